This design comes from an exercise in tuning for small area, a short achievable clock period and few clock cycles on the open sky130 flow, not from production work.
In this exercise RTL edits were held to simulation tests only and were not proved equivalent to the original.
Runs are listed by start time; runs that overlapped did not see each other's results, and the first one shown may already differ from the original design.
The series may have gaps, and a smaller design here may also do less where the tests do not look.
Power and IR drop assume default switching activity.

==> run.sh <==
#!/bin/bash
# synth_recipe.tcl (not shown) runs the flow's synth.tcl, then flattens the netlist and writes it again
# the make line also repeats each setting of config.mk as NAME=value (left out here)
make -C /OpenROAD-flow-scripts/flow DESIGN_CONFIG=/design/flow/config.mk WORK_HOME=/design/flow/orfs CLKGATE_MAP_FILE= SYNTH_SCRIPT=/design/flow/synth_recipe.tcl finish
==> config.mk <==
export PLATFORM = sky130hd
export DESIGN_NAME = mips_core
export DESIGN_NICKNAME = mips_core
export VERILOG_FILES = /design/flow/design.v
export SDC_FILE = /design/flow/constraint.sdc
export NUM_CORES = 4
export LEC_CHECK = 0
export CAP_MARGIN = 20
export CORE_MARGIN = 2
export CORE_UTILIZATION = 35
export PLACE_DENSITY = 0.55
export SLEW_MARGIN = 20
==> constraint.sdc <==
create_clock -name core_clock -period 22.0 [get_ports {clk}]
set_input_delay 4.4000 -clock core_clock [delete_from_list [all_inputs] [get_ports {clk}]]
set_output_delay 4.4000 -clock core_clock [all_outputs]
set_load 0.01 [all_outputs]
==> design.v <==
module Adder32 (
    input wire [31:0]   A_in,
    input wire [31:0]   B_in,
    output wire [31:0]   C_out
);
    assign C_out = A_in + B_in;
endmodule
module MUX2x1 
    #(parameter WIDTH = 32)
(
    input wire [WIDTH-1:0] In1,
    input wire [WIDTH-1:0] In2,
    output wire [WIDTH-1:0] MUX_out,
    input wire Select
);
reg [WIDTH-1:0] MUX_reg;
assign MUX_out = MUX_reg;
    always @(*) begin
        if (Select)
            MUX_reg = In2;
        else
            MUX_reg = In1;
    end
endmodule
module shift_left_twice 
#(parameter WIDTH = 4 )
( input wire [WIDTH-1:0]in,
  output wire [WIDTH-1:0]out
);
assign out = in << 2 ;
endmodule
module sign_extend 
( input wire [15:0]Inst,
  output reg  [31:0]Signlmm
);
wire [15:0] ones = 16'b 1111_1111_1111_1111 ;
wire [15:0] zeros = 16'b 0000_0000_0000_0000 ;
always @(*) begin
    if(Inst[15]==1)
        begin
        Signlmm = { ones , Inst[15:0]};
        end
        else
        begin
        Signlmm = {zeros , Inst[15:0]};
        end 
end
endmodule 
module P_Count (
    input wire [31:0]   PC_bar,
    input wire clk,
    input wire rst,
    output wire [31:0]   PC
);
    reg [31:0] PC_internal;
    assign PC = PC_internal;
    always @(posedge clk or negedge rst) begin
        if(~rst) begin
            PC_internal <= 32'b0;
        end
        else begin
            PC_internal <= PC_bar;
        end
    end
endmodule
module register_file 
#(parameter  WIDTH =32,
  parameter  DEPTH = 32 
)
(
    input wire [$clog2(WIDTH)-1:0] A1,A2,A3,
    input wire [WIDTH-1:0] WD3,
    input wire WE3,
    input wire clk,
    output wire [WIDTH-1:0]RD1,
    output wire [WIDTH-1:0]RD2,
    input wire rst
);   
 integer  i;
 reg[WIDTH-1:0]register_Bank[DEPTH-1:0];
       assign RD1 = register_Bank[A1];
       assign RD2 = register_Bank[A2];
    always @(posedge clk, negedge rst) begin
      if(rst == 0)
      begin 
            for(i=0;i<32;i=i+1)
            begin
            register_Bank[i] <= 0 ; 
             end 
      end 
      else if(WE3 == 1)
      begin
        register_Bank[A3] <= WD3;
      end 
    end
endmodule
module ALU 
(
input wire [2:0]ALU_Control,
input wire [31:0] SrcA,
input wire [31:0] SrcB,
output wire [31:0] ALUResult,
output wire zero 
);
reg [31:0] Res ;
reg zero_temp ;
always @(*) begin
case(ALU_Control)
3'b000:
    begin
        Res = SrcA & SrcB ;
        zero_temp = ~|Res;
    end 
3'b001:
    begin 
        Res = SrcA | SrcB ;
        zero_temp = ~|Res;
    end 
3'b010:
    begin 
        Res = SrcA + SrcB ; 
        zero_temp = ~|Res;
    end 
3'b100:
    begin 
        Res = SrcA - SrcB ;
        zero_temp = ~|Res;
    end 
3'b101:
    begin 
        Res = SrcA * SrcB;
        zero_temp = ~|Res;
    end
3'b110:
    begin 
        Res = (SrcA < SrcB ? 1 : 0);  
        zero_temp = ~|Res;
    end 
default:
     begin 
        Res = 0;
        zero_temp = 1; 
    end 
endcase
end 
    assign ALUResult = Res;
    assign zero = zero_temp;
endmodule
module control_unit
#( parameter WIDTH = 32, 
   loadWord = 6'b10_0011,
   storeWord = 6'b10_1011,
   rType = 6'b00_0000,
   addImmediate = 6'b00_1000,
   branchIfEqual = 6'b00_0100,
   jump_inst = 6'b00_0010
)
( input wire [WIDTH-1:0]Instr,
  output wire MemtoReg,
  output wire Branch,
  output wire ALUSrc,
  output wire RegDst,
  output wire RegWrite,
  output wire Jump,
  output wire [2:0]ALUControl,
  output wire MemWrite
);
       wire [5:0]Opcode;
       wire [5:0]Funct;
assign Opcode = Instr[31:26];
assign Funct =  Instr[5:0];
   reg MemtoReg_temp;
   reg Branch_temp; 
   reg ALUSrc_temp;
   reg RegDst_temp;
   reg RegWrite_temp;
   reg Jump_temp; 
   reg [1:0]ALUOp_temp;
   reg [2:0]ALUControl_temp;
   reg MemWrite_temp;
always @(*) begin
case(Opcode)
loadWord:
        begin 
        Jump_temp = 0 ;
        ALUOp_temp = 2'b00;
        MemWrite_temp = 1'b0;
        RegWrite_temp = 1'b1;
        RegDst_temp  = 1'b0;
        ALUSrc_temp = 1'b1;
        MemtoReg_temp = 1'b1;
        Branch_temp = 1'b0;
        end 
storeWord:
        begin 
        Jump_temp = 0 ;
        ALUOp_temp = 2'b00;
        MemWrite_temp = 1'b1;
        RegWrite_temp = 1'b0;
        RegDst_temp  = 1'b0;
        ALUSrc_temp = 1'b1;
        MemtoReg_temp = 1'b1;
        Branch_temp = 1'b0;
        end 
rType: 
       begin 
        Jump_temp = 0 ;
        ALUOp_temp = 2'b10;
        MemWrite_temp = 1'b0;
        RegWrite_temp = 1'b1;
        RegDst_temp  = 1'b1;
        ALUSrc_temp = 1'b0;
        MemtoReg_temp = 1'b0;
        Branch_temp = 1'b0;
       end 
addImmediate:
        begin 
        Jump_temp = 0 ;
        ALUOp_temp = 2'b00;
        MemWrite_temp = 1'b0;
        RegWrite_temp = 1'b1;
        RegDst_temp  = 1'b0;
        ALUSrc_temp = 1'b1;
        MemtoReg_temp = 1'b0;
        Branch_temp = 1'b0;
        end 
branchIfEqual:
        begin 
            Jump_temp = 0 ;
        ALUOp_temp = 2'b01;
        MemWrite_temp = 1'b0;
        RegWrite_temp = 1'b0;
        RegDst_temp  = 1'b0;
        ALUSrc_temp = 1'b0;
        MemtoReg_temp = 1'b0;
        Branch_temp = 1'b1;
        end 
jump_inst: 
        begin 
         Jump_temp = 1 ;
        ALUOp_temp = 2'b00;
        MemWrite_temp = 1'b0;
        RegWrite_temp = 1'b0;
        RegDst_temp  = 1'b0;
        ALUSrc_temp = 1'b0;
        MemtoReg_temp = 1'b0;
        Branch_temp = 1'b0;
        end 
  default:
       begin 
        Jump_temp = 0 ;
        ALUOp_temp = 2'b00;
        MemWrite_temp = 1'b0;
        RegWrite_temp = 1'b0;
        RegDst_temp  = 1'b0;
        ALUSrc_temp = 1'b0;
        MemtoReg_temp = 1'b0;
        Branch_temp = 1'b0;
       end 
endcase 
end
      wire [1:0]ALUOp;
      assign      Jump    = Jump_temp ;
      assign     ALUOp  = ALUOp_temp ;
      assign    MemWrite = MemWrite_temp;
      assign     RegWrite   = RegWrite_temp ;
      assign    RegDst   = RegDst_temp ;
      assign    ALUSrc   = ALUSrc_temp ;
      assign    MemtoReg  = MemtoReg_temp  ;
      assign    Branch  = Branch_temp ;
always @(*) begin
   case(ALUOp)
   2'b00:
    begin
     ALUControl_temp = 3'b010;
    end 
   2'b01:
   begin 
    ALUControl_temp =  3'b100;
   end 
   2'b10:
   begin
    case(Funct)
     6'b100000:  
        begin
    ALUControl_temp = 3'b010;
        end 
     6'b100010:  
        begin  
     ALUControl_temp = 3'b100;
        end 
     6'b101010:  
        begin 
        ALUControl_temp = 3'b110;
        end 
     6'b011100:  
       begin 
        ALUControl_temp = 3'b101;
       end 
     6'b100100:  
       begin
        ALUControl_temp = 3'b000;
       end
     6'b100101:  
       begin
        ALUControl_temp = 3'b001;
       end
     default:
       begin
        ALUControl_temp = 3'b010;
       end
    endcase   
   end 
   default:
   begin
    ALUControl_temp =  3'b010;
   end 
   endcase  
end
assign ALUControl = ALUControl_temp;
endmodule 
module data_path 
#(parameter WIDTH = 32)
(
input wire  clk,PCSrc,rst,
input wire  [2:0]ALUControl,
input wire  MemtoReg,ALUSrc,RegDst,RegWrite,
input wire  [WIDTH-1:0]ReadData,
input wire  [WIDTH-1:0]Instr,
input wire  Jump,
output wire zero,
output wire [WIDTH-1:0]PC,
output wire [WIDTH-1:0]ALUOut,
output wire [WIDTH-1:0]WriteData
);
wire [WIDTH-1:0]PCBranch;
wire [WIDTH-1:0]PCPlus4;
wire [25:0]shift1_input;
wire [WIDTH-1:0]SrcA;
wire [WIDTH-1:0]SrcB;
wire [WIDTH-1:0]RD2;
wire [4:0]MUX_A3;
wire [WIDTH-1:0]MUX_WD3;
wire [WIDTH-1:0]Signlmm;
wire [25:0] output_shifter;
wire [WIDTH-1:0] MUX1_OUT;
wire [WIDTH-1:0] PCJump;
wire [WIDTH-1:0] PC_temp;
wire [WIDTH-1:0]PC_OUTPUT;
wire [WIDTH-1:0] input1;
assign PC_OUTPUT = PC ; 
assign PCJump = {PC[31:28],Instr[25:0],2'b00};
assign WriteData = RD2;
register_file inst1 (
.A1(Instr[25:21]),
.A2(Instr[20:16]),
.A3(MUX_A3),
.WD3(MUX_WD3),
.WE3(RegWrite),
.RD1(SrcA),
.RD2(RD2),
.clk(clk),
.rst(rst)
);
ALU A1(
.SrcA(SrcA),
.SrcB(SrcB),
.zero(zero),
.ALU_Control(ALUControl),
.ALUResult(ALUOut)
);
sign_extend inst3(
.Inst(Instr[15:0]),
.Signlmm(Signlmm)
);
MUX2x1 M4(
.In1(RD2),
.In2(Signlmm),
.MUX_out(SrcB),
.Select(ALUSrc)
);
MUX2x1 #(.WIDTH(5)) M3(
.In1(Instr[20:16]),
.In2(Instr[15:11]),
.MUX_out(MUX_A3),
.Select(RegDst)
);
MUX2x1 M5(
.In1(ALUOut),
.In2(ReadData),
.MUX_out(MUX_WD3),
.Select(MemtoReg)
);
MUX2x1 M1(
 .In1(PCPlus4),
 .In2(PCBranch),
 .MUX_out(MUX1_OUT),
 .Select(PCSrc)
);
MUX2x1 M2(
    .In1(MUX1_OUT),
    .In2(PCJump),
    .MUX_out(PC_temp),
    .Select(Jump)
    );
P_Count p1(
.clk(clk),
.rst(rst),
.PC_bar(PC_temp),
.PC(PC)
);
shift_left_twice  #(.WIDTH(32)) shift_twice1(
.in(Signlmm),
.out(input1)
);
Adder32 Add1(
.A_in(input1),
.B_in(PCPlus4),
.C_out(PCBranch)
);
Adder32 Add2(
  .A_in(PC_OUTPUT),
  .B_in(32'b100),
  .C_out(PCPlus4) 
);
endmodule
module mips_core
( input  wire        clk,
  input  wire        rst_n,
  output wire [31:0] imem_addr,
  input  wire [31:0] imem_rdata,
  output wire [31:0] dmem_addr,
  output wire [31:0] dmem_wdata,
  output wire        dmem_we,
  input  wire [31:0] dmem_rdata
);
wire [31:0] PC, ALUOut , WriteData, ReadData, Instr ;
wire MemtoReg, ALUSrc, RegDst, RegWrite, MemWrite, Branch, Jump , PCSrc, zero ;
wire [2:0]  ALUControl;
assign PCSrc  = zero & Branch ;
assign imem_addr  = PC;
assign Instr      = imem_rdata;
assign dmem_addr  = ALUOut;
assign dmem_wdata = WriteData;
assign dmem_we    = MemWrite;
assign ReadData   = dmem_rdata;
 data_path D1 (
.clk(clk),
.rst(rst_n),
.PCSrc(PCSrc),
.ALUControl(ALUControl),
.MemtoReg(MemtoReg),
.ALUSrc(ALUSrc),
.RegDst(RegDst),
.RegWrite(RegWrite),
.ReadData(ReadData),
.Instr(Instr),
.Jump(Jump),
.zero(zero),
.PC(PC),
.ALUOut(ALUOut),
.WriteData(WriteData)
);
 control_unit C1(
.Instr(Instr),
.MemtoReg(MemtoReg),
.Branch(Branch),
.ALUSrc(ALUSrc),
.RegDst(RegDst),
.RegWrite(RegWrite),
.Jump(Jump),
.ALUControl(ALUControl),
.MemWrite(MemWrite)
);
endmodule
==> summary.txt, run 1 <==
Avg WL per Cell about 36 µm; Leak Pwr approximately 38 nW; Synth Instances 8712; slew margin rel. 11.7%; CTS tree built; RSZ-0062 raised after global routing no; Hold Fails Final Rpt 0; Power Density approximately 59 nW/µm²; nets@finish ~9.4k; hold_buf cts 0; # clock sinks 1054; part of the power in combinational logic 15.7%; layout cells sized above 1 between 8 and 9%; Peak Freq 0.0460 GHz; top-area cell type share of the netlist area 35.7%; Post-synth ARST share 100%; Die W 464 µm; vias per cell 6.41; FF+latch count, synth 1054; First DRT Iteration DRCs 11.9k; worst-margin pin slew about 1.3 ns; area of the multi-input gates around 43000 µm²; Synth area leader dfrtp_1; final setup TNS 0 ns; grt ovf 0; synth unique cells approximately 100; Pint 3.45 mW; fillers 21.2k; critical path type in2out; sequential-to-total area share from yosys stat 35.7%; die footprint 215000 µm²; GP Congestion roughly 1.0; Initial Util 35.2%; All-Layer GR Usage 37.7%; Final Slew Violations 0; worst hold path type reg2reg; Clk pin slew, worst setup/hold paths around 0.06 ns; placeable core area 210000 µm²; switching share of power 29.9%; Yosys warnings 8; Clock power frac 43.0%; DRT Wirelength around 420000 µm; register share of total power 41.3%; highest-count cells in the layout ignoring fill and taps nand2_1 (1558), o21ai_0 (1079), dfrtp_1 (1054), a22oi_1 (732), inv_1 (620); hold endpoint D1.p1.PC_internal[31]$_DFFE_PN0N_; Register-to-Register Path Depth 42; CP peak stage delay 0.69 ns; # Post-CTS Setup Buffers 0; cell row count 168; CP Launch Type input pin; Critical Path End Type primary output; Gates resized, CTS repair 0; flop-to-flop setup slack 9.62 ns; Die Y 464 µm; number of port buffers 160; synth top area cells dfrtp_1 (36%), fa_1 (11%), nand2_1 (8.1%); post-route insts no fill 11.6k; Hold Path Origin D1.p1.PC_internal[31]$_DFFE_PN0N_; Num CTS Buffers 112; worst vdd ir 71.5 µV; CTS Buffer Depth 3; final setup fails 0; Max Cap Viol 0; first-pass GRT wire length between 500000 and 600000 µm; CP Max Fanout 21; area grow syn2layout 13.8%; initial antenna violation count 31; net switching power 1.47 mW; Antenna Violating Nets Remaining 0; H-tree levels 3; WHS Path Cells 1; Post-Syn Area 73900 µm²; maximum number of pins on one net before global-route repair 144; DR vias about 74k; Tmin final 21.73 ns; number of top-level pins 163; Skew-Pair Late Insertion Delay about 0.85 ns; Critical Path AT 17.33 ns; met1 Usage GRT a little under 50%; WP data required 17.60 ns; GR Layer Usage met2 51.7%; placed insts 11.4k; number of flops mapped to enable cells by yosys 0; CP max-delay cell buf_4; period utilization 98.8%; cell repeated most along the worst path fa_1; R2R Path End D1.p1.PC_internal[31]$_DFFE_PN0N_; 1st-pass router iterations 8; DPL Wire Length 285000 µm; Main synth FF type dfrtp_1; met3 Track Usage GR 14.5%; outcome finished clean; mean area per synthesized cell 8.49 µm²; commonest non-fill, non-tap cell in the layout nand2_1; clk root buf clkbuf_16; DRC viols 0; global route hottest layer met2; Max Clock Skew between 0.1 and 0.15 ns; r2r startpoint D1.inst1.register_Bank[6][2]$_DFFE_PN0P_; FF/Latch Area 26400 µm²; vias in the first global route 70.9k
power by group through the flow:
stage	combinational, mW	sequential, mW	clock (mW)
after global routing	0.812	2.04	2.20
after global placement	0.734	2.07	0
after floorplan	0.396	2.06	0
after detailed placement	0.743	2.07	0
after CTS	0.746	2.03	2.12
final	0.772	2.03	2.12
cell families (layout without fill, tap and decap cells):
kind of cell | after synthesis | count (layout) | share of synthesized area (%)
flip-flops | 1054 | 1054 | 35.7
XOR/XNOR | 179 | 179 | 2.23
multiplexers | 87 | 87 | 1.20
AND/OR/NAND/NOR | 2966 | 2966 | 17.4
adder cells (fa/ha/maj) | 661 | 661 | 15.4
other | 1 | 18 | 0.00507
buffers and inverters | 1309 | 1378 | 7.07
AO/OA/AOI/OAI | 2455 | 2455 | 21.0
worst max path at each step:
| stage | from | cells past startpoint | slack, ns | end |
|---|---|---|---|---|
| floorplan | imem_rdata[17] | 42 | 4.04 | dmem_addr[31] |
| global placement | imem_rdata[24] | 39 | 0.76 | dmem_addr[31] |
| detailed placement | imem_rdata[25] | 34 | 0.80 | dmem_addr[31] |
| CTS | imem_rdata[25] | 34 | 0.78 | dmem_addr[31] |
| global route | imem_rdata[24] | 37 | 0.21 | dmem_addr[31] |
| finish | imem_rdata[24] | 39 | 0.27 | dmem_addr[31] |
critical path: cells and delay by family:
family	cells	cell delay [ns]
buf+inv	9	2.99
compound gates	13	3.06
simple gates	7	2.31
xor+xnor	1	0.33
fa+ha+maj	9	4.18
Yosys cell counts, drive strengths merged, types with 8 or more instances:
cell type,count
nor2,619
clkbuf,449
a21oi,238
and3,50
nor3,81
o21ai,1088
or3b,8
o22ai,9
a31oi,32
o31a,8
or2,9
mux2i,79
nand2b,31
and2,29
xnor2,137
xor2,36
o31ai,11
or3,23
nand3,229
inv,629
nor4,69
nand4,113
a221oi,66
a2111oi,15
nand3b,25
ha,250
nor2b,22
buf,221
mux2,8
o221ai,13
nand2,1594
clkinv,10
a22oi,732
a22o,64
o21bai,18
dfrtp,1054
a21o,27
fa,411
o21a,30
and4,18
or4,17
a211oi,31
through the flow:
stage | utilization (%) | worst slack (ns) | hold WS, ns | instance area [µm²] | total power [mW]
6_report | 40.1 | 0.266 | 0.474 | 84200 | 4.92
4_1_cts | 40.1 | 0.780 | 0.478 | 84100 | 4.90
2_1_floorplan | - | 4.04 | 0.450 | 73900 | 2.46
3_5_place_dp | 38.2 | 0.801 | 0.466 | 80100 | 2.81
3_3_place_gp | 38.1 | 0.756 | 0.467 | 80000 | 2.80
5_1_grt | 40.1 | 0.205 | 0.507 | 84100 | 5.05
routing by layer:
layer | vias up | share of wire (%)
li1 | 29900 | -
met4 | 38 | 8.4
met2 | 6044 | 39
met5 | - | 0.063
met3 | 1698 | 14
met1 | 36700 | 38
flip-flops by register name (all words and copies together) (netlist names):
| register | flops |
|---|---|
| D1.inst1.register_Bank | 1024 |
| D1.p1.PC_internal | 30 |
cell type report:
type                       count  share of cell area (%)
inverter                     639                    2.85
sequential                  1054                    31.3
tap                         2805                    4.17
timing repair buffer         533                    5.39
clock inverter                48                   0.935
multi-input combinational   6350                    51.4
antenna                       16                  0.0476
clock buffer                 158                    3.82
Testbench counts, summed over its fixed seeds: cycles 15,144.
==> run 2, diff against run 1 <==
==> design.v (replaced) <==
module mul_csa (
    input  wire [31:0] a,
    input  wire [31:0] b,
    output wire [31:0] s,
    output wire [31:0] c
);
wire t1, t2, t3, t4, t5, t6, t7, t8, t9, t10, t11, t12, t13, t14, t15, t16, t17, t18, t19, t20, t21, t22, t23, t24, t25, t26, t27, t28, t29, t30, t31, t32, t33, t34, t35, t36, t37, t38, t39, t40, t41, t42, t43, t44, t45, t46, t47, t48, t49, t50, t51, t52, t53, t54, t55, t56, t57, t58, t59, t60, t61, t62, t63, t64, t65, t66, t67, t68, t69, t70, t71, t72, t73, t74, t75, t76, t77, t78, t79, t80, t81, t82, t83, t84, t85, t86, t87, t88, t89, t90, t91, t92, t93, t94, t95, t96, t97, t98, t99, t100, t101, t102, t103, t104, t105, t106, t107, t108, t109, t110, t111, t112, t113, t114, t115, t116, t117, t118, t119, t120, t121, t122, t123, t124, t125, t126, t127, t128, t129, t130, t131, t132, t133, t134, t135, t136, t137, t138, t139, t140, t141, t142, t143, t144, t145, t146, t147, t148, t149, t150, t151, t152, t153, t154, t155, t156, t157, t158, t159, t160, t161, t162, t163, t164, t165, t166, t167, t168, t169, t170, t171, t172, t173, t174, t175, t176, t177, t178, t179, t180, t181, t182, t183, t184, t185, t186, t187, t188, t189, t190, t191, t192, t193, t194, t195, t196, t197, t198, t199, t200, t201, t202, t203, t204, t205, t206, t207, t208, t209, t210, t211, t212, t213, t214, t215, t216, t217, t218, t219, t220, t221, t222, t223, t224, t225, t226, t227, t228, t229, t230, t231, t232, t233, t234, t235, t236, t237, t238, t239, t240, t241, t242, t243, t244, t245, t246, t247, t248, t249, t250, t251, t252, t253, t254, t255, t256, t257, t258, t259, t260, t261, t262, t263, t264, t265, t266, t267, t268, t269, t270, t271, t272, t273, t274, t275, t276, t277, t278, t279, t280, t281, t282, t283, t284, t285, t286, t287, t288, t289, t290, t291, t292, t293, t294, t295, t296, t297, t298, t299, t300, t301, t302, t303, t304, t305, t306, t307, t308, t309, t310, t311, t312, t313, t314, t315, t316, t317, t318, t319, t320, t321, t322, t323, t324, t325, t326, t327, t328, t329, t330, t331, t332, t333, t334, t335, t336, t337, t338, t339, t340, t341, t342, t343, t344, t345, t346, t347, t348, t349, t350, t351, t352, t353, t354, t355, t356, t357, t358, t359, t360, t361, t362, t363, t364, t365, t366, t367, t368, t369, t370, t371, t372, t373, t374, t375, t376, t377, t378, t379, t380, t381, t382, t383, t384, t385, t386, t387, t388, t389, t390, t391, t392, t393, t394, t395, t396, t397, t398, t399, t400, t401, t402, t403, t404, t405, t406, t407, t408, t409, t410, t411, t412, t413, t414, t415, t416, t417, t418, t419, t420, t421, t422, t423, t424, t425, t426, t427, t428, t429, t430, t431, t432, t433, t434, t435, t436, t437, t438, t439, t440, t441, t442, t443, t444, t445, t446, t447, t448, t449, t450, t451, t452, t453, t454, t455, t456, t457, t458, t459, t460, t461, t462, t463, t464, t465, t466, t467, t468, t469, t470, t471, t472, t473, t474, t475, t476, t477, t478, t479, t480, t481, t482, t483, t484, t485, t486, t487, t488, t489, t490, t491, t492, t493, t494, t495, t496, t497, t498, t499, t500, t501, t502, t503, t504, t505, t506, t507, t508, t509, t510, t511, t512, t513, t514, t515, t516, t517, t518, t519, t520, t521, t522, t523, t524, t525, t526, t527, t528, t529, t530, t531, t532, t533, t534, t535, t536, t537, t538, t539, t540, t541, t542, t543, t544, t545, t546, t547, t548, t549, t550, t551, t552, t553, t554, t555, t556, t557, t558, t559, t560, t561, t562, t563, t564, t565, t566, t567, t568, t569, t570, t571, t572, t573, t574, t575, t576, t577, t578, t579, t580, t581, t582, t583, t584, t585, t586, t587, t588, t589, t590, t591, t592, t593, t594, t595, t596, t597, t598, t599, t600, t601, t602, t603, t604, t605, t606, t607, t608, t609, t610, t611, t612, t613, t614, t615, t616, t617, t618, t619, t620, t621, t622, t623, t624, t625, t626, t627, t628, t629, t630, t631, t632, t633, t634, t635, t636, t637, t638, t639, t640, t641, t642, t643, t644, t645, t646, t647, t648, t649, t650, t651, t652, t653, t654, t655, t656, t657, t658, t659, t660, t661, t662, t663, t664, t665, t666, t667, t668, t669, t670, t671, t672, t673, t674, t675, t676, t677, t678, t679, t680, t681, t682, t683, t684, t685, t686, t687, t688, t689, t690, t691, t692, t693, t694, t695, t696, t697, t698, t699, t700, t701, t702, t703, t704, t705, t706, t707, t708, t709, t710, t711, t712, t713, t714, t715, t716, t717, t718, t719, t720, t721, t722, t723, t724, t725, t726, t727, t728, t729, t730, t731, t732, t733, t734, t735, t736, t737, t738, t739, t740, t741, t742, t743, t744, t745, t746, t747, t748, t749, t750, t751, t752, t753, t754, t755, t756, t757, t758, t759, t760, t761, t762, t763, t764, t765, t766, t767, t768, t769, t770, t771, t772, t773, t774, t775, t776, t777, t778, t779, t780, t781, t782, t783, t784, t785, t786, t787, t788, t789, t790, t791, t792, t793, t794, t795, t796, t797, t798, t799, t800, t801, t802, t803, t804, t805, t806, t807, t808, t809, t810, t811, t812, t813, t814, t815, t816, t817, t818, t819, t820, t821, t822, t823, t824, t825, t826, t827, t828, t829, t830, t831, t832, t833, t834, t835, t836, t837, t838, t839, t840, t841, t842, t843, t844, t845, t846, t847, t848, t849, t850, t851, t852, t853, t854, t855, t856, t857, t858, t859, t860, t861, t862, t863, t864, t865, t866, t867, t868, t869, t870, t871, t872, t873, t874, t875, t876, t877, t878, t879, t880, t881, t882, t883, t884, t885, t886, t887, t888, t889, t890, t891, t892, t893, t894, t895, t896, t897, t898, t899, t900, t901, t902, t903, t904, t905, t906, t907, t908, t909, t910, t911, t912, t913, t914, t915, t916, t917, t918, t919, t920, t921, t922, t923, t924, t925, t926, t927, t928, t929, t930, t931, t932, t933, t934, t935, t936, t937, t938, t939, t940, t941, t942, t943, t944, t945, t946, t947, t948, t949, t950, t951, t952, t953, t954, t955, t956, t957, t958, t959, t960, t961, t962, t963, t964, t965, t966, t967, t968, t969, t970, t971, t972, t973, t974, t975, t976, t977, t978, t979, t980, t981, t982, t983, t984, t985, t986, t987, t988, t989, t990, t991, t992, t993, t994, t995, t996, t997, t998, t999, t1000, t1001, t1002, t1003, t1004, t1005, t1006, t1007, t1008, t1009, t1010, t1011, t1012, t1013, t1014, t1015, t1016, t1017, t1018, t1019, t1020, t1021, t1022, t1023, t1024, t1025, t1026, t1027, t1028, t1029, t1030, t1031, t1032, t1033, t1034, t1035, t1036, t1037, t1038, t1039, t1040, t1041, t1042, t1043, t1044, t1045, t1046, t1047, t1048, t1049, t1050, t1051, t1052, t1053, t1054, t1055, t1056, t1057, t1058, t1059, t1060, t1061, t1062, t1063, t1064, t1065, t1066, t1067, t1068, t1069, t1070, t1071, t1072, t1073, t1074, t1075, t1076, t1077, t1078, t1079, t1080, t1081, t1082, t1083, t1084, t1085, t1086, t1087, t1088, t1089, t1090, t1091, t1092, t1093, t1094, t1095, t1096, t1097, t1098, t1099, t1100, t1101, t1102, t1103, t1104, t1105, t1106, t1107, t1108, t1109, t1110, t1111, t1112, t1113, t1114, t1115, t1116, t1117, t1118, t1119, t1120, t1121, t1122, t1123, t1124, t1125, t1126, t1127, t1128, t1129, t1130, t1131, t1132, t1133, t1134, t1135, t1136, t1137, t1138, t1139, t1140, t1141, t1142, t1143, t1144, t1145, t1146, t1147, t1148, t1149, t1150, t1151, t1152, t1153, t1154, t1155, t1156, t1157, t1158, t1159, t1160, t1161, t1162, t1163, t1164, t1165, t1166, t1167, t1168, t1169, t1170, t1171, t1172, t1173, t1174, t1175, t1176, t1177, t1178, t1179, t1180, t1181, t1182, t1183, t1184, t1185, t1186, t1187, t1188, t1189, t1190, t1191, t1192, t1193, t1194, t1195, t1196, t1197, t1198, t1199, t1200, t1201, t1202, t1203, t1204, t1205, t1206, t1207, t1208, t1209, t1210, t1211, t1212, t1213, t1214, t1215, t1216, t1217, t1218, t1219, t1220, t1221, t1222, t1223, t1224, t1225, t1226, t1227, t1228, t1229, t1230, t1231, t1232, t1233, t1234, t1235, t1236, t1237, t1238, t1239, t1240, t1241, t1242, t1243, t1244, t1245, t1246, t1247, t1248, t1249, t1250, t1251, t1252, t1253, t1254, t1255, t1256, t1257, t1258, t1259, t1260, t1261, t1262, t1263, t1264, t1265, t1266, t1267, t1268, t1269, t1270, t1271, t1272, t1273, t1274, t1275, t1276, t1277, t1278, t1279, t1280, t1281, t1282, t1283, t1284, t1285, t1286, t1287, t1288, t1289, t1290, t1291, t1292, t1293, t1294, t1295, t1296, t1297, t1298, t1299, t1300, t1301, t1302, t1303, t1304, t1305, t1306, t1307, t1308, t1309, t1310, t1311, t1312, t1313, t1314, t1315, t1316, t1317, t1318, t1319, t1320, t1321, t1322, t1323, t1324, t1325, t1326, t1327, t1328, t1329, t1330, t1331, t1332, t1333, t1334, t1335, t1336, t1337, t1338, t1339, t1340, t1341, t1342, t1343, t1344, t1345, t1346, t1347, t1348, t1349, t1350, t1351, t1352, t1353, t1354, t1355, t1356, t1357, t1358, t1359, t1360, t1361, t1362, t1363, t1364, t1365, t1366, t1367, t1368, t1369, t1370, t1371, t1372, t1373, t1374, t1375, t1376, t1377, t1378, t1379, t1380, t1381, t1382, t1383, t1384, t1385, t1386, t1387, t1388, t1389, t1390, t1391, t1392, t1393, t1394, t1395, t1396, t1397, t1398, t1399, t1400, t1401, t1402, t1403, t1404, t1405, t1406, t1407, t1408, t1409, t1410, t1411, t1412, t1413, t1414, t1415, t1416, t1417, t1418, t1419, t1420, t1421, t1422, t1423, t1424, t1425, t1426, t1427, t1428, t1429, t1430, t1431, t1432, t1433, t1434, t1435, t1436, t1437, t1438, t1439, t1440, t1441, t1442, t1443, t1444, t1445, t1446, t1447, t1448, t1449, t1450, t1451, t1452, t1453, t1454, t1455, t1456, t1457, t1458;
assign t1 = a[0]&b[0];
assign t2 = a[0]&b[1];
assign t3 = a[1]&b[0];
assign t4 = a[0]&b[2];
assign t5 = a[1]&b[1];
assign t6 = a[2]&b[0];
assign t7 = a[0]&b[3];
assign t8 = a[1]&b[2];
assign t9 = a[2]&b[1];
assign t10 = a[3]&b[0];
assign t11 = a[0]&b[4];
assign t12 = a[1]&b[3];
assign t13 = a[2]&b[2];
assign t14 = a[3]&b[1];
assign t15 = a[4]&b[0];
assign t16 = a[0]&b[5];
assign t17 = a[1]&b[4];
assign t18 = a[2]&b[3];
assign t19 = a[3]&b[2];
assign t20 = a[4]&b[1];
assign t21 = a[5]&b[0];
assign t22 = a[0]&b[6];
assign t23 = a[1]&b[5];
assign t24 = a[2]&b[4];
assign t25 = a[3]&b[3];
assign t26 = a[4]&b[2];
assign t27 = a[5]&b[1];
assign t28 = a[6]&b[0];
assign t29 = a[0]&b[7];
assign t30 = a[1]&b[6];
assign t31 = a[2]&b[5];
assign t32 = a[3]&b[4];
assign t33 = a[4]&b[3];
assign t34 = a[5]&b[2];
assign t35 = a[6]&b[1];
assign t36 = a[7]&b[0];
assign t37 = a[0]&b[8];
assign t38 = a[1]&b[7];
assign t39 = a[2]&b[6];
assign t40 = a[3]&b[5];
assign t41 = a[4]&b[4];
assign t42 = a[5]&b[3];
assign t43 = a[6]&b[2];
assign t44 = a[7]&b[1];
assign t45 = a[8]&b[0];
assign t46 = a[0]&b[9];
assign t47 = a[1]&b[8];
assign t48 = a[2]&b[7];
assign t49 = a[3]&b[6];
assign t50 = a[4]&b[5];
assign t51 = a[5]&b[4];
assign t52 = a[6]&b[3];
assign t53 = a[7]&b[2];
assign t54 = a[8]&b[1];
assign t55 = a[9]&b[0];
assign t56 = a[0]&b[10];
assign t57 = a[1]&b[9];
assign t58 = a[2]&b[8];
assign t59 = a[3]&b[7];
assign t60 = a[4]&b[6];
assign t61 = a[5]&b[5];
assign t62 = a[6]&b[4];
assign t63 = a[7]&b[3];
assign t64 = a[8]&b[2];
assign t65 = a[9]&b[1];
assign t66 = a[10]&b[0];
assign t67 = a[0]&b[11];
assign t68 = a[1]&b[10];
assign t69 = a[2]&b[9];
assign t70 = a[3]&b[8];
assign t71 = a[4]&b[7];
assign t72 = a[5]&b[6];
assign t73 = a[6]&b[5];
assign t74 = a[7]&b[4];
assign t75 = a[8]&b[3];
assign t76 = a[9]&b[2];
assign t77 = a[10]&b[1];
assign t78 = a[11]&b[0];
assign t79 = a[0]&b[12];
assign t80 = a[1]&b[11];
assign t81 = a[2]&b[10];
assign t82 = a[3]&b[9];
assign t83 = a[4]&b[8];
assign t84 = a[5]&b[7];
assign t85 = a[6]&b[6];
assign t86 = a[7]&b[5];
assign t87 = a[8]&b[4];
assign t88 = a[9]&b[3];
assign t89 = a[10]&b[2];
assign t90 = a[11]&b[1];
assign t91 = a[12]&b[0];
assign t92 = a[0]&b[13];
assign t93 = a[1]&b[12];
assign t94 = a[2]&b[11];
assign t95 = a[3]&b[10];
assign t96 = a[4]&b[9];
assign t97 = a[5]&b[8];
assign t98 = a[6]&b[7];
assign t99 = a[7]&b[6];
assign t100 = a[8]&b[5];
assign t101 = a[9]&b[4];
assign t102 = a[10]&b[3];
assign t103 = a[11]&b[2];
assign t104 = a[12]&b[1];
assign t105 = a[13]&b[0];
assign t106 = a[0]&b[14];
assign t107 = a[1]&b[13];
assign t108 = a[2]&b[12];
assign t109 = a[3]&b[11];
assign t110 = a[4]&b[10];
assign t111 = a[5]&b[9];
assign t112 = a[6]&b[8];
assign t113 = a[7]&b[7];
assign t114 = a[8]&b[6];
assign t115 = a[9]&b[5];
assign t116 = a[10]&b[4];
assign t117 = a[11]&b[3];
assign t118 = a[12]&b[2];
assign t119 = a[13]&b[1];
assign t120 = a[14]&b[0];
assign t121 = a[0]&b[15];
assign t122 = a[1]&b[14];
assign t123 = a[2]&b[13];
assign t124 = a[3]&b[12];
assign t125 = a[4]&b[11];
assign t126 = a[5]&b[10];
assign t127 = a[6]&b[9];
assign t128 = a[7]&b[8];
assign t129 = a[8]&b[7];
assign t130 = a[9]&b[6];
assign t131 = a[10]&b[5];
assign t132 = a[11]&b[4];
assign t133 = a[12]&b[3];
assign t134 = a[13]&b[2];
assign t135 = a[14]&b[1];
assign t136 = a[15]&b[0];
assign t137 = a[0]&b[16];
assign t138 = a[1]&b[15];
assign t139 = a[2]&b[14];
assign t140 = a[3]&b[13];
assign t141 = a[4]&b[12];
assign t142 = a[5]&b[11];
assign t143 = a[6]&b[10];
assign t144 = a[7]&b[9];
assign t145 = a[8]&b[8];
assign t146 = a[9]&b[7];
assign t147 = a[10]&b[6];
assign t148 = a[11]&b[5];
assign t149 = a[12]&b[4];
assign t150 = a[13]&b[3];
assign t151 = a[14]&b[2];
assign t152 = a[15]&b[1];
assign t153 = a[16]&b[0];
assign t154 = a[0]&b[17];
assign t155 = a[1]&b[16];
assign t156 = a[2]&b[15];
assign t157 = a[3]&b[14];
assign t158 = a[4]&b[13];
assign t159 = a[5]&b[12];
assign t160 = a[6]&b[11];
assign t161 = a[7]&b[10];
assign t162 = a[8]&b[9];
assign t163 = a[9]&b[8];
assign t164 = a[10]&b[7];
assign t165 = a[11]&b[6];
assign t166 = a[12]&b[5];
assign t167 = a[13]&b[4];
assign t168 = a[14]&b[3];
assign t169 = a[15]&b[2];
assign t170 = a[16]&b[1];
assign t171 = a[17]&b[0];
assign t172 = a[0]&b[18];
assign t173 = a[1]&b[17];
assign t174 = a[2]&b[16];
assign t175 = a[3]&b[15];
assign t176 = a[4]&b[14];
assign t177 = a[5]&b[13];
assign t178 = a[6]&b[12];
assign t179 = a[7]&b[11];
assign t180 = a[8]&b[10];
assign t181 = a[9]&b[9];
assign t182 = a[10]&b[8];
assign t183 = a[11]&b[7];
assign t184 = a[12]&b[6];
assign t185 = a[13]&b[5];
assign t186 = a[14]&b[4];
assign t187 = a[15]&b[3];
assign t188 = a[16]&b[2];
assign t189 = a[17]&b[1];
assign t190 = a[18]&b[0];
assign t191 = a[0]&b[19];
assign t192 = a[1]&b[18];
assign t193 = a[2]&b[17];
assign t194 = a[3]&b[16];
assign t195 = a[4]&b[15];
assign t196 = a[5]&b[14];
assign t197 = a[6]&b[13];
assign t198 = a[7]&b[12];
assign t199 = a[8]&b[11];
assign t200 = a[9]&b[10];
assign t201 = a[10]&b[9];
assign t202 = a[11]&b[8];
assign t203 = a[12]&b[7];
assign t204 = a[13]&b[6];
assign t205 = a[14]&b[5];
assign t206 = a[15]&b[4];
assign t207 = a[16]&b[3];
assign t208 = a[17]&b[2];
assign t209 = a[18]&b[1];
assign t210 = a[19]&b[0];
assign t211 = a[0]&b[20];
assign t212 = a[1]&b[19];
assign t213 = a[2]&b[18];
assign t214 = a[3]&b[17];
assign t215 = a[4]&b[16];
assign t216 = a[5]&b[15];
assign t217 = a[6]&b[14];
assign t218 = a[7]&b[13];
assign t219 = a[8]&b[12];
assign t220 = a[9]&b[11];
assign t221 = a[10]&b[10];
assign t222 = a[11]&b[9];
assign t223 = a[12]&b[8];
assign t224 = a[13]&b[7];
assign t225 = a[14]&b[6];
assign t226 = a[15]&b[5];
assign t227 = a[16]&b[4];
assign t228 = a[17]&b[3];
assign t229 = a[18]&b[2];
assign t230 = a[19]&b[1];
assign t231 = a[20]&b[0];
assign t232 = a[0]&b[21];
assign t233 = a[1]&b[20];
assign t234 = a[2]&b[19];
assign t235 = a[3]&b[18];
assign t236 = a[4]&b[17];
assign t237 = a[5]&b[16];
assign t238 = a[6]&b[15];
assign t239 = a[7]&b[14];
assign t240 = a[8]&b[13];
assign t241 = a[9]&b[12];
assign t242 = a[10]&b[11];
assign t243 = a[11]&b[10];
assign t244 = a[12]&b[9];
assign t245 = a[13]&b[8];
assign t246 = a[14]&b[7];
assign t247 = a[15]&b[6];
assign t248 = a[16]&b[5];
assign t249 = a[17]&b[4];
assign t250 = a[18]&b[3];
assign t251 = a[19]&b[2];
assign t252 = a[20]&b[1];
assign t253 = a[21]&b[0];
assign t254 = a[0]&b[22];
assign t255 = a[1]&b[21];
assign t256 = a[2]&b[20];
assign t257 = a[3]&b[19];
assign t258 = a[4]&b[18];
assign t259 = a[5]&b[17];
assign t260 = a[6]&b[16];
assign t261 = a[7]&b[15];
assign t262 = a[8]&b[14];
assign t263 = a[9]&b[13];
assign t264 = a[10]&b[12];
assign t265 = a[11]&b[11];
assign t266 = a[12]&b[10];
assign t267 = a[13]&b[9];
assign t268 = a[14]&b[8];
assign t269 = a[15]&b[7];
assign t270 = a[16]&b[6];
assign t271 = a[17]&b[5];
assign t272 = a[18]&b[4];
assign t273 = a[19]&b[3];
assign t274 = a[20]&b[2];
assign t275 = a[21]&b[1];
assign t276 = a[22]&b[0];
assign t277 = a[0]&b[23];
assign t278 = a[1]&b[22];
assign t279 = a[2]&b[21];
assign t280 = a[3]&b[20];
assign t281 = a[4]&b[19];
assign t282 = a[5]&b[18];
assign t283 = a[6]&b[17];
assign t284 = a[7]&b[16];
assign t285 = a[8]&b[15];
assign t286 = a[9]&b[14];
assign t287 = a[10]&b[13];
assign t288 = a[11]&b[12];
assign t289 = a[12]&b[11];
assign t290 = a[13]&b[10];
assign t291 = a[14]&b[9];
assign t292 = a[15]&b[8];
assign t293 = a[16]&b[7];
assign t294 = a[17]&b[6];
assign t295 = a[18]&b[5];
assign t296 = a[19]&b[4];
assign t297 = a[20]&b[3];
assign t298 = a[21]&b[2];
assign t299 = a[22]&b[1];
assign t300 = a[23]&b[0];
assign t301 = a[0]&b[24];
assign t302 = a[1]&b[23];
assign t303 = a[2]&b[22];
assign t304 = a[3]&b[21];
assign t305 = a[4]&b[20];
assign t306 = a[5]&b[19];
assign t307 = a[6]&b[18];
assign t308 = a[7]&b[17];
assign t309 = a[8]&b[16];
assign t310 = a[9]&b[15];
assign t311 = a[10]&b[14];
assign t312 = a[11]&b[13];
assign t313 = a[12]&b[12];
assign t314 = a[13]&b[11];
assign t315 = a[14]&b[10];
assign t316 = a[15]&b[9];
assign t317 = a[16]&b[8];
assign t318 = a[17]&b[7];
assign t319 = a[18]&b[6];
assign t320 = a[19]&b[5];
assign t321 = a[20]&b[4];
assign t322 = a[21]&b[3];
assign t323 = a[22]&b[2];
assign t324 = a[23]&b[1];
assign t325 = a[24]&b[0];
assign t326 = a[0]&b[25];
assign t327 = a[1]&b[24];
assign t328 = a[2]&b[23];
assign t329 = a[3]&b[22];
assign t330 = a[4]&b[21];
assign t331 = a[5]&b[20];
assign t332 = a[6]&b[19];
assign t333 = a[7]&b[18];
assign t334 = a[8]&b[17];
assign t335 = a[9]&b[16];
assign t336 = a[10]&b[15];
assign t337 = a[11]&b[14];
assign t338 = a[12]&b[13];
assign t339 = a[13]&b[12];
assign t340 = a[14]&b[11];
assign t341 = a[15]&b[10];
assign t342 = a[16]&b[9];
assign t343 = a[17]&b[8];
assign t344 = a[18]&b[7];
assign t345 = a[19]&b[6];
assign t346 = a[20]&b[5];
assign t347 = a[21]&b[4];
assign t348 = a[22]&b[3];
assign t349 = a[23]&b[2];
assign t350 = a[24]&b[1];
assign t351 = a[25]&b[0];
assign t352 = a[0]&b[26];
assign t353 = a[1]&b[25];
assign t354 = a[2]&b[24];
assign t355 = a[3]&b[23];
assign t356 = a[4]&b[22];
assign t357 = a[5]&b[21];
assign t358 = a[6]&b[20];
assign t359 = a[7]&b[19];
assign t360 = a[8]&b[18];
assign t361 = a[9]&b[17];
assign t362 = a[10]&b[16];
assign t363 = a[11]&b[15];
assign t364 = a[12]&b[14];
assign t365 = a[13]&b[13];
assign t366 = a[14]&b[12];
assign t367 = a[15]&b[11];
assign t368 = a[16]&b[10];
assign t369 = a[17]&b[9];
assign t370 = a[18]&b[8];
assign t371 = a[19]&b[7];
assign t372 = a[20]&b[6];
assign t373 = a[21]&b[5];
assign t374 = a[22]&b[4];
assign t375 = a[23]&b[3];
assign t376 = a[24]&b[2];
assign t377 = a[25]&b[1];
assign t378 = a[26]&b[0];
assign t379 = a[0]&b[27];
assign t380 = a[1]&b[26];
assign t381 = a[2]&b[25];
assign t382 = a[3]&b[24];
assign t383 = a[4]&b[23];
assign t384 = a[5]&b[22];
assign t385 = a[6]&b[21];
assign t386 = a[7]&b[20];
assign t387 = a[8]&b[19];
assign t388 = a[9]&b[18];
assign t389 = a[10]&b[17];
assign t390 = a[11]&b[16];
assign t391 = a[12]&b[15];
assign t392 = a[13]&b[14];
assign t393 = a[14]&b[13];
assign t394 = a[15]&b[12];
assign t395 = a[16]&b[11];
assign t396 = a[17]&b[10];
assign t397 = a[18]&b[9];
assign t398 = a[19]&b[8];
assign t399 = a[20]&b[7];
assign t400 = a[21]&b[6];
assign t401 = a[22]&b[5];
assign t402 = a[23]&b[4];
assign t403 = a[24]&b[3];
assign t404 = a[25]&b[2];
assign t405 = a[26]&b[1];
assign t406 = a[27]&b[0];
assign t407 = a[0]&b[28];
assign t408 = a[1]&b[27];
assign t409 = a[2]&b[26];
assign t410 = a[3]&b[25];
assign t411 = a[4]&b[24];
assign t412 = a[5]&b[23];
assign t413 = a[6]&b[22];
assign t414 = a[7]&b[21];
assign t415 = a[8]&b[20];
assign t416 = a[9]&b[19];
assign t417 = a[10]&b[18];
assign t418 = a[11]&b[17];
assign t419 = a[12]&b[16];
assign t420 = a[13]&b[15];
assign t421 = a[14]&b[14];
assign t422 = a[15]&b[13];
assign t423 = a[16]&b[12];
assign t424 = a[17]&b[11];
assign t425 = a[18]&b[10];
assign t426 = a[19]&b[9];
assign t427 = a[20]&b[8];
assign t428 = a[21]&b[7];
assign t429 = a[22]&b[6];
assign t430 = a[23]&b[5];
assign t431 = a[24]&b[4];
assign t432 = a[25]&b[3];
assign t433 = a[26]&b[2];
assign t434 = a[27]&b[1];
assign t435 = a[28]&b[0];
assign t436 = a[0]&b[29];
assign t437 = a[1]&b[28];
assign t438 = a[2]&b[27];
assign t439 = a[3]&b[26];
assign t440 = a[4]&b[25];
assign t441 = a[5]&b[24];
assign t442 = a[6]&b[23];
assign t443 = a[7]&b[22];
assign t444 = a[8]&b[21];
assign t445 = a[9]&b[20];
assign t446 = a[10]&b[19];
assign t447 = a[11]&b[18];
assign t448 = a[12]&b[17];
assign t449 = a[13]&b[16];
assign t450 = a[14]&b[15];
assign t451 = a[15]&b[14];
assign t452 = a[16]&b[13];
assign t453 = a[17]&b[12];
assign t454 = a[18]&b[11];
assign t455 = a[19]&b[10];
assign t456 = a[20]&b[9];
assign t457 = a[21]&b[8];
assign t458 = a[22]&b[7];
assign t459 = a[23]&b[6];
assign t460 = a[24]&b[5];
assign t461 = a[25]&b[4];
assign t462 = a[26]&b[3];
assign t463 = a[27]&b[2];
assign t464 = a[28]&b[1];
assign t465 = a[29]&b[0];
assign t466 = a[0]&b[30];
assign t467 = a[1]&b[29];
assign t468 = a[2]&b[28];
assign t469 = a[3]&b[27];
assign t470 = a[4]&b[26];
assign t471 = a[5]&b[25];
assign t472 = a[6]&b[24];
assign t473 = a[7]&b[23];
assign t474 = a[8]&b[22];
assign t475 = a[9]&b[21];
assign t476 = a[10]&b[20];
assign t477 = a[11]&b[19];
assign t478 = a[12]&b[18];
assign t479 = a[13]&b[17];
assign t480 = a[14]&b[16];
assign t481 = a[15]&b[15];
assign t482 = a[16]&b[14];
assign t483 = a[17]&b[13];
assign t484 = a[18]&b[12];
assign t485 = a[19]&b[11];
assign t486 = a[20]&b[10];
assign t487 = a[21]&b[9];
assign t488 = a[22]&b[8];
assign t489 = a[23]&b[7];
assign t490 = a[24]&b[6];
assign t491 = a[25]&b[5];
assign t492 = a[26]&b[4];
assign t493 = a[27]&b[3];
assign t494 = a[28]&b[2];
assign t495 = a[29]&b[1];
assign t496 = a[30]&b[0];
assign t497 = a[0]&b[31];
assign t498 = a[1]&b[30];
assign t499 = a[2]&b[29];
assign t500 = a[3]&b[28];
assign t501 = a[4]&b[27];
assign t502 = a[5]&b[26];
assign t503 = a[6]&b[25];
assign t504 = a[7]&b[24];
assign t505 = a[8]&b[23];
assign t506 = a[9]&b[22];
assign t507 = a[10]&b[21];
assign t508 = a[11]&b[20];
assign t509 = a[12]&b[19];
assign t510 = a[13]&b[18];
assign t511 = a[14]&b[17];
assign t512 = a[15]&b[16];
assign t513 = a[16]&b[15];
assign t514 = a[17]&b[14];
assign t515 = a[18]&b[13];
assign t516 = a[19]&b[12];
assign t517 = a[20]&b[11];
assign t518 = a[21]&b[10];
assign t519 = a[22]&b[9];
assign t520 = a[23]&b[8];
assign t521 = a[24]&b[7];
assign t522 = a[25]&b[6];
assign t523 = a[26]&b[5];
assign t524 = a[27]&b[4];
assign t525 = a[28]&b[3];
assign t526 = a[29]&b[2];
assign t527 = a[30]&b[1];
assign t528 = a[31]&b[0];
assign t529 = t407^t408;
assign t530 = t407&t408;
assign t531 = t436^t437^t438;
assign t532 = (t436&t437)|(t436&t438)|(t437&t438);
assign t533 = t439^t440;
assign t534 = t439&t440;
assign t535 = t466^t467^t468;
assign t536 = (t466&t467)|(t466&t468)|(t467&t468);
assign t537 = t469^t470^t471;
assign t538 = (t469&t470)|(t469&t471)|(t470&t471);
assign t539 = t472^t473;
assign t540 = t472&t473;
assign t541 = t497^t498^t499;
assign t542 = (t497&t498)|(t497&t499)|(t498&t499);
assign t543 = t500^t501^t502;
assign t544 = (t500&t501)|(t500&t502)|(t501&t502);
assign t545 = t503^t504^t505;
assign t546 = (t503&t504)|(t503&t505)|(t504&t505);
assign t547 = t506^t507;
assign t548 = t506&t507;
assign t549 = t191^t192;
assign t550 = t191&t192;
assign t551 = t211^t212^t213;
assign t552 = (t211&t212)|(t211&t213)|(t212&t213);
assign t553 = t214^t215;
assign t554 = t214&t215;
assign t555 = t232^t233^t234;
assign t556 = (t232&t233)|(t232&t234)|(t233&t234);
assign t557 = t235^t236^t237;
assign t558 = (t235&t236)|(t235&t237)|(t236&t237);
assign t559 = t238^t239;
assign t560 = t238&t239;
assign t561 = t254^t255^t256;
assign t562 = (t254&t255)|(t254&t256)|(t255&t256);
assign t563 = t257^t258^t259;
assign t564 = (t257&t258)|(t257&t259)|(t258&t259);
assign t565 = t260^t261^t262;
assign t566 = (t260&t261)|(t260&t262)|(t261&t262);
assign t567 = t263^t264;
assign t568 = t263&t264;
assign t569 = t277^t278^t279;
assign t570 = (t277&t278)|(t277&t279)|(t278&t279);
assign t571 = t280^t281^t282;
assign t572 = (t280&t281)|(t280&t282)|(t281&t282);
assign t573 = t283^t284^t285;
assign t574 = (t283&t284)|(t283&t285)|(t284&t285);
assign t575 = t286^t287^t288;
assign t576 = (t286&t287)|(t286&t288)|(t287&t288);
assign t577 = t289^t290;
assign t578 = t289&t290;
assign t579 = t301^t302^t303;
assign t580 = (t301&t302)|(t301&t303)|(t302&t303);
assign t581 = t304^t305^t306;
assign t582 = (t304&t305)|(t304&t306)|(t305&t306);
assign t583 = t307^t308^t309;
assign t584 = (t307&t308)|(t307&t309)|(t308&t309);
assign t585 = t310^t311^t312;
assign t586 = (t310&t311)|(t310&t312)|(t311&t312);
assign t587 = t313^t314^t315;
assign t588 = (t313&t314)|(t313&t315)|(t314&t315);
assign t589 = t316^t317;
assign t590 = t316&t317;
assign t591 = t326^t327^t328;
assign t592 = (t326&t327)|(t326&t328)|(t327&t328);
assign t593 = t329^t330^t331;
assign t594 = (t329&t330)|(t329&t331)|(t330&t331);
assign t595 = t332^t333^t334;
assign t596 = (t332&t333)|(t332&t334)|(t333&t334);
assign t597 = t335^t336^t337;
assign t598 = (t335&t336)|(t335&t337)|(t336&t337);
assign t599 = t338^t339^t340;
assign t600 = (t338&t339)|(t338&t340)|(t339&t340);
assign t601 = t341^t342^t343;
assign t602 = (t341&t342)|(t341&t343)|(t342&t343);
assign t603 = t344^t345;
assign t604 = t344&t345;
assign t605 = t352^t353^t354;
assign t606 = (t352&t353)|(t352&t354)|(t353&t354);
assign t607 = t355^t356^t357;
assign t608 = (t355&t356)|(t355&t357)|(t356&t357);
assign t609 = t358^t359^t360;
assign t610 = (t358&t359)|(t358&t360)|(t359&t360);
assign t611 = t361^t362^t363;
assign t612 = (t361&t362)|(t361&t363)|(t362&t363);
assign t613 = t364^t365^t366;
assign t614 = (t364&t365)|(t364&t366)|(t365&t366);
assign t615 = t367^t368^t369;
assign t616 = (t367&t368)|(t367&t369)|(t368&t369);
assign t617 = t370^t371^t372;
assign t618 = (t370&t371)|(t370&t372)|(t371&t372);
assign t619 = t373^t374;
assign t620 = t373&t374;
assign t621 = t379^t380^t381;
assign t622 = (t379&t380)|(t379&t381)|(t380&t381);
assign t623 = t382^t383^t384;
assign t624 = (t382&t383)|(t382&t384)|(t383&t384);
assign t625 = t385^t386^t387;
assign t626 = (t385&t386)|(t385&t387)|(t386&t387);
assign t627 = t388^t389^t390;
assign t628 = (t388&t389)|(t388&t390)|(t389&t390);
assign t629 = t391^t392^t393;
assign t630 = (t391&t392)|(t391&t393)|(t392&t393);
assign t631 = t394^t395^t396;
assign t632 = (t394&t395)|(t394&t396)|(t395&t396);
assign t633 = t397^t398^t399;
assign t634 = (t397&t398)|(t397&t399)|(t398&t399);
assign t635 = t400^t401^t402;
assign t636 = (t400&t401)|(t400&t402)|(t401&t402);
assign t637 = t403^t404;
assign t638 = t403&t404;
assign t639 = t529^t409^t410;
assign t640 = (t529&t409)|(t529&t410)|(t409&t410);
assign t641 = t411^t412^t413;
assign t642 = (t411&t412)|(t411&t413)|(t412&t413);
assign t643 = t414^t415^t416;
assign t644 = (t414&t415)|(t414&t416)|(t415&t416);
assign t645 = t417^t418^t419;
assign t646 = (t417&t418)|(t417&t419)|(t418&t419);
assign t647 = t420^t421^t422;
assign t648 = (t420&t421)|(t420&t422)|(t421&t422);
assign t649 = t423^t424^t425;
assign t650 = (t423&t424)|(t423&t425)|(t424&t425);
assign t651 = t426^t427^t428;
assign t652 = (t426&t427)|(t426&t428)|(t427&t428);
assign t653 = t429^t430^t431;
assign t654 = (t429&t430)|(t429&t431)|(t430&t431);
assign t655 = t432^t433^t434;
assign t656 = (t432&t433)|(t432&t434)|(t433&t434);
assign t657 = t531^t533^t441;
assign t658 = (t531&t533)|(t531&t441)|(t533&t441);
assign t659 = t442^t443^t444;
assign t660 = (t442&t443)|(t442&t444)|(t443&t444);
assign t661 = t445^t446^t447;
assign t662 = (t445&t446)|(t445&t447)|(t446&t447);
assign t663 = t448^t449^t450;
assign t664 = (t448&t449)|(t448&t450)|(t449&t450);
assign t665 = t451^t452^t453;
assign t666 = (t451&t452)|(t451&t453)|(t452&t453);
assign t667 = t454^t455^t456;
assign t668 = (t454&t455)|(t454&t456)|(t455&t456);
assign t669 = t457^t458^t459;
assign t670 = (t457&t458)|(t457&t459)|(t458&t459);
assign t671 = t460^t461^t462;
assign t672 = (t460&t461)|(t460&t462)|(t461&t462);
assign t673 = t463^t464^t465;
assign t674 = (t463&t464)|(t463&t465)|(t464&t465);
assign t675 = t535^t537^t539;
assign t676 = (t535&t537)|(t535&t539)|(t537&t539);
assign t677 = t474^t475^t476;
assign t678 = (t474&t475)|(t474&t476)|(t475&t476);
assign t679 = t477^t478^t479;
assign t680 = (t477&t478)|(t477&t479)|(t478&t479);
assign t681 = t480^t481^t482;
assign t682 = (t480&t481)|(t480&t482)|(t481&t482);
assign t683 = t483^t484^t485;
assign t684 = (t483&t484)|(t483&t485)|(t484&t485);
assign t685 = t486^t487^t488;
assign t686 = (t486&t487)|(t486&t488)|(t487&t488);
assign t687 = t489^t490^t491;
assign t688 = (t489&t490)|(t489&t491)|(t490&t491);
assign t689 = t492^t493^t494;
assign t690 = (t492&t493)|(t492&t494)|(t493&t494);
assign t691 = t495^t496^t532;
assign t692 = (t495&t496)|(t495&t532)|(t496&t532);
assign t693 = t541^t543^t545;
assign t694 = (t541&t543)|(t541&t545)|(t543&t545);
assign t695 = t547^t508^t509;
assign t696 = (t547&t508)|(t547&t509)|(t508&t509);
assign t697 = t510^t511^t512;
assign t698 = (t510&t511)|(t510&t512)|(t511&t512);
assign t699 = t513^t514^t515;
assign t700 = (t513&t514)|(t513&t515)|(t514&t515);
assign t701 = t516^t517^t518;
assign t702 = (t516&t517)|(t516&t518)|(t517&t518);
assign t703 = t519^t520^t521;
assign t704 = (t519&t520)|(t519&t521)|(t520&t521);
assign t705 = t522^t523^t524;
assign t706 = (t522&t523)|(t522&t524)|(t523&t524);
assign t707 = t525^t526^t527;
assign t708 = (t525&t526)|(t525&t527)|(t526&t527);
assign t709 = t528^t536^t538;
assign t710 = (t528&t536)|(t528&t538)|(t536&t538);
assign t711 = t92^t93;
assign t712 = t92&t93;
assign t713 = t106^t107^t108;
assign t714 = (t106&t107)|(t106&t108)|(t107&t108);
assign t715 = t109^t110;
assign t716 = t109&t110;
assign t717 = t121^t122^t123;
assign t718 = (t121&t122)|(t121&t123)|(t122&t123);
assign t719 = t124^t125^t126;
assign t720 = (t124&t125)|(t124&t126)|(t125&t126);
assign t721 = t127^t128;
assign t722 = t127&t128;
assign t723 = t137^t138^t139;
assign t724 = (t137&t138)|(t137&t139)|(t138&t139);
assign t725 = t140^t141^t142;
assign t726 = (t140&t141)|(t140&t142)|(t141&t142);
assign t727 = t143^t144^t145;
assign t728 = (t143&t144)|(t143&t145)|(t144&t145);
assign t729 = t146^t147;
assign t730 = t146&t147;
assign t731 = t154^t155^t156;
assign t732 = (t154&t155)|(t154&t156)|(t155&t156);
assign t733 = t157^t158^t159;
assign t734 = (t157&t158)|(t157&t159)|(t158&t159);
assign t735 = t160^t161^t162;
assign t736 = (t160&t161)|(t160&t162)|(t161&t162);
assign t737 = t163^t164^t165;
assign t738 = (t163&t164)|(t163&t165)|(t164&t165);
assign t739 = t166^t167;
assign t740 = t166&t167;
assign t741 = t172^t173^t174;
assign t742 = (t172&t173)|(t172&t174)|(t173&t174);
assign t743 = t175^t176^t177;
assign t744 = (t175&t176)|(t175&t177)|(t176&t177);
assign t745 = t178^t179^t180;
assign t746 = (t178&t179)|(t178&t180)|(t179&t180);
assign t747 = t181^t182^t183;
assign t748 = (t181&t182)|(t181&t183)|(t182&t183);
assign t749 = t184^t185^t186;
assign t750 = (t184&t185)|(t184&t186)|(t185&t186);
assign t751 = t187^t188;
assign t752 = t187&t188;
assign t753 = t549^t193^t194;
assign t754 = (t549&t193)|(t549&t194)|(t193&t194);
assign t755 = t195^t196^t197;
assign t756 = (t195&t196)|(t195&t197)|(t196&t197);
assign t757 = t198^t199^t200;
assign t758 = (t198&t199)|(t198&t200)|(t199&t200);
assign t759 = t201^t202^t203;
assign t760 = (t201&t202)|(t201&t203)|(t202&t203);
assign t761 = t204^t205^t206;
assign t762 = (t204&t205)|(t204&t206)|(t205&t206);
assign t763 = t207^t208^t209;
assign t764 = (t207&t208)|(t207&t209)|(t208&t209);
assign t765 = t551^t553^t216;
assign t766 = (t551&t553)|(t551&t216)|(t553&t216);
assign t767 = t217^t218^t219;
assign t768 = (t217&t218)|(t217&t219)|(t218&t219);
assign t769 = t220^t221^t222;
assign t770 = (t220&t221)|(t220&t222)|(t221&t222);
assign t771 = t223^t224^t225;
assign t772 = (t223&t224)|(t223&t225)|(t224&t225);
assign t773 = t226^t227^t228;
assign t774 = (t226&t227)|(t226&t228)|(t227&t228);
assign t775 = t229^t230^t231;
assign t776 = (t229&t230)|(t229&t231)|(t230&t231);
assign t777 = t555^t557^t559;
assign t778 = (t555&t557)|(t555&t559)|(t557&t559);
assign t779 = t240^t241^t242;
assign t780 = (t240&t241)|(t240&t242)|(t241&t242);
assign t781 = t243^t244^t245;
assign t782 = (t243&t244)|(t243&t245)|(t244&t245);
assign t783 = t246^t247^t248;
assign t784 = (t246&t247)|(t246&t248)|(t247&t248);
assign t785 = t249^t250^t251;
assign t786 = (t249&t250)|(t249&t251)|(t250&t251);
assign t787 = t252^t253^t552;
assign t788 = (t252&t253)|(t252&t552)|(t253&t552);
assign t789 = t561^t563^t565;
assign t790 = (t561&t563)|(t561&t565)|(t563&t565);
assign t791 = t567^t265^t266;
assign t792 = (t567&t265)|(t567&t266)|(t265&t266);
assign t793 = t267^t268^t269;
assign t794 = (t267&t268)|(t267&t269)|(t268&t269);
assign t795 = t270^t271^t272;
assign t796 = (t270&t271)|(t270&t272)|(t271&t272);
assign t797 = t273^t274^t275;
assign t798 = (t273&t274)|(t273&t275)|(t274&t275);
assign t799 = t276^t556^t558;
assign t800 = (t276&t556)|(t276&t558)|(t556&t558);
assign t801 = t569^t571^t573;
assign t802 = (t569&t571)|(t569&t573)|(t571&t573);
assign t803 = t575^t577^t291;
assign t804 = (t575&t577)|(t575&t291)|(t577&t291);
assign t805 = t292^t293^t294;
assign t806 = (t292&t293)|(t292&t294)|(t293&t294);
assign t807 = t295^t296^t297;
assign t808 = (t295&t296)|(t295&t297)|(t296&t297);
assign t809 = t298^t299^t300;
assign t810 = (t298&t299)|(t298&t300)|(t299&t300);
assign t811 = t562^t564^t566;
assign t812 = (t562&t564)|(t562&t566)|(t564&t566);
assign t813 = t579^t581^t583;
assign t814 = (t579&t581)|(t579&t583)|(t581&t583);
assign t815 = t585^t587^t589;
assign t816 = (t585&t587)|(t585&t589)|(t587&t589);
assign t817 = t318^t319^t320;
assign t818 = (t318&t319)|(t318&t320)|(t319&t320);
assign t819 = t321^t322^t323;
assign t820 = (t321&t322)|(t321&t323)|(t322&t323);
assign t821 = t324^t325^t570;
assign t822 = (t324&t325)|(t324&t570)|(t325&t570);
assign t823 = t572^t574^t576;
assign t824 = (t572&t574)|(t572&t576)|(t574&t576);
assign t825 = t591^t593^t595;
assign t826 = (t591&t593)|(t591&t595)|(t593&t595);
assign t827 = t597^t599^t601;
assign t828 = (t597&t599)|(t597&t601)|(t599&t601);
assign t829 = t603^t346^t347;
assign t830 = (t603&t346)|(t603&t347)|(t346&t347);
assign t831 = t348^t349^t350;
assign t832 = (t348&t349)|(t348&t350)|(t349&t350);
assign t833 = t351^t580^t582;
assign t834 = (t351&t580)|(t351&t582)|(t580&t582);
assign t835 = t584^t586^t588;
assign t836 = (t584&t586)|(t584&t588)|(t586&t588);
assign t837 = t605^t607^t609;
assign t838 = (t605&t607)|(t605&t609)|(t607&t609);
assign t839 = t611^t613^t615;
assign t840 = (t611&t613)|(t611&t615)|(t613&t615);
assign t841 = t617^t619^t375;
assign t842 = (t617&t619)|(t617&t375)|(t619&t375);
assign t843 = t376^t377^t378;
assign t844 = (t376&t377)|(t376&t378)|(t377&t378);
assign t845 = t592^t594^t596;
assign t846 = (t592&t594)|(t592&t596)|(t594&t596);
assign t847 = t598^t600^t602;
assign t848 = (t598&t600)|(t598&t602)|(t600&t602);
assign t849 = t621^t623^t625;
assign t850 = (t621&t623)|(t621&t625)|(t623&t625);
assign t851 = t627^t629^t631;
assign t852 = (t627&t629)|(t627&t631)|(t629&t631);
assign t853 = t633^t635^t637;
assign t854 = (t633&t635)|(t633&t637)|(t635&t637);
assign t855 = t405^t406^t606;
assign t856 = (t405&t406)|(t405&t606)|(t406&t606);
assign t857 = t608^t610^t612;
assign t858 = (t608&t610)|(t608&t612)|(t610&t612);
assign t859 = t614^t616^t618;
assign t860 = (t614&t616)|(t614&t618)|(t616&t618);
assign t861 = t639^t641^t643;
assign t862 = (t639&t641)|(t639&t643)|(t641&t643);
assign t863 = t645^t647^t649;
assign t864 = (t645&t647)|(t645&t649)|(t647&t649);
assign t865 = t651^t653^t655;
assign t866 = (t651&t653)|(t651&t655)|(t653&t655);
assign t867 = t435^t622^t624;
assign t868 = (t435&t622)|(t435&t624)|(t622&t624);
assign t869 = t626^t628^t630;
assign t870 = (t626&t628)|(t626&t630)|(t628&t630);
assign t871 = t632^t634^t636;
assign t872 = (t632&t634)|(t632&t636)|(t634&t636);
assign t873 = t657^t659^t661;
assign t874 = (t657&t659)|(t657&t661)|(t659&t661);
assign t875 = t663^t665^t667;
assign t876 = (t663&t665)|(t663&t667)|(t665&t667);
assign t877 = t669^t671^t673;
assign t878 = (t669&t671)|(t669&t673)|(t671&t673);
assign t879 = t530^t640^t642;
assign t880 = (t530&t640)|(t530&t642)|(t640&t642);
assign t881 = t644^t646^t648;
assign t882 = (t644&t646)|(t644&t648)|(t646&t648);
assign t883 = t650^t652^t654;
assign t884 = (t650&t652)|(t650&t654)|(t652&t654);
assign t885 = t675^t677^t679;
assign t886 = (t675&t677)|(t675&t679)|(t677&t679);
assign t887 = t681^t683^t685;
assign t888 = (t681&t683)|(t681&t685)|(t683&t685);
assign t889 = t687^t689^t691;
assign t890 = (t687&t689)|(t687&t691)|(t689&t691);
assign t891 = t534^t658^t660;
assign t892 = (t534&t658)|(t534&t660)|(t658&t660);
assign t893 = t662^t664^t666;
assign t894 = (t662&t664)|(t662&t666)|(t664&t666);
assign t895 = t668^t670^t672;
assign t896 = (t668&t670)|(t668&t672)|(t670&t672);
assign t897 = t693^t695^t697;
assign t898 = (t693&t695)|(t693&t697)|(t695&t697);
assign t899 = t699^t701^t703;
assign t900 = (t699&t701)|(t699&t703)|(t701&t703);
assign t901 = t705^t707^t709;
assign t902 = (t705&t707)|(t705&t709)|(t707&t709);
assign t903 = t540^t676^t678;
assign t904 = (t540&t676)|(t540&t678)|(t676&t678);
assign t905 = t680^t682^t684;
assign t906 = (t680&t682)|(t680&t684)|(t682&t684);
assign t907 = t686^t688^t690;
assign t908 = (t686&t688)|(t686&t690)|(t688&t690);
assign t909 = t46^t47;
assign t910 = t46&t47;
assign t911 = t56^t57^t58;
assign t912 = (t56&t57)|(t56&t58)|(t57&t58);
assign t913 = t59^t60;
assign t914 = t59&t60;
assign t915 = t67^t68^t69;
assign t916 = (t67&t68)|(t67&t69)|(t68&t69);
assign t917 = t70^t71^t72;
assign t918 = (t70&t71)|(t70&t72)|(t71&t72);
assign t919 = t73^t74;
assign t920 = t73&t74;
assign t921 = t79^t80^t81;
assign t922 = (t79&t80)|(t79&t81)|(t80&t81);
assign t923 = t82^t83^t84;
assign t924 = (t82&t83)|(t82&t84)|(t83&t84);
assign t925 = t85^t86^t87;
assign t926 = (t85&t86)|(t85&t87)|(t86&t87);
assign t927 = t88^t89;
assign t928 = t88&t89;
assign t929 = t711^t94^t95;
assign t930 = (t711&t94)|(t711&t95)|(t94&t95);
assign t931 = t96^t97^t98;
assign t932 = (t96&t97)|(t96&t98)|(t97&t98);
assign t933 = t99^t100^t101;
assign t934 = (t99&t100)|(t99&t101)|(t100&t101);
assign t935 = t102^t103^t104;
assign t936 = (t102&t103)|(t102&t104)|(t103&t104);
assign t937 = t713^t715^t111;
assign t938 = (t713&t715)|(t713&t111)|(t715&t111);
assign t939 = t112^t113^t114;
assign t940 = (t112&t113)|(t112&t114)|(t113&t114);
assign t941 = t115^t116^t117;
assign t942 = (t115&t116)|(t115&t117)|(t116&t117);
assign t943 = t118^t119^t120;
assign t944 = (t118&t119)|(t118&t120)|(t119&t120);
assign t945 = t717^t719^t721;
assign t946 = (t717&t719)|(t717&t721)|(t719&t721);
assign t947 = t129^t130^t131;
assign t948 = (t129&t130)|(t129&t131)|(t130&t131);
assign t949 = t132^t133^t134;
assign t950 = (t132&t133)|(t132&t134)|(t133&t134);
assign t951 = t135^t136^t714;
assign t952 = (t135&t136)|(t135&t714)|(t136&t714);
assign t953 = t723^t725^t727;
assign t954 = (t723&t725)|(t723&t727)|(t725&t727);
assign t955 = t729^t148^t149;
assign t956 = (t729&t148)|(t729&t149)|(t148&t149);
assign t957 = t150^t151^t152;
assign t958 = (t150&t151)|(t150&t152)|(t151&t152);
assign t959 = t153^t718^t720;
assign t960 = (t153&t718)|(t153&t720)|(t718&t720);
assign t961 = t731^t733^t735;
assign t962 = (t731&t733)|(t731&t735)|(t733&t735);
assign t963 = t737^t739^t168;
assign t964 = (t737&t739)|(t737&t168)|(t739&t168);
assign t965 = t169^t170^t171;
assign t966 = (t169&t170)|(t169&t171)|(t170&t171);
assign t967 = t724^t726^t728;
assign t968 = (t724&t726)|(t724&t728)|(t726&t728);
assign t969 = t741^t743^t745;
assign t970 = (t741&t743)|(t741&t745)|(t743&t745);
assign t971 = t747^t749^t751;
assign t972 = (t747&t749)|(t747&t751)|(t749&t751);
assign t973 = t189^t190^t732;
assign t974 = (t189&t190)|(t189&t732)|(t190&t732);
assign t975 = t734^t736^t738;
assign t976 = (t734&t736)|(t734&t738)|(t736&t738);
assign t977 = t753^t755^t757;
assign t978 = (t753&t755)|(t753&t757)|(t755&t757);
assign t979 = t759^t761^t763;
assign t980 = (t759&t761)|(t759&t763)|(t761&t763);
assign t981 = t210^t742^t744;
assign t982 = (t210&t742)|(t210&t744)|(t742&t744);
assign t983 = t746^t748^t750;
assign t984 = (t746&t748)|(t746&t750)|(t748&t750);
assign t985 = t765^t767^t769;
assign t986 = (t765&t767)|(t765&t769)|(t767&t769);
assign t987 = t771^t773^t775;
assign t988 = (t771&t773)|(t771&t775)|(t773&t775);
assign t989 = t550^t754^t756;
assign t990 = (t550&t754)|(t550&t756)|(t754&t756);
assign t991 = t758^t760^t762;
assign t992 = (t758&t760)|(t758&t762)|(t760&t762);
assign t993 = t777^t779^t781;
assign t994 = (t777&t779)|(t777&t781)|(t779&t781);
assign t995 = t783^t785^t787;
assign t996 = (t783&t785)|(t783&t787)|(t785&t787);
assign t997 = t554^t766^t768;
assign t998 = (t554&t766)|(t554&t768)|(t766&t768);
assign t999 = t770^t772^t774;
assign t1000 = (t770&t772)|(t770&t774)|(t772&t774);
assign t1001 = t789^t791^t793;
assign t1002 = (t789&t791)|(t789&t793)|(t791&t793);
assign t1003 = t795^t797^t799;
assign t1004 = (t795&t797)|(t795&t799)|(t797&t799);
assign t1005 = t560^t778^t780;
assign t1006 = (t560&t778)|(t560&t780)|(t778&t780);
assign t1007 = t782^t784^t786;
assign t1008 = (t782&t784)|(t782&t786)|(t784&t786);
assign t1009 = t801^t803^t805;
assign t1010 = (t801&t803)|(t801&t805)|(t803&t805);
assign t1011 = t807^t809^t811;
assign t1012 = (t807&t809)|(t807&t811)|(t809&t811);
assign t1013 = t568^t790^t792;
assign t1014 = (t568&t790)|(t568&t792)|(t790&t792);
assign t1015 = t794^t796^t798;
assign t1016 = (t794&t796)|(t794&t798)|(t796&t798);
assign t1017 = t813^t815^t817;
assign t1018 = (t813&t815)|(t813&t817)|(t815&t817);
assign t1019 = t819^t821^t823;
assign t1020 = (t819&t821)|(t819&t823)|(t821&t823);
assign t1021 = t578^t802^t804;
assign t1022 = (t578&t802)|(t578&t804)|(t802&t804);
assign t1023 = t806^t808^t810;
assign t1024 = (t806&t808)|(t806&t810)|(t808&t810);
assign t1025 = t825^t827^t829;
assign t1026 = (t825&t827)|(t825&t829)|(t827&t829);
assign t1027 = t831^t833^t835;
assign t1028 = (t831&t833)|(t831&t835)|(t833&t835);
assign t1029 = t590^t814^t816;
assign t1030 = (t590&t814)|(t590&t816)|(t814&t816);
assign t1031 = t818^t820^t822;
assign t1032 = (t818&t820)|(t818&t822)|(t820&t822);
assign t1033 = t837^t839^t841;
assign t1034 = (t837&t839)|(t837&t841)|(t839&t841);
assign t1035 = t843^t845^t847;
assign t1036 = (t843&t845)|(t843&t847)|(t845&t847);
assign t1037 = t604^t826^t828;
assign t1038 = (t604&t826)|(t604&t828)|(t826&t828);
assign t1039 = t830^t832^t834;
assign t1040 = (t830&t832)|(t830&t834)|(t832&t834);
assign t1041 = t849^t851^t853;
assign t1042 = (t849&t851)|(t849&t853)|(t851&t853);
assign t1043 = t855^t857^t859;
assign t1044 = (t855&t857)|(t855&t859)|(t857&t859);
assign t1045 = t620^t838^t840;
assign t1046 = (t620&t838)|(t620&t840)|(t838&t840);
assign t1047 = t842^t844^t846;
assign t1048 = (t842&t844)|(t842&t846)|(t844&t846);
assign t1049 = t861^t863^t865;
assign t1050 = (t861&t863)|(t861&t865)|(t863&t865);
assign t1051 = t867^t869^t871;
assign t1052 = (t867&t869)|(t867&t871)|(t869&t871);
assign t1053 = t638^t850^t852;
assign t1054 = (t638&t850)|(t638&t852)|(t850&t852);
assign t1055 = t854^t856^t858;
assign t1056 = (t854&t856)|(t854&t858)|(t856&t858);
assign t1057 = t873^t875^t877;
assign t1058 = (t873&t875)|(t873&t877)|(t875&t877);
assign t1059 = t879^t881^t883;
assign t1060 = (t879&t881)|(t879&t883)|(t881&t883);
assign t1061 = t656^t862^t864;
assign t1062 = (t656&t862)|(t656&t864)|(t862&t864);
assign t1063 = t866^t868^t870;
assign t1064 = (t866&t868)|(t866&t870)|(t868&t870);
assign t1065 = t885^t887^t889;
assign t1066 = (t885&t887)|(t885&t889)|(t887&t889);
assign t1067 = t891^t893^t895;
assign t1068 = (t891&t893)|(t891&t895)|(t893&t895);
assign t1069 = t674^t874^t876;
assign t1070 = (t674&t874)|(t674&t876)|(t874&t876);
assign t1071 = t878^t880^t882;
assign t1072 = (t878&t880)|(t878&t882)|(t880&t882);
assign t1073 = t897^t899^t901;
assign t1074 = (t897&t899)|(t897&t901)|(t899&t901);
assign t1075 = t903^t905^t907;
assign t1076 = (t903&t905)|(t903&t907)|(t905&t907);
assign t1077 = t692^t886^t888;
assign t1078 = (t692&t886)|(t692&t888)|(t886&t888);
assign t1079 = t890^t892^t894;
assign t1080 = (t890&t892)|(t890&t894)|(t892&t894);
assign t1081 = t22^t23;
assign t1082 = t22&t23;
assign t1083 = t29^t30^t31;
assign t1084 = (t29&t30)|(t29&t31)|(t30&t31);
assign t1085 = t32^t33;
assign t1086 = t32&t33;
assign t1087 = t37^t38^t39;
assign t1088 = (t37&t38)|(t37&t39)|(t38&t39);
assign t1089 = t40^t41^t42;
assign t1090 = (t40&t41)|(t40&t42)|(t41&t42);
assign t1091 = t43^t44;
assign t1092 = t43&t44;
assign t1093 = t909^t48^t49;
assign t1094 = (t909&t48)|(t909&t49)|(t48&t49);
assign t1095 = t50^t51^t52;
assign t1096 = (t50&t51)|(t50&t52)|(t51&t52);
assign t1097 = t53^t54^t55;
assign t1098 = (t53&t54)|(t53&t55)|(t54&t55);
assign t1099 = t911^t913^t61;
assign t1100 = (t911&t913)|(t911&t61)|(t913&t61);
assign t1101 = t62^t63^t64;
assign t1102 = (t62&t63)|(t62&t64)|(t63&t64);
assign t1103 = t65^t66^t910;
assign t1104 = (t65&t66)|(t65&t910)|(t66&t910);
assign t1105 = t915^t917^t919;
assign t1106 = (t915&t917)|(t915&t919)|(t917&t919);
assign t1107 = t75^t76^t77;
assign t1108 = (t75&t76)|(t75&t77)|(t76&t77);
assign t1109 = t78^t912^t914;
assign t1110 = (t78&t912)|(t78&t914)|(t912&t914);
assign t1111 = t921^t923^t925;
assign t1112 = (t921&t923)|(t921&t925)|(t923&t925);
assign t1113 = t927^t90^t91;
assign t1114 = (t927&t90)|(t927&t91)|(t90&t91);
assign t1115 = t916^t918^t920;
assign t1116 = (t916&t918)|(t916&t920)|(t918&t920);
assign t1117 = t929^t931^t933;
assign t1118 = (t929&t931)|(t929&t933)|(t931&t933);
assign t1119 = t935^t105^t922;
assign t1120 = (t935&t105)|(t935&t922)|(t105&t922);
assign t1121 = t924^t926^t928;
assign t1122 = (t924&t926)|(t924&t928)|(t926&t928);
assign t1123 = t937^t939^t941;
assign t1124 = (t937&t939)|(t937&t941)|(t939&t941);
assign t1125 = t943^t712^t930;
assign t1126 = (t943&t712)|(t943&t930)|(t712&t930);
assign t1127 = t932^t934^t936;
assign t1128 = (t932&t934)|(t932&t936)|(t934&t936);
assign t1129 = t945^t947^t949;
assign t1130 = (t945&t947)|(t945&t949)|(t947&t949);
assign t1131 = t951^t716^t938;
assign t1132 = (t951&t716)|(t951&t938)|(t716&t938);
assign t1133 = t940^t942^t944;
assign t1134 = (t940&t942)|(t940&t944)|(t942&t944);
assign t1135 = t953^t955^t957;
assign t1136 = (t953&t955)|(t953&t957)|(t955&t957);
assign t1137 = t959^t722^t946;
assign t1138 = (t959&t722)|(t959&t946)|(t722&t946);
assign t1139 = t948^t950^t952;
assign t1140 = (t948&t950)|(t948&t952)|(t950&t952);
assign t1141 = t961^t963^t965;
assign t1142 = (t961&t963)|(t961&t965)|(t963&t965);
assign t1143 = t967^t730^t954;
assign t1144 = (t967&t730)|(t967&t954)|(t730&t954);
assign t1145 = t956^t958^t960;
assign t1146 = (t956&t958)|(t956&t960)|(t958&t960);
assign t1147 = t969^t971^t973;
assign t1148 = (t969&t971)|(t969&t973)|(t971&t973);
assign t1149 = t975^t740^t962;
assign t1150 = (t975&t740)|(t975&t962)|(t740&t962);
assign t1151 = t964^t966^t968;
assign t1152 = (t964&t966)|(t964&t968)|(t966&t968);
assign t1153 = t977^t979^t981;
assign t1154 = (t977&t979)|(t977&t981)|(t979&t981);
assign t1155 = t983^t752^t970;
assign t1156 = (t983&t752)|(t983&t970)|(t752&t970);
assign t1157 = t972^t974^t976;
assign t1158 = (t972&t974)|(t972&t976)|(t974&t976);
assign t1159 = t985^t987^t989;
assign t1160 = (t985&t987)|(t985&t989)|(t987&t989);
assign t1161 = t991^t764^t978;
assign t1162 = (t991&t764)|(t991&t978)|(t764&t978);
assign t1163 = t980^t982^t984;
assign t1164 = (t980&t982)|(t980&t984)|(t982&t984);
assign t1165 = t993^t995^t997;
assign t1166 = (t993&t995)|(t993&t997)|(t995&t997);
assign t1167 = t999^t776^t986;
assign t1168 = (t999&t776)|(t999&t986)|(t776&t986);
assign t1169 = t988^t990^t992;
assign t1170 = (t988&t990)|(t988&t992)|(t990&t992);
assign t1171 = t1001^t1003^t1005;
assign t1172 = (t1001&t1003)|(t1001&t1005)|(t1003&t1005);
assign t1173 = t1007^t788^t994;
assign t1174 = (t1007&t788)|(t1007&t994)|(t788&t994);
assign t1175 = t996^t998^t1000;
assign t1176 = (t996&t998)|(t996&t1000)|(t998&t1000);
assign t1177 = t1009^t1011^t1013;
assign t1178 = (t1009&t1011)|(t1009&t1013)|(t1011&t1013);
assign t1179 = t1015^t800^t1002;
assign t1180 = (t1015&t800)|(t1015&t1002)|(t800&t1002);
assign t1181 = t1004^t1006^t1008;
assign t1182 = (t1004&t1006)|(t1004&t1008)|(t1006&t1008);
assign t1183 = t1017^t1019^t1021;
assign t1184 = (t1017&t1019)|(t1017&t1021)|(t1019&t1021);
assign t1185 = t1023^t812^t1010;
assign t1186 = (t1023&t812)|(t1023&t1010)|(t812&t1010);
assign t1187 = t1012^t1014^t1016;
assign t1188 = (t1012&t1014)|(t1012&t1016)|(t1014&t1016);
assign t1189 = t1025^t1027^t1029;
assign t1190 = (t1025&t1027)|(t1025&t1029)|(t1027&t1029);
assign t1191 = t1031^t824^t1018;
assign t1192 = (t1031&t824)|(t1031&t1018)|(t824&t1018);
assign t1193 = t1020^t1022^t1024;
assign t1194 = (t1020&t1022)|(t1020&t1024)|(t1022&t1024);
assign t1195 = t1033^t1035^t1037;
assign t1196 = (t1033&t1035)|(t1033&t1037)|(t1035&t1037);
assign t1197 = t1039^t836^t1026;
assign t1198 = (t1039&t836)|(t1039&t1026)|(t836&t1026);
assign t1199 = t1028^t1030^t1032;
assign t1200 = (t1028&t1030)|(t1028&t1032)|(t1030&t1032);
assign t1201 = t1041^t1043^t1045;
assign t1202 = (t1041&t1043)|(t1041&t1045)|(t1043&t1045);
assign t1203 = t1047^t848^t1034;
assign t1204 = (t1047&t848)|(t1047&t1034)|(t848&t1034);
assign t1205 = t1036^t1038^t1040;
assign t1206 = (t1036&t1038)|(t1036&t1040)|(t1038&t1040);
assign t1207 = t1049^t1051^t1053;
assign t1208 = (t1049&t1051)|(t1049&t1053)|(t1051&t1053);
assign t1209 = t1055^t860^t1042;
assign t1210 = (t1055&t860)|(t1055&t1042)|(t860&t1042);
assign t1211 = t1044^t1046^t1048;
assign t1212 = (t1044&t1046)|(t1044&t1048)|(t1046&t1048);
assign t1213 = t1057^t1059^t1061;
assign t1214 = (t1057&t1059)|(t1057&t1061)|(t1059&t1061);
assign t1215 = t1063^t872^t1050;
assign t1216 = (t1063&t872)|(t1063&t1050)|(t872&t1050);
assign t1217 = t1052^t1054^t1056;
assign t1218 = (t1052&t1054)|(t1052&t1056)|(t1054&t1056);
assign t1219 = t1065^t1067^t1069;
assign t1220 = (t1065&t1067)|(t1065&t1069)|(t1067&t1069);
assign t1221 = t1071^t884^t1058;
assign t1222 = (t1071&t884)|(t1071&t1058)|(t884&t1058);
assign t1223 = t1060^t1062^t1064;
assign t1224 = (t1060&t1062)|(t1060&t1064)|(t1062&t1064);
assign t1225 = t1073^t1075^t1077;
assign t1226 = (t1073&t1075)|(t1073&t1077)|(t1075&t1077);
assign t1227 = t1079^t896^t1066;
assign t1228 = (t1079&t896)|(t1079&t1066)|(t896&t1066);
assign t1229 = t1068^t1070^t1072;
assign t1230 = (t1068&t1070)|(t1068&t1072)|(t1070&t1072);
assign t1231 = t11^t12;
assign t1232 = t11&t12;
assign t1233 = t16^t17^t18;
assign t1234 = (t16&t17)|(t16&t18)|(t17&t18);
assign t1235 = t19^t20;
assign t1236 = t19&t20;
assign t1237 = t1081^t24^t25;
assign t1238 = (t1081&t24)|(t1081&t25)|(t24&t25);
assign t1239 = t26^t27^t28;
assign t1240 = (t26&t27)|(t26&t28)|(t27&t28);
assign t1241 = t1083^t1085^t34;
assign t1242 = (t1083&t1085)|(t1083&t34)|(t1085&t34);
assign t1243 = t35^t36^t1082;
assign t1244 = (t35&t36)|(t35&t1082)|(t36&t1082);
assign t1245 = t1087^t1089^t1091;
assign t1246 = (t1087&t1089)|(t1087&t1091)|(t1089&t1091);
assign t1247 = t45^t1084^t1086;
assign t1248 = (t45&t1084)|(t45&t1086)|(t1084&t1086);
assign t1249 = t1093^t1095^t1097;
assign t1250 = (t1093&t1095)|(t1093&t1097)|(t1095&t1097);
assign t1251 = t1088^t1090^t1092;
assign t1252 = (t1088&t1090)|(t1088&t1092)|(t1090&t1092);
assign t1253 = t1099^t1101^t1103;
assign t1254 = (t1099&t1101)|(t1099&t1103)|(t1101&t1103);
assign t1255 = t1094^t1096^t1098;
assign t1256 = (t1094&t1096)|(t1094&t1098)|(t1096&t1098);
assign t1257 = t1105^t1107^t1109;
assign t1258 = (t1105&t1107)|(t1105&t1109)|(t1107&t1109);
assign t1259 = t1100^t1102^t1104;
assign t1260 = (t1100&t1102)|(t1100&t1104)|(t1102&t1104);
assign t1261 = t1111^t1113^t1115;
assign t1262 = (t1111&t1113)|(t1111&t1115)|(t1113&t1115);
assign t1263 = t1106^t1108^t1110;
assign t1264 = (t1106&t1108)|(t1106&t1110)|(t1108&t1110);
assign t1265 = t1117^t1119^t1121;
assign t1266 = (t1117&t1119)|(t1117&t1121)|(t1119&t1121);
assign t1267 = t1112^t1114^t1116;
assign t1268 = (t1112&t1114)|(t1112&t1116)|(t1114&t1116);
assign t1269 = t1123^t1125^t1127;
assign t1270 = (t1123&t1125)|(t1123&t1127)|(t1125&t1127);
assign t1271 = t1118^t1120^t1122;
assign t1272 = (t1118&t1120)|(t1118&t1122)|(t1120&t1122);
assign t1273 = t1129^t1131^t1133;
assign t1274 = (t1129&t1131)|(t1129&t1133)|(t1131&t1133);
assign t1275 = t1124^t1126^t1128;
assign t1276 = (t1124&t1126)|(t1124&t1128)|(t1126&t1128);
assign t1277 = t1135^t1137^t1139;
assign t1278 = (t1135&t1137)|(t1135&t1139)|(t1137&t1139);
assign t1279 = t1130^t1132^t1134;
assign t1280 = (t1130&t1132)|(t1130&t1134)|(t1132&t1134);
assign t1281 = t1141^t1143^t1145;
assign t1282 = (t1141&t1143)|(t1141&t1145)|(t1143&t1145);
assign t1283 = t1136^t1138^t1140;
assign t1284 = (t1136&t1138)|(t1136&t1140)|(t1138&t1140);
assign t1285 = t1147^t1149^t1151;
assign t1286 = (t1147&t1149)|(t1147&t1151)|(t1149&t1151);
assign t1287 = t1142^t1144^t1146;
assign t1288 = (t1142&t1144)|(t1142&t1146)|(t1144&t1146);
assign t1289 = t1153^t1155^t1157;
assign t1290 = (t1153&t1155)|(t1153&t1157)|(t1155&t1157);
assign t1291 = t1148^t1150^t1152;
assign t1292 = (t1148&t1150)|(t1148&t1152)|(t1150&t1152);
assign t1293 = t1159^t1161^t1163;
assign t1294 = (t1159&t1161)|(t1159&t1163)|(t1161&t1163);
assign t1295 = t1154^t1156^t1158;
assign t1296 = (t1154&t1156)|(t1154&t1158)|(t1156&t1158);
assign t1297 = t1165^t1167^t1169;
assign t1298 = (t1165&t1167)|(t1165&t1169)|(t1167&t1169);
assign t1299 = t1160^t1162^t1164;
assign t1300 = (t1160&t1162)|(t1160&t1164)|(t1162&t1164);
assign t1301 = t1171^t1173^t1175;
assign t1302 = (t1171&t1173)|(t1171&t1175)|(t1173&t1175);
assign t1303 = t1166^t1168^t1170;
assign t1304 = (t1166&t1168)|(t1166&t1170)|(t1168&t1170);
assign t1305 = t1177^t1179^t1181;
assign t1306 = (t1177&t1179)|(t1177&t1181)|(t1179&t1181);
assign t1307 = t1172^t1174^t1176;
assign t1308 = (t1172&t1174)|(t1172&t1176)|(t1174&t1176);
assign t1309 = t1183^t1185^t1187;
assign t1310 = (t1183&t1185)|(t1183&t1187)|(t1185&t1187);
assign t1311 = t1178^t1180^t1182;
assign t1312 = (t1178&t1180)|(t1178&t1182)|(t1180&t1182);
assign t1313 = t1189^t1191^t1193;
assign t1314 = (t1189&t1191)|(t1189&t1193)|(t1191&t1193);
assign t1315 = t1184^t1186^t1188;
assign t1316 = (t1184&t1186)|(t1184&t1188)|(t1186&t1188);
assign t1317 = t1195^t1197^t1199;
assign t1318 = (t1195&t1197)|(t1195&t1199)|(t1197&t1199);
assign t1319 = t1190^t1192^t1194;
assign t1320 = (t1190&t1192)|(t1190&t1194)|(t1192&t1194);
assign t1321 = t1201^t1203^t1205;
assign t1322 = (t1201&t1203)|(t1201&t1205)|(t1203&t1205);
assign t1323 = t1196^t1198^t1200;
assign t1324 = (t1196&t1198)|(t1196&t1200)|(t1198&t1200);
assign t1325 = t1207^t1209^t1211;
assign t1326 = (t1207&t1209)|(t1207&t1211)|(t1209&t1211);
assign t1327 = t1202^t1204^t1206;
assign t1328 = (t1202&t1204)|(t1202&t1206)|(t1204&t1206);
assign t1329 = t1213^t1215^t1217;
assign t1330 = (t1213&t1215)|(t1213&t1217)|(t1215&t1217);
assign t1331 = t1208^t1210^t1212;
assign t1332 = (t1208&t1210)|(t1208&t1212)|(t1210&t1212);
assign t1333 = t1219^t1221^t1223;
assign t1334 = (t1219&t1221)|(t1219&t1223)|(t1221&t1223);
assign t1335 = t1214^t1216^t1218;
assign t1336 = (t1214&t1216)|(t1214&t1218)|(t1216&t1218);
assign t1337 = t1225^t1227^t1229;
assign t1338 = (t1225&t1227)|(t1225&t1229)|(t1227&t1229);
assign t1339 = t1220^t1222^t1224;
assign t1340 = (t1220&t1222)|(t1220&t1224)|(t1222&t1224);
assign t1341 = t7^t8;
assign t1342 = t7&t8;
assign t1343 = t1231^t13^t14;
assign t1344 = (t1231&t13)|(t1231&t14)|(t13&t14);
assign t1345 = t1233^t1235^t21;
assign t1346 = (t1233&t1235)|(t1233&t21)|(t1235&t21);
assign t1347 = t1237^t1239^t1234;
assign t1348 = (t1237&t1239)|(t1237&t1234)|(t1239&t1234);
assign t1349 = t1241^t1243^t1238;
assign t1350 = (t1241&t1243)|(t1241&t1238)|(t1243&t1238);
assign t1351 = t1245^t1247^t1242;
assign t1352 = (t1245&t1247)|(t1245&t1242)|(t1247&t1242);
assign t1353 = t1249^t1251^t1246;
assign t1354 = (t1249&t1251)|(t1249&t1246)|(t1251&t1246);
assign t1355 = t1253^t1255^t1250;
assign t1356 = (t1253&t1255)|(t1253&t1250)|(t1255&t1250);
assign t1357 = t1257^t1259^t1254;
assign t1358 = (t1257&t1259)|(t1257&t1254)|(t1259&t1254);
assign t1359 = t1261^t1263^t1258;
assign t1360 = (t1261&t1263)|(t1261&t1258)|(t1263&t1258);
assign t1361 = t1265^t1267^t1262;
assign t1362 = (t1265&t1267)|(t1265&t1262)|(t1267&t1262);
assign t1363 = t1269^t1271^t1266;
assign t1364 = (t1269&t1271)|(t1269&t1266)|(t1271&t1266);
assign t1365 = t1273^t1275^t1270;
assign t1366 = (t1273&t1275)|(t1273&t1270)|(t1275&t1270);
assign t1367 = t1277^t1279^t1274;
assign t1368 = (t1277&t1279)|(t1277&t1274)|(t1279&t1274);
assign t1369 = t1281^t1283^t1278;
assign t1370 = (t1281&t1283)|(t1281&t1278)|(t1283&t1278);
assign t1371 = t1285^t1287^t1282;
assign t1372 = (t1285&t1287)|(t1285&t1282)|(t1287&t1282);
assign t1373 = t1289^t1291^t1286;
assign t1374 = (t1289&t1291)|(t1289&t1286)|(t1291&t1286);
assign t1375 = t1293^t1295^t1290;
assign t1376 = (t1293&t1295)|(t1293&t1290)|(t1295&t1290);
assign t1377 = t1297^t1299^t1294;
assign t1378 = (t1297&t1299)|(t1297&t1294)|(t1299&t1294);
assign t1379 = t1301^t1303^t1298;
assign t1380 = (t1301&t1303)|(t1301&t1298)|(t1303&t1298);
assign t1381 = t1305^t1307^t1302;
assign t1382 = (t1305&t1307)|(t1305&t1302)|(t1307&t1302);
assign t1383 = t1309^t1311^t1306;
assign t1384 = (t1309&t1311)|(t1309&t1306)|(t1311&t1306);
assign t1385 = t1313^t1315^t1310;
assign t1386 = (t1313&t1315)|(t1313&t1310)|(t1315&t1310);
assign t1387 = t1317^t1319^t1314;
assign t1388 = (t1317&t1319)|(t1317&t1314)|(t1319&t1314);
assign t1389 = t1321^t1323^t1318;
assign t1390 = (t1321&t1323)|(t1321&t1318)|(t1323&t1318);
assign t1391 = t1325^t1327^t1322;
assign t1392 = (t1325&t1327)|(t1325&t1322)|(t1327&t1322);
assign t1393 = t1329^t1331^t1326;
assign t1394 = (t1329&t1331)|(t1329&t1326)|(t1331&t1326);
assign t1395 = t1333^t1335^t1330;
assign t1396 = (t1333&t1335)|(t1333&t1330)|(t1335&t1330);
assign t1397 = t1337^t1339^t1334;
assign t1398 = (t1337&t1339)|(t1337&t1334)|(t1339&t1334);
assign t1399 = t4^t5;
assign t1400 = t4&t5;
assign t1401 = t1341^t9^t10;
assign t1402 = (t1341&t9)|(t1341&t10)|(t9&t10);
assign t1403 = t1343^t15^t1342;
assign t1404 = (t1343&t15)|(t1343&t1342)|(t15&t1342);
assign t1405 = t1345^t1232^t1344;
assign t1406 = (t1345&t1232)|(t1345&t1344)|(t1232&t1344);
assign t1407 = t1347^t1236^t1346;
assign t1408 = (t1347&t1236)|(t1347&t1346)|(t1236&t1346);
assign t1409 = t1349^t1240^t1348;
assign t1410 = (t1349&t1240)|(t1349&t1348)|(t1240&t1348);
assign t1411 = t1351^t1244^t1350;
assign t1412 = (t1351&t1244)|(t1351&t1350)|(t1244&t1350);
assign t1413 = t1353^t1248^t1352;
assign t1414 = (t1353&t1248)|(t1353&t1352)|(t1248&t1352);
assign t1415 = t1355^t1252^t1354;
assign t1416 = (t1355&t1252)|(t1355&t1354)|(t1252&t1354);
assign t1417 = t1357^t1256^t1356;
assign t1418 = (t1357&t1256)|(t1357&t1356)|(t1256&t1356);
assign t1419 = t1359^t1260^t1358;
assign t1420 = (t1359&t1260)|(t1359&t1358)|(t1260&t1358);
assign t1421 = t1361^t1264^t1360;
assign t1422 = (t1361&t1264)|(t1361&t1360)|(t1264&t1360);
assign t1423 = t1363^t1268^t1362;
assign t1424 = (t1363&t1268)|(t1363&t1362)|(t1268&t1362);
assign t1425 = t1365^t1272^t1364;
assign t1426 = (t1365&t1272)|(t1365&t1364)|(t1272&t1364);
assign t1427 = t1367^t1276^t1366;
assign t1428 = (t1367&t1276)|(t1367&t1366)|(t1276&t1366);
assign t1429 = t1369^t1280^t1368;
assign t1430 = (t1369&t1280)|(t1369&t1368)|(t1280&t1368);
assign t1431 = t1371^t1284^t1370;
assign t1432 = (t1371&t1284)|(t1371&t1370)|(t1284&t1370);
assign t1433 = t1373^t1288^t1372;
assign t1434 = (t1373&t1288)|(t1373&t1372)|(t1288&t1372);
assign t1435 = t1375^t1292^t1374;
assign t1436 = (t1375&t1292)|(t1375&t1374)|(t1292&t1374);
assign t1437 = t1377^t1296^t1376;
assign t1438 = (t1377&t1296)|(t1377&t1376)|(t1296&t1376);
assign t1439 = t1379^t1300^t1378;
assign t1440 = (t1379&t1300)|(t1379&t1378)|(t1300&t1378);
assign t1441 = t1381^t1304^t1380;
assign t1442 = (t1381&t1304)|(t1381&t1380)|(t1304&t1380);
assign t1443 = t1383^t1308^t1382;
assign t1444 = (t1383&t1308)|(t1383&t1382)|(t1308&t1382);
assign t1445 = t1385^t1312^t1384;
assign t1446 = (t1385&t1312)|(t1385&t1384)|(t1312&t1384);
assign t1447 = t1387^t1316^t1386;
assign t1448 = (t1387&t1316)|(t1387&t1386)|(t1316&t1386);
assign t1449 = t1389^t1320^t1388;
assign t1450 = (t1389&t1320)|(t1389&t1388)|(t1320&t1388);
assign t1451 = t1391^t1324^t1390;
assign t1452 = (t1391&t1324)|(t1391&t1390)|(t1324&t1390);
assign t1453 = t1393^t1328^t1392;
assign t1454 = (t1393&t1328)|(t1393&t1392)|(t1328&t1392);
assign t1455 = t1395^t1332^t1394;
assign t1456 = (t1395&t1332)|(t1395&t1394)|(t1332&t1394);
assign t1457 = t1397^t1336^t1396;
assign t1458 = (t1397&t1336)|(t1397&t1396)|(t1336&t1396);
assign s[0] = t1;
assign c[0] = 1'b0;
assign s[1] = t2;
assign c[1] = t3;
assign s[2] = t1399;
assign c[2] = t6;
assign s[3] = t1401;
assign c[3] = t1400;
assign s[4] = t1403;
assign c[4] = t1402;
assign s[5] = t1405;
assign c[5] = t1404;
assign s[6] = t1407;
assign c[6] = t1406;
assign s[7] = t1409;
assign c[7] = t1408;
assign s[8] = t1411;
assign c[8] = t1410;
assign s[9] = t1413;
assign c[9] = t1412;
assign s[10] = t1415;
assign c[10] = t1414;
assign s[11] = t1417;
assign c[11] = t1416;
assign s[12] = t1419;
assign c[12] = t1418;
assign s[13] = t1421;
assign c[13] = t1420;
assign s[14] = t1423;
assign c[14] = t1422;
assign s[15] = t1425;
assign c[15] = t1424;
assign s[16] = t1427;
assign c[16] = t1426;
assign s[17] = t1429;
assign c[17] = t1428;
assign s[18] = t1431;
assign c[18] = t1430;
assign s[19] = t1433;
assign c[19] = t1432;
assign s[20] = t1435;
assign c[20] = t1434;
assign s[21] = t1437;
assign c[21] = t1436;
assign s[22] = t1439;
assign c[22] = t1438;
assign s[23] = t1441;
assign c[23] = t1440;
assign s[24] = t1443;
assign c[24] = t1442;
assign s[25] = t1445;
assign c[25] = t1444;
assign s[26] = t1447;
assign c[26] = t1446;
assign s[27] = t1449;
assign c[27] = t1448;
assign s[28] = t1451;
assign c[28] = t1450;
assign s[29] = t1453;
assign c[29] = t1452;
assign s[30] = t1455;
assign c[30] = t1454;
assign s[31] = t1457;
assign c[31] = t1456;
endmodule
module register_file (
    input  wire        clk,
    input  wire        rst_n,
    input  wire [4:0]  ra1,
    input  wire [4:0]  ra2,
    output wire [31:0] rd1,
    output wire [31:0] rd2,
    input  wire        we,
    input  wire [4:0]  wa,
    input  wire [31:0] wd
);
    reg [31:0] bank [0:31];
    reg [31:0] valid;
    integer i;
    always @(posedge clk) begin
        for (i = 0; i < 32; i = i + 1)
            if (we && wa == i) bank[i] <= wd;
    end
    always @(posedge clk or negedge rst_n) begin
        if (!rst_n)
            valid <= 32'b0;
        else if (we)
            valid[wa] <= 1'b1;
    end
    assign rd1 = bank[ra1] & {32{valid[ra1]}};
    assign rd2 = bank[ra2] & {32{valid[ra2]}};
endmodule
module ALU (
    input  wire [31:0] a,
    input  wire [31:0] b,
    input  wire        sub,       
    input  wire [1:0]  sel,       
    output reg  [31:0] y
);
    wire [32:0] s = {1'b0, a} + {1'b0, sub ? ~b : b} + {32'b0, sub};
    always @(*) begin
        case (sel)
            2'd0: y = s[31:0];
            2'd1: y = a & b;
            2'd2: y = a | b;
            default: y = {31'b0, ~s[32]};
        endcase
    end
endmodule
module mips_core
( input  wire        clk,
  input  wire        rst_n,
  output wire [31:0] imem_addr,
  input  wire [31:0] imem_rdata,
  output wire [31:0] dmem_addr,
  output wire [31:0] dmem_wdata,
  output wire        dmem_we,
  input  wire [31:0] dmem_rdata
);
reg  [31:2] pc;
reg  [31:0] ir;
reg         ir_v;
assign imem_addr = {pc, 2'b00};
wire f_jump = (imem_rdata[31:26] == 6'b000010);
wire [5:0] op = ir[31:26];
wire [5:0] fn = ir[5:0];
wire [4:0] rs = ir[25:21];
wire [4:0] rt = ir[20:16];
wire [4:0] rd = ir[15:11];
wire e_rtype = (op == 6'b000000);
wire e_addi  = (op == 6'b001000);
wire e_lw    = (op == 6'b100011);
wire e_sw    = (op == 6'b101011);
wire e_beq   = (op == 6'b000100);
wire e_sub = e_rtype & ((fn == 6'b100010) | (fn == 6'b101010));
wire e_mul = e_rtype & (fn == 6'b011100);
wire e_and = e_rtype & (fn == 6'b100100);
wire e_or  = e_rtype & (fn == 6'b100101);
wire e_slt = e_rtype & (fn == 6'b101010);
wire       e_wr = e_rtype | e_addi | e_lw;
wire [4:0] e_wa = e_rtype ? rd : rt;
wire use_rs = e_rtype | e_addi | e_lw | e_sw | e_beq;
wire use_rt = e_rtype | e_sw | e_beq;
reg         m_wr;       
reg         m_st;       
reg         m_ld;
reg         m_mul;
reg  [4:0]  m_wa;
reg  [31:0] m_res;      
reg  [31:0] m_x;        
wire [31:0] rf_a, rf_b;
wire        m_late = m_ld | m_mul;
wire        hit_a  = m_wr & (m_wa == rs);
wire        hit_b  = m_wr & (m_wa == rt);
wire        stall  = ir_v & m_late & ((use_rs & hit_a) | (use_rt & hit_b));
wire [31:0] a = hit_a ? m_res : rf_a;
wire [31:0] b = hit_b ? m_res : rf_b;
wire [31:0] sx = {{16{ir[15]}}, ir[15:0]};
wire [31:0] alu_b = e_rtype ? b : sx;
wire [1:0]  alu_sel = e_and ? 2'd1 : e_or ? 2'd2 : e_slt ? 2'd3 : 2'd0;
wire [31:0] alu_y;
ALU alu (.a(a), .b(alu_b), .sub(e_sub), .sel(alu_sel), .y(alu_y));
wire [31:0] mul_s, mul_c;
mul_csa mulcsa (.a(a), .b(b), .s(mul_s), .c(mul_c));
wire go       = ir_v & ~stall;
wire br_taken = go & e_beq & (a == b);
wire [31:2] br_target = pc + sx[29:0];    
wire [31:0] mul_y = m_res + m_x;
wire [31:0] wb    = m_ld ? dmem_rdata : m_mul ? mul_y : m_res;
register_file rf (
    .clk(clk), .rst_n(rst_n),
    .ra1(rs), .ra2(rt), .rd1(rf_a), .rd2(rf_b),
    .we(m_wr), .wa(m_wa), .wd(wb)
);
assign dmem_addr  = m_res;
assign dmem_wdata = m_x;
assign dmem_we    = m_st;
wire [31:2] pc_seq  = stall ? pc : br_taken ? br_target : pc + 30'd1;
wire        take_j  = f_jump & ~stall & ~br_taken;
wire [31:2] pc_next = take_j ? {pc[31:28], imem_rdata[25:0]} : pc_seq;
always @(posedge clk or negedge rst_n) begin
    if (!rst_n) begin
        pc   <= 30'b0;
        ir_v <= 1'b0;
        m_wr <= 1'b0;
        m_st <= 1'b0;
    end else begin
        pc   <= pc_next;
        ir_v <= stall ? ir_v : ~br_taken;
        m_wr <= go & e_wr;
        m_st <= go & e_sw;
    end
end
always @(posedge clk) begin
    if (!stall) ir <= imem_rdata;
    m_ld  <= e_lw;
    m_mul <= e_mul;
    m_wa  <= e_wa;
    m_res <= e_mul ? mul_s : alu_y;
    m_x   <= e_mul ? mul_c : b;
end
endmodule
--- a/config.mk
+++ b/config.mk
@@ -5,6 +5,7 @@
 export SDC_FILE = /design/flow/constraint.sdc
 export NUM_CORES = 4
 export LEC_CHECK = 0
+export ABC_CLOCK_PERIOD_IN_PS = 5000
 export CAP_MARGIN = 20
 export CORE_MARGIN = 2
 export CORE_UTILIZATION = 35
==> run 2 against run 1 <==
Effect of this change:
- area after synthesis shrank 2.6%
- flip-flop and latch count grew 138
- design area shrank 1.4%
- non-clock buffer count shrank 101
- critical path type is now reg2reg
- final cell count shrank 19%
- clock power grew 14%
- global-route usage grew 0.14 points
- critical endpoint is now pc[31]$_DFFE_PN0P_
- still clean
- synthesized cell count shrank 26%
- clock skew shrank 0.065 ns
==> summary.txt, run 2 <==
top-area cell type share of the netlist area 44.0%; count leader, synth edfxtp_1; cell row count 166; DPL Wire Length 257000 µm; clk root buf clkbuf_16; DRT Wirelength 405000 µm; Biggest register rf.bank; final setup fails 0; maximum number of pins on one net before global-route repair 76; Peak Freq roughly 0.090 GHz; 1st-pass router iterations 10; cell repeated most along the worst path buf_4; CTS tree built; First DRT Iteration DRCs about 14k; synth unique cells 108; CP Max Fanout 47; Max Cap Viol 0; WHS between 0.4 and 0.5 ns; RSZ-0062 raised after global routing no; Die Y approximately 460 µm; hold_buf cts 0; GP Congestion 1.04; Worst setup startpoint ir[16]$_DFFE_PN_; Antenna Violating Nets Remaining 0; critical path type reg2reg; DRC viols 0; grt ovf 0; r2r startpoint ir[16]$_DFFE_PN_; worst hold path type reg2reg; Critical Path End Type flop; Main synth FF type edfxtp_1; CTS Buffer Depth 3; sequential-to-total area share from yosys stat 48.2%; All-Layer GR Usage between 30 and 40%; Post-synth ARST share between 5 and 6%; Leak Pwr 31.3 nW; worst-margin pin slew roughly 1.3 ns; largest family of logic cells by synthesized area compound AO/OA/AOI/OAI gates; Max Clock Skew 0.0561 ns; flop-to-flop setup slack roughly 11 ns; FF+latch count, synth 1192; Gates resized, CTS repair 0; Register-to-Register Path Depth 33; fillers 19.3k; period utilization 50.3%; Hold Fails Final Rpt 0; commonest non-fill, non-tap cell in the layout edfxtp_1; number of top-level pins between 150 and 200; number of flops mapped to enable cells by yosys 1056; vias in the first global route 61.6k; first-pass GRT wire length about 540000 µm; highest-count cells in the layout ignoring fill and taps edfxtp_1 (1056), a22oi_1 (629), inv_1 (503), nor2_1 (464), nand2_1 (447); WP data required 22.69 ns; Post-Syn Area 72000 µm²; H-tree levels 4; Synth area leader edfxtp_1; layout cells sized above 1 12.1%; Avg WL per Cell 43.1 µm; Critical Path AT 11.75 ns; mean area per synthesized cell around 11 µm²; # clock sinks 1192; Die W 458 µm; outcome finished clean; Synth Area in XOR/XNOR 2.45%; die footprint approximately 210000 µm²; Synth Instances 6417; Post-Synth Adder-Cell Area between 10 and 15%; number of port buffers 160; post-synthesis simple-gate area fraction about 13%; Power Density roughly 74 nW/µm²; initial antenna violation count 35; Final Slew Violations 0; Initial Util 35.2%; vias per cell 6.91; crit path capture pc[31]$_DFFE_PN0P_; Num CTS Buffers 140; nets@finish just over 7k; Clk pin slew, worst setup/hold paths 0.05 ns; area grow syn2layout 15.1%; final setup TNS 0 ns; Yosys warnings 4; slew margin rel. 13.1%; Tmin final 11.07 ns; Skew-Pair Late Insertion Delay between 0.8 and 0.9 ns; CP peak stage delay between 0.6 and 0.7 ns; DR vias ~65k; CP Launch Type flop; CP max-delay cell a2111oi_0; Synth Area in Compound Gates 15.3%; # Post-CTS Setup Buffers 0; mux contribution to synthesized area 1.15%; R2R Path End pc[31]$_DFFE_PN0P_; max FFs per register 1024; placeable core area 205000 µm²; Post-synth top cells edfxtp_1 (1056), a22oi_1 (633), nor2_1 (535); worst vdd ir between 80 and 90 µV; synth top area cells edfxtp_1 (44%), fa_1 (11%), a22oi_1 (6.6%)
## run 2: cell types whose count changed in the layout (fill, tap and decap cells not counted), sizes merged, moves of 99 or more
cell	previous run	this run
and3	50	313
buf	379	273
edfxtp	0	1056
nand2	1594	448
inv	635	517
ha	250	142
o21ai	1088	146
dfrtp	1054	65
nand3	229	130
## run 2: final cells by class
| class | instances | area [µm²] | area share (%) |
|---|---|---|---|
| flip-flops and latches | 1192 | 34800 | 41.9 |
| clock inverters | 83 | 917 | 1.11 |
| clock buffers | 171 | 3740 | 4.51 |
| diodes | 38 | 95.1 | 0.115 |
| repair buffers | 432 | 3640 | 4.39 |
| multi-input cells | 4284 | 34400 | 41.5 |
| well taps | 2688 | 3360 | 4.05 |
| inverters | 527 | 1980 | 2.38 |
## run 2: logic make-up (layout without fill, tap and decap cells)
family / count (synthesis) / count (layout)
other cells: 1 / 40
flops: 1192 / 1192
mux: 75 / 75
fa+ha+maj: 571 / 571
xor+xnor: 200 / 200
buf+inv: 942 / 1213
simple gates: 1939 / 1939
compound gates: 1497 / 1497
## run 2: how the worst min path moves through the flow
stage / from / endpoint / slack, ns / depth (start not counted)
finish: pc[31]$_DFFE_PN0P_ / pc[31]$_DFFE_PN0P_ / 0.48 / 1
global route: pc[31]$_DFFE_PN0P_ / pc[31]$_DFFE_PN0P_ / 0.50 / 1
CTS: pc[31]$_DFFE_PN0P_ / pc[31]$_DFFE_PN0P_ / 0.48 / 1
detailed placement: pc[31]$_DFFE_PN0P_ / pc[31]$_DFFE_PN0P_ / 0.47 / 1
global placement: rf.valid[10]$_DFFE_PN0P_ / rf.valid[10]$_DFFE_PN0P_ / 0.46 / 1
floorplan: rf.valid[26]$_DFFE_PN0P_ / rf.valid[26]$_DFFE_PN0P_ / 0.43 / 1
## run 2: per-stage QoR
stage / util, % / setup slack [ns] / cell area, µm² / power, mW / std cells
CTS: 40.4 / 11.27 / 82700 / 6.08 / 9377
detailed placement: 38.2 / 11.34 / 78100 / 3.71 / 9123
global placement: 38.2 / 11.30 / 78100 / 3.70 / 9123
global route: 40.5 / 10.55 / 82900 / 6.25 / 9385
finish: 40.5 / 10.93 / 82900 / 6.15 / 9415
floorplan: - / 13.73 / 72000 / 3.17 / 6418
## run 2: critical path: cells and delay by family, from the launching register on
| kind | cells | cell delay [ns] |
|---|---|---|
| AND/OR/NAND/NOR | 11 | 4.25 |
| adder cells (fa/ha/maj) | 2 | 0.63 |
| XOR/XNOR | 2 | 0.31 |
| AO/OA/AOI/OAI | 12 | 3.15 |
| buffers and inverters | 6 | 2.13 |
| flip-flops | 1 | 0.32 |
## run 2: report_power, final
| part | internal (mW) | total, mW | switching, mW |
|---|---|---|---|
| Clock | 1.36 | 2.42 | 1.07 |
| Combinational | 0.319 | 1.06 | 0.745 |
| Sequential | 2.58 | 2.66 | 0.0797 |
| Total | 4.26 | 6.15 | 1.89 |
## run 2: metal layers
layer	part of all wire (%)	track usage, %	vias to the layer above
met3	16	16.1	1835
met5	0.028	0	-
li1	-	-	24100
met2	38	50.3	6879
met4	9.2	26.7	14
met1	36	48.9	32200
Testbench counts for the RTL of run 2, summed over its fixed seeds: cycles 15,856.
==> run 3, diff against run 2 <==
==> design.v (replaced) <==
module mul_csa (
    input  wire [31:0] a,
    input  wire [31:0] b,
    output wire [31:0] s,
    output wire [31:0] c
);
wire t1, t2, t3, t4, t5, t6, t7, t8, t9, t10, t11, t12, t13, t14, t15, t16;
wire t17, t18, t19, t20, t21, t22, t23, t24, t25, t26, t27, t28, t29, t30, t31, t32;
wire t33, t34, t35, t36, t37, t38, t39, t40, t41, t42, t43, t44, t45, t46, t47, t48;
wire t49, t50, t51, t52, t53, t54, t55, t56, t57, t58, t59, t60, t61, t62, t63, t64;
wire t65, t66, t67, t68, t69, t70, t71, t72, t73, t74, t75, t76, t77, t78, t79, t80;
wire t81, t82, t83, t84, t85, t86, t87, t88, t89, t90, t91, t92, t93, t94, t95, t96;
wire t97, t98, t99, t100, t101, t102, t103, t104, t105, t106, t107, t108, t109, t110, t111, t112;
wire t113, t114, t115, t116, t117, t118, t119, t120, t121, t122, t123, t124, t125, t126, t127, t128;
wire t129, t130, t131, t132, t133, t134, t135, t136, t137, t138, t139, t140, t141, t142, t143, t144;
wire t145, t146, t147, t148, t149, t150, t151, t152, t153, t154, t155, t156, t157, t158, t159, t160;
wire t161, t162, t163, t164, t165, t166, t167, t168, t169, t170, t171, t172, t173, t174, t175, t176;
wire t177, t178, t179, t180, t181, t182, t183, t184, t185, t186, t187, t188, t189, t190, t191, t192;
wire t193, t194, t195, t196, t197, t198, t199, t200, t201, t202, t203, t204, t205, t206, t207, t208;
wire t209, t210, t211, t212, t213, t214, t215, t216, t217, t218, t219, t220, t221, t222, t223, t224;
wire t225, t226, t227, t228, t229, t230, t231, t232, t233, t234, t235, t236, t237, t238, t239, t240;
wire t241, t242, t243, t244, t245, t246, t247, t248, t249, t250, t251, t252, t253, t254, t255, t256;
wire t257, t258, t259, t260, t261, t262, t263, t264, t265, t266, t267, t268, t269, t270, t271, t272;
wire t273, t274, t275, t276, t277, t278, t279, t280, t281, t282, t283, t284, t285, t286, t287, t288;
wire t289, t290, t291, t292, t293, t294, t295, t296, t297, t298, t299, t300, t301, t302, t303, t304;
wire t305, t306, t307, t308, t309, t310, t311, t312, t313, t314, t315, t316, t317, t318, t319, t320;
wire t321, t322, t323, t324, t325, t326, t327, t328, t329, t330, t331, t332, t333, t334, t335, t336;
wire t337, t338, t339, t340, t341, t342, t343, t344, t345, t346, t347, t348, t349, t350, t351, t352;
wire t353, t354, t355, t356, t357, t358, t359, t360, t361, t362, t363, t364, t365, t366, t367, t368;
wire t369, t370, t371, t372, t373, t374, t375, t376, t377, t378, t379, t380, t381, t382, t383, t384;
wire t385, t386, t387, t388, t389, t390, t391, t392, t393, t394, t395, t396, t397, t398, t399, t400;
wire t401, t402, t403, t404, t405, t406, t407, t408, t409, t410, t411, t412, t413, t414, t415, t416;
wire t417, t418, t419, t420, t421, t422, t423, t424, t425, t426, t427, t428, t429, t430, t431, t432;
wire t433, t434, t435, t436, t437, t438, t439, t440, t441, t442, t443, t444, t445, t446, t447, t448;
wire t449, t450, t451, t452, t453, t454, t455, t456, t457, t458, t459, t460, t461, t462, t463, t464;
wire t465, t466, t467, t468, t469, t470, t471, t472, t473, t474, t475, t476, t477, t478, t479, t480;
wire t481, t482, t483, t484, t485, t486, t487, t488, t489, t490, t491, t492, t493, t494, t495, t496;
wire t497, t498, t499, t500, t501, t502, t503, t504, t505, t506, t507, t508, t509, t510, t511, t512;
wire t513, t514, t515, t516, t517, t518, t519, t520, t521, t522, t523, t524, t525, t526, t527, t528;
wire t529, t530, t531, t532, t533, t534, t535, t536, t537, t538, t539, t540, t541, t542, t543, t544;
wire t545, t546, t547, t548, t549, t550, t551, t552, t553, t554, t555, t556, t557, t558, t559, t560;
wire t561, t562, t563, t564, t565, t566, t567, t568, t569, t570, t571, t572, t573, t574, t575, t576;
wire t577, t578, t579, t580, t581, t582, t583, t584, t585, t586, t587, t588, t589, t590, t591, t592;
wire t593, t594, t595, t596, t597, t598, t599, t600, t601, t602, t603, t604, t605, t606, t607, t608;
wire t609, t610, t611, t612, t613, t614, t615, t616, t617, t618, t619, t620, t621, t622, t623, t624;
wire t625, t626, t627, t628, t629, t630, t631, t632, t633, t634, t635, t636, t637, t638, t639, t640;
wire t641, t642, t643, t644, t645, t646, t647, t648, t649, t650, t651, t652, t653, t654, t655, t656;
wire t657, t658, t659, t660, t661, t662, t663, t664, t665, t666, t667, t668, t669, t670, t671, t672;
wire t673, t674, t675, t676, t677, t678, t679, t680, t681, t682, t683, t684, t685, t686, t687, t688;
wire t689, t690, t691, t692, t693, t694, t695, t696, t697, t698, t699, t700, t701, t702, t703, t704;
wire t705, t706, t707, t708, t709, t710, t711, t712, t713, t714, t715, t716, t717, t718, t719, t720;
wire t721, t722, t723, t724, t725, t726, t727, t728, t729, t730, t731, t732, t733, t734, t735, t736;
wire t737, t738, t739, t740, t741, t742, t743, t744, t745, t746, t747, t748, t749, t750, t751, t752;
wire one0 = b[0] ^ 1'b0;
wire two0 = (b[1] & ~b[0] & ~1'b0) | (~b[1] & b[0] & 1'b0);
wire neg0 = b[1];
assign t1 = ((one0 & a[0]) | (two0 & 1'b0)) ^ neg0;
assign t2 = ((one0 & a[1]) | (two0 & a[0])) ^ neg0;
assign t3 = ((one0 & a[2]) | (two0 & a[1])) ^ neg0;
assign t4 = ((one0 & a[3]) | (two0 & a[2])) ^ neg0;
assign t5 = ((one0 & a[4]) | (two0 & a[3])) ^ neg0;
assign t6 = ((one0 & a[5]) | (two0 & a[4])) ^ neg0;
assign t7 = ((one0 & a[6]) | (two0 & a[5])) ^ neg0;
assign t8 = ((one0 & a[7]) | (two0 & a[6])) ^ neg0;
assign t9 = ((one0 & a[8]) | (two0 & a[7])) ^ neg0;
assign t10 = ((one0 & a[9]) | (two0 & a[8])) ^ neg0;
assign t11 = ((one0 & a[10]) | (two0 & a[9])) ^ neg0;
assign t12 = ((one0 & a[11]) | (two0 & a[10])) ^ neg0;
assign t13 = ((one0 & a[12]) | (two0 & a[11])) ^ neg0;
assign t14 = ((one0 & a[13]) | (two0 & a[12])) ^ neg0;
assign t15 = ((one0 & a[14]) | (two0 & a[13])) ^ neg0;
assign t16 = ((one0 & a[15]) | (two0 & a[14])) ^ neg0;
assign t17 = ((one0 & a[16]) | (two0 & a[15])) ^ neg0;
assign t18 = ((one0 & a[17]) | (two0 & a[16])) ^ neg0;
assign t19 = ((one0 & a[18]) | (two0 & a[17])) ^ neg0;
assign t20 = ((one0 & a[19]) | (two0 & a[18])) ^ neg0;
assign t21 = ((one0 & a[20]) | (two0 & a[19])) ^ neg0;
assign t22 = ((one0 & a[21]) | (two0 & a[20])) ^ neg0;
assign t23 = ((one0 & a[22]) | (two0 & a[21])) ^ neg0;
assign t24 = ((one0 & a[23]) | (two0 & a[22])) ^ neg0;
assign t25 = ((one0 & a[24]) | (two0 & a[23])) ^ neg0;
assign t26 = ((one0 & a[25]) | (two0 & a[24])) ^ neg0;
assign t27 = ((one0 & a[26]) | (two0 & a[25])) ^ neg0;
assign t28 = ((one0 & a[27]) | (two0 & a[26])) ^ neg0;
assign t29 = ((one0 & a[28]) | (two0 & a[27])) ^ neg0;
assign t30 = ((one0 & a[29]) | (two0 & a[28])) ^ neg0;
assign t31 = ((one0 & a[30]) | (two0 & a[29])) ^ neg0;
assign t32 = ((one0 & a[31]) | (two0 & a[30])) ^ neg0;
wire one1 = b[2] ^ b[1];
wire two1 = (b[3] & ~b[2] & ~b[1]) | (~b[3] & b[2] & b[1]);
wire neg1 = b[3];
assign t33 = ((one1 & a[0]) | (two1 & 1'b0)) ^ neg1;
assign t34 = ((one1 & a[1]) | (two1 & a[0])) ^ neg1;
assign t35 = ((one1 & a[2]) | (two1 & a[1])) ^ neg1;
assign t36 = ((one1 & a[3]) | (two1 & a[2])) ^ neg1;
assign t37 = ((one1 & a[4]) | (two1 & a[3])) ^ neg1;
assign t38 = ((one1 & a[5]) | (two1 & a[4])) ^ neg1;
assign t39 = ((one1 & a[6]) | (two1 & a[5])) ^ neg1;
assign t40 = ((one1 & a[7]) | (two1 & a[6])) ^ neg1;
assign t41 = ((one1 & a[8]) | (two1 & a[7])) ^ neg1;
assign t42 = ((one1 & a[9]) | (two1 & a[8])) ^ neg1;
assign t43 = ((one1 & a[10]) | (two1 & a[9])) ^ neg1;
assign t44 = ((one1 & a[11]) | (two1 & a[10])) ^ neg1;
assign t45 = ((one1 & a[12]) | (two1 & a[11])) ^ neg1;
assign t46 = ((one1 & a[13]) | (two1 & a[12])) ^ neg1;
assign t47 = ((one1 & a[14]) | (two1 & a[13])) ^ neg1;
assign t48 = ((one1 & a[15]) | (two1 & a[14])) ^ neg1;
assign t49 = ((one1 & a[16]) | (two1 & a[15])) ^ neg1;
assign t50 = ((one1 & a[17]) | (two1 & a[16])) ^ neg1;
assign t51 = ((one1 & a[18]) | (two1 & a[17])) ^ neg1;
assign t52 = ((one1 & a[19]) | (two1 & a[18])) ^ neg1;
assign t53 = ((one1 & a[20]) | (two1 & a[19])) ^ neg1;
assign t54 = ((one1 & a[21]) | (two1 & a[20])) ^ neg1;
assign t55 = ((one1 & a[22]) | (two1 & a[21])) ^ neg1;
assign t56 = ((one1 & a[23]) | (two1 & a[22])) ^ neg1;
assign t57 = ((one1 & a[24]) | (two1 & a[23])) ^ neg1;
assign t58 = ((one1 & a[25]) | (two1 & a[24])) ^ neg1;
assign t59 = ((one1 & a[26]) | (two1 & a[25])) ^ neg1;
assign t60 = ((one1 & a[27]) | (two1 & a[26])) ^ neg1;
assign t61 = ((one1 & a[28]) | (two1 & a[27])) ^ neg1;
assign t62 = ((one1 & a[29]) | (two1 & a[28])) ^ neg1;
wire one2 = b[4] ^ b[3];
wire two2 = (b[5] & ~b[4] & ~b[3]) | (~b[5] & b[4] & b[3]);
wire neg2 = b[5];
assign t63 = ((one2 & a[0]) | (two2 & 1'b0)) ^ neg2;
assign t64 = ((one2 & a[1]) | (two2 & a[0])) ^ neg2;
assign t65 = ((one2 & a[2]) | (two2 & a[1])) ^ neg2;
assign t66 = ((one2 & a[3]) | (two2 & a[2])) ^ neg2;
assign t67 = ((one2 & a[4]) | (two2 & a[3])) ^ neg2;
assign t68 = ((one2 & a[5]) | (two2 & a[4])) ^ neg2;
assign t69 = ((one2 & a[6]) | (two2 & a[5])) ^ neg2;
assign t70 = ((one2 & a[7]) | (two2 & a[6])) ^ neg2;
assign t71 = ((one2 & a[8]) | (two2 & a[7])) ^ neg2;
assign t72 = ((one2 & a[9]) | (two2 & a[8])) ^ neg2;
assign t73 = ((one2 & a[10]) | (two2 & a[9])) ^ neg2;
assign t74 = ((one2 & a[11]) | (two2 & a[10])) ^ neg2;
assign t75 = ((one2 & a[12]) | (two2 & a[11])) ^ neg2;
assign t76 = ((one2 & a[13]) | (two2 & a[12])) ^ neg2;
assign t77 = ((one2 & a[14]) | (two2 & a[13])) ^ neg2;
assign t78 = ((one2 & a[15]) | (two2 & a[14])) ^ neg2;
assign t79 = ((one2 & a[16]) | (two2 & a[15])) ^ neg2;
assign t80 = ((one2 & a[17]) | (two2 & a[16])) ^ neg2;
assign t81 = ((one2 & a[18]) | (two2 & a[17])) ^ neg2;
assign t82 = ((one2 & a[19]) | (two2 & a[18])) ^ neg2;
assign t83 = ((one2 & a[20]) | (two2 & a[19])) ^ neg2;
assign t84 = ((one2 & a[21]) | (two2 & a[20])) ^ neg2;
assign t85 = ((one2 & a[22]) | (two2 & a[21])) ^ neg2;
assign t86 = ((one2 & a[23]) | (two2 & a[22])) ^ neg2;
assign t87 = ((one2 & a[24]) | (two2 & a[23])) ^ neg2;
assign t88 = ((one2 & a[25]) | (two2 & a[24])) ^ neg2;
assign t89 = ((one2 & a[26]) | (two2 & a[25])) ^ neg2;
assign t90 = ((one2 & a[27]) | (two2 & a[26])) ^ neg2;
wire one3 = b[6] ^ b[5];
wire two3 = (b[7] & ~b[6] & ~b[5]) | (~b[7] & b[6] & b[5]);
wire neg3 = b[7];
assign t91 = ((one3 & a[0]) | (two3 & 1'b0)) ^ neg3;
assign t92 = ((one3 & a[1]) | (two3 & a[0])) ^ neg3;
assign t93 = ((one3 & a[2]) | (two3 & a[1])) ^ neg3;
assign t94 = ((one3 & a[3]) | (two3 & a[2])) ^ neg3;
assign t95 = ((one3 & a[4]) | (two3 & a[3])) ^ neg3;
assign t96 = ((one3 & a[5]) | (two3 & a[4])) ^ neg3;
assign t97 = ((one3 & a[6]) | (two3 & a[5])) ^ neg3;
assign t98 = ((one3 & a[7]) | (two3 & a[6])) ^ neg3;
assign t99 = ((one3 & a[8]) | (two3 & a[7])) ^ neg3;
assign t100 = ((one3 & a[9]) | (two3 & a[8])) ^ neg3;
assign t101 = ((one3 & a[10]) | (two3 & a[9])) ^ neg3;
assign t102 = ((one3 & a[11]) | (two3 & a[10])) ^ neg3;
assign t103 = ((one3 & a[12]) | (two3 & a[11])) ^ neg3;
assign t104 = ((one3 & a[13]) | (two3 & a[12])) ^ neg3;
assign t105 = ((one3 & a[14]) | (two3 & a[13])) ^ neg3;
assign t106 = ((one3 & a[15]) | (two3 & a[14])) ^ neg3;
assign t107 = ((one3 & a[16]) | (two3 & a[15])) ^ neg3;
assign t108 = ((one3 & a[17]) | (two3 & a[16])) ^ neg3;
assign t109 = ((one3 & a[18]) | (two3 & a[17])) ^ neg3;
assign t110 = ((one3 & a[19]) | (two3 & a[18])) ^ neg3;
assign t111 = ((one3 & a[20]) | (two3 & a[19])) ^ neg3;
assign t112 = ((one3 & a[21]) | (two3 & a[20])) ^ neg3;
assign t113 = ((one3 & a[22]) | (two3 & a[21])) ^ neg3;
assign t114 = ((one3 & a[23]) | (two3 & a[22])) ^ neg3;
assign t115 = ((one3 & a[24]) | (two3 & a[23])) ^ neg3;
assign t116 = ((one3 & a[25]) | (two3 & a[24])) ^ neg3;
wire one4 = b[8] ^ b[7];
wire two4 = (b[9] & ~b[8] & ~b[7]) | (~b[9] & b[8] & b[7]);
wire neg4 = b[9];
assign t117 = ((one4 & a[0]) | (two4 & 1'b0)) ^ neg4;
assign t118 = ((one4 & a[1]) | (two4 & a[0])) ^ neg4;
assign t119 = ((one4 & a[2]) | (two4 & a[1])) ^ neg4;
assign t120 = ((one4 & a[3]) | (two4 & a[2])) ^ neg4;
assign t121 = ((one4 & a[4]) | (two4 & a[3])) ^ neg4;
assign t122 = ((one4 & a[5]) | (two4 & a[4])) ^ neg4;
assign t123 = ((one4 & a[6]) | (two4 & a[5])) ^ neg4;
assign t124 = ((one4 & a[7]) | (two4 & a[6])) ^ neg4;
assign t125 = ((one4 & a[8]) | (two4 & a[7])) ^ neg4;
assign t126 = ((one4 & a[9]) | (two4 & a[8])) ^ neg4;
assign t127 = ((one4 & a[10]) | (two4 & a[9])) ^ neg4;
assign t128 = ((one4 & a[11]) | (two4 & a[10])) ^ neg4;
assign t129 = ((one4 & a[12]) | (two4 & a[11])) ^ neg4;
assign t130 = ((one4 & a[13]) | (two4 & a[12])) ^ neg4;
assign t131 = ((one4 & a[14]) | (two4 & a[13])) ^ neg4;
assign t132 = ((one4 & a[15]) | (two4 & a[14])) ^ neg4;
assign t133 = ((one4 & a[16]) | (two4 & a[15])) ^ neg4;
assign t134 = ((one4 & a[17]) | (two4 & a[16])) ^ neg4;
assign t135 = ((one4 & a[18]) | (two4 & a[17])) ^ neg4;
assign t136 = ((one4 & a[19]) | (two4 & a[18])) ^ neg4;
assign t137 = ((one4 & a[20]) | (two4 & a[19])) ^ neg4;
assign t138 = ((one4 & a[21]) | (two4 & a[20])) ^ neg4;
assign t139 = ((one4 & a[22]) | (two4 & a[21])) ^ neg4;
assign t140 = ((one4 & a[23]) | (two4 & a[22])) ^ neg4;
wire one5 = b[10] ^ b[9];
wire two5 = (b[11] & ~b[10] & ~b[9]) | (~b[11] & b[10] & b[9]);
wire neg5 = b[11];
assign t141 = ((one5 & a[0]) | (two5 & 1'b0)) ^ neg5;
assign t142 = ((one5 & a[1]) | (two5 & a[0])) ^ neg5;
assign t143 = ((one5 & a[2]) | (two5 & a[1])) ^ neg5;
assign t144 = ((one5 & a[3]) | (two5 & a[2])) ^ neg5;
assign t145 = ((one5 & a[4]) | (two5 & a[3])) ^ neg5;
assign t146 = ((one5 & a[5]) | (two5 & a[4])) ^ neg5;
assign t147 = ((one5 & a[6]) | (two5 & a[5])) ^ neg5;
assign t148 = ((one5 & a[7]) | (two5 & a[6])) ^ neg5;
assign t149 = ((one5 & a[8]) | (two5 & a[7])) ^ neg5;
assign t150 = ((one5 & a[9]) | (two5 & a[8])) ^ neg5;
assign t151 = ((one5 & a[10]) | (two5 & a[9])) ^ neg5;
assign t152 = ((one5 & a[11]) | (two5 & a[10])) ^ neg5;
assign t153 = ((one5 & a[12]) | (two5 & a[11])) ^ neg5;
assign t154 = ((one5 & a[13]) | (two5 & a[12])) ^ neg5;
assign t155 = ((one5 & a[14]) | (two5 & a[13])) ^ neg5;
assign t156 = ((one5 & a[15]) | (two5 & a[14])) ^ neg5;
assign t157 = ((one5 & a[16]) | (two5 & a[15])) ^ neg5;
assign t158 = ((one5 & a[17]) | (two5 & a[16])) ^ neg5;
assign t159 = ((one5 & a[18]) | (two5 & a[17])) ^ neg5;
assign t160 = ((one5 & a[19]) | (two5 & a[18])) ^ neg5;
assign t161 = ((one5 & a[20]) | (two5 & a[19])) ^ neg5;
assign t162 = ((one5 & a[21]) | (two5 & a[20])) ^ neg5;
wire one6 = b[12] ^ b[11];
wire two6 = (b[13] & ~b[12] & ~b[11]) | (~b[13] & b[12] & b[11]);
wire neg6 = b[13];
assign t163 = ((one6 & a[0]) | (two6 & 1'b0)) ^ neg6;
assign t164 = ((one6 & a[1]) | (two6 & a[0])) ^ neg6;
assign t165 = ((one6 & a[2]) | (two6 & a[1])) ^ neg6;
assign t166 = ((one6 & a[3]) | (two6 & a[2])) ^ neg6;
assign t167 = ((one6 & a[4]) | (two6 & a[3])) ^ neg6;
assign t168 = ((one6 & a[5]) | (two6 & a[4])) ^ neg6;
assign t169 = ((one6 & a[6]) | (two6 & a[5])) ^ neg6;
assign t170 = ((one6 & a[7]) | (two6 & a[6])) ^ neg6;
assign t171 = ((one6 & a[8]) | (two6 & a[7])) ^ neg6;
assign t172 = ((one6 & a[9]) | (two6 & a[8])) ^ neg6;
assign t173 = ((one6 & a[10]) | (two6 & a[9])) ^ neg6;
assign t174 = ((one6 & a[11]) | (two6 & a[10])) ^ neg6;
assign t175 = ((one6 & a[12]) | (two6 & a[11])) ^ neg6;
assign t176 = ((one6 & a[13]) | (two6 & a[12])) ^ neg6;
assign t177 = ((one6 & a[14]) | (two6 & a[13])) ^ neg6;
assign t178 = ((one6 & a[15]) | (two6 & a[14])) ^ neg6;
assign t179 = ((one6 & a[16]) | (two6 & a[15])) ^ neg6;
assign t180 = ((one6 & a[17]) | (two6 & a[16])) ^ neg6;
assign t181 = ((one6 & a[18]) | (two6 & a[17])) ^ neg6;
assign t182 = ((one6 & a[19]) | (two6 & a[18])) ^ neg6;
wire one7 = b[14] ^ b[13];
wire two7 = (b[15] & ~b[14] & ~b[13]) | (~b[15] & b[14] & b[13]);
wire neg7 = b[15];
assign t183 = ((one7 & a[0]) | (two7 & 1'b0)) ^ neg7;
assign t184 = ((one7 & a[1]) | (two7 & a[0])) ^ neg7;
assign t185 = ((one7 & a[2]) | (two7 & a[1])) ^ neg7;
assign t186 = ((one7 & a[3]) | (two7 & a[2])) ^ neg7;
assign t187 = ((one7 & a[4]) | (two7 & a[3])) ^ neg7;
assign t188 = ((one7 & a[5]) | (two7 & a[4])) ^ neg7;
assign t189 = ((one7 & a[6]) | (two7 & a[5])) ^ neg7;
assign t190 = ((one7 & a[7]) | (two7 & a[6])) ^ neg7;
assign t191 = ((one7 & a[8]) | (two7 & a[7])) ^ neg7;
assign t192 = ((one7 & a[9]) | (two7 & a[8])) ^ neg7;
assign t193 = ((one7 & a[10]) | (two7 & a[9])) ^ neg7;
assign t194 = ((one7 & a[11]) | (two7 & a[10])) ^ neg7;
assign t195 = ((one7 & a[12]) | (two7 & a[11])) ^ neg7;
assign t196 = ((one7 & a[13]) | (two7 & a[12])) ^ neg7;
assign t197 = ((one7 & a[14]) | (two7 & a[13])) ^ neg7;
assign t198 = ((one7 & a[15]) | (two7 & a[14])) ^ neg7;
assign t199 = ((one7 & a[16]) | (two7 & a[15])) ^ neg7;
assign t200 = ((one7 & a[17]) | (two7 & a[16])) ^ neg7;
wire one8 = b[16] ^ b[15];
wire two8 = (b[17] & ~b[16] & ~b[15]) | (~b[17] & b[16] & b[15]);
wire neg8 = b[17];
assign t201 = ((one8 & a[0]) | (two8 & 1'b0)) ^ neg8;
assign t202 = ((one8 & a[1]) | (two8 & a[0])) ^ neg8;
assign t203 = ((one8 & a[2]) | (two8 & a[1])) ^ neg8;
assign t204 = ((one8 & a[3]) | (two8 & a[2])) ^ neg8;
assign t205 = ((one8 & a[4]) | (two8 & a[3])) ^ neg8;
assign t206 = ((one8 & a[5]) | (two8 & a[4])) ^ neg8;
assign t207 = ((one8 & a[6]) | (two8 & a[5])) ^ neg8;
assign t208 = ((one8 & a[7]) | (two8 & a[6])) ^ neg8;
assign t209 = ((one8 & a[8]) | (two8 & a[7])) ^ neg8;
assign t210 = ((one8 & a[9]) | (two8 & a[8])) ^ neg8;
assign t211 = ((one8 & a[10]) | (two8 & a[9])) ^ neg8;
assign t212 = ((one8 & a[11]) | (two8 & a[10])) ^ neg8;
assign t213 = ((one8 & a[12]) | (two8 & a[11])) ^ neg8;
assign t214 = ((one8 & a[13]) | (two8 & a[12])) ^ neg8;
assign t215 = ((one8 & a[14]) | (two8 & a[13])) ^ neg8;
assign t216 = ((one8 & a[15]) | (two8 & a[14])) ^ neg8;
wire one9 = b[18] ^ b[17];
wire two9 = (b[19] & ~b[18] & ~b[17]) | (~b[19] & b[18] & b[17]);
wire neg9 = b[19];
assign t217 = ((one9 & a[0]) | (two9 & 1'b0)) ^ neg9;
assign t218 = ((one9 & a[1]) | (two9 & a[0])) ^ neg9;
assign t219 = ((one9 & a[2]) | (two9 & a[1])) ^ neg9;
assign t220 = ((one9 & a[3]) | (two9 & a[2])) ^ neg9;
assign t221 = ((one9 & a[4]) | (two9 & a[3])) ^ neg9;
assign t222 = ((one9 & a[5]) | (two9 & a[4])) ^ neg9;
assign t223 = ((one9 & a[6]) | (two9 & a[5])) ^ neg9;
assign t224 = ((one9 & a[7]) | (two9 & a[6])) ^ neg9;
assign t225 = ((one9 & a[8]) | (two9 & a[7])) ^ neg9;
assign t226 = ((one9 & a[9]) | (two9 & a[8])) ^ neg9;
assign t227 = ((one9 & a[10]) | (two9 & a[9])) ^ neg9;
assign t228 = ((one9 & a[11]) | (two9 & a[10])) ^ neg9;
assign t229 = ((one9 & a[12]) | (two9 & a[11])) ^ neg9;
assign t230 = ((one9 & a[13]) | (two9 & a[12])) ^ neg9;
wire one10 = b[20] ^ b[19];
wire two10 = (b[21] & ~b[20] & ~b[19]) | (~b[21] & b[20] & b[19]);
wire neg10 = b[21];
assign t231 = ((one10 & a[0]) | (two10 & 1'b0)) ^ neg10;
assign t232 = ((one10 & a[1]) | (two10 & a[0])) ^ neg10;
assign t233 = ((one10 & a[2]) | (two10 & a[1])) ^ neg10;
assign t234 = ((one10 & a[3]) | (two10 & a[2])) ^ neg10;
assign t235 = ((one10 & a[4]) | (two10 & a[3])) ^ neg10;
assign t236 = ((one10 & a[5]) | (two10 & a[4])) ^ neg10;
assign t237 = ((one10 & a[6]) | (two10 & a[5])) ^ neg10;
assign t238 = ((one10 & a[7]) | (two10 & a[6])) ^ neg10;
assign t239 = ((one10 & a[8]) | (two10 & a[7])) ^ neg10;
assign t240 = ((one10 & a[9]) | (two10 & a[8])) ^ neg10;
assign t241 = ((one10 & a[10]) | (two10 & a[9])) ^ neg10;
assign t242 = ((one10 & a[11]) | (two10 & a[10])) ^ neg10;
wire one11 = b[22] ^ b[21];
wire two11 = (b[23] & ~b[22] & ~b[21]) | (~b[23] & b[22] & b[21]);
wire neg11 = b[23];
assign t243 = ((one11 & a[0]) | (two11 & 1'b0)) ^ neg11;
assign t244 = ((one11 & a[1]) | (two11 & a[0])) ^ neg11;
assign t245 = ((one11 & a[2]) | (two11 & a[1])) ^ neg11;
assign t246 = ((one11 & a[3]) | (two11 & a[2])) ^ neg11;
assign t247 = ((one11 & a[4]) | (two11 & a[3])) ^ neg11;
assign t248 = ((one11 & a[5]) | (two11 & a[4])) ^ neg11;
assign t249 = ((one11 & a[6]) | (two11 & a[5])) ^ neg11;
assign t250 = ((one11 & a[7]) | (two11 & a[6])) ^ neg11;
assign t251 = ((one11 & a[8]) | (two11 & a[7])) ^ neg11;
assign t252 = ((one11 & a[9]) | (two11 & a[8])) ^ neg11;
wire one12 = b[24] ^ b[23];
wire two12 = (b[25] & ~b[24] & ~b[23]) | (~b[25] & b[24] & b[23]);
wire neg12 = b[25];
assign t253 = ((one12 & a[0]) | (two12 & 1'b0)) ^ neg12;
assign t254 = ((one12 & a[1]) | (two12 & a[0])) ^ neg12;
assign t255 = ((one12 & a[2]) | (two12 & a[1])) ^ neg12;
assign t256 = ((one12 & a[3]) | (two12 & a[2])) ^ neg12;
assign t257 = ((one12 & a[4]) | (two12 & a[3])) ^ neg12;
assign t258 = ((one12 & a[5]) | (two12 & a[4])) ^ neg12;
assign t259 = ((one12 & a[6]) | (two12 & a[5])) ^ neg12;
assign t260 = ((one12 & a[7]) | (two12 & a[6])) ^ neg12;
wire one13 = b[26] ^ b[25];
wire two13 = (b[27] & ~b[26] & ~b[25]) | (~b[27] & b[26] & b[25]);
wire neg13 = b[27];
assign t261 = ((one13 & a[0]) | (two13 & 1'b0)) ^ neg13;
assign t262 = ((one13 & a[1]) | (two13 & a[0])) ^ neg13;
assign t263 = ((one13 & a[2]) | (two13 & a[1])) ^ neg13;
assign t264 = ((one13 & a[3]) | (two13 & a[2])) ^ neg13;
assign t265 = ((one13 & a[4]) | (two13 & a[3])) ^ neg13;
assign t266 = ((one13 & a[5]) | (two13 & a[4])) ^ neg13;
wire one14 = b[28] ^ b[27];
wire two14 = (b[29] & ~b[28] & ~b[27]) | (~b[29] & b[28] & b[27]);
wire neg14 = b[29];
assign t267 = ((one14 & a[0]) | (two14 & 1'b0)) ^ neg14;
assign t268 = ((one14 & a[1]) | (two14 & a[0])) ^ neg14;
assign t269 = ((one14 & a[2]) | (two14 & a[1])) ^ neg14;
assign t270 = ((one14 & a[3]) | (two14 & a[2])) ^ neg14;
wire one15 = b[30] ^ b[29];
wire two15 = (b[31] & ~b[30] & ~b[29]) | (~b[31] & b[30] & b[29]);
wire neg15 = b[31];
assign t271 = ((one15 & a[0]) | (two15 & 1'b0)) ^ neg15;
assign t272 = ((one15 & a[1]) | (two15 & a[0])) ^ neg15;
assign t273 = t25^t55;
assign t274 = t25&t55;
assign t275 = t26^t56;
assign t276 = t26&t56;
assign t277 = t27^t57^t85;
assign t278 = (t27&t57)|(t27&t85)|(t57&t85);
assign t279 = t111^t135;
assign t280 = t111&t135;
assign t281 = t28^t58^t86;
assign t282 = (t28&t58)|(t28&t86)|(t58&t86);
assign t283 = t112^t136;
assign t284 = t112&t136;
assign t285 = t29^t59^t87;
assign t286 = (t29&t59)|(t29&t87)|(t59&t87);
assign t287 = t113^t137^t159;
assign t288 = (t113&t137)|(t113&t159)|(t137&t159);
assign t289 = t179^t197;
assign t290 = t179&t197;
assign t291 = t30^t60^t88;
assign t292 = (t30&t60)|(t30&t88)|(t60&t88);
assign t293 = t114^t138^t160;
assign t294 = (t114&t138)|(t114&t160)|(t138&t160);
assign t295 = t180^t198;
assign t296 = t180&t198;
assign t297 = t31^t61^t89;
assign t298 = (t31&t61)|(t31&t89)|(t61&t89);
assign t299 = t115^t139^t161;
assign t300 = (t115&t139)|(t115&t161)|(t139&t161);
assign t301 = t181^t199^t215;
assign t302 = (t181&t199)|(t181&t215)|(t199&t215);
assign t303 = t229^t241;
assign t304 = t229&t241;
assign t305 = t32^t62^t90;
assign t306 = (t32&t62)|(t32&t90)|(t62&t90);
assign t307 = t116^t140^t162;
assign t308 = (t116&t140)|(t116&t162)|(t140&t162);
assign t309 = t182^t200^t216;
assign t310 = (t182&t200)|(t182&t216)|(t200&t216);
assign t311 = t230^t242;
assign t312 = t230&t242;
assign t313 = t17^t47;
assign t314 = t17&t47;
assign t315 = t18^t48;
assign t316 = t18&t48;
assign t317 = t19^t49^t77;
assign t318 = (t19&t49)|(t19&t77)|(t49&t77);
assign t319 = t103^t127;
assign t320 = t103&t127;
assign t321 = t20^t50^t78;
assign t322 = (t20&t50)|(t20&t78)|(t50&t78);
assign t323 = t104^t128;
assign t324 = t104&t128;
assign t325 = t21^t51^t79;
assign t326 = (t21&t51)|(t21&t79)|(t51&t79);
assign t327 = t105^t129^t151;
assign t328 = (t105&t129)|(t105&t151)|(t129&t151);
assign t329 = t171^t189;
assign t330 = t171&t189;
assign t331 = t22^t52^t80;
assign t332 = (t22&t52)|(t22&t80)|(t52&t80);
assign t333 = t106^t130^t152;
assign t334 = (t106&t130)|(t106&t152)|(t130&t152);
assign t335 = t172^t190;
assign t336 = t172&t190;
assign t337 = t23^t53^t81;
assign t338 = (t23&t53)|(t23&t81)|(t53&t81);
assign t339 = t107^t131^t153;
assign t340 = (t107&t131)|(t107&t153)|(t131&t153);
assign t341 = t173^t191^t207;
assign t342 = (t173&t191)|(t173&t207)|(t191&t207);
assign t343 = t221^t233;
assign t344 = t221&t233;
assign t345 = t24^t54^t82;
assign t346 = (t24&t54)|(t24&t82)|(t54&t82);
assign t347 = t108^t132^t154;
assign t348 = (t108&t132)|(t108&t154)|(t132&t154);
assign t349 = t174^t192^t208;
assign t350 = (t174&t192)|(t174&t208)|(t192&t208);
assign t351 = t222^t234;
assign t352 = t222&t234;
assign t353 = t83^t109^t133;
assign t354 = (t83&t109)|(t83&t133)|(t109&t133);
assign t355 = t155^t175^t193;
assign t356 = (t155&t175)|(t155&t193)|(t175&t193);
assign t357 = t209^t223^t235;
assign t358 = (t209&t223)|(t209&t235)|(t223&t235);
assign t359 = t245^t253^neg12;
assign t360 = (t245&t253)|(t245&neg12)|(t253&neg12);
assign t361 = t84^t110^t134;
assign t362 = (t84&t110)|(t84&t134)|(t110&t134);
assign t363 = t156^t176^t194;
assign t364 = (t156&t176)|(t156&t194)|(t176&t194);
assign t365 = t210^t224^t236;
assign t366 = (t210&t224)|(t210&t236)|(t224&t236);
assign t367 = t246^t254^t275;
assign t368 = (t246&t254)|(t246&t275)|(t254&t275);
assign t369 = t157^t177^t195;
assign t370 = (t157&t177)|(t157&t195)|(t177&t195);
assign t371 = t211^t225^t237;
assign t372 = (t211&t225)|(t211&t237)|(t225&t237);
assign t373 = t247^t255^t261;
assign t374 = (t247&t255)|(t247&t261)|(t255&t261);
assign t375 = neg13^t277^t279;
assign t376 = (neg13&t277)|(neg13&t279)|(t277&t279);
assign t377 = t158^t178^t196;
assign t378 = (t158&t178)|(t158&t196)|(t178&t196);
assign t379 = t212^t226^t238;
assign t380 = (t212&t226)|(t212&t238)|(t226&t238);
assign t381 = t248^t256^t262;
assign t382 = (t248&t256)|(t248&t262)|(t256&t262);
assign t383 = t281^t283^t278;
assign t384 = (t281&t283)|(t281&t278)|(t283&t278);
assign t385 = t213^t227^t239;
assign t386 = (t213&t227)|(t213&t239)|(t227&t239);
assign t387 = t249^t257^t263;
assign t388 = (t249&t257)|(t249&t263)|(t257&t263);
assign t389 = t267^neg14^t285;
assign t390 = (t267&neg14)|(t267&t285)|(neg14&t285);
assign t391 = t287^t289^t282;
assign t392 = (t287&t289)|(t287&t282)|(t289&t282);
assign t393 = t214^t228^t240;
assign t394 = (t214&t228)|(t214&t240)|(t228&t240);
assign t395 = t250^t258^t264;
assign t396 = (t250&t258)|(t250&t264)|(t258&t264);
assign t397 = t268^t291^t293;
assign t398 = (t268&t291)|(t268&t293)|(t291&t293);
assign t399 = t295^t286^t288;
assign t400 = (t295&t286)|(t295&t288)|(t286&t288);
assign t401 = t251^t259^t265;
assign t402 = (t251&t259)|(t251&t265)|(t259&t265);
assign t403 = t269^t271^neg15;
assign t404 = (t269&t271)|(t269&neg15)|(t271&neg15);
assign t405 = t297^t299^t301;
assign t406 = (t297&t299)|(t297&t301)|(t299&t301);
assign t407 = t303^t292^t294;
assign t408 = (t303&t292)|(t303&t294)|(t292&t294);
assign t409 = t252^t260^t266;
assign t410 = (t252&t260)|(t252&t266)|(t260&t266);
assign t411 = t270^t272^t305;
assign t412 = (t270&t272)|(t270&t305)|(t272&t305);
assign t413 = t307^t309^t311;
assign t414 = (t307&t309)|(t307&t311)|(t309&t311);
assign t415 = t298^t300^t302;
assign t416 = (t298&t300)|(t298&t302)|(t300&t302);
assign t417 = t11^t41;
assign t418 = t11&t41;
assign t419 = t12^t42;
assign t420 = t12&t42;
assign t421 = t13^t43^t71;
assign t422 = (t13&t43)|(t13&t71)|(t43&t71);
assign t423 = t97^t121;
assign t424 = t97&t121;
assign t425 = t14^t44^t72;
assign t426 = (t14&t44)|(t14&t72)|(t44&t72);
assign t427 = t98^t122;
assign t428 = t98&t122;
assign t429 = t15^t45^t73;
assign t430 = (t15&t45)|(t15&t73)|(t45&t73);
assign t431 = t99^t123^t145;
assign t432 = (t99&t123)|(t99&t145)|(t123&t145);
assign t433 = t165^t183;
assign t434 = t165&t183;
assign t435 = t16^t46^t74;
assign t436 = (t16&t46)|(t16&t74)|(t46&t74);
assign t437 = t100^t124^t146;
assign t438 = (t100&t124)|(t100&t146)|(t124&t146);
assign t439 = t166^t184;
assign t440 = t166&t184;
assign t441 = t75^t101^t125;
assign t442 = (t75&t101)|(t75&t125)|(t101&t125);
assign t443 = t147^t167^t185;
assign t444 = (t147&t167)|(t147&t185)|(t167&t185);
assign t445 = t201^neg8^t313;
assign t446 = (t201&neg8)|(t201&t313)|(neg8&t313);
assign t447 = t76^t102^t126;
assign t448 = (t76&t102)|(t76&t126)|(t102&t126);
assign t449 = t148^t168^t186;
assign t450 = (t148&t168)|(t148&t186)|(t168&t186);
assign t451 = t202^t315^t314;
assign t452 = (t202&t315)|(t202&t314)|(t315&t314);
assign t453 = t149^t169^t187;
assign t454 = (t149&t169)|(t149&t187)|(t169&t187);
assign t455 = t203^t217^neg9;
assign t456 = (t203&t217)|(t203&neg9)|(t217&neg9);
assign t457 = t317^t319^t316;
assign t458 = (t317&t319)|(t317&t316)|(t319&t316);
assign t459 = t150^t170^t188;
assign t460 = (t150&t170)|(t150&t188)|(t170&t188);
assign t461 = t204^t218^t321;
assign t462 = (t204&t218)|(t204&t321)|(t218&t321);
assign t463 = t323^t318^t320;
assign t464 = (t323&t318)|(t323&t320)|(t318&t320);
assign t465 = t205^t219^t231;
assign t466 = (t205&t219)|(t205&t231)|(t219&t231);
assign t467 = neg10^t325^t327;
assign t468 = (neg10&t325)|(neg10&t327)|(t325&t327);
assign t469 = t329^t322^t324;
assign t470 = (t329&t322)|(t329&t324)|(t322&t324);
assign t471 = t206^t220^t232;
assign t472 = (t206&t220)|(t206&t232)|(t220&t232);
assign t473 = t331^t333^t335;
assign t474 = (t331&t333)|(t331&t335)|(t333&t335);
assign t475 = t326^t328^t330;
assign t476 = (t326&t328)|(t326&t330)|(t328&t330);
assign t477 = t243^neg11^t337;
assign t478 = (t243&neg11)|(t243&t337)|(neg11&t337);
assign t479 = t339^t341^t343;
assign t480 = (t339&t341)|(t339&t343)|(t341&t343);
assign t481 = t332^t334^t336;
assign t482 = (t332&t334)|(t332&t336)|(t334&t336);
assign t483 = t244^t345^t347;
assign t484 = (t244&t345)|(t244&t347)|(t345&t347);
assign t485 = t349^t351^t338;
assign t486 = (t349&t351)|(t349&t338)|(t351&t338);
assign t487 = t340^t342^t344;
assign t488 = (t340&t342)|(t340&t344)|(t342&t344);
assign t489 = t273^t353^t355;
assign t490 = (t273&t353)|(t273&t355)|(t353&t355);
assign t491 = t357^t359^t346;
assign t492 = (t357&t359)|(t357&t346)|(t359&t346);
assign t493 = t348^t350^t352;
assign t494 = (t348&t350)|(t348&t352)|(t350&t352);
assign t495 = t274^t361^t363;
assign t496 = (t274&t361)|(t274&t363)|(t361&t363);
assign t497 = t365^t367^t354;
assign t498 = (t365&t367)|(t365&t354)|(t367&t354);
assign t499 = t356^t358^t360;
assign t500 = (t356&t358)|(t356&t360)|(t358&t360);
assign t501 = t276^t369^t371;
assign t502 = (t276&t369)|(t276&t371)|(t369&t371);
assign t503 = t373^t375^t362;
assign t504 = (t373&t375)|(t373&t362)|(t375&t362);
assign t505 = t364^t366^t368;
assign t506 = (t364&t366)|(t364&t368)|(t366&t368);
assign t507 = t280^t377^t379;
assign t508 = (t280&t377)|(t280&t379)|(t377&t379);
assign t509 = t381^t383^t370;
assign t510 = (t381&t383)|(t381&t370)|(t383&t370);
assign t511 = t372^t374^t376;
assign t512 = (t372&t374)|(t372&t376)|(t374&t376);
assign t513 = t284^t385^t387;
assign t514 = (t284&t385)|(t284&t387)|(t385&t387);
assign t515 = t389^t391^t378;
assign t516 = (t389&t391)|(t389&t378)|(t391&t378);
assign t517 = t380^t382^t384;
assign t518 = (t380&t382)|(t380&t384)|(t382&t384);
assign t519 = t290^t393^t395;
assign t520 = (t290&t393)|(t290&t395)|(t393&t395);
assign t521 = t397^t399^t386;
assign t522 = (t397&t399)|(t397&t386)|(t399&t386);
assign t523 = t388^t390^t392;
assign t524 = (t388&t390)|(t388&t392)|(t390&t392);
assign t525 = t296^t401^t403;
assign t526 = (t296&t401)|(t296&t403)|(t401&t403);
assign t527 = t405^t407^t394;
assign t528 = (t405&t407)|(t405&t394)|(t407&t394);
assign t529 = t396^t398^t400;
assign t530 = (t396&t398)|(t396&t400)|(t398&t400);
assign t531 = t304^t409^t411;
assign t532 = (t304&t409)|(t304&t411)|(t409&t411);
assign t533 = t413^t415^t402;
assign t534 = (t413&t415)|(t413&t402)|(t415&t402);
assign t535 = t404^t406^t408;
assign t536 = (t404&t406)|(t404&t408)|(t406&t408);
assign t537 = t7^t37;
assign t538 = t7&t37;
assign t539 = t8^t38;
assign t540 = t8&t38;
assign t541 = t9^t39^t67;
assign t542 = (t9&t39)|(t9&t67)|(t39&t67);
assign t543 = t93^t117;
assign t544 = t93&t117;
assign t545 = t10^t40^t68;
assign t546 = (t10&t40)|(t10&t68)|(t40&t68);
assign t547 = t94^t118;
assign t548 = t94&t118;
assign t549 = t69^t95^t119;
assign t550 = (t69&t95)|(t69&t119)|(t95&t119);
assign t551 = t141^neg5^t417;
assign t552 = (t141&neg5)|(t141&t417)|(neg5&t417);
assign t553 = t70^t96^t120;
assign t554 = (t70&t96)|(t70&t120)|(t96&t120);
assign t555 = t142^t419^t418;
assign t556 = (t142&t419)|(t142&t418)|(t419&t418);
assign t557 = t143^t163^neg6;
assign t558 = (t143&t163)|(t143&neg6)|(t163&neg6);
assign t559 = t421^t423^t420;
assign t560 = (t421&t423)|(t421&t420)|(t423&t420);
assign t561 = t144^t164^t425;
assign t562 = (t144&t164)|(t144&t425)|(t164&t425);
assign t563 = t427^t422^t424;
assign t564 = (t427&t422)|(t427&t424)|(t422&t424);
assign t565 = neg7^t429^t431;
assign t566 = (neg7&t429)|(neg7&t431)|(t429&t431);
assign t567 = t433^t426^t428;
assign t568 = (t433&t426)|(t433&t428)|(t426&t428);
assign t569 = t435^t437^t439;
assign t570 = (t435&t437)|(t435&t439)|(t437&t439);
assign t571 = t430^t432^t434;
assign t572 = (t430&t432)|(t430&t434)|(t432&t434);
assign t573 = t441^t443^t445;
assign t574 = (t441&t443)|(t441&t445)|(t443&t445);
assign t575 = t436^t438^t440;
assign t576 = (t436&t438)|(t436&t440)|(t438&t440);
assign t577 = t447^t449^t451;
assign t578 = (t447&t449)|(t447&t451)|(t449&t451);
assign t579 = t442^t444^t446;
assign t580 = (t442&t444)|(t442&t446)|(t444&t446);
assign t581 = t453^t455^t457;
assign t582 = (t453&t455)|(t453&t457)|(t455&t457);
assign t583 = t448^t450^t452;
assign t584 = (t448&t450)|(t448&t452)|(t450&t452);
assign t585 = t459^t461^t463;
assign t586 = (t459&t461)|(t459&t463)|(t461&t463);
assign t587 = t454^t456^t458;
assign t588 = (t454&t456)|(t454&t458)|(t456&t458);
assign t589 = t465^t467^t469;
assign t590 = (t465&t467)|(t465&t469)|(t467&t469);
assign t591 = t460^t462^t464;
assign t592 = (t460&t462)|(t460&t464)|(t462&t464);
assign t593 = t471^t473^t475;
assign t594 = (t471&t473)|(t471&t475)|(t473&t475);
assign t595 = t466^t468^t470;
assign t596 = (t466&t468)|(t466&t470)|(t468&t470);
assign t597 = t477^t479^t481;
assign t598 = (t477&t479)|(t477&t481)|(t479&t481);
assign t599 = t472^t474^t476;
assign t600 = (t472&t474)|(t472&t476)|(t474&t476);
assign t601 = t483^t485^t487;
assign t602 = (t483&t485)|(t483&t487)|(t485&t487);
assign t603 = t478^t480^t482;
assign t604 = (t478&t480)|(t478&t482)|(t480&t482);
assign t605 = t489^t491^t493;
assign t606 = (t489&t491)|(t489&t493)|(t491&t493);
assign t607 = t484^t486^t488;
assign t608 = (t484&t486)|(t484&t488)|(t486&t488);
assign t609 = t495^t497^t499;
assign t610 = (t495&t497)|(t495&t499)|(t497&t499);
assign t611 = t490^t492^t494;
assign t612 = (t490&t492)|(t490&t494)|(t492&t494);
assign t613 = t501^t503^t505;
assign t614 = (t501&t503)|(t501&t505)|(t503&t505);
assign t615 = t496^t498^t500;
assign t616 = (t496&t498)|(t496&t500)|(t498&t500);
assign t617 = t507^t509^t511;
assign t618 = (t507&t509)|(t507&t511)|(t509&t511);
assign t619 = t502^t504^t506;
assign t620 = (t502&t504)|(t502&t506)|(t504&t506);
assign t621 = t513^t515^t517;
assign t622 = (t513&t515)|(t513&t517)|(t515&t517);
assign t623 = t508^t510^t512;
assign t624 = (t508&t510)|(t508&t512)|(t510&t512);
assign t625 = t519^t521^t523;
assign t626 = (t519&t521)|(t519&t523)|(t521&t523);
assign t627 = t514^t516^t518;
assign t628 = (t514&t516)|(t514&t518)|(t516&t518);
assign t629 = t525^t527^t529;
assign t630 = (t525&t527)|(t525&t529)|(t527&t529);
assign t631 = t520^t522^t524;
assign t632 = (t520&t522)|(t520&t524)|(t522&t524);
assign t633 = t531^t533^t535;
assign t634 = (t531&t533)|(t531&t535)|(t533&t535);
assign t635 = t526^t528^t530;
assign t636 = (t526&t528)|(t526&t530)|(t528&t530);
assign t637 = t5^t35;
assign t638 = t5&t35;
assign t639 = t6^t36;
assign t640 = t6&t36;
assign t641 = t65^t91^neg3;
assign t642 = (t65&t91)|(t65&neg3)|(t91&neg3);
assign t643 = t66^t92^t539;
assign t644 = (t66&t92)|(t66&t539)|(t92&t539);
assign t645 = neg4^t541^t543;
assign t646 = (neg4&t541)|(neg4&t543)|(t541&t543);
assign t647 = t545^t547^t542;
assign t648 = (t545&t547)|(t545&t542)|(t547&t542);
assign t649 = t549^t551^t546;
assign t650 = (t549&t551)|(t549&t546)|(t551&t546);
assign t651 = t553^t555^t550;
assign t652 = (t553&t555)|(t553&t550)|(t555&t550);
assign t653 = t557^t559^t554;
assign t654 = (t557&t559)|(t557&t554)|(t559&t554);
assign t655 = t561^t563^t558;
assign t656 = (t561&t563)|(t561&t558)|(t563&t558);
assign t657 = t565^t567^t562;
assign t658 = (t565&t567)|(t565&t562)|(t567&t562);
assign t659 = t569^t571^t566;
assign t660 = (t569&t571)|(t569&t566)|(t571&t566);
assign t661 = t573^t575^t570;
assign t662 = (t573&t575)|(t573&t570)|(t575&t570);
assign t663 = t577^t579^t574;
assign t664 = (t577&t579)|(t577&t574)|(t579&t574);
assign t665 = t581^t583^t578;
assign t666 = (t581&t583)|(t581&t578)|(t583&t578);
assign t667 = t585^t587^t582;
assign t668 = (t585&t587)|(t585&t582)|(t587&t582);
assign t669 = t589^t591^t586;
assign t670 = (t589&t591)|(t589&t586)|(t591&t586);
assign t671 = t593^t595^t590;
assign t672 = (t593&t595)|(t593&t590)|(t595&t590);
assign t673 = t597^t599^t594;
assign t674 = (t597&t599)|(t597&t594)|(t599&t594);
assign t675 = t601^t603^t598;
assign t676 = (t601&t603)|(t601&t598)|(t603&t598);
assign t677 = t605^t607^t602;
assign t678 = (t605&t607)|(t605&t602)|(t607&t602);
assign t679 = t609^t611^t606;
assign t680 = (t609&t611)|(t609&t606)|(t611&t606);
assign t681 = t613^t615^t610;
assign t682 = (t613&t615)|(t613&t610)|(t615&t610);
assign t683 = t617^t619^t614;
assign t684 = (t617&t619)|(t617&t614)|(t619&t614);
assign t685 = t621^t623^t618;
assign t686 = (t621&t623)|(t621&t618)|(t623&t618);
assign t687 = t625^t627^t622;
assign t688 = (t625&t627)|(t625&t622)|(t627&t622);
assign t689 = t629^t631^t626;
assign t690 = (t629&t631)|(t629&t626)|(t631&t626);
assign t691 = t633^t635^t630;
assign t692 = (t633&t635)|(t633&t630)|(t635&t630);
assign t693 = t3^t33;
assign t694 = t3&t33;
assign t695 = t4^t34;
assign t696 = t4&t34;
assign t697 = t63^neg2^t637;
assign t698 = (t63&neg2)|(t63&t637)|(neg2&t637);
assign t699 = t64^t639^t638;
assign t700 = (t64&t639)|(t64&t638)|(t639&t638);
assign t701 = t537^t641^t640;
assign t702 = (t537&t641)|(t537&t640)|(t641&t640);
assign t703 = t538^t643^t642;
assign t704 = (t538&t643)|(t538&t642)|(t643&t642);
assign t705 = t540^t645^t644;
assign t706 = (t540&t645)|(t540&t644)|(t645&t644);
assign t707 = t544^t647^t646;
assign t708 = (t544&t647)|(t544&t646)|(t647&t646);
assign t709 = t548^t649^t648;
assign t710 = (t548&t649)|(t548&t648)|(t649&t648);
assign t711 = t552^t651^t650;
assign t712 = (t552&t651)|(t552&t650)|(t651&t650);
assign t713 = t556^t653^t652;
assign t714 = (t556&t653)|(t556&t652)|(t653&t652);
assign t715 = t560^t655^t654;
assign t716 = (t560&t655)|(t560&t654)|(t655&t654);
assign t717 = t564^t657^t656;
assign t718 = (t564&t657)|(t564&t656)|(t657&t656);
assign t719 = t568^t659^t658;
assign t720 = (t568&t659)|(t568&t658)|(t659&t658);
assign t721 = t572^t661^t660;
assign t722 = (t572&t661)|(t572&t660)|(t661&t660);
assign t723 = t576^t663^t662;
assign t724 = (t576&t663)|(t576&t662)|(t663&t662);
assign t725 = t580^t665^t664;
assign t726 = (t580&t665)|(t580&t664)|(t665&t664);
assign t727 = t584^t667^t666;
assign t728 = (t584&t667)|(t584&t666)|(t667&t666);
assign t729 = t588^t669^t668;
assign t730 = (t588&t669)|(t588&t668)|(t669&t668);
assign t731 = t592^t671^t670;
assign t732 = (t592&t671)|(t592&t670)|(t671&t670);
assign t733 = t596^t673^t672;
assign t734 = (t596&t673)|(t596&t672)|(t673&t672);
assign t735 = t600^t675^t674;
assign t736 = (t600&t675)|(t600&t674)|(t675&t674);
assign t737 = t604^t677^t676;
assign t738 = (t604&t677)|(t604&t676)|(t677&t676);
assign t739 = t608^t679^t678;
assign t740 = (t608&t679)|(t608&t678)|(t679&t678);
assign t741 = t612^t681^t680;
assign t742 = (t612&t681)|(t612&t680)|(t681&t680);
assign t743 = t616^t683^t682;
assign t744 = (t616&t683)|(t616&t682)|(t683&t682);
assign t745 = t620^t685^t684;
assign t746 = (t620&t685)|(t620&t684)|(t685&t684);
assign t747 = t624^t687^t686;
assign t748 = (t624&t687)|(t624&t686)|(t687&t686);
assign t749 = t628^t689^t688;
assign t750 = (t628&t689)|(t628&t688)|(t689&t688);
assign t751 = t632^t691^t690;
assign t752 = (t632&t691)|(t632&t690)|(t691&t690);
assign s[0] = t1;
assign c[0] = neg0;
assign s[1] = t2;
assign c[1] = 1'b0;
assign s[2] = neg1;
assign c[2] = t693;
assign s[3] = t695;
assign c[3] = t694;
assign s[4] = t697;
assign c[4] = t696;
assign s[5] = t699;
assign c[5] = t698;
assign s[6] = t701;
assign c[6] = t700;
assign s[7] = t703;
assign c[7] = t702;
assign s[8] = t705;
assign c[8] = t704;
assign s[9] = t707;
assign c[9] = t706;
assign s[10] = t709;
assign c[10] = t708;
assign s[11] = t711;
assign c[11] = t710;
assign s[12] = t713;
assign c[12] = t712;
assign s[13] = t715;
assign c[13] = t714;
assign s[14] = t717;
assign c[14] = t716;
assign s[15] = t719;
assign c[15] = t718;
assign s[16] = t721;
assign c[16] = t720;
assign s[17] = t723;
assign c[17] = t722;
assign s[18] = t725;
assign c[18] = t724;
assign s[19] = t727;
assign c[19] = t726;
assign s[20] = t729;
assign c[20] = t728;
assign s[21] = t731;
assign c[21] = t730;
assign s[22] = t733;
assign c[22] = t732;
assign s[23] = t735;
assign c[23] = t734;
assign s[24] = t737;
assign c[24] = t736;
assign s[25] = t739;
assign c[25] = t738;
assign s[26] = t741;
assign c[26] = t740;
assign s[27] = t743;
assign c[27] = t742;
assign s[28] = t745;
assign c[28] = t744;
assign s[29] = t747;
assign c[29] = t746;
assign s[30] = t749;
assign c[30] = t748;
assign s[31] = t751;
assign c[31] = t750;
endmodule
module register_file (
    input  wire        clk,
    input  wire        rst_n,
    input  wire [31:0] sel1,
    input  wire [31:0] sel2,
    output reg  [31:0] rd1,
    output reg  [31:0] rd2,
    input  wire        we,
    input  wire [4:0]  wa,
    input  wire [31:0] wd
);
    reg [31:0] bank [0:31];
    reg [31:0] valid;
    integer i;
    always @(posedge clk) begin
        for (i = 0; i < 32; i = i + 1)
            if (we && wa == i) bank[i] <= wd;
    end
    always @(posedge clk or negedge rst_n) begin
        if (!rst_n)
            valid <= 32'b0;
        else if (we)
            valid[wa] <= 1'b1;
    end
    wire [31:0] s1 = sel1 & valid;
    wire [31:0] s2 = sel2 & valid;
    always @(*) begin
        rd1 = 32'b0;
        rd2 = 32'b0;
        for (i = 0; i < 32; i = i + 1) begin
            rd1 = rd1 | (bank[i] & {32{s1[i]}});
            rd2 = rd2 | (bank[i] & {32{s2[i]}});
        end
    end
endmodule
module ks_add #(parameter W = 32) (
    input  wire [W-1:0] a,
    input  wire [W-1:0] b,
    input  wire         ci,
    output wire [W-1:0] s,
    output wire         co
);
    localparam L = $clog2(W + 1);
    wire [W-1:0] p0 = a ^ b;
    wire [W-1:0] g0 = (a & b) | {{(W-1){1'b0}}, p0[0] & ci};
    wire [W-1:0] g [0:L];
    wire [W-1:0] p [0:L];
    assign g[0] = g0;
    assign p[0] = p0;
    genvar l, i;
    generate
        for (l = 0; l < L; l = l + 1) begin : lv
            for (i = 0; i < W; i = i + 1) begin : bt
                if (i >= (1 << l)) begin : cmb
                    assign g[l+1][i] = g[l][i] | (p[l][i] & g[l][i - (1 << l)]);
                    assign p[l+1][i] = p[l][i] & p[l][i - (1 << l)];
                end else begin : pas
                    assign g[l+1][i] = g[l][i];
                    assign p[l+1][i] = p[l][i];
                end
            end
        end
    endgenerate
    wire [W:0] c = {g[L], ci};
    assign s  = p0 ^ c[W-1:0];
    assign co = c[W];
endmodule
module ALU (
    input  wire [31:0] a,
    input  wire [31:0] b,
    input  wire        sub,       
    input  wire [1:0]  sel,       
    output reg  [31:0] y
);
    wire [31:0] s;
    wire        co;
    ks_add #(32) add (.a(a), .b(sub ? ~b : b), .ci(sub), .s(s), .co(co));
    always @(*) begin
        case (sel)
            2'd0: y = s;
            2'd1: y = a & b;
            2'd2: y = a | b;
            default: y = {31'b0, ~co};
        endcase
    end
endmodule
module mips_core
( input  wire        clk,
  input  wire        rst_n,
  output wire [31:0] imem_addr,
  input  wire [31:0] imem_rdata,
  output wire [31:0] dmem_addr,
  output wire [31:0] dmem_wdata,
  output wire        dmem_we,
  input  wire [31:0] dmem_rdata
);
reg  [31:2] pc;
reg  [31:0] ir;
reg         ir_v;
reg  [31:0] sel_a, sel_b;    
wire [31:0] f_sel_a = 32'b1 << imem_rdata[25:21];
wire [31:0] f_sel_b = 32'b1 << imem_rdata[20:16];
assign imem_addr = {pc, 2'b00};
wire f_jump = (imem_rdata[31:26] == 6'b000010);
wire [5:0] op = ir[31:26];
wire [5:0] fn = ir[5:0];
wire [4:0] rs = ir[25:21];
wire [4:0] rt = ir[20:16];
wire [4:0] rd = ir[15:11];
wire e_rtype = (op == 6'b000000);
wire e_addi  = (op == 6'b001000);
wire e_lw    = (op == 6'b100011);
wire e_sw    = (op == 6'b101011);
wire e_beq   = (op == 6'b000100);
wire e_sub = e_rtype & ((fn == 6'b100010) | (fn == 6'b101010));
wire e_mul = e_rtype & (fn == 6'b011100);
wire e_and = e_rtype & (fn == 6'b100100);
wire e_or  = e_rtype & (fn == 6'b100101);
wire e_slt = e_rtype & (fn == 6'b101010);
wire       e_wr = e_rtype | e_addi | e_lw;
wire [4:0] e_wa = e_rtype ? rd : rt;
wire use_rs = e_rtype | e_addi | e_lw | e_sw | e_beq;
wire use_rt = e_rtype | e_sw | e_beq;
reg         m_wr;       
reg         m_st;       
reg         m_ld;
reg         m_mul1;     
reg         m_mul2;     
reg  [4:0]  m_wa;
reg  [31:0] m_res;      
reg  [31:0] m_x;        
wire [31:0] rf_a, rf_b;
wire        m_late = m_ld | m_mul2;
wire        hit_a  = m_wr & (m_wa == rs);
wire        hit_b  = m_wr & (m_wa == rt);
wire        stall  = ir_v & (m_mul1 | (m_late & ((use_rs & hit_a) | (use_rt & hit_b))));
wire [31:0] a = hit_a ? m_res : rf_a;
wire [31:0] b = hit_b ? m_res : rf_b;
wire [31:0] sx = {{16{ir[15]}}, ir[15:0]};
wire [31:0] alu_b = e_rtype ? b : sx;
wire [1:0]  alu_sel = e_and ? 2'd1 : e_or ? 2'd2 : e_slt ? 2'd3 : 2'd0;
wire [31:0] alu_y;
ALU alu (.a(a), .b(alu_b), .sub(e_sub), .sel(alu_sel), .y(alu_y));
wire go       = ir_v & ~stall;
wire br_taken = go & e_beq & (a == b);
wire [31:2] br_target = pc + sx[29:0];    
wire [31:0] mul_s, mul_c;
mul_csa mulcsa (.a(m_res), .b(m_x), .s(mul_s), .c(mul_c));
wire [31:0] mul_y;
wire        mul_co;
ks_add #(32) muladd (.a(m_res), .b(m_x), .ci(1'b0), .s(mul_y), .co(mul_co));
wire [31:0] wb    = m_ld ? dmem_rdata : m_mul2 ? mul_y : m_res;
register_file rf (
    .clk(clk), .rst_n(rst_n),
    .sel1(sel_a), .sel2(sel_b), .rd1(rf_a), .rd2(rf_b),
    .we(m_wr), .wa(m_wa), .wd(wb)
);
assign dmem_addr  = m_res;
assign dmem_wdata = m_x;
assign dmem_we    = m_st;
reg  [31:2] pc_inc;
reg         pc_all1;
integer k;
always @(*) begin
    pc_all1 = 1'b1;
    for (k = 2; k < 32; k = k + 1) begin
        pc_inc[k] = pc[k] ^ pc_all1;
        pc_all1   = pc_all1 & pc[k];
    end
end
wire [31:2] pc_seq  = stall ? pc : br_taken ? br_target : pc_inc;
wire        take_j  = f_jump & ~stall & ~br_taken;
wire [31:2] pc_next = take_j ? {pc[31:28], imem_rdata[25:0]} : pc_seq;
always @(posedge clk or negedge rst_n) begin
    if (!rst_n) begin
        pc   <= 30'b0;
        ir_v <= 1'b0;
        m_wr <= 1'b0;
        m_st <= 1'b0;
        m_mul1 <= 1'b0;
        m_mul2 <= 1'b0;
    end else begin
        pc   <= pc_next;
        ir_v <= stall ? ir_v : ~br_taken;
        m_wr <= (go & e_wr & ~e_mul) | m_mul1;
        m_st <= go & e_sw;
        m_mul1 <= go & e_mul;
        m_mul2 <= m_mul1;
    end
end
always @(posedge clk) begin
    if (!stall) begin
        ir    <= imem_rdata;
        sel_a <= f_sel_a;
        sel_b <= f_sel_b;
    end
    m_ld  <= e_lw & ~m_mul1;
    if (!m_mul1) m_wa <= e_wa;
    m_res <= m_mul1 ? mul_s : e_mul ? a : alu_y;
    m_x   <= m_mul1 ? mul_c : b;
end
endmodule
==> flow/run.sh (new file) <==
#!/bin/bash
# The standard layout, with ORFS's repair_timing asked to keep a larger
# setup margin than the 22 ns clock needs, so that it works on the period the
# design achieves. The constraints and the clock period are the standard flow's own.
set -euo pipefail
bash standard.sh SETUP_SLACK_MARGIN=16.5 finish > standard_flow.log 2>&1
==> standard.sh (new file) <==
#!/bin/bash
# synth_recipe.tcl (not shown) runs the flow's synth.tcl, then flattens the netlist and writes it again
# the make line also repeats each setting of config.mk as NAME=value (left out here)
make -C /OpenROAD-flow-scripts/flow DESIGN_CONFIG=/design/flow/config.mk WORK_HOME=/design/flow/orfs CLKGATE_MAP_FILE= SYNTH_SCRIPT=/design/flow/synth_recipe.tcl "${@:-finish}"
--- a/config.mk
+++ b/config.mk
@@ -5,7 +5,7 @@
 export SDC_FILE = /design/flow/constraint.sdc
 export NUM_CORES = 4
 export LEC_CHECK = 0
-export ABC_CLOCK_PERIOD_IN_PS = 5000
+export ABC_CLOCK_PERIOD_IN_PS = 2500
 export CAP_MARGIN = 20
 export CORE_MARGIN = 2
 export CORE_UTILIZATION = 35
removed: run.sh
==> run 3 against run 2 <==
Effect of this change:
- utilization increased by 2.0 points
- sequential share of layout area shrank 0.46 points
- critical path type is now reg2out
- non-clock buffer count up 233
- synthesized cell count up 8.4%
- flip-flop and latch count increased by 65
- critical path depth down 31
- still clean on timing, DRC and antenna
==> summary.txt, run 3 <==
highest-count cells in the layout ignoring fill and taps edfxtp_1 (1126), a22oi_1 (1031), nand2_1 (609), nor2_1 (420), a21oi_1 (361); Area after DPL 79500 µm²; maximum number of pins on one net before global-route repair 86; r2r startpoint rf.valid[16]$_DFFE_PN0P_; worst vdd ir 87.7 µV; Clk pin slew, worst setup/hold paths approximately 0.07 ns; cell row count 168; sequential-to-total area share from yosys stat approximately half; All-Layer GR Usage 37.1%; 1st-pass router iterations 10; post-route insts no fill 10.1k; Main synth FF type edfxtp_1; GP Congestion roughly 0.97; Register-to-Register Path Depth 21; mean area per synthesized cell roughly 11 µm²; Synth Instances 6957; vias per cell about 7.1; area grow syn2layout 20.7%; max FFs per register 1024; FF+latch count, synth about 1.3k; Post-synth top cells edfxtp_1 (1126), a22oi_1 (1038), nand2_1 (612); RSZ-0062 raised after global routing yes; H-tree levels 4; Power Density 80.5 nW/µm²; critical path type reg2out; Final Power 7.18 mW; clk root buf clkbuf_16; period utilization 27.1%; slew margin rel. between 10% and 20%; Avg WL per Cell 41.4 µm; top-area cell type share of the netlist area 45.7%; initial antenna violation count 24; DR vias approximately 71k; DPL Wire Length 242000 µm; CP Max Fanout 3; vias in the first global route 65.0k; CTS tree built; placeable core area 210000 µm²; first-pass GRT wire length 554000 µm; First DRT Iteration DRCs 14.9k; Max Clock Skew 0.0449 ns; Peak Freq 0.168 GHz; outcome finished clean; worst-margin pin slew 1.31 ns; Hold Fails Final Rpt 0; Initial Util 35.3%; synth top area cells edfxtp_1 (46%), a22oi_1 (11%), fa_1 (5.1%); count leader, synth edfxtp_1; Max Cap Viol 0; Antenna Violating Nets Remaining 0; WP data required 17.60 ns; Biggest register rf.bank; Num CTS Buffers 138; Final Slew Violations 0; DRT Wirelength 417000 µm; Critical Path End Type primary output; flop-to-flop setup slack 16.34 ns; R2R Path End m_res[31]$_DFF_P_; Yosys warnings 5; DRC viols 0; # clock sinks 1257; Post-synth ARST share about 5.3%; Synth area leader edfxtp_1; design area 89300 µm²; grt ovf 0; Die W 464 µm; placed insts 9560; final setup TNS 0 ns; number of flops mapped to enable cells by yosys 1126; Critical Path AT 1.56 ns; layout cells sized above 1 17.2%; Leak Pwr 31.3 nW; CP Launch Type flop; CTS Buffer Depth 3; Skew-Pair Late Insertion Delay ~0.84 ns; number of port buffers 160; final setup fails 0; die footprint 215000 µm²; hold_buf cts 0; crit path capture dmem_wdata[5]; Die Y 464 µm; number of top-level pins 163; synth unique cells 90; nets@finish around 7.5k; Tmin final 5.97 ns; Post-Syn Area 74000 µm²; worst hold path type reg2reg; commonest non-fill, non-tap cell in the layout edfxtp_1
-- run 3: cell count changes after synthesis, sizes merged, moves of 76 or more --
cell     change
nor2        -82
a2111oi     -95
a22oi      +404
and3       -286
o22ai       +90
nand2      +165
fa         -220
o21ai      +173
clkbuf     +246
a21oi      +156
inv        -316
a211oi      +76
-- run 3: layout make-up --
type	instances	area (µm²)
Fill cell	19600	121000
Sequential cell	1257	37000
Multi-Input combinational cell	4872	35800
Timing Repair Buffer	665	7460
Clock buffer	159	3570
Tap cell	2805	3510
Clock inverter	89	1100
Inverter	198	764
Antenna cell	21	52.6
Timing Repair inverter	2	10.0
-- run 3: cells by family after synthesis --
group	share of synthesized area, %
multiplexers	1.06
XOR/XNOR	2.70
AND/OR/NAND/NOR	10.7
buffers and inverters	4.32
AO/OA/AOI/OAI	22.6
flip-flops	49.7
adder cells (fa/ha/maj)	8.84
other	0.00507
-- run 3: through the flow --
step                      util (%)  setup WS [ns]  hold slack (ns)
final                         42.5          16.04            0.505
after global placement        37.9          15.30            0.469
after global routing          42.5          15.99            0.521
after floorplan                  -          16.18            0.391
after detailed placement      37.9          15.42            0.479
after CTS                     41.9          16.00            0.494
-- run 3: worst min path at each step --
stage                                        start                       end  slack [ns]  cells past startpoint
final                     rf.valid[22]$_DFFE_PN0P_  rf.valid[22]$_DFFE_PN0P_        0.51                      1
after floorplan                   m_mul1$_DFF_PN0_          m_mul2$_DFF_PN0_        0.39                      0
after global placement    rf.valid[14]$_DFFE_PN0P_  rf.valid[14]$_DFFE_PN0P_        0.47                      1
after global routing      rf.valid[14]$_DFFE_PN0P_  rf.valid[14]$_DFFE_PN0P_        0.52                      1
after CTS                 rf.valid[22]$_DFFE_PN0P_  rf.valid[22]$_DFFE_PN0P_        0.49                      1
after detailed placement  rf.valid[22]$_DFFE_PN0P_  rf.valid[22]$_DFFE_PN0P_        0.48                      1
-- run 3: report_power, final --
| part | leakage, nW | internal, mW | switching, mW |
|---|---|---|---|
| sequential | 11.8 | 2.73 | 0.0697 |
| clock | 2.24 | 1.39 | 1.07 |
| combinational | 17.2 | 0.723 | 1.21 |
-- run 3: critical path: stages, from the launching register on --
cell and delay [ns]:
edfxtp_1 0.43, buf_12 0.17, buf_8 0.13
-- run 3: what timing repair did --
item	in CTS	in global routing
pin swaps	16	30
setup endpoints to repair	350	307
resized for setup	840	189
setup buffers	152	40
cloned	37	8
-- run 3: per-layer routing --
metal	vias to the layer above	track usage, %	part of all wire (%)
met3	2288	16.2	16
li1	27200	-	-
met4	26	30.4	11
met1	34500	43.4	33
met5	-	0.512	0.083
met2	7346	52.5	40
Testbench counts for the RTL of run 3, summed over its fixed seeds: cycles 16,483.
==> run 4, diff against run 3 <==
--- a/design.v
+++ b/design.v
@@ -371,550 +371,550 @@
 wire neg15 = b[31];
 assign t271 = ((one15 & a[0]) | (two15 & 1'b0)) ^ neg15;
 assign t272 = ((one15 & a[1]) | (two15 & a[0])) ^ neg15;
-assign t273 = t25^t55;
-assign t274 = t25&t55;
-assign t275 = t26^t56;
-assign t276 = t26&t56;
-assign t277 = t27^t57^t85;
-assign t278 = (t27&t57)|(t27&t85)|(t57&t85);
-assign t279 = t111^t135;
-assign t280 = t111&t135;
-assign t281 = t28^t58^t86;
-assign t282 = (t28&t58)|(t28&t86)|(t58&t86);
-assign t283 = t112^t136;
-assign t284 = t112&t136;
-assign t285 = t29^t59^t87;
-assign t286 = (t29&t59)|(t29&t87)|(t59&t87);
-assign t287 = t113^t137^t159;
-assign t288 = (t113&t137)|(t113&t159)|(t137&t159);
-assign t289 = t179^t197;
-assign t290 = t179&t197;
-assign t291 = t30^t60^t88;
-assign t292 = (t30&t60)|(t30&t88)|(t60&t88);
-assign t293 = t114^t138^t160;
-assign t294 = (t114&t138)|(t114&t160)|(t138&t160);
-assign t295 = t180^t198;
-assign t296 = t180&t198;
-assign t297 = t31^t61^t89;
-assign t298 = (t31&t61)|(t31&t89)|(t61&t89);
-assign t299 = t115^t139^t161;
-assign t300 = (t115&t139)|(t115&t161)|(t139&t161);
-assign t301 = t181^t199^t215;
-assign t302 = (t181&t199)|(t181&t215)|(t199&t215);
-assign t303 = t229^t241;
-assign t304 = t229&t241;
-assign t305 = t32^t62^t90;
-assign t306 = (t32&t62)|(t32&t90)|(t62&t90);
-assign t307 = t116^t140^t162;
-assign t308 = (t116&t140)|(t116&t162)|(t140&t162);
-assign t309 = t182^t200^t216;
-assign t310 = (t182&t200)|(t182&t216)|(t200&t216);
-assign t311 = t230^t242;
-assign t312 = t230&t242;
-assign t313 = t17^t47;
-assign t314 = t17&t47;
-assign t315 = t18^t48;
-assign t316 = t18&t48;
-assign t317 = t19^t49^t77;
-assign t318 = (t19&t49)|(t19&t77)|(t49&t77);
-assign t319 = t103^t127;
-assign t320 = t103&t127;
-assign t321 = t20^t50^t78;
-assign t322 = (t20&t50)|(t20&t78)|(t50&t78);
-assign t323 = t104^t128;
-assign t324 = t104&t128;
-assign t325 = t21^t51^t79;
-assign t326 = (t21&t51)|(t21&t79)|(t51&t79);
-assign t327 = t105^t129^t151;
-assign t328 = (t105&t129)|(t105&t151)|(t129&t151);
-assign t329 = t171^t189;
-assign t330 = t171&t189;
-assign t331 = t22^t52^t80;
-assign t332 = (t22&t52)|(t22&t80)|(t52&t80);
-assign t333 = t106^t130^t152;
-assign t334 = (t106&t130)|(t106&t152)|(t130&t152);
-assign t335 = t172^t190;
-assign t336 = t172&t190;
-assign t337 = t23^t53^t81;
-assign t338 = (t23&t53)|(t23&t81)|(t53&t81);
-assign t339 = t107^t131^t153;
-assign t340 = (t107&t131)|(t107&t153)|(t131&t153);
-assign t341 = t173^t191^t207;
-assign t342 = (t173&t191)|(t173&t207)|(t191&t207);
-assign t343 = t221^t233;
-assign t344 = t221&t233;
-assign t345 = t24^t54^t82;
-assign t346 = (t24&t54)|(t24&t82)|(t54&t82);
-assign t347 = t108^t132^t154;
-assign t348 = (t108&t132)|(t108&t154)|(t132&t154);
-assign t349 = t174^t192^t208;
-assign t350 = (t174&t192)|(t174&t208)|(t192&t208);
-assign t351 = t222^t234;
-assign t352 = t222&t234;
-assign t353 = t83^t109^t133;
-assign t354 = (t83&t109)|(t83&t133)|(t109&t133);
-assign t355 = t155^t175^t193;
-assign t356 = (t155&t175)|(t155&t193)|(t175&t193);
-assign t357 = t209^t223^t235;
-assign t358 = (t209&t223)|(t209&t235)|(t223&t235);
-assign t359 = t245^t253^neg12;
-assign t360 = (t245&t253)|(t245&neg12)|(t253&neg12);
-assign t361 = t84^t110^t134;
-assign t362 = (t84&t110)|(t84&t134)|(t110&t134);
-assign t363 = t156^t176^t194;
-assign t364 = (t156&t176)|(t156&t194)|(t176&t194);
-assign t365 = t210^t224^t236;
-assign t366 = (t210&t224)|(t210&t236)|(t224&t236);
-assign t367 = t246^t254^t275;
-assign t368 = (t246&t254)|(t246&t275)|(t254&t275);
-assign t369 = t157^t177^t195;
-assign t370 = (t157&t177)|(t157&t195)|(t177&t195);
-assign t371 = t211^t225^t237;
-assign t372 = (t211&t225)|(t211&t237)|(t225&t237);
-assign t373 = t247^t255^t261;
-assign t374 = (t247&t255)|(t247&t261)|(t255&t261);
-assign t375 = neg13^t277^t279;
-assign t376 = (neg13&t277)|(neg13&t279)|(t277&t279);
-assign t377 = t158^t178^t196;
-assign t378 = (t158&t178)|(t158&t196)|(t178&t196);
-assign t379 = t212^t226^t238;
-assign t380 = (t212&t226)|(t212&t238)|(t226&t238);
-assign t381 = t248^t256^t262;
-assign t382 = (t248&t256)|(t248&t262)|(t256&t262);
-assign t383 = t281^t283^t278;
-assign t384 = (t281&t283)|(t281&t278)|(t283&t278);
-assign t385 = t213^t227^t239;
-assign t386 = (t213&t227)|(t213&t239)|(t227&t239);
-assign t387 = t249^t257^t263;
-assign t388 = (t249&t257)|(t249&t263)|(t257&t263);
-assign t389 = t267^neg14^t285;
-assign t390 = (t267&neg14)|(t267&t285)|(neg14&t285);
-assign t391 = t287^t289^t282;
-assign t392 = (t287&t289)|(t287&t282)|(t289&t282);
-assign t393 = t214^t228^t240;
-assign t394 = (t214&t228)|(t214&t240)|(t228&t240);
-assign t395 = t250^t258^t264;
-assign t396 = (t250&t258)|(t250&t264)|(t258&t264);
-assign t397 = t268^t291^t293;
-assign t398 = (t268&t291)|(t268&t293)|(t291&t293);
-assign t399 = t295^t286^t288;
-assign t400 = (t295&t286)|(t295&t288)|(t286&t288);
-assign t401 = t251^t259^t265;
-assign t402 = (t251&t259)|(t251&t265)|(t259&t265);
-assign t403 = t269^t271^neg15;
-assign t404 = (t269&t271)|(t269&neg15)|(t271&neg15);
-assign t405 = t297^t299^t301;
-assign t406 = (t297&t299)|(t297&t301)|(t299&t301);
-assign t407 = t303^t292^t294;
-assign t408 = (t303&t292)|(t303&t294)|(t292&t294);
-assign t409 = t252^t260^t266;
-assign t410 = (t252&t260)|(t252&t266)|(t260&t266);
-assign t411 = t270^t272^t305;
-assign t412 = (t270&t272)|(t270&t305)|(t272&t305);
-assign t413 = t307^t309^t311;
-assign t414 = (t307&t309)|(t307&t311)|(t309&t311);
-assign t415 = t298^t300^t302;
-assign t416 = (t298&t300)|(t298&t302)|(t300&t302);
-assign t417 = t11^t41;
-assign t418 = t11&t41;
-assign t419 = t12^t42;
-assign t420 = t12&t42;
-assign t421 = t13^t43^t71;
-assign t422 = (t13&t43)|(t13&t71)|(t43&t71);
-assign t423 = t97^t121;
-assign t424 = t97&t121;
-assign t425 = t14^t44^t72;
-assign t426 = (t14&t44)|(t14&t72)|(t44&t72);
-assign t427 = t98^t122;
-assign t428 = t98&t122;
-assign t429 = t15^t45^t73;
-assign t430 = (t15&t45)|(t15&t73)|(t45&t73);
-assign t431 = t99^t123^t145;
-assign t432 = (t99&t123)|(t99&t145)|(t123&t145);
-assign t433 = t165^t183;
-assign t434 = t165&t183;
-assign t435 = t16^t46^t74;
-assign t436 = (t16&t46)|(t16&t74)|(t46&t74);
-assign t437 = t100^t124^t146;
-assign t438 = (t100&t124)|(t100&t146)|(t124&t146);
-assign t439 = t166^t184;
-assign t440 = t166&t184;
-assign t441 = t75^t101^t125;
-assign t442 = (t75&t101)|(t75&t125)|(t101&t125);
-assign t443 = t147^t167^t185;
-assign t444 = (t147&t167)|(t147&t185)|(t167&t185);
-assign t445 = t201^neg8^t313;
-assign t446 = (t201&neg8)|(t201&t313)|(neg8&t313);
-assign t447 = t76^t102^t126;
-assign t448 = (t76&t102)|(t76&t126)|(t102&t126);
-assign t449 = t148^t168^t186;
-assign t450 = (t148&t168)|(t148&t186)|(t168&t186);
-assign t451 = t202^t315^t314;
-assign t452 = (t202&t315)|(t202&t314)|(t315&t314);
-assign t453 = t149^t169^t187;
-assign t454 = (t149&t169)|(t149&t187)|(t169&t187);
-assign t455 = t203^t217^neg9;
-assign t456 = (t203&t217)|(t203&neg9)|(t217&neg9);
-assign t457 = t317^t319^t316;
-assign t458 = (t317&t319)|(t317&t316)|(t319&t316);
-assign t459 = t150^t170^t188;
-assign t460 = (t150&t170)|(t150&t188)|(t170&t188);
-assign t461 = t204^t218^t321;
-assign t462 = (t204&t218)|(t204&t321)|(t218&t321);
-assign t463 = t323^t318^t320;
-assign t464 = (t323&t318)|(t323&t320)|(t318&t320);
-assign t465 = t205^t219^t231;
-assign t466 = (t205&t219)|(t205&t231)|(t219&t231);
-assign t467 = neg10^t325^t327;
-assign t468 = (neg10&t325)|(neg10&t327)|(t325&t327);
-assign t469 = t329^t322^t324;
-assign t470 = (t329&t322)|(t329&t324)|(t322&t324);
-assign t471 = t206^t220^t232;
-assign t472 = (t206&t220)|(t206&t232)|(t220&t232);
-assign t473 = t331^t333^t335;
-assign t474 = (t331&t333)|(t331&t335)|(t333&t335);
-assign t475 = t326^t328^t330;
-assign t476 = (t326&t328)|(t326&t330)|(t328&t330);
-assign t477 = t243^neg11^t337;
-assign t478 = (t243&neg11)|(t243&t337)|(neg11&t337);
-assign t479 = t339^t341^t343;
-assign t480 = (t339&t341)|(t339&t343)|(t341&t343);
-assign t481 = t332^t334^t336;
-assign t482 = (t332&t334)|(t332&t336)|(t334&t336);
-assign t483 = t244^t345^t347;
-assign t484 = (t244&t345)|(t244&t347)|(t345&t347);
-assign t485 = t349^t351^t338;
-assign t486 = (t349&t351)|(t349&t338)|(t351&t338);
-assign t487 = t340^t342^t344;
-assign t488 = (t340&t342)|(t340&t344)|(t342&t344);
-assign t489 = t273^t353^t355;
-assign t490 = (t273&t353)|(t273&t355)|(t353&t355);
-assign t491 = t357^t359^t346;
-assign t492 = (t357&t359)|(t357&t346)|(t359&t346);
-assign t493 = t348^t350^t352;
-assign t494 = (t348&t350)|(t348&t352)|(t350&t352);
-assign t495 = t274^t361^t363;
-assign t496 = (t274&t361)|(t274&t363)|(t361&t363);
-assign t497 = t365^t367^t354;
-assign t498 = (t365&t367)|(t365&t354)|(t367&t354);
-assign t499 = t356^t358^t360;
-assign t500 = (t356&t358)|(t356&t360)|(t358&t360);
-assign t501 = t276^t369^t371;
-assign t502 = (t276&t369)|(t276&t371)|(t369&t371);
-assign t503 = t373^t375^t362;
-assign t504 = (t373&t375)|(t373&t362)|(t375&t362);
-assign t505 = t364^t366^t368;
-assign t506 = (t364&t366)|(t364&t368)|(t366&t368);
-assign t507 = t280^t377^t379;
-assign t508 = (t280&t377)|(t280&t379)|(t377&t379);
-assign t509 = t381^t383^t370;
-assign t510 = (t381&t383)|(t381&t370)|(t383&t370);
-assign t511 = t372^t374^t376;
-assign t512 = (t372&t374)|(t372&t376)|(t374&t376);
-assign t513 = t284^t385^t387;
-assign t514 = (t284&t385)|(t284&t387)|(t385&t387);
-assign t515 = t389^t391^t378;
-assign t516 = (t389&t391)|(t389&t378)|(t391&t378);
-assign t517 = t380^t382^t384;
-assign t518 = (t380&t382)|(t380&t384)|(t382&t384);
-assign t519 = t290^t393^t395;
-assign t520 = (t290&t393)|(t290&t395)|(t393&t395);
-assign t521 = t397^t399^t386;
-assign t522 = (t397&t399)|(t397&t386)|(t399&t386);
-assign t523 = t388^t390^t392;
-assign t524 = (t388&t390)|(t388&t392)|(t390&t392);
-assign t525 = t296^t401^t403;
-assign t526 = (t296&t401)|(t296&t403)|(t401&t403);
-assign t527 = t405^t407^t394;
-assign t528 = (t405&t407)|(t405&t394)|(t407&t394);
-assign t529 = t396^t398^t400;
-assign t530 = (t396&t398)|(t396&t400)|(t398&t400);
-assign t531 = t304^t409^t411;
-assign t532 = (t304&t409)|(t304&t411)|(t409&t411);
-assign t533 = t413^t415^t402;
-assign t534 = (t413&t415)|(t413&t402)|(t415&t402);
-assign t535 = t404^t406^t408;
-assign t536 = (t404&t406)|(t404&t408)|(t406&t408);
-assign t537 = t7^t37;
-assign t538 = t7&t37;
-assign t539 = t8^t38;
-assign t540 = t8&t38;
-assign t541 = t9^t39^t67;
-assign t542 = (t9&t39)|(t9&t67)|(t39&t67);
-assign t543 = t93^t117;
-assign t544 = t93&t117;
-assign t545 = t10^t40^t68;
-assign t546 = (t10&t40)|(t10&t68)|(t40&t68);
-assign t547 = t94^t118;
-assign t548 = t94&t118;
-assign t549 = t69^t95^t119;
-assign t550 = (t69&t95)|(t69&t119)|(t95&t119);
-assign t551 = t141^neg5^t417;
-assign t552 = (t141&neg5)|(t141&t417)|(neg5&t417);
-assign t553 = t70^t96^t120;
-assign t554 = (t70&t96)|(t70&t120)|(t96&t120);
-assign t555 = t142^t419^t418;
-assign t556 = (t142&t419)|(t142&t418)|(t419&t418);
-assign t557 = t143^t163^neg6;
-assign t558 = (t143&t163)|(t143&neg6)|(t163&neg6);
-assign t559 = t421^t423^t420;
-assign t560 = (t421&t423)|(t421&t420)|(t423&t420);
-assign t561 = t144^t164^t425;
-assign t562 = (t144&t164)|(t144&t425)|(t164&t425);
-assign t563 = t427^t422^t424;
-assign t564 = (t427&t422)|(t427&t424)|(t422&t424);
-assign t565 = neg7^t429^t431;
-assign t566 = (neg7&t429)|(neg7&t431)|(t429&t431);
-assign t567 = t433^t426^t428;
-assign t568 = (t433&t426)|(t433&t428)|(t426&t428);
-assign t569 = t435^t437^t439;
-assign t570 = (t435&t437)|(t435&t439)|(t437&t439);
-assign t571 = t430^t432^t434;
-assign t572 = (t430&t432)|(t430&t434)|(t432&t434);
-assign t573 = t441^t443^t445;
-assign t574 = (t441&t443)|(t441&t445)|(t443&t445);
-assign t575 = t436^t438^t440;
-assign t576 = (t436&t438)|(t436&t440)|(t438&t440);
-assign t577 = t447^t449^t451;
-assign t578 = (t447&t449)|(t447&t451)|(t449&t451);
-assign t579 = t442^t444^t446;
-assign t580 = (t442&t444)|(t442&t446)|(t444&t446);
-assign t581 = t453^t455^t457;
-assign t582 = (t453&t455)|(t453&t457)|(t455&t457);
-assign t583 = t448^t450^t452;
-assign t584 = (t448&t450)|(t448&t452)|(t450&t452);
-assign t585 = t459^t461^t463;
-assign t586 = (t459&t461)|(t459&t463)|(t461&t463);
-assign t587 = t454^t456^t458;
-assign t588 = (t454&t456)|(t454&t458)|(t456&t458);
-assign t589 = t465^t467^t469;
-assign t590 = (t465&t467)|(t465&t469)|(t467&t469);
-assign t591 = t460^t462^t464;
-assign t592 = (t460&t462)|(t460&t464)|(t462&t464);
-assign t593 = t471^t473^t475;
-assign t594 = (t471&t473)|(t471&t475)|(t473&t475);
-assign t595 = t466^t468^t470;
-assign t596 = (t466&t468)|(t466&t470)|(t468&t470);
-assign t597 = t477^t479^t481;
-assign t598 = (t477&t479)|(t477&t481)|(t479&t481);
-assign t599 = t472^t474^t476;
-assign t600 = (t472&t474)|(t472&t476)|(t474&t476);
-assign t601 = t483^t485^t487;
-assign t602 = (t483&t485)|(t483&t487)|(t485&t487);
-assign t603 = t478^t480^t482;
-assign t604 = (t478&t480)|(t478&t482)|(t480&t482);
-assign t605 = t489^t491^t493;
-assign t606 = (t489&t491)|(t489&t493)|(t491&t493);
-assign t607 = t484^t486^t488;
-assign t608 = (t484&t486)|(t484&t488)|(t486&t488);
-assign t609 = t495^t497^t499;
-assign t610 = (t495&t497)|(t495&t499)|(t497&t499);
-assign t611 = t490^t492^t494;
-assign t612 = (t490&t492)|(t490&t494)|(t492&t494);
-assign t613 = t501^t503^t505;
-assign t614 = (t501&t503)|(t501&t505)|(t503&t505);
-assign t615 = t496^t498^t500;
-assign t616 = (t496&t498)|(t496&t500)|(t498&t500);
-assign t617 = t507^t509^t511;
-assign t618 = (t507&t509)|(t507&t511)|(t509&t511);
-assign t619 = t502^t504^t506;
-assign t620 = (t502&t504)|(t502&t506)|(t504&t506);
-assign t621 = t513^t515^t517;
-assign t622 = (t513&t515)|(t513&t517)|(t515&t517);
-assign t623 = t508^t510^t512;
-assign t624 = (t508&t510)|(t508&t512)|(t510&t512);
-assign t625 = t519^t521^t523;
-assign t626 = (t519&t521)|(t519&t523)|(t521&t523);
-assign t627 = t514^t516^t518;
-assign t628 = (t514&t516)|(t514&t518)|(t516&t518);
-assign t629 = t525^t527^t529;
-assign t630 = (t525&t527)|(t525&t529)|(t527&t529);
-assign t631 = t520^t522^t524;
-assign t632 = (t520&t522)|(t520&t524)|(t522&t524);
-assign t633 = t531^t533^t535;
-assign t634 = (t531&t533)|(t531&t535)|(t533&t535);
-assign t635 = t526^t528^t530;
-assign t636 = (t526&t528)|(t526&t530)|(t528&t530);
-assign t637 = t5^t35;
-assign t638 = t5&t35;
-assign t639 = t6^t36;
-assign t640 = t6&t36;
-assign t641 = t65^t91^neg3;
-assign t642 = (t65&t91)|(t65&neg3)|(t91&neg3);
-assign t643 = t66^t92^t539;
-assign t644 = (t66&t92)|(t66&t539)|(t92&t539);
-assign t645 = neg4^t541^t543;
-assign t646 = (neg4&t541)|(neg4&t543)|(t541&t543);
-assign t647 = t545^t547^t542;
-assign t648 = (t545&t547)|(t545&t542)|(t547&t542);
-assign t649 = t549^t551^t546;
-assign t650 = (t549&t551)|(t549&t546)|(t551&t546);
-assign t651 = t553^t555^t550;
-assign t652 = (t553&t555)|(t553&t550)|(t555&t550);
-assign t653 = t557^t559^t554;
-assign t654 = (t557&t559)|(t557&t554)|(t559&t554);
-assign t655 = t561^t563^t558;
-assign t656 = (t561&t563)|(t561&t558)|(t563&t558);
-assign t657 = t565^t567^t562;
-assign t658 = (t565&t567)|(t565&t562)|(t567&t562);
-assign t659 = t569^t571^t566;
-assign t660 = (t569&t571)|(t569&t566)|(t571&t566);
-assign t661 = t573^t575^t570;
-assign t662 = (t573&t575)|(t573&t570)|(t575&t570);
-assign t663 = t577^t579^t574;
-assign t664 = (t577&t579)|(t577&t574)|(t579&t574);
-assign t665 = t581^t583^t578;
-assign t666 = (t581&t583)|(t581&t578)|(t583&t578);
-assign t667 = t585^t587^t582;
-assign t668 = (t585&t587)|(t585&t582)|(t587&t582);
-assign t669 = t589^t591^t586;
-assign t670 = (t589&t591)|(t589&t586)|(t591&t586);
-assign t671 = t593^t595^t590;
-assign t672 = (t593&t595)|(t593&t590)|(t595&t590);
-assign t673 = t597^t599^t594;
-assign t674 = (t597&t599)|(t597&t594)|(t599&t594);
-assign t675 = t601^t603^t598;
-assign t676 = (t601&t603)|(t601&t598)|(t603&t598);
-assign t677 = t605^t607^t602;
-assign t678 = (t605&t607)|(t605&t602)|(t607&t602);
-assign t679 = t609^t611^t606;
-assign t680 = (t609&t611)|(t609&t606)|(t611&t606);
-assign t681 = t613^t615^t610;
-assign t682 = (t613&t615)|(t613&t610)|(t615&t610);
-assign t683 = t617^t619^t614;
-assign t684 = (t617&t619)|(t617&t614)|(t619&t614);
-assign t685 = t621^t623^t618;
-assign t686 = (t621&t623)|(t621&t618)|(t623&t618);
-assign t687 = t625^t627^t622;
-assign t688 = (t625&t627)|(t625&t622)|(t627&t622);
-assign t689 = t629^t631^t626;
-assign t690 = (t629&t631)|(t629&t626)|(t631&t626);
-assign t691 = t633^t635^t630;
-assign t692 = (t633&t635)|(t633&t630)|(t635&t630);
-assign t693 = t3^t33;
-assign t694 = t3&t33;
-assign t695 = t4^t34;
-assign t696 = t4&t34;
-assign t697 = t63^neg2^t637;
-assign t698 = (t63&neg2)|(t63&t637)|(neg2&t637);
-assign t699 = t64^t639^t638;
-assign t700 = (t64&t639)|(t64&t638)|(t639&t638);
-assign t701 = t537^t641^t640;
-assign t702 = (t537&t641)|(t537&t640)|(t641&t640);
-assign t703 = t538^t643^t642;
-assign t704 = (t538&t643)|(t538&t642)|(t643&t642);
-assign t705 = t540^t645^t644;
-assign t706 = (t540&t645)|(t540&t644)|(t645&t644);
-assign t707 = t544^t647^t646;
-assign t708 = (t544&t647)|(t544&t646)|(t647&t646);
-assign t709 = t548^t649^t648;
-assign t710 = (t548&t649)|(t548&t648)|(t649&t648);
-assign t711 = t552^t651^t650;
-assign t712 = (t552&t651)|(t552&t650)|(t651&t650);
-assign t713 = t556^t653^t652;
-assign t714 = (t556&t653)|(t556&t652)|(t653&t652);
-assign t715 = t560^t655^t654;
-assign t716 = (t560&t655)|(t560&t654)|(t655&t654);
-assign t717 = t564^t657^t656;
-assign t718 = (t564&t657)|(t564&t656)|(t657&t656);
-assign t719 = t568^t659^t658;
-assign t720 = (t568&t659)|(t568&t658)|(t659&t658);
-assign t721 = t572^t661^t660;
-assign t722 = (t572&t661)|(t572&t660)|(t661&t660);
-assign t723 = t576^t663^t662;
-assign t724 = (t576&t663)|(t576&t662)|(t663&t662);
-assign t725 = t580^t665^t664;
-assign t726 = (t580&t665)|(t580&t664)|(t665&t664);
-assign t727 = t584^t667^t666;
-assign t728 = (t584&t667)|(t584&t666)|(t667&t666);
-assign t729 = t588^t669^t668;
-assign t730 = (t588&t669)|(t588&t668)|(t669&t668);
-assign t731 = t592^t671^t670;
-assign t732 = (t592&t671)|(t592&t670)|(t671&t670);
-assign t733 = t596^t673^t672;
-assign t734 = (t596&t673)|(t596&t672)|(t673&t672);
-assign t735 = t600^t675^t674;
-assign t736 = (t600&t675)|(t600&t674)|(t675&t674);
-assign t737 = t604^t677^t676;
-assign t738 = (t604&t677)|(t604&t676)|(t677&t676);
-assign t739 = t608^t679^t678;
-assign t740 = (t608&t679)|(t608&t678)|(t679&t678);
-assign t741 = t612^t681^t680;
-assign t742 = (t612&t681)|(t612&t680)|(t681&t680);
-assign t743 = t616^t683^t682;
-assign t744 = (t616&t683)|(t616&t682)|(t683&t682);
-assign t745 = t620^t685^t684;
-assign t746 = (t620&t685)|(t620&t684)|(t685&t684);
-assign t747 = t624^t687^t686;
-assign t748 = (t624&t687)|(t624&t686)|(t687&t686);
-assign t749 = t628^t689^t688;
-assign t750 = (t628&t689)|(t628&t688)|(t689&t688);
-assign t751 = t632^t691^t690;
-assign t752 = (t632&t691)|(t632&t690)|(t691&t690);
+assign t273 = neg1^t3;
+assign t274 = neg1&t3;
+assign t275 = t4^t34;
+assign t276 = t4&t34;
+assign t277 = neg2^t5^t35;
+assign t278 = (neg2&t5)|(neg2&t35)|(t5&t35);
+assign t279 = t63^t276;
+assign t280 = t63&t276;
+assign t281 = t6^t36^t64;
+assign t282 = (t6&t36)|(t6&t64)|(t36&t64);
+assign t283 = t278^t281;
+assign t284 = t278&t281;
+assign t285 = neg3^t7^t37;
+assign t286 = (neg3&t7)|(neg3&t37)|(t7&t37);
+assign t287 = t65^t91^t282;
+assign t288 = (t65&t91)|(t65&t282)|(t91&t282);
+assign t289 = t285^t284;
+assign t290 = t285&t284;
+assign t291 = t8^t38^t66;
+assign t292 = (t8&t38)|(t8&t66)|(t38&t66);
+assign t293 = t92^t286^t291;
+assign t294 = (t92&t286)|(t92&t291)|(t286&t291);
+assign t295 = t288^t293;
+assign t296 = t288&t293;
+assign t297 = neg4^t9^t39;
+assign t298 = (neg4&t9)|(neg4&t39)|(t9&t39);
+assign t299 = t67^t93^t117;
+assign t300 = (t67&t93)|(t67&t117)|(t93&t117);
+assign t301 = t292^t297^t299;
+assign t302 = (t292&t297)|(t292&t299)|(t297&t299);
+assign t303 = t294^t301;
+assign t304 = t294&t301;
+assign t305 = t10^t40^t68;
+assign t306 = (t10&t40)|(t10&t68)|(t40&t68);
+assign t307 = t94^t118^t298;
+assign t308 = (t94&t118)|(t94&t298)|(t118&t298);
+assign t309 = t300^t305^t302;
+assign t310 = (t300&t305)|(t300&t302)|(t305&t302);
+assign t311 = t307^t304;
+assign t312 = t307&t304;
+assign t313 = neg5^t11^t41;
+assign t314 = (neg5&t11)|(neg5&t41)|(t11&t41);
+assign t315 = t69^t95^t119;
+assign t316 = (t69&t95)|(t69&t119)|(t95&t119);
+assign t317 = t141^t306^t313;
+assign t318 = (t141&t306)|(t141&t313)|(t306&t313);
+assign t319 = t315^t308^t317;
+assign t320 = (t315&t308)|(t315&t317)|(t308&t317);
+assign t321 = t310^t319;
+assign t322 = t310&t319;
+assign t323 = t12^t42^t70;
+assign t324 = (t12&t42)|(t12&t70)|(t42&t70);
+assign t325 = t96^t120^t142;
+assign t326 = (t96&t120)|(t96&t142)|(t120&t142);
+assign t327 = t314^t316^t323;
+assign t328 = (t314&t316)|(t314&t323)|(t316&t323);
+assign t329 = t325^t318^t327;
+assign t330 = (t325&t318)|(t325&t327)|(t318&t327);
+assign t331 = t320^t329;
+assign t332 = t320&t329;
+assign t333 = neg6^t13^t43;
+assign t334 = (neg6&t13)|(neg6&t43)|(t13&t43);
+assign t335 = t71^t97^t121;
+assign t336 = (t71&t97)|(t71&t121)|(t97&t121);
+assign t337 = t143^t163^t324;
+assign t338 = (t143&t163)|(t143&t324)|(t163&t324);
+assign t339 = t326^t333^t335;
+assign t340 = (t326&t333)|(t326&t335)|(t333&t335);
+assign t341 = t328^t337^t339;
+assign t342 = (t328&t337)|(t328&t339)|(t337&t339);
+assign t343 = t330^t341;
+assign t344 = t330&t341;
+assign t345 = t14^t44^t72;
+assign t346 = (t14&t44)|(t14&t72)|(t44&t72);
+assign t347 = t98^t122^t144;
+assign t348 = (t98&t122)|(t98&t144)|(t122&t144);
+assign t349 = t164^t334^t336;
+assign t350 = (t164&t334)|(t164&t336)|(t334&t336);
+assign t351 = t345^t347^t338;
+assign t352 = (t345&t347)|(t345&t338)|(t347&t338);
+assign t353 = t340^t349^t342;
+assign t354 = (t340&t349)|(t340&t342)|(t349&t342);
+assign t355 = t351^t344;
+assign t356 = t351&t344;
+assign t357 = neg7^t15^t45;
+assign t358 = (neg7&t15)|(neg7&t45)|(t15&t45);
+assign t359 = t73^t99^t123;
+assign t360 = (t73&t99)|(t73&t123)|(t99&t123);
+assign t361 = t145^t165^t183;
+assign t362 = (t145&t165)|(t145&t183)|(t165&t183);
+assign t363 = t346^t348^t357;
+assign t364 = (t346&t348)|(t346&t357)|(t348&t357);
+assign t365 = t359^t361^t350;
+assign t366 = (t359&t361)|(t359&t350)|(t361&t350);
+assign t367 = t363^t352^t365;
+assign t368 = (t363&t352)|(t363&t365)|(t352&t365);
+assign t369 = t354^t367;
+assign t370 = t354&t367;
+assign t371 = t16^t46^t74;
+assign t372 = (t16&t46)|(t16&t74)|(t46&t74);
+assign t373 = t100^t124^t146;
+assign t374 = (t100&t124)|(t100&t146)|(t124&t146);
+assign t375 = t166^t184^t358;
+assign t376 = (t166&t184)|(t166&t358)|(t184&t358);
+assign t377 = t360^t362^t371;
+assign t378 = (t360&t362)|(t360&t371)|(t362&t371);
+assign t379 = t373^t364^t375;
+assign t380 = (t373&t364)|(t373&t375)|(t364&t375);
+assign t381 = t377^t366^t379;
+assign t382 = (t377&t366)|(t377&t379)|(t366&t379);
+assign t383 = t368^t381;
+assign t384 = t368&t381;
+assign t385 = neg8^t17^t47;
+assign t386 = (neg8&t17)|(neg8&t47)|(t17&t47);
+assign t387 = t75^t101^t125;
+assign t388 = (t75&t101)|(t75&t125)|(t101&t125);
+assign t389 = t147^t167^t185;
+assign t390 = (t147&t167)|(t147&t185)|(t167&t185);
+assign t391 = t201^t372^t374;
+assign t392 = (t201&t372)|(t201&t374)|(t372&t374);
+assign t393 = t385^t387^t389;
+assign t394 = (t385&t387)|(t385&t389)|(t387&t389);
+assign t395 = t376^t378^t391;
+assign t396 = (t376&t378)|(t376&t391)|(t378&t391);
+assign t397 = t393^t380^t395;
+assign t398 = (t393&t380)|(t393&t395)|(t380&t395);
+assign t399 = t382^t397;
+assign t400 = t382&t397;
+assign t401 = t18^t48^t76;
+assign t402 = (t18&t48)|(t18&t76)|(t48&t76);
+assign t403 = t102^t126^t148;
+assign t404 = (t102&t126)|(t102&t148)|(t126&t148);
+assign t405 = t168^t186^t202;
+assign t406 = (t168&t186)|(t168&t202)|(t186&t202);
+assign t407 = t386^t388^t390;
+assign t408 = (t386&t388)|(t386&t390)|(t388&t390);
+assign t409 = t401^t403^t405;
+assign t410 = (t401&t403)|(t401&t405)|(t403&t405);
+assign t411 = t392^t394^t407;
+assign t412 = (t392&t394)|(t392&t407)|(t394&t407);
+assign t413 = t409^t396^t411;
+assign t414 = (t409&t396)|(t409&t411)|(t396&t411);
+assign t415 = t398^t413;
+assign t416 = t398&t413;
+assign t417 = neg9^t19^t49;
+assign t418 = (neg9&t19)|(neg9&t49)|(t19&t49);
+assign t419 = t77^t103^t127;
+assign t420 = (t77&t103)|(t77&t127)|(t103&t127);
+assign t421 = t149^t169^t187;
+assign t422 = (t149&t169)|(t149&t187)|(t169&t187);
+assign t423 = t203^t217^t402;
+assign t424 = (t203&t217)|(t203&t402)|(t217&t402);
+assign t425 = t404^t406^t417;
+assign t426 = (t404&t406)|(t404&t417)|(t406&t417);
+assign t427 = t419^t421^t408;
+assign t428 = (t419&t421)|(t419&t408)|(t421&t408);
+assign t429 = t410^t423^t425;
+assign t430 = (t410&t423)|(t410&t425)|(t423&t425);
+assign t431 = t412^t427^t429;
+assign t432 = (t412&t427)|(t412&t429)|(t427&t429);
+assign t433 = t414^t431;
+assign t434 = t414&t431;
+assign t435 = t20^t50^t78;
+assign t436 = (t20&t50)|(t20&t78)|(t50&t78);
+assign t437 = t104^t128^t150;
+assign t438 = (t104&t128)|(t104&t150)|(t128&t150);
+assign t439 = t170^t188^t204;
+assign t440 = (t170&t188)|(t170&t204)|(t188&t204);
+assign t441 = t218^t418^t420;
+assign t442 = (t218&t418)|(t218&t420)|(t418&t420);
+assign t443 = t422^t435^t437;
+assign t444 = (t422&t435)|(t422&t437)|(t435&t437);
+assign t445 = t439^t424^t426;
+assign t446 = (t439&t424)|(t439&t426)|(t424&t426);
+assign t447 = t441^t443^t428;
+assign t448 = (t441&t443)|(t441&t428)|(t443&t428);
+assign t449 = t430^t445^t432;
+assign t450 = (t430&t445)|(t430&t432)|(t445&t432);
+assign t451 = t447^t434;
+assign t452 = t447&t434;
+assign t453 = neg10^t21^t51;
+assign t454 = (neg10&t21)|(neg10&t51)|(t21&t51);
+assign t455 = t79^t105^t129;
+assign t456 = (t79&t105)|(t79&t129)|(t105&t129);
+assign t457 = t151^t171^t189;
+assign t458 = (t151&t171)|(t151&t189)|(t171&t189);
+assign t459 = t205^t219^t231;
+assign t460 = (t205&t219)|(t205&t231)|(t219&t231);
+assign t461 = t436^t438^t440;
+assign t462 = (t436&t438)|(t436&t440)|(t438&t440);
+assign t463 = t453^t455^t457;
+assign t464 = (t453&t455)|(t453&t457)|(t455&t457);
+assign t465 = t459^t442^t444;
+assign t466 = (t459&t442)|(t459&t444)|(t442&t444);
+assign t467 = t461^t463^t446;
+assign t468 = (t461&t463)|(t461&t446)|(t463&t446);
+assign t469 = t465^t448^t467;
+assign t470 = (t465&t448)|(t465&t467)|(t448&t467);
+assign t471 = t450^t469;
+assign t472 = t450&t469;
+assign t473 = t22^t52^t80;
+assign t474 = (t22&t52)|(t22&t80)|(t52&t80);
+assign t475 = t106^t130^t152;
+assign t476 = (t106&t130)|(t106&t152)|(t130&t152);
+assign t477 = t172^t190^t206;
+assign t478 = (t172&t190)|(t172&t206)|(t190&t206);
+assign t479 = t220^t232^t454;
+assign t480 = (t220&t232)|(t220&t454)|(t232&t454);
+assign t481 = t456^t458^t460;
+assign t482 = (t456&t458)|(t456&t460)|(t458&t460);
+assign t483 = t473^t475^t477;
+assign t484 = (t473&t475)|(t473&t477)|(t475&t477);
+assign t485 = t462^t464^t479;
+assign t486 = (t462&t464)|(t462&t479)|(t464&t479);
+assign t487 = t481^t483^t466;
+assign t488 = (t481&t483)|(t481&t466)|(t483&t466);
+assign t489 = t485^t468^t487;
+assign t490 = (t485&t468)|(t485&t487)|(t468&t487);
+assign t491 = t470^t489;
+assign t492 = t470&t489;
+assign t493 = neg11^t23^t53;
+assign t494 = (neg11&t23)|(neg11&t53)|(t23&t53);
+assign t495 = t81^t107^t131;
+assign t496 = (t81&t107)|(t81&t131)|(t107&t131);
+assign t497 = t153^t173^t191;
+assign t498 = (t153&t173)|(t153&t191)|(t173&t191);
+assign t499 = t207^t221^t233;
+assign t500 = (t207&t221)|(t207&t233)|(t221&t233);
+assign t501 = t243^t474^t476;
+assign t502 = (t243&t474)|(t243&t476)|(t474&t476);
+assign t503 = t478^t493^t495;
+assign t504 = (t478&t493)|(t478&t495)|(t493&t495);
+assign t505 = t497^t499^t480;
+assign t506 = (t497&t499)|(t497&t480)|(t499&t480);
+assign t507 = t482^t484^t501;
+assign t508 = (t482&t484)|(t482&t501)|(t484&t501);
+assign t509 = t503^t486^t505;
+assign t510 = (t503&t486)|(t503&t505)|(t486&t505);
+assign t511 = t507^t488^t509;
+assign t512 = (t507&t488)|(t507&t509)|(t488&t509);
+assign t513 = t490^t511;
+assign t514 = t490&t511;
+assign t515 = t24^t54^t82;
+assign t516 = (t24&t54)|(t24&t82)|(t54&t82);
+assign t517 = t108^t132^t154;
+assign t518 = (t108&t132)|(t108&t154)|(t132&t154);
+assign t519 = t174^t192^t208;
+assign t520 = (t174&t192)|(t174&t208)|(t192&t208);
+assign t521 = t222^t234^t244;
+assign t522 = (t222&t234)|(t222&t244)|(t234&t244);
+assign t523 = t494^t496^t498;
+assign t524 = (t494&t496)|(t494&t498)|(t496&t498);
+assign t525 = t500^t515^t517;
+assign t526 = (t500&t515)|(t500&t517)|(t515&t517);
+assign t527 = t519^t521^t502;
+assign t528 = (t519&t521)|(t519&t502)|(t521&t502);
+assign t529 = t504^t523^t525;
+assign t530 = (t504&t523)|(t504&t525)|(t523&t525);
+assign t531 = t506^t508^t527;
+assign t532 = (t506&t508)|(t506&t527)|(t508&t527);
+assign t533 = t529^t510^t531;
+assign t534 = (t529&t510)|(t529&t531)|(t510&t531);
+assign t535 = t512^t533;
+assign t536 = t512&t533;
+assign t537 = neg12^t25^t55;
+assign t538 = (neg12&t25)|(neg12&t55)|(t25&t55);
+assign t539 = t83^t109^t133;
+assign t540 = (t83&t109)|(t83&t133)|(t109&t133);
+assign t541 = t155^t175^t193;
+assign t542 = (t155&t175)|(t155&t193)|(t175&t193);
+assign t543 = t209^t223^t235;
+assign t544 = (t209&t223)|(t209&t235)|(t223&t235);
+assign t545 = t245^t253^t516;
+assign t546 = (t245&t253)|(t245&t516)|(t253&t516);
+assign t547 = t518^t520^t522;
+assign t548 = (t518&t520)|(t518&t522)|(t520&t522);
+assign t549 = t537^t539^t541;
+assign t550 = (t537&t539)|(t537&t541)|(t539&t541);
+assign t551 = t543^t524^t526;
+assign t552 = (t543&t524)|(t543&t526)|(t524&t526);
+assign t553 = t545^t547^t549;
+assign t554 = (t545&t547)|(t545&t549)|(t547&t549);
+assign t555 = t528^t530^t551;
+assign t556 = (t528&t530)|(t528&t551)|(t530&t551);
+assign t557 = t553^t532^t555;
+assign t558 = (t553&t532)|(t553&t555)|(t532&t555);
+assign t559 = t534^t557;
+assign t560 = t534&t557;
+assign t561 = t26^t56^t84;
+assign t562 = (t26&t56)|(t26&t84)|(t56&t84);
+assign t563 = t110^t134^t156;
+assign t564 = (t110&t134)|(t110&t156)|(t134&t156);
+assign t565 = t176^t194^t210;
+assign t566 = (t176&t194)|(t176&t210)|(t194&t210);
+assign t567 = t224^t236^t246;
+assign t568 = (t224&t236)|(t224&t246)|(t236&t246);
+assign t569 = t254^t538^t540;
+assign t570 = (t254&t538)|(t254&t540)|(t538&t540);
+assign t571 = t542^t544^t561;
+assign t572 = (t542&t544)|(t542&t561)|(t544&t561);
+assign t573 = t563^t565^t567;
+assign t574 = (t563&t565)|(t563&t567)|(t565&t567);
+assign t575 = t546^t548^t550;
+assign t576 = (t546&t548)|(t546&t550)|(t548&t550);
+assign t577 = t569^t571^t573;
+assign t578 = (t569&t571)|(t569&t573)|(t571&t573);
+assign t579 = t552^t554^t575;
+assign t580 = (t552&t554)|(t552&t575)|(t554&t575);
+assign t581 = t577^t556^t579;
+assign t582 = (t577&t556)|(t577&t579)|(t556&t579);
+assign t583 = t558^t581;
+assign t584 = t558&t581;
+assign t585 = neg13^t27^t57;
+assign t586 = (neg13&t27)|(neg13&t57)|(t27&t57);
+assign t587 = t85^t111^t135;
+assign t588 = (t85&t111)|(t85&t135)|(t111&t135);
+assign t589 = t157^t177^t195;
+assign t590 = (t157&t177)|(t157&t195)|(t177&t195);
+assign t591 = t211^t225^t237;
+assign t592 = (t211&t225)|(t211&t237)|(t225&t237);
+assign t593 = t247^t255^t261;
+assign t594 = (t247&t255)|(t247&t261)|(t255&t261);
+assign t595 = t562^t564^t566;
+assign t596 = (t562&t564)|(t562&t566)|(t564&t566);
+assign t597 = t568^t585^t587;
+assign t598 = (t568&t585)|(t568&t587)|(t585&t587);
+assign t599 = t589^t591^t593;
+assign t600 = (t589&t591)|(t589&t593)|(t591&t593);
+assign t601 = t570^t572^t574;
+assign t602 = (t570&t572)|(t570&t574)|(t572&t574);
+assign t603 = t595^t597^t599;
+assign t604 = (t595&t597)|(t595&t599)|(t597&t599);
+assign t605 = t576^t578^t601;
+assign t606 = (t576&t578)|(t576&t601)|(t578&t601);
+assign t607 = t603^t580^t605;
+assign t608 = (t603&t580)|(t603&t605)|(t580&t605);
+assign t609 = t582^t607;
+assign t610 = t582&t607;
+assign t611 = t28^t58^t86;
+assign t612 = (t28&t58)|(t28&t86)|(t58&t86);
+assign t613 = t112^t136^t158;
+assign t614 = (t112&t136)|(t112&t158)|(t136&t158);
+assign t615 = t178^t196^t212;
+assign t616 = (t178&t196)|(t178&t212)|(t196&t212);
+assign t617 = t226^t238^t248;
+assign t618 = (t226&t238)|(t226&t248)|(t238&t248);
+assign t619 = t256^t262^t586;
+assign t620 = (t256&t262)|(t256&t586)|(t262&t586);
+assign t621 = t588^t590^t592;
+assign t622 = (t588&t590)|(t588&t592)|(t590&t592);
+assign t623 = t594^t611^t613;
+assign t624 = (t594&t611)|(t594&t613)|(t611&t613);
+assign t625 = t615^t617^t596;
+assign t626 = (t615&t617)|(t615&t596)|(t617&t596);
+assign t627 = t598^t600^t619;
+assign t628 = (t598&t600)|(t598&t619)|(t600&t619);
+assign t629 = t621^t623^t602;
+assign t630 = (t621&t623)|(t621&t602)|(t623&t602);
+assign t631 = t604^t625^t627;
+assign t632 = (t604&t625)|(t604&t627)|(t625&t627);
+assign t633 = t606^t629^t631;
+assign t634 = (t606&t629)|(t606&t631)|(t629&t631);
+assign t635 = t608^t633;
+assign t636 = t608&t633;
+assign t637 = neg14^t29^t59;
+assign t638 = (neg14&t29)|(neg14&t59)|(t29&t59);
+assign t639 = t87^t113^t137;
+assign t640 = (t87&t113)|(t87&t137)|(t113&t137);
+assign t641 = t159^t179^t197;
+assign t642 = (t159&t179)|(t159&t197)|(t179&t197);
+assign t643 = t213^t227^t239;
+assign t644 = (t213&t227)|(t213&t239)|(t227&t239);
+assign t645 = t249^t257^t263;
+assign t646 = (t249&t257)|(t249&t263)|(t257&t263);
+assign t647 = t267^t612^t614;
+assign t648 = (t267&t612)|(t267&t614)|(t612&t614);
+assign t649 = t616^t618^t637;
+assign t650 = (t616&t618)|(t616&t637)|(t618&t637);
+assign t651 = t639^t641^t643;
+assign t652 = (t639&t641)|(t639&t643)|(t641&t643);
+assign t653 = t645^t620^t622;
+assign t654 = (t645&t620)|(t645&t622)|(t620&t622);
+assign t655 = t624^t647^t649;
+assign t656 = (t624&t647)|(t624&t649)|(t647&t649);
+assign t657 = t651^t626^t628;
+assign t658 = (t651&t626)|(t651&t628)|(t626&t628);
+assign t659 = t653^t655^t630;
+assign t660 = (t653&t655)|(t653&t630)|(t655&t630);
+assign t661 = t632^t657^t634;
+assign t662 = (t632&t657)|(t632&t634)|(t657&t634);
+assign t663 = t659^t636;
+assign t664 = t659&t636;
+assign t665 = t30^t60^t88;
+assign t666 = (t30&t60)|(t30&t88)|(t60&t88);
+assign t667 = t114^t138^t160;
+assign t668 = (t114&t138)|(t114&t160)|(t138&t160);
+assign t669 = t180^t198^t214;
+assign t670 = (t180&t198)|(t180&t214)|(t198&t214);
+assign t671 = t228^t240^t250;
+assign t672 = (t228&t240)|(t228&t250)|(t240&t250);
+assign t673 = t258^t264^t268;
+assign t674 = (t258&t264)|(t258&t268)|(t264&t268);
+assign t675 = t638^t640^t642;
+assign t676 = (t638&t640)|(t638&t642)|(t640&t642);
+assign t677 = t644^t646^t665;
+assign t678 = (t644&t646)|(t644&t665)|(t646&t665);
+assign t679 = t667^t669^t671;
+assign t680 = (t667&t669)|(t667&t671)|(t669&t671);
+assign t681 = t673^t648^t650;
+assign t682 = (t673&t648)|(t673&t650)|(t648&t650);
+assign t683 = t652^t675^t677;
+assign t684 = (t652&t675)|(t652&t677)|(t675&t677);
+assign t685 = t679^t654^t656;
+assign t686 = (t679&t654)|(t679&t656)|(t654&t656);
+assign t687 = t681^t683^t658;
+assign t688 = (t681&t683)|(t681&t658)|(t683&t658);
+assign t689 = t685^t660^t687;
+assign t690 = (t685&t660)|(t685&t687)|(t660&t687);
+assign t691 = t662^t689;
+assign t692 = t662&t689;
+assign t693 = neg15^t31^t61;
+assign t694 = (neg15&t31)|(neg15&t61)|(t31&t61);
+assign t695 = t89^t115^t139;
+assign t696 = (t89&t115)|(t89&t139)|(t115&t139);
+assign t697 = t161^t181^t199;
+assign t698 = (t161&t181)|(t161&t199)|(t181&t199);
+assign t699 = t215^t229^t241;
+assign t700 = (t215&t229)|(t215&t241)|(t229&t241);
+assign t701 = t251^t259^t265;
+assign t702 = (t251&t259)|(t251&t265)|(t259&t265);
+assign t703 = t269^t271^t666;
+assign t704 = (t269&t271)|(t269&t666)|(t271&t666);
+assign t705 = t668^t670^t672;
+assign t706 = (t668&t670)|(t668&t672)|(t670&t672);
+assign t707 = t674^t693^t695;
+assign t708 = (t674&t693)|(t674&t695)|(t693&t695);
+assign t709 = t697^t699^t701;
+assign t710 = (t697&t699)|(t697&t701)|(t699&t701);
+assign t711 = t676^t678^t680;
+assign t712 = (t676&t678)|(t676&t680)|(t678&t680);
+assign t713 = t703^t705^t707;
+assign t714 = (t703&t705)|(t703&t707)|(t705&t707);
+assign t715 = t709^t682^t684;
+assign t716 = (t709&t682)|(t709&t684)|(t682&t684);
+assign t717 = t711^t713^t686;
+assign t718 = (t711&t713)|(t711&t686)|(t713&t686);
+assign t719 = t715^t688^t717;
+assign t720 = (t715&t688)|(t715&t717)|(t688&t717);
+assign t721 = t690^t719;
+assign t722 = t690&t719;
+assign t723 = t32^t62^t90;
+assign t724 = (t32&t62)|(t32&t90)|(t62&t90);
+assign t725 = t116^t140^t162;
+assign t726 = (t116&t140)|(t116&t162)|(t140&t162);
+assign t727 = t182^t200^t216;
+assign t728 = (t182&t200)|(t182&t216)|(t200&t216);
+assign t729 = t230^t242^t252;
+assign t730 = (t230&t242)|(t230&t252)|(t242&t252);
+assign t731 = t260^t266^t270;
+assign t732 = (t260&t266)|(t260&t270)|(t266&t270);
+assign t733 = t272^t694^t696;
+assign t734 = (t272&t694)|(t272&t696)|(t694&t696);
+assign t735 = t698^t700^t702;
+assign t736 = (t698&t700)|(t698&t702)|(t700&t702);
+assign t737 = t723^t725^t727;
+assign t738 = (t723&t725)|(t723&t727)|(t725&t727);
+assign t739 = t729^t731^t704;
+assign t740 = (t729&t731)|(t729&t704)|(t731&t704);
+assign t741 = t706^t708^t710;
+assign t742 = (t706&t708)|(t706&t710)|(t708&t710);
+assign t743 = t733^t735^t737;
+assign t744 = (t733&t735)|(t733&t737)|(t735&t737);
+assign t745 = t712^t714^t739;
+assign t746 = (t712&t714)|(t712&t739)|(t714&t739);
+assign t747 = t741^t743^t716;
+assign t748 = (t741&t743)|(t741&t716)|(t743&t716);
+assign t749 = t745^t718^t747;
+assign t750 = (t745&t718)|(t745&t747)|(t718&t747);
+assign t751 = t720^t749;
+assign t752 = t720&t749;
 assign s[0] = t1;
 assign c[0] = neg0;
 assign s[1] = t2;
 assign c[1] = 1'b0;
-assign s[2] = neg1;
-assign c[2] = t693;
-assign s[3] = t695;
-assign c[3] = t694;
-assign s[4] = t697;
-assign c[4] = t696;
-assign s[5] = t699;
-assign c[5] = t698;
-assign s[6] = t701;
-assign c[6] = t700;
-assign s[7] = t703;
-assign c[7] = t702;
-assign s[8] = t705;
-assign c[8] = t704;
-assign s[9] = t707;
-assign c[9] = t706;
-assign s[10] = t709;
-assign c[10] = t708;
-assign s[11] = t711;
-assign c[11] = t710;
-assign s[12] = t713;
-assign c[12] = t712;
-assign s[13] = t715;
-assign c[13] = t714;
-assign s[14] = t717;
-assign c[14] = t716;
-assign s[15] = t719;
-assign c[15] = t718;
-assign s[16] = t721;
-assign c[16] = t720;
-assign s[17] = t723;
-assign c[17] = t722;
-assign s[18] = t725;
-assign c[18] = t724;
-assign s[19] = t727;
-assign c[19] = t726;
-assign s[20] = t729;
-assign c[20] = t728;
-assign s[21] = t731;
-assign c[21] = t730;
-assign s[22] = t733;
-assign c[22] = t732;
-assign s[23] = t735;
-assign c[23] = t734;
-assign s[24] = t737;
-assign c[24] = t736;
-assign s[25] = t739;
-assign c[25] = t738;
-assign s[26] = t741;
-assign c[26] = t740;
-assign s[27] = t743;
-assign c[27] = t742;
-assign s[28] = t745;
-assign c[28] = t744;
-assign s[29] = t747;
-assign c[29] = t746;
-assign s[30] = t749;
-assign c[30] = t748;
-assign s[31] = t751;
-assign c[31] = t750;
+assign s[2] = t33;
+assign c[2] = t273;
+assign s[3] = t274;
+assign c[3] = t275;
+assign s[4] = t277;
+assign c[4] = t279;
+assign s[5] = t280;
+assign c[5] = t283;
+assign s[6] = t287;
+assign c[6] = t289;
+assign s[7] = t290;
+assign c[7] = t295;
+assign s[8] = t296;
+assign c[8] = t303;
+assign s[9] = t309;
+assign c[9] = t311;
+assign s[10] = t312;
+assign c[10] = t321;
+assign s[11] = t322;
+assign c[11] = t331;
+assign s[12] = t332;
+assign c[12] = t343;
+assign s[13] = t353;
+assign c[13] = t355;
+assign s[14] = t356;
+assign c[14] = t369;
+assign s[15] = t370;
+assign c[15] = t383;
+assign s[16] = t384;
+assign c[16] = t399;
+assign s[17] = t400;
+assign c[17] = t415;
+assign s[18] = t416;
+assign c[18] = t433;
+assign s[19] = t449;
+assign c[19] = t451;
+assign s[20] = t452;
+assign c[20] = t471;
+assign s[21] = t472;
+assign c[21] = t491;
+assign s[22] = t492;
+assign c[22] = t513;
+assign s[23] = t514;
+assign c[23] = t535;
+assign s[24] = t536;
+assign c[24] = t559;
+assign s[25] = t560;
+assign c[25] = t583;
+assign s[26] = t584;
+assign c[26] = t609;
+assign s[27] = t610;
+assign c[27] = t635;
+assign s[28] = t661;
+assign c[28] = t663;
+assign s[29] = t664;
+assign c[29] = t691;
+assign s[30] = t692;
+assign c[30] = t721;
+assign s[31] = t722;
+assign c[31] = t751;
 endmodule
 module register_file (
     input  wire        clk,
@@ -1016,29 +1016,23 @@
 reg  [31:0] ir;
 reg         ir_v;
 reg  [31:0] sel_a, sel_b;    
+assign imem_addr = {pc, 2'b00};
+wire [5:0] f_op = imem_rdata[31:26];
+wire [5:0] f_fn = imem_rdata[5:0];
+wire f_rtype = (f_op == 6'b000000);
+wire f_addi  = (f_op == 6'b001000);
+wire f_lw    = (f_op == 6'b100011);
+wire f_sw    = (f_op == 6'b101011);
+wire f_beq   = (f_op == 6'b000100);
+wire f_jump  = (f_op == 6'b000010);
 wire [31:0] f_sel_a = 32'b1 << imem_rdata[25:21];
 wire [31:0] f_sel_b = 32'b1 << imem_rdata[20:16];
-assign imem_addr = {pc, 2'b00};
-wire f_jump = (imem_rdata[31:26] == 6'b000010);
-wire [5:0] op = ir[31:26];
-wire [5:0] fn = ir[5:0];
+reg e_rtype, e_lw, e_sw, e_beq, e_wr, e_mul, e_sub, use_rs, use_rt;
+reg [1:0] e_sel;             
 wire [4:0] rs = ir[25:21];
 wire [4:0] rt = ir[20:16];
 wire [4:0] rd = ir[15:11];
-wire e_rtype = (op == 6'b000000);
-wire e_addi  = (op == 6'b001000);
-wire e_lw    = (op == 6'b100011);
-wire e_sw    = (op == 6'b101011);
-wire e_beq   = (op == 6'b000100);
-wire e_sub = e_rtype & ((fn == 6'b100010) | (fn == 6'b101010));
-wire e_mul = e_rtype & (fn == 6'b011100);
-wire e_and = e_rtype & (fn == 6'b100100);
-wire e_or  = e_rtype & (fn == 6'b100101);
-wire e_slt = e_rtype & (fn == 6'b101010);
-wire       e_wr = e_rtype | e_addi | e_lw;
 wire [4:0] e_wa = e_rtype ? rd : rt;
-wire use_rs = e_rtype | e_addi | e_lw | e_sw | e_beq;
-wire use_rt = e_rtype | e_sw | e_beq;
 reg         m_wr;       
 reg         m_st;       
 reg         m_ld;
@@ -1047,23 +1041,27 @@
 reg  [4:0]  m_wa;
 reg  [31:0] m_res;      
 reg  [31:0] m_x;        
+reg  [31:0] o_addr;     
+reg  [31:0] o_wdata;    
 wire [31:0] rf_a, rf_b;
 wire        m_late = m_ld | m_mul2;
-wire        hit_a  = m_wr & (m_wa == rs);
-wire        hit_b  = m_wr & (m_wa == rt);
-wire        stall  = ir_v & (m_mul1 | (m_late & ((use_rs & hit_a) | (use_rt & hit_b))));
+wire        eq_a   = (m_wa == rs);
+wire        eq_b   = (m_wa == rt);
+wire        hit_a  = m_wr & eq_a;
+wire        hit_b  = m_wr & eq_b;
+wire        dep    = (use_rs & eq_a) | (use_rt & eq_b);
+wire        stall  = ir_v & ((m_mul1 & (e_wr | dep)) | (m_late & m_wr & dep));
 wire [31:0] a = hit_a ? m_res : rf_a;
 wire [31:0] b = hit_b ? m_res : rf_b;
 wire [31:0] sx = {{16{ir[15]}}, ir[15:0]};
 wire [31:0] alu_b = e_rtype ? b : sx;
-wire [1:0]  alu_sel = e_and ? 2'd1 : e_or ? 2'd2 : e_slt ? 2'd3 : 2'd0;
 wire [31:0] alu_y;
-ALU alu (.a(a), .b(alu_b), .sub(e_sub), .sel(alu_sel), .y(alu_y));
+ALU alu (.a(a), .b(alu_b), .sub(e_sub), .sel(e_sel), .y(alu_y));
 wire go       = ir_v & ~stall;
 wire br_taken = go & e_beq & (a == b);
 wire [31:2] br_target = pc + sx[29:0];    
 wire [31:0] mul_s, mul_c;
-mul_csa mulcsa (.a(m_res), .b(m_x), .s(mul_s), .c(mul_c));
+mul_csa mulcsa (.a(m_x), .b(m_res), .s(mul_s), .c(mul_c));
 wire [31:0] mul_y;
 wire        mul_co;
 ks_add #(32) muladd (.a(m_res), .b(m_x), .ci(1'b0), .s(mul_y), .co(mul_co));
@@ -1073,48 +1071,64 @@
     .sel1(sel_a), .sel2(sel_b), .rd1(rf_a), .rd2(rf_b),
     .we(m_wr), .wa(m_wa), .wd(wb)
 );
-assign dmem_addr  = m_res;
-assign dmem_wdata = m_x;
+assign dmem_addr  = o_addr;
+assign dmem_wdata = o_wdata;
 assign dmem_we    = m_st;
-reg  [31:2] pc_inc;
-reg         pc_all1;
-integer k;
-always @(*) begin
-    pc_all1 = 1'b1;
-    for (k = 2; k < 32; k = k + 1) begin
-        pc_inc[k] = pc[k] ^ pc_all1;
-        pc_all1   = pc_all1 & pc[k];
+wire [31:2] pc_inc;
+genvar k;
+generate
+    for (k = 2; k < 32; k = k + 1) begin : inc
+        if (k == 2) begin : b0
+            assign pc_inc[k] = ~pc[k];
+        end else begin : bn
+            assign pc_inc[k] = pc[k] ^ (&pc[k-1:2]);
+        end
     end
-end
+endgenerate
 wire [31:2] pc_seq  = stall ? pc : br_taken ? br_target : pc_inc;
 wire        take_j  = f_jump & ~stall & ~br_taken;
 wire [31:2] pc_next = take_j ? {pc[31:28], imem_rdata[25:0]} : pc_seq;
 always @(posedge clk or negedge rst_n) begin
     if (!rst_n) begin
-        pc   <= 30'b0;
-        ir_v <= 1'b0;
-        m_wr <= 1'b0;
-        m_st <= 1'b0;
+        pc     <= 30'b0;
+        ir_v   <= 1'b0;
+        m_wr   <= 1'b0;
+        m_st   <= 1'b0;
         m_mul1 <= 1'b0;
         m_mul2 <= 1'b0;
     end else begin
-        pc   <= pc_next;
-        ir_v <= stall ? ir_v : ~br_taken;
-        m_wr <= (go & e_wr & ~e_mul) | m_mul1;
-        m_st <= go & e_sw;
+        pc     <= pc_next;
+        ir_v   <= stall ? ir_v : ~br_taken;
+        m_wr   <= (go & e_wr & ~e_mul) | m_mul1;
+        m_st   <= go & e_sw;
         m_mul1 <= go & e_mul;
         m_mul2 <= m_mul1;
     end
 end
 always @(posedge clk) begin
     if (!stall) begin
-        ir    <= imem_rdata;
-        sel_a <= f_sel_a;
-        sel_b <= f_sel_b;
+        ir      <= imem_rdata;
+        sel_a   <= f_sel_a;
+        sel_b   <= f_sel_b;
+        e_rtype <= f_rtype;
+        e_lw    <= f_lw;
+        e_sw    <= f_sw;
+        e_beq   <= f_beq;
+        e_wr    <= f_rtype | f_addi | f_lw;
+        e_mul   <= f_rtype & (f_fn == 6'b011100);
+        e_sub   <= f_rtype & ((f_fn == 6'b100010) | (f_fn == 6'b101010));
+        e_sel   <= ~f_rtype                ? 2'd0 :
+                   (f_fn == 6'b100100)     ? 2'd1 :
+                   (f_fn == 6'b100101)     ? 2'd2 :
+                   (f_fn == 6'b101010)     ? 2'd3 : 2'd0;
+        use_rs  <= f_rtype | f_addi | f_lw | f_sw | f_beq;
+        use_rt  <= f_rtype | f_sw | f_beq;
     end
-    m_ld  <= e_lw & ~m_mul1;
+    m_ld    <= e_lw & ~m_mul1;
     if (!m_mul1) m_wa <= e_wa;
-    m_res <= m_mul1 ? mul_s : e_mul ? a : alu_y;
-    m_x   <= m_mul1 ? mul_c : b;
+    m_res   <= m_mul1 ? mul_s : e_mul ? b : alu_y;
+    m_x     <= m_mul1 ? mul_c : a;
+    o_addr  <= alu_y;
+    o_wdata <= b;
 end
 endmodule
==> flow/run.sh (replaced) <==
#!/bin/bash
# The standard layout, with ORFS's repair_timing asked to keep a larger
# setup margin than the 22 ns clock needs, so that it works on the period the
# design achieves. The constraints and the clock period are the standard flow's own.
set -euo pipefail
bash standard.sh SETUP_SLACK_MARGIN=16.2 finish > standard_flow.log 2>&1
--- a/config.mk
+++ b/config.mk
@@ -5,9 +5,10 @@
 export SDC_FILE = /design/flow/constraint.sdc
 export NUM_CORES = 4
 export LEC_CHECK = 0
+export ABC_AREA = 1
 export ABC_CLOCK_PERIOD_IN_PS = 2500
 export CAP_MARGIN = 20
 export CORE_MARGIN = 2
-export CORE_UTILIZATION = 35
-export PLACE_DENSITY = 0.55
+export CORE_UTILIZATION = 55
+export PLACE_DENSITY = 0.7
 export SLEW_MARGIN = 20
==> run 4 against run 3 <==
Effect of this change:
- flip-flop and latch count increased by 69
- final cell count grew 1.5%
- still clean on timing, DRC and antenna
- highest routed layer unchanged
- hold slack worse by 0.065 ns
- synthesized cell count increased by 18%
==> summary.txt, run 4 <==
Placement Setup Slack around 15 ns; CTS Buffer Depth 3; worst vdd ir 340 µV; Top delay family on crit path flip-flops; setup ws final 16.19 ns; Die Y approximately 370 µm; cell row count 136; Final Slew Violations 0; Num CTS Buffers around 140; worst-margin pin slew 1.23 ns; Synth Instances 8216; # clock sinks 1326; mean area per synthesized cell between 9 and 10 µm²; DR vias 70.9k; Clk pin slew, worst setup/hold paths 0.06 ns; Hold Fails Final Rpt 0; Final Power 8.92 mW; H-tree levels 4; DRT Wirelength 341000 µm; vias per cell 6.93; CP Launch Type flop; First DRT Iteration DRCs ~15k; maximum number of pins on one net before global-route repair 84; count leader, synth inv_1; commonest non-fill, non-tap cell in the layout inv_1; Critical Path AT around 1.4 ns; synth unique cells 60; post-route insts no fill 10.2k; CTS tree built; Layout Utilization 61.8%; layout cells sized above 1 ~8%; final setup fails 0; Biggest register rf.bank; die footprint between 100000 and 150000 µm²; number of top-level pins 163; worst hold path type reg2reg; WHS 0.440 ns; Area after DPL 79500 µm²; top-area cell type share of the netlist area 44.8%; final setup TNS 0 ns; sequential-to-total area share from yosys stat 50.5%; slew margin rel. between 10% and 20%; number of flops mapped to enable cells by yosys approximately 1.1k; first-pass GRT wire length 468000 µm; hold_buf cts 0; max FFs per register 1024; WP data required approximately 18 ns; Tmin final 5.81 ns; Post-synth top cells inv_1 (1467), o22ai_1 (1246), nand2_1 (1143); outcome finished clean; vias in the first global route 65.5k; All-Layer GR Usage 47.1%; nets@finish 8692; DRC viols 0; clk root buf clkbuf_16; period utilization about a quarter; CP bufs+invs 1; Post-Syn Area 75700 µm²; FF+latch count, synth 1326; Max Cap Viol 0; Initial Util 55.2%; RSZ-0062 raised after global routing yes; CP Max Fanout 2; 1st-pass router iterations 14; design area about 85000 µm²; DPL Wire Length 193000 µm; Power Density 105 nW/µm²; Max Clock Skew 0.0497 ns; grt ovf 0; area grow syn2layout 11.8%; crit-path cells buf_6; fillers 11.5k; Post-synth ARST share under 10%; critical path type reg2out; number of port buffers 160; initial antenna violation count 14; Yosys warnings 5; placeable core area 137000 µm²; Peak Freq 0.172 GHz; highest-count cells in the layout ignoring fill and taps inv_1 (1460), o22ai_1 (1246), edfxtp_1 (1130), nand2_1 (1076), nor2_1 (814); Critical Path End Type primary output; CP max-delay cell dfrtp_2; Die W 375 µm; Leak Pwr about 37 nW; Antenna Violating Nets Remaining 0; Main synth FF type edfxtp_1; CP peak stage delay 0.45 ns; Skew-Pair Late Insertion Delay 0.85 ns; Synth area leader edfxtp_1; synth top area cells edfxtp_1 (45%), o22ai_1 (10%), inv_1 (7.3%); placed insts 9901; GP Congestion around 1.0; Avg WL per Cell 33.4 µm
run 4: final cells by class:
class | instances | area [µm²] | share of cell area [%]
clock inverter | 77 | 871 | 1.03
timing repair buffer | 339 | 2840 | 3.36
tap | 1794 | 2240 | 2.65
multi-input combinational | 4958 | 30800 | 36.4
clock buffer | 180 | 3800 | 4.49
antenna | 21 | 52.6 | 0.0621
sequential | 1326 | 38300 | 45.2
inverter | 1529 | 5780 | 6.83
run 4: path summary, 6_finish.rpt:
path / start / to / slack, ns / cells past startpoint
max reg2reg: sel_b[8]$_SDFFCE_PP0N_ / m_res[29]$_DFF_P_ / 16.21 / 24
max in group asynchronous: rst_n / pc[23]$_DFFE_PN0P_ / 17.51 / 1
min: e_lw$_DFFE_PN_ / m_ld$_DFF_P_ / 0.44 / 2
max: pc[26]$_DFFE_PN0P_ / imem_addr[26] / 16.19 / 1
min reg2reg: e_lw$_DFFE_PN_ / m_ld$_DFF_P_ / 0.44 / 2
min in group asynchronous: rst_n / pc[28]$_DFFE_PN0P_ / 3.72 / 1
run 4: routing by layer:
metal / wire length [µm] / share of wire (%) / global-route usage (%)
met1: 111000 / 32 / 58.9
met2: 132000 / 39 / 63.3
met3: 62600 / 18 / 20.5
met4: 35400 / 10 / 37.0
met5: 163 / 0.048 / 0.892
run 4: repair_timing:
item | in CTS | in global routing
setup buffers | 29 | 15
endpoints found under the setup margin | 122 | 80
resized for setup | 336 | 51
pin swaps | 0 | 1
gates cloned | 0 | 1
run 4: logic make-up (layout without fill, tap and decap cells):
family,count (synthesis),count (layout),synth area share (%)
AO/OA/AOI/OAI,1811,1811,14.4
buffers and inverters,1934,2125,9.92
XOR/XNOR,399,399,4.62
AND/OR/NAND/NOR,2414,2415,13.1
other,1,23,0.00496
adder cells (fa/ha/maj),331,331,7.45
flip-flops,1326,1326,50.5
run 4: power by group:
part / internal [mW] / switching [mW]
sequential: 2.86 / 0.0835
clock: 1.38 / 1.08
combinational: 1.35 / 2.17
total: 5.59 / 3.33
Testbench counts for the RTL of run 4, summed over its fixed seeds: cycles 16,365.
==> run 5, diff against run 4 <==
--- a/config.mk
+++ b/config.mk
@@ -10,5 +10,7 @@
 export CAP_MARGIN = 20
 export CORE_MARGIN = 2
 export CORE_UTILIZATION = 55
+export CTS_CLUSTER_DIAMETER = 80
+export CTS_CLUSTER_SIZE = 20
 export PLACE_DENSITY = 0.7
 export SLEW_MARGIN = 20
==> run 5 against run 4 <==
Effect of this change:
- still clean
- die area stayed put
- clock skew is 0.019 ns higher
- design area is 2.7% lower
- sequential power hardly changed
- non-clock buffer count is 1 lower
- final cell count is 1.4% lower
- utilization is 1.7 points lower
- count of clock-buffer cells in the layout is 83 lower
- synthesized cell count stayed put
- sequential share of layout area is 1.3 points higher
- critical path depth is 22 higher
==> summary.txt, run 5 <==
outcome finished clean; Max Cap Viol 0; initial antenna violation count 21; Power Density between 90 and 100 nW/µm²; Biggest register rf.bank; CTS Buffer Depth 3; DPL Wire Length about 190000 µm; Die Y ~370 µm; Avg WL per Cell 33.6 µm; first-pass GRT wire length 465000 µm; highest-count cells in the layout ignoring fill and taps inv_1 (1460), o22ai_1 (1246), edfxtp_1 (1130), nand2_1 (1077), nor2_1 (813); top-area cell type share of the netlist area 44.8%; Tmin final approximately 6 ns; Yosys warnings 5; # clock sinks 1326; final setup fails 0; critical path type reg2reg; Main synth FF type edfxtp_1; Post-Syn Area 75700 µm²; FF+latch count, synth 1326; Peak Freq 0.167 GHz; number of port buffers 160; crit-path cells nand2_4 -> buf_4 -> o22ai_1 -> nor2_1 -> nand4_1 -> nand3b_1 -> nand2_1 -> o21ai_0 -> xor2_1 -> ha_1 -> a21oi_1 -> o21ai_0 -> nand2_1 -> nand2_1 -> inv_1 -> o21ai_0 -> a21oi_1 -> nand2_1 -> nand2_1 -> nand3_1 -> nand2_1 -> o21ai_0 -> nand2_1; Post-synth top cells inv_1 (1467), o22ai_1 (1246), nand2_1 (1143); Leak Pwr 36.2 nW; period utilization between 20% and 30%; DRC viols 0; layout cells sized above 1 6.66%; CP peak stage delay between 0.5 and 0.6 ns; Initial Util 55.2%; Post-synth ARST share 5.05%; area grow syn2layout 8.76%; DRT Wirelength 339000 µm; clk root buf clkbuf_16; Critical Path AT 6.61 ns; slew margin rel. 17.9%; number of flops mapped to enable cells by yosys about 1.1k; CTS tree built; placeable core area 137000 µm²; vias per cell 6.93; First DRT Iteration DRCs 14.5k; CP Launch Type flop; grt ovf 0; cell row count roughly 140; mean area per synthesized cell 9.21 µm²; Max Clock Skew 0.0689 ns; CP max-delay cell nand3b_1; All-Layer GR Usage between 40% and 50%; RSZ-0062 raised after global routing yes; hold_buf cts 0; Final Slew Violations 0; vias in the first global route between 60k and 70k; Synth Area in XOR/XNOR 4.62%; Layout Utilization 60.1%; worst vdd ir 343 µV; DR vias 69.8k; number of top-level pins between 150 and 200; count leader, synth inv_1; Top delay family on crit path simple AND/OR/NAND/NOR gates; cell repeated most along the worst path nand2_1; Die W 375 µm; die footprint 141000 µm²; GP Congestion 1.04; Antenna Violating Nets Remaining 0; worst-margin pin slew 1.23 ns; commonest non-fill, non-tap cell in the layout inv_1; maximum number of pins on one net before global-route repair 84; synth unique cells 60; WHS 0.456 ns; Hold Fails Final Rpt 0; Synth Area in Compound Gates 14.4%; Critical Path End Type flop; sequential-to-total area share from yosys stat 50.5%; Clk pin slew, worst setup/hold paths 0.09 ns; final setup TNS 0 ns; H-tree levels 3; mux contribution to synthesized area 0%; WP data required ~23 ns; CP bufs+invs 2; nets@finish about 8.6k; Skew-Pair Late Insertion Delay about 0.80 ns; Synth area leader edfxtp_1; worst hold path type reg2reg; Post-Synth Adder-Cell Area 7.45%; max FFs per register 1024; Num CTS Buffers 81; post-synthesis simple-gate area fraction 13.1%; 1st-pass router iterations 14; synth top area cells edfxtp_1 (45%), o22ai_1 (10%), inv_1 (7.3%); largest family of logic cells by synthesized area compound AO/OA/AOI/OAI gates; Synth Instances 8216; CP Max Fanout 19
## run 5: cell counts after synthesis
No cell type changed its count.
## run 5: tightest hold or removal path, stage by stage, from the launching register on
cell and delay [ns]:
edfxtp_1 0.33, inv_1 0.04, nor2_1 0.06
## run 5: cell type report
type                       instances  area [µm²]
fill                           11700       54700
sequential                      1326       38200
multi-input combinational       4958       30800
inverter                        1529        5780
timing repair buffer             338        2800
tap                             1794        2240
clock buffer                      97        2150
clock inverter                    20         243
antenna                           17        42.5
timing repair inverter             1        6.26
## run 5: what timing repair did
item,in CTS,in global routing
setup endpoints to repair,124,85
pin swaps,0,1
setup buffers,29,13
gates resized for setup,220,54
gates cloned,0,2
## run 5: metrics by stage
stage               power (mW)  instances  instance area [µm²]  setup WS, ns
finish                    8.06      10100                82300         16.01
global route              8.43      10100                82300         16.11
CTS                       7.88      10000                82000         16.20
detailed placement        6.28       9901                79500         15.42
global placement          6.23       9900                79400         15.47
floorplan                 5.00       8217                75700         16.24
## run 5: worst paths after layout
path,startpoint,slack (ns),endpoint,cells after the start
setup / recovery,rf.valid[15]$_DFFE_PN0P_,16.01,m_res[25]$_DFF_P_,23
hold / removal,e_lw$_DFFE_PN_,0.46,m_ld$_DFF_P_,2
setup reg to reg,rf.valid[15]$_DFFE_PN0P_,16.01,m_res[25]$_DFF_P_,23
hold reg to reg,e_lw$_DFFE_PN_,0.46,m_ld$_DFF_P_,2
max in group asynchronous,rst_n,17.44,pc[22]$_DFFE_PN0P_,1
min in group asynchronous,rst_n,3.76,pc[28]$_DFFE_PN0P_,1
## run 5: power by group
| group | internal [mW] | total [mW] | switching, mW |
|---|---|---|---|
| combinational | 1.34 | 3.50 | 2.16 |
| clock | 0.708 | 1.62 | 0.917 |
| sequential | 2.86 | 2.94 | 0.0806 |
## run 5: cell families after synthesis
kind of cell | count (synthesis)
AND/OR/NAND/NOR | 2414
buffers and inverters | 1934
AO/OA/AOI/OAI | 1811
flip-flops | 1326
XOR/XNOR | 399
adder cells (fa/ha/maj) | 331
other | 1
## run 5: routing by layer
layer  vias to the layer above  global-route usage, %  share of wire (%)
met5                         -                  0.995              0.079
met4                        22                   35.8                 10
li1                      27900                      -                  -
met1                     32200                   58.7                 32
met2                      7552                   63.1                 39
met3                      2176                   20.1                 19
==> run 6, diff against run 5 <==
==> flow/run.sh (replaced) <==
#!/bin/bash
# The standard layout, with ORFS's repair_timing asked to keep a larger
# setup margin than the 22 ns clock needs, so that it works on the period the
# design achieves. The constraints and the clock period are the standard flow's own.
set -euo pipefail
bash standard.sh SETUP_SLACK_MARGIN=16.35 finish > standard_flow.log 2>&1
==> run 6 against run 5 <==
Effect of this change:
- global-route usage is 0.59 points higher
- non-clock buffer count is 22 higher
- wire length is 0.80% higher
- via count is 0.18% higher
- utilization is 0.27 points higher
- setup slack better by 0.24 ns
- final cell count is 0.29% higher
- first-iteration DRC count is 4.2% higher
- combinational power is 4% higher
- design area is 0.45% higher
- clock power hardly changed
- count of clock-buffer cells in the layout is 3 higher
==> summary.txt, run 6 <==
Critical Path End Type primary output; vias per cell about 6.9; CTS Buffer Depth 3; First DRT Iteration DRCs 15.1k; stages on the worst setup path 1; WP data required 17.60 ns; clk root buf clkbuf_16; layout cells sized above 1 between 7 and 8%; nets@finish just under 9k; Avg WL per Cell 33.8 µm; Worst setup startpoint pc[26]$_DFFE_PN0P_; synth unique cells 60; Register-to-Register Path Depth 23; DR vias about 70k; crit path capture imem_addr[26]; sequential-to-total area share from yosys stat between 50% and 60%; Hold Fails Final Rpt 0; count leader, synth inv_1; Die Y 375 µm; Critical Path AT about 1.4 ns; Pint between 4 and 5 mW; Num CTS Buffers 82; DRT Wirelength between 300000 and 400000 µm; max FFs per register 1024; slew margin rel. 14.0%; Post-Syn Area between 70000 and 80000 µm²; Post-synth top cells inv_1 (1467), o22ai_1 (1246), nand2_1 (1143); r2r startpoint sel_b[27]$_SDFFCE_PN0N_; RSZ-0062 raised after global routing yes; FF+latch count, synth 1326; die footprint between 100000 and 150000 µm²; DPL Wire Length 195000 µm; first-pass GRT wire length 469000 µm; Yosys warnings 5; worst-margin pin slew 1.29 ns; Skew-Pair Late Insertion Delay slightly below 0.8 ns; part of the power in combinational logic around 44%; 1st-pass router iterations 10; flop-to-flop setup slack 16.26 ns; number of top-level pins 163; synth top area cells edfxtp_1 (45%), o22ai_1 (10%), inv_1 (7.3%); Tmin final 5.75 ns; CP Max Fanout 2; Clock power frac 20.1%; outcome finished clean; CP max-delay cell dfrtp_2; Antenna Violating Nets Remaining 0; Max Cap Viol 0; Max Clock Skew ~0.062 ns; cell row count 136; DRC viols 0; crit-path cells buf_6; worst vdd ir a little over 300 µV; net switching power 3.27 mW; Top delay family on crit path flip-flops; Clk pin slew, worst setup/hold paths 0.09 ns; commonest non-fill, non-tap cell in the layout inv_1; H-tree levels 3; R2R Path End m_res[28]$_DFF_P_; Synth Instances 8216; CP Launch Type flop; All-Layer GR Usage 47.3%; grt ovf 0; initial antenna violation count 18; setup ws final roughly 16 ns; Final Slew Violations 0; Die W approximately 370 µm; # clock sinks 1326; maximum number of pins on one net before global-route repair a little under 70; CTS tree built; top-area cell type share of the netlist area around 45%; highest-count cells in the layout ignoring fill and taps inv_1 (1459), o22ai_1 (1246), edfxtp_1 (1130), nand2_1 (1068), nor2_1 (812); mean area per synthesized cell 9.21 µm²; period utilization 26.1%; final setup TNS 0 ns; Main synth FF type edfxtp_1; GP Congestion 1.02; Leak Pwr 36.2 nW; CP bufs+invs 1; area grow syn2layout 9.26%; CP peak stage delay approximately 0.46 ns; Power Density 99.7 nW/µm²; worst hold path type reg2reg; Peak Freq 0.174 GHz; Post-synth ARST share a little over 5%; number of flops mapped to enable cells by yosys 1130; Initial Util 55.2%; number of port buffers 160; critical path type reg2out; placeable core area ~140000 µm²; Biggest register rf.bank; final setup fails 0; vias in the first global route 65.0k; register share of total power 35.7%; Synth area leader edfxtp_1; Placement Setup Slack 14.58 ns; Final Power 8.24 mW; switching share of power slightly below 40%
[run 6: changes by cell type in the layout (fill, tap and decap cells not counted), moves of 10 or more]
cell | previous run | this run
dlygate4sd2_1 | 52 | 0
buf_2 | 23 | 63
buf_8 | 1 | 13
nand2_2 | 27 | 51
nand2_4 | 41 | 23
clkdlybuf4s15_1 | 10 | 0
buf_6 | 12 | 47
dfxtp_1 | 120 | 110
[run 6: logic make-up after synthesis]
| kind of cell | share of synthesized area, % |
|---|---|
| AO/OA/AOI/OAI | 14.4 |
| XOR/XNOR | 4.62 |
| adder cells (fa/ha/maj) | 7.45 |
| buffers and inverters | 9.92 |
| flip-flops | 50.5 |
| other | 0.00496 |
| AND/OR/NAND/NOR | 13.1 |
[run 6: power by group through the flow]
stage	clock, mW	sequential (mW)	combinational [mW]
3_3_place_gp	0	3.02	3.33
4_1_cts	1.63	2.94	3.47
2_1_floorplan	0	2.98	2.01
3_5_place_dp	0	3.02	3.36
5_1_grt	1.71	2.95	3.93
6_report	1.65	2.95	3.64
[run 6: layer usage]
layer	global-route usage [%]	wire length (µm)	vias to the layer above
met3	21.3	62300	2109
met4	33.6	33500	20
met2	64.5	133000	7366
met5	0.137	115	-
li1	-	-	28000
met1	59.4	113000	32500
[run 6: what timing repair did]
item / CTS / global route
hold buffers: 0 / 0
gates cloned: 2 / 1
resized for setup: 469 / 99
pin swaps: 0 / 7
setup buffers: 36 / 18
setup endpoints to repair: 158 / 128
[run 6: layout make-up]
type / instances / area, µm²
well taps: 1794 / 2240
clock inverters: 22 / 273
inverters: 1529 / 5780
fillers: 11600 / 54300
flip-flops and latches: 1326 / 38300
repair inverters: 2 / 13.8
multi-input cells: 4957 / 30800
repair buffers: 360 / 3120
clock buffers: 100 / 2180
diodes: 19 / 47.5
[run 6: through the flow]
step                      area, µm²  hold WS, ns  util, %  std cells
after floorplan               75700        0.408        -       8217
after global placement        79400        0.462     58.0       9909
after detailed placement      79400        0.470     58.0       9909
after CTS                     82000        0.492     59.9      10100
after global routing          82600        0.514     60.3      10100
final                         82700        0.485     60.4      10100
[run 6: worst min-delay path by stage]
| stage | from | to | cells past startpoint |
|---|---|---|---|
| after CTS | e_lw$_DFFE_PN_ | m_ld$_DFF_P_ | 2 |
| after global routing | e_lw$_DFFE_PN_ | m_ld$_DFF_P_ | 2 |
| final | e_sw$_DFFE_PN_ | m_st$_DFF_PN0_ | 2 |
| after global placement | e_lw$_DFFE_PN_ | m_ld$_DFF_P_ | 2 |
| after detailed placement | e_lw$_DFFE_PN_ | m_ld$_DFF_P_ | 2 |
| after floorplan | m_mul1$_DFF_PN0_ | m_mul2$_DFF_PN0_ | 0 |
==> run 7, diff against run 6 <==
--- a/design.v
+++ b/design.v
@@ -918,7 +918,6 @@
 endmodule
 module register_file (
     input  wire        clk,
-    input  wire        rst_n,
     input  wire [31:0] sel1,
     input  wire [31:0] sel2,
     output reg  [31:0] rd1,
@@ -928,26 +927,17 @@
     input  wire [31:0] wd
 );
     reg [31:0] bank [0:31];
-    reg [31:0] valid;
     integer i;
     always @(posedge clk) begin
         for (i = 0; i < 32; i = i + 1)
             if (we && wa == i) bank[i] <= wd;
     end
-    always @(posedge clk or negedge rst_n) begin
-        if (!rst_n)
-            valid <= 32'b0;
-        else if (we)
-            valid[wa] <= 1'b1;
-    end
-    wire [31:0] s1 = sel1 & valid;
-    wire [31:0] s2 = sel2 & valid;
     always @(*) begin
         rd1 = 32'b0;
         rd2 = 32'b0;
         for (i = 0; i < 32; i = i + 1) begin
-            rd1 = rd1 | (bank[i] & {32{s1[i]}});
-            rd2 = rd2 | (bank[i] & {32{s2[i]}});
+            rd1 = rd1 | (bank[i] & {32{sel1[i]}});
+            rd2 = rd2 | (bank[i] & {32{sel2[i]}});
         end
     end
 endmodule
@@ -1016,6 +1006,7 @@
 reg  [31:0] ir;
 reg         ir_v;
 reg  [31:0] sel_a, sel_b;    
+reg  [31:0] valid;           
 assign imem_addr = {pc, 2'b00};
 wire [5:0] f_op = imem_rdata[31:26];
 wire [5:0] f_fn = imem_rdata[5:0];
@@ -1067,10 +1058,11 @@
 ks_add #(32) muladd (.a(m_res), .b(m_x), .ci(1'b0), .s(mul_y), .co(mul_co));
 wire [31:0] wb    = m_ld ? dmem_rdata : m_mul2 ? mul_y : m_res;
 register_file rf (
-    .clk(clk), .rst_n(rst_n),
+    .clk(clk),
     .sel1(sel_a), .sel2(sel_b), .rd1(rf_a), .rd2(rf_b),
     .we(m_wr), .wa(m_wa), .wd(wb)
 );
+wire [31:0] valid_nx = valid | ({31'b0, m_wr} << m_wa);
 assign dmem_addr  = o_addr;
 assign dmem_wdata = o_wdata;
 assign dmem_we    = m_st;
@@ -1096,6 +1088,7 @@
         m_st   <= 1'b0;
         m_mul1 <= 1'b0;
         m_mul2 <= 1'b0;
+        valid  <= 32'b0;
     end else begin
         pc     <= pc_next;
         ir_v   <= stall ? ir_v : ~br_taken;
@@ -1103,13 +1096,14 @@
         m_st   <= go & e_sw;
         m_mul1 <= go & e_mul;
         m_mul2 <= m_mul1;
+        valid  <= valid_nx;
     end
 end
 always @(posedge clk) begin
+    sel_a <= (stall ? (32'b1 << rs) : f_sel_a) & valid_nx;
+    sel_b <= (stall ? (32'b1 << rt) : f_sel_b) & valid_nx;
     if (!stall) begin
         ir      <= imem_rdata;
-        sel_a   <= f_sel_a;
-        sel_b   <= f_sel_b;
         e_rtype <= f_rtype;
         e_lw    <= f_lw;
         e_sw    <= f_sw;
==> flow/run.sh (replaced) <==
#!/bin/bash
# The standard layout, with ORFS's repair_timing asked to keep a larger
# setup margin than the 22 ns clock needs, so that it works on the period the
# design achieves. The constraints and the clock period are the standard flow's own.
set -euo pipefail
bash standard.sh SETUP_SLACK_MARGIN=16.3 finish > standard_flow.log 2>&1
==> run 7 against run 6 <==
Effect of this change:
- still clean on timing, DRC and antenna
- utilization grew 0.54 points
- setup slack gained 0.015 ns
- design area decreased by 1.7%
- maximum frequency increased by 0.26%
- largest power group unchanged
- highest routed layer unchanged
==> summary.txt, run 7 <==
crit-path cells buf_6; CP Launch Type flop; Final Slew Violations 0; post-route insts no fill 10.1k; outcome finished clean; cell row count between 100 and 150; vias in the first global route approximately 63k; nets@finish between 8k and 9k; Hold Fails Final Rpt 0; net switching power approximately 3.4 mW; First DRT Iteration DRCs 14.1k; Top delay family on crit path flip-flops; critical path type reg2out; worst hold path type reg2reg; switching share of power 40.5%; placed insts a little under 10k; worst-margin pin slew 1.26 ns; Layout Utilization around three fifths; Tmin final 5.74 ns; sequential-to-total area share from yosys stat 50.8%; number of port buffers 160; CP peak stage delay ~0.45 ns; part of the power in combinational logic 44.3%; Synth area leader edfxtp_1; final setup fails 0; highest-count cells in the layout ignoring fill and taps nand2_1 (2959), edfxtp_1 (1066), inv_1 (599), xor2_1 (361), nor2_1 (327); placeable core area ~130000 µm²; Leak Pwr between 30 and 40 nW; Skew-Pair Late Insertion Delay 0.80 ns; RSZ-0062 raised after global routing yes; Area after DPL 77800 µm²; Biggest register rf.bank; design area 81300 µm²; final setup TNS 0 ns; number of top-level pins 163; count leader, synth nand2_1; Critical Path End Type primary output; synth top area cells edfxtp_1 (43%), nand2_1 (15%), fa_1 (5.4%); WHS 0.466 ns; initial antenna violation count 12; All-Layer GR Usage 49.0%; first-pass GRT wire length 468000 µm; Final Power 8.28 mW; Synth Instances 8219; commonest non-fill, non-tap cell in the layout nand2_1; WP data required about 18 ns; Die W 371 µm; Avg WL per Cell 34.0 µm; layout cells sized above 1 about 9.2%; mean area per synthesized cell 8.99 µm²; Main synth FF type edfxtp_1; register share of total power 35.1%; Num CTS Buffers 83; Max Clock Skew 0.0753 ns; maximum number of pins on one net before global-route repair 104; Yosys warnings 5; area grow syn2layout 10.0%; number of flops mapped to enable cells by yosys 1066; CP Max Fanout 2; CTS Buffer Depth 3; slew margin rel. 15.3%; clk root buf clkbuf_16; DRC viols 0; Power Density between 100 and 150 nW/µm²; CP bufs+invs 1; Antenna Violating Nets Remaining 0; CTS tree built; setup ws final approximately 16 ns; DR vias about 69k; max FFs per register 1024; DRT Wirelength 345000 µm; Pint 4.93 mW; Post-synth top cells nand2_1 (2974), edfxtp_1 (1066), inv_1 (608); top-area cell type share of the netlist area about 43%; # clock sinks 1326; worst vdd ir 225 µV; Placement Setup Slack ~15 ns; Post-Syn Area 73900 µm²; die footprint 137000 µm²; synth unique cells 70; 1st-pass router iterations 13; Max Cap Viol 0; period utilization 26.1%; Critical Path AT roughly 1.3 ns; grt ovf 0; Post-synth ARST share 5.05%; Initial Util 55.4%; Clk pin slew, worst setup/hold paths 0.09 ns; DPL Wire Length 209000 µm; CP max-delay cell dfrtp_2; Peak Freq 0.174 GHz; vias per cell 6.80; Clock power frac 20.7%; H-tree levels 3; GP Congestion 1.03; Die Y 371 µm; FF+latch count, synth 1326
run 7: cells by family (layout without fill, tap and decap cells):
| logic type | count (synthesis) | in the layout | share of synthesized area, % |
|---|---|---|---|
| buf+inv | 1059 | 1198 | 5.52 |
| flops | 1326 | 1326 | 50.8 |
| simple gates | 4004 | 4004 | 22.2 |
| compound gates | 1102 | 1102 | 9.18 |
| other cells | 1 | 14 | 0.00508 |
| fa+ha+maj | 324 | 324 | 7.51 |
| xor+xnor | 403 | 403 | 4.78 |
run 7: path summary, 6_finish.rpt:
kind                                    startpoint            endpoint  slack (ns)  cells past startpoint
worst min-delay path                e_lw$_DFFE_PN_        m_ld$_DFF_P_        0.47                      2
min in group asynchronous                    rst_n  pc[17]$_DFFE_PN0P_        3.81                      1
max in group asynchronous                    rst_n    m_mul1$_DFF_PN0_       17.43                      1
worst max-delay path            pc[21]$_DFFE_PN0P_       imem_addr[21]       16.26                      1
worst min register to register      e_lw$_DFFE_PN_        m_ld$_DFF_P_        0.47                      2
worst max register to register    sel_a[4]$_DFF_P_   m_res[28]$_DFF_P_       16.32                     21
run 7: power groups by stage:
stage / clock, mW / combinational, mW / sequential (mW)
2_1_floorplan: 0 / 1.87 / 2.94
3_3_place_gp: 0 / 3.34 / 2.98
3_5_place_dp: 0 / 3.34 / 2.98
4_1_cts: 1.68 / 3.43 / 2.90
5_1_grt: 1.77 / 3.89 / 2.91
6_report: 1.71 / 3.67 / 2.90
run 7: layer usage:
layer	vias up	track usage [%]	wire, µm
li1	27800	-	-
met1	32300	63.1	116000
met2	7004	65.3	132000
met3	1820	22.8	65100
met4	15	32.9	30900
met5	-	0.245	352
run 7: layout make-up:
class | instances | area, µm²
well taps | 1768 | 2210
diodes | 12 | 30.0
fillers | 11400 | 52200
clock inverters | 24 | 417
clock buffers | 104 | 2200
repair buffers | 402 | 3340
inverters | 668 | 2580
multi-input cells | 5835 | 32700
flip-flops and latches | 1326 | 37800
run 7: repair_timing:
action                     in CTS  in global routing
pin swaps                       1                  3
setup endpoints to repair     154                131
gates cloned                    0                  2
gates resized for setup       421                162
buffers inserted               36                 30
hold buffers                    0                  0
hold endpoints to repair        0                  0
Testbench counts for the RTL of run 7, summed over its fixed seeds: cycles 16,365.
==> run 8, diff against run 7 <==
==> flow/run.sh (replaced) <==
#!/bin/bash
# The standard layout, with ORFS's repair_timing asked to keep a larger
# setup margin than the 22 ns clock needs, so that it works on the period the
# design achieves. The constraints and the clock period are the standard flow's own.
set -euo pipefail
bash standard.sh SETUP_SLACK_MARGIN=16.45 finish > standard_flow.log 2>&1
==> run 8 against run 7 <==
Effect of this change:
- design area increased by 1.0%
- critical endpoint is now imem_addr[20]
- non-clock buffer count increased by 35
- largest cell class unchanged
- area after synthesis unchanged
- sequential power about the same
==> summary.txt, run 8 <==
met2 wire len 133000 µm; Initial Util 55.4%; Main synth FF type edfxtp_1; worst-margin pin slew 1.20 ns; nets@finish between 8k and 9k; FF+latch count, synth 1326; cell row count roughly 130; critical path type reg2out; outcome finished clean; # clock sinks 1326; Leak Pwr 33.8 nW; Critical Path AT between 1 and 1.5 ns; number of port buffers 160; DR top layer met5; Clock power frac 20.1%; Die Y 371 µm; number of top-level pins 163; synth unique cells 70; layout cells sized above 1 a little over a tenth; part of the power in combinational logic ~45%; CP Launch Type flop; All-Layer GR Usage 48.9%; period utilization a little over a quarter; CTS Buffer Depth 3; Top delay family on crit path flip-flops; Num CTS Buffers 82; First DRT Iteration DRCs 14.1k; top-area cell type share of the netlist area around 43%; final setup TNS 0 ns; sequential-to-total area share from yosys stat 50.8%; WP data required roughly 18 ns; Peak Freq about 0.17 GHz; vias per cell between 6 and 7; worst hold path type reg2reg; placeable core area 133000 µm²; switching share of power between 40% and 50%; slew margin rel. 20.3%; DRT Wirelength 343000 µm; mean area per synthesized cell between 8 and 9 µm²; Layout Utilization between 60% and 70%; Tmin final 5.72 ns; Power Density around 100 nW/µm²; initial antenna violation count 27; CP bufs+invs 1; count leader, synth nand2_1; GP Congestion 1.04; Post-Syn Area 73900 µm²; worst vdd ir 142 µV; net switching power 3.33 mW; hold_buf cts 0; DRT met1 WL 114000 µm; Synth Instances 8219; Skew-Pair Late Insertion Delay 0.77 ns; number of flops mapped to enable cells by yosys 1066; grt ovf 0; clk root buf clkbuf_16; commonest non-fill, non-tap cell in the layout nand2_1; Antenna Violating Nets Remaining 0; DPL Wire Length 211000 µm; first-pass GRT wire length 470000 µm; Max Clock Skew 0.0821 ns; CP peak stage delay 0.45 ns; DR vias 69.5k; Critical Path End Type primary output; Post-synth ARST share 5.05%; synth top area cells edfxtp_1 (43%), nand2_1 (15%), fa_1 (5.4%); DRC viols 0; Die W 371 µm; Biggest register rf.bank; Max Cap Viol 0; H-tree levels 3; CP max-delay cell dfrtp_2; Hold Fails Final Rpt 0; Synth area leader edfxtp_1; Post-synth top cells nand2_1 (2974), edfxtp_1 (1066), inv_1 (608); final setup fails 0; die footprint 137000 µm²; RSZ-0062 raised after global routing yes; Clk pin slew, worst setup/hold paths 0.09 ns; Pint 4.94 mW; DR WL met3 65900 µm; Yosys warnings 5; max FFs per register roughly 1k; CTS tree built; crit-path cells buf_6; highest-count cells in the layout ignoring fill and taps nand2_1 (2950), edfxtp_1 (1066), inv_1 (595), xor2_1 (360), nor2_1 (323); maximum number of pins on one net before global-route repair 87; area grow syn2layout 11.1%; 1st-pass router iterations 9; register share of total power 35.2%; Final Slew Violations 0; CP Max Fanout 2; fillers 11.4k; Avg WL per Cell 33.7 µm; vias in the first global route 63.9k
==> run 8: cell counts after synthesis <==
Identical to the previous run, type by type.
==> run 8: what timing repair did <==
item                       CTS  global route
buffers inserted            45            35
resized for setup          570           191
setup endpoints to repair  172           365
pin swaps                    0            20
gates cloned                 0             5
==> run 8: worst paths after layout <==
kind	from	endpoint	slack [ns]	depth (start not counted)
min reg2reg	valid[0]$_DFF_PN0_	valid[0]$_DFF_PN0_	0.47	2
min in group asynchronous	rst_n	pc[17]$_DFFE_PN0P_	3.79	1
min	valid[0]$_DFF_PN0_	valid[0]$_DFF_PN0_	0.47	2
max	pc[20]$_DFFE_PN0P_	imem_addr[20]	16.28	1
max reg2reg	sel_b[24]$_DFF_P_	m_res[15]$_DFF_P_	16.44	22
max in group asynchronous	rst_n	m_mul1$_DFF_PN0_	17.44	1
==> run 8: logic make-up after synthesis <==
| family | Yosys count | share of synthesized area (%) |
|---|---|---|
| AND/OR/NAND/NOR | 4004 | 22.2 |
| flip-flops | 1326 | 50.8 |
| AO/OA/AOI/OAI | 1102 | 9.18 |
| buffers and inverters | 1059 | 5.52 |
| XOR/XNOR | 403 | 4.78 |
| adder cells (fa/ha/maj) | 324 | 7.51 |
| other | 1 | 0.00508 |
==> run 8: stage by stage <==
stage                     area (µm²)  cells  hold slack, ns  setup WS, ns  total power, mW
after floorplan                73900   8220           0.372         16.35             4.81
after global placement         77900   9942           0.434         15.07             6.29
after detailed placement       77900   9944           0.445         15.01             6.29
after global routing           82000  10200           0.504         16.26             8.54
after CTS                      80900  10100           0.464         16.19             7.96
final                          82100  10200           0.469         16.28             8.27
==> run 8: power by group through the flow <==
stage          sequential [mW]  clock (mW)  combinational (mW)
2_1_floorplan             2.94           0                1.87
3_3_place_gp              2.98           0                3.32
3_5_place_dp              2.98           0                3.32
4_1_cts                   2.90        1.64                3.42
5_1_grt                   2.91        1.72                3.91
6_report                  2.91        1.66                3.70
==> run 8: area by class of cell <==
class / instances / area (µm²) / area share [%]
repair buffers: 437 / 4000 / 4.87
inverters: 668 / 2610 / 3.18
diodes: 27 / 67.6 / 0.0823
well taps: 1768 / 2210 / 2.69
flip-flops and latches: 1326 / 37800 / 46.1
clock buffers: 100 / 2160 / 2.63
multi-input cells: 5835 / 32900 / 40.0
clock inverters: 25 / 350 / 0.427
==> run 8: layer usage <==
metal,GRT usage (%),up-vias
met2,65.3,7216
met5,0.420,-
met4,33.2,32
met1,62.5,32400
met3,22.8,1887
li1,-,27900
==> run 9, diff against run 8 <==
==> flow/run.sh (replaced) <==
#!/bin/bash
# The standard layout, with ORFS's repair_timing asked to keep a larger
# setup margin than the 22 ns clock needs, so that it works on the period the
# design achieves. The constraints and the clock period are the standard flow's own.
set -euo pipefail
bash standard.sh SETUP_SLACK_MARGIN=16.6 finish > standard_flow.log 2>&1
==> run 9 against run 8 <==
Effect of this change:
- clock power rose by 6%
- global-route usage is 0.75 points higher
- flip-flop and latch count unchanged
- non-clock buffer count is 5 higher
- sequential power is essentially flat
- final cell count rose by 0.20%
- critical path type unchanged
==> summary.txt, run 9 <==
Placement Setup Slack approximately 15 ns; final setup fails 0; Hold Fails Final Rpt 0; Final Slew Violations 0; cell row count approximately 130; Die W 371 µm; CP Max Fanout 2; crit path capture imem_addr[25]; Yosys warnings 5; sequential-to-total area share from yosys stat 50.8%; Power Density 100 nW/µm²; setup ws final 16.26 ns; initial antenna violation count 28; Post-synth ARST share 5.05%; global route hottest layer met2; Area after DPL 77900 µm²; Max Cap Viol 0; area grow syn2layout 11.9%; CTS tree built; All-Layer GR Usage 49.6%; vias per cell 6.85; DR vias 69.9k; Clk pin slew, worst setup/hold paths 0.09 ns; Initial Util a little under three fifths; Layout Utilization about three fifths; commonest non-fill, non-tap cell in the layout nand2_1; GR Layer Usage met2 approximately two thirds; 1st-pass router iterations 15; vias in the first global route 63.9k; worst vdd ir 184 µV; number of port buffers 160; Main synth FF type edfxtp_1; Top delay family on crit path flip-flops; Die Y 371 µm; r2r startpoint m_res[3]$_DFF_P_; Leak Pwr roughly 34 nW; Peak Freq 0.174 GHz; stages on the worst setup path 1; layout cells sized above 1 11.4%; CP max-delay cell dfrtp_1; DPL Wire Length around 210000 µm; grt ovf 0; final setup TNS 0 ns; Tmin final 5.74 ns; number of flops mapped to enable cells by yosys 1066; # clock sinks approximately 1.3k; met1 Usage GRT about 63%; Antenna Violating Nets Remaining 0; number of top-level pins 163; DRC viols 0; period utilization 26.1%; worst-margin pin slew 1.27 ns; CP bufs+invs 1; Critical Path AT 1.34 ns; RSZ-0062 raised after global routing yes; slew margin rel. 15.2%; design area 82700 µm²; crit-path cells buf_2; count leader, synth nand2_1; flop-to-flop setup slack 16.40 ns; Synth area leader edfxtp_1; worst hold path type reg2reg; Skew-Pair Late Insertion Delay 0.81 ns; nets@finish around 8.8k; critical path type reg2out; highest-count cells in the layout ignoring fill and taps nand2_1 (2940), edfxtp_1 (1066), inv_1 (598), xor2_1 (360), nor2_1 (308); top-area cell type share of the netlist area around 43%; CP Launch Type flop; Post-Syn Area 73900 µm²; R2R Path End m_x[31]$_DFF_P_; FF+latch count, synth ~1.3k; mean area per synthesized cell between 8 and 9 µm²; Num CTS Buffers 86; CP peak stage delay 0.43 ns; clk root buf clkbuf_16; WHS Path Cells 2; synth top area cells edfxtp_1 (43%), nand2_1 (15%), fa_1 (5.4%); Avg WL per Cell 34.1 µm; Final Power a little over 8 mW; first-pass GRT wire length 475000 µm; H-tree levels 3; CTS Buffer Depth 3; max FFs per register between 1k and 1.5k; DRT Wirelength approximately 350000 µm; GP Congestion between 1 and 1.5; placeable core area 133000 µm²; Synth Instances 8219; Max Clock Skew 0.0927 ns; Worst setup startpoint pc[25]$_DFFE_PN0P_; Post-synth top cells nand2_1 (2974), edfxtp_1 (1066), inv_1 (608); outcome finished clean; First DRT Iteration DRCs 14.3k; met3 Track Usage GR between 20% and 30%; maximum number of pins on one net before global-route repair 102; Critical Path End Type primary output; Biggest register rf.bank; WP data required approximately 18 ns; Register-to-Register Path Depth 23; synth unique cells 70; die footprint 137000 µm²
run 9: worst register-to-register path, cell delays in order (launching register included):
cell,delay (ns)
dfxtp_1,0.36
buf_12,0.11
clkinvlp_4,0.18
nand2_1,0.19
o21ai_4,0.09
buf_12,0.16
o22ai_1,0.15
xor2_1,0.26
fa_2,0.52
fa_2,0.58
fa_1,0.19
inv_1,0.06
fa_1,0.40
inv_1,0.09
fa_1,0.44
fa_2,0.42
xor2_2,0.15
xnor2_1,0.21
xnor2_1,0.11
xor2_1,0.17
xor2_1,0.18
or2_2,0.30
nand3_1,0.06
o21ai_0,0.09
run 9: final cells by class:
class | count | area [µm²]
Timing Repair Buffer | 442 | 3990
Clock buffer | 108 | 2270
Multi-Input combinational cell | 5836 | 33300
Sequential cell | 1326 | 37800
Clock inverter | 34 | 497
Inverter | 668 | 2590
Tap cell | 1768 | 2210
Fill cell | 11200 | 50800
Antenna cell | 24 | 60.1
run 9: repair_timing:
item                       4_1_cts  5_1_grt
setup endpoints to repair      673      284
hold buffers                     0        0
buffers inserted                51       44
cloned                           1        5
resized for setup              642      180
pin swaps                        6       17
run 9: through the flow:
stage	std cells	hold WS, ns
after detailed placement	9936	0.444
after CTS	10100	0.463
after floorplan	8220	0.372
final	10200	0.473
after global routing	10200	0.470
after global placement	9933	0.435
run 9: routing by layer:
metal,wire [µm],up-vias
li1,-,27900
met1,114000,32700
met2,134000,7380
met3,67600,1912
met4,32500,28
met5,347,-
run 9: worst min-delay path by stage:
stage	slack, ns	to	start
after floorplan	0.37	m_mul2$_DFF_PN0_	m_mul1$_DFF_PN0_
after global placement	0.44	m_ld$_DFF_P_	e_lw$_DFFE_PN_
after detailed placement	0.44	valid[11]$_DFF_PN0_	valid[11]$_DFF_PN0_
after CTS	0.46	valid[11]$_DFF_PN0_	valid[11]$_DFF_PN0_
after global routing	0.47	valid[13]$_DFF_PN0_	valid[13]$_DFF_PN0_
final	0.47	m_ld$_DFF_P_	e_lw$_DFFE_PN_
run 9: power breakdown:
group,switching [mW],internal (mW),total [mW]
clock network,0.958,0.805,1.76
logic,2.29,1.34,3.63
registers,0.0813,2.83,2.91
total,3.33,4.98,8.30
run 9: logic make-up (layout without fill, tap and decap cells):
family / after synthesis / after routing / synth area share, %
AO/OA/AOI/OAI: 1102 / 1102 / 9.18
AND/OR/NAND/NOR: 4004 / 4005 / 22.2
adder cells (fa/ha/maj): 324 / 324 / 7.51
other: 1 / 26 / 0.00508
buffers and inverters: 1059 / 1252 / 5.52
flip-flops: 1326 / 1326 / 50.8
XOR/XNOR: 403 / 403 / 4.78

-- afterwards: timing with drivers on the ports --
Ports are ideal in the flow. The routed layouts listed here were re-timed in OpenROAD. Step 1 sets driving cells, clkbuf_16 on the clock port and buf_2 on the other inputs (assumed; they add their load-dependent delay and slew). Step 2 moves the port delays by t, midway between the first and last clock arrival at a register: inputs arrive t later, outputs are due t later. That takes back most of the time a late clock gives input paths. Slacks: ideal ports / drivers / drivers and shift; pairs: ideal ports / drivers.
run	t (ns)	setup slack, ns	worst register clock-pin slew, ns
run 1	0.885	0.266 / 0.217 / 0.217	0.08 / 0.08
run 2	0.913	10.933 / 10.933 / 10.933	0.07 / 0.07
run 3	0.905	16.035 / 15.948 / 15.753	0.08 / 0.08
run 4	0.908	16.193 / 16.104 / 15.442	0.07 / 0.07
run 5	0.846	16.012 / 16.012 / 15.455	0.10 / 0.10
run 6	0.840	16.250 / 16.167 / 15.544	0.10 / 0.10
run 7	0.846	16.265 / 16.177 / 15.497	0.09 / 0.09
run 8	0.811	16.275 / 16.192 / 15.636	0.09 / 0.09
run 9	0.849	16.262 / 16.173 / 15.791	0.09 / 0.09
After both steps every run listed still meets setup and hold. For run 7, which loses most, drivers alone change the setup slack by -0.088 ns; drivers and shift together by -0.768 ns.
